Context: an optimization exercise on an open-source flow, tuned for small area. The choices shown serve that exercise and are no tape-out recipe. At most, simulation tests tie the RTL to the original design; equivalence was not proved. The runs stand in the order in which they began. Some may have run side by side, so a run need not build on the results above it, and the first need not be the original design. Some runs may be left out. An edit can pass the tests and still lose a function that they never use. Function not checked in run 1: the RTL went through the layout flow alone. No activity file was given, so power comes from the tool's default toggle rates.

==> flow/design.v <==
module ahb_pwm(
    input              I_ahb_clk,
    input              I_rst,
    input   [1:0]      I_ahb_htrans,
    input              I_ahb_hwrite,
    input   [31:0]     I_ahb_haddr,        
    input   [2:0]      I_ahb_hsize,
    input   [2:0]      I_ahb_hburst,
    input   [3:0]      I_ahb_hprot,
    input              I_ahb_hmastlock,
    input   [31:0]     I_ahb_hwdata,       
    output  reg [31:0] O_ahb_hrdata,       
    output  wire[1:0]  O_ahb_hresp,
    output  reg        O_ahb_hready,
    output  [7:0]  	   pwmo
);
    reg        S_ahb_wr_trig;
    reg        S_ahb_wr_trig_1d;
    reg[7:0]   S_ahb_wr_addr;
    reg[31:0]  S_ahb_wr_data;
    reg        S_ahb_rd_trig;
    reg        S_ahb_rd_trig_1d;
    reg[7:0]   S_ahb_rd_addr;
reg [31:00] clkdiv;
reg [15:00] period0;
reg [15:00] period1;
reg [15:00] period2;
reg [15:00] period3;
reg [15:00] period4;
reg [15:00] period5;
reg [15:00] period6;
reg [15:00] period7;
reg [15:00] duty0;
reg [15:00] duty1;
reg [15:00] duty2;
reg [15:00] duty3;
reg [15:00] duty4;
reg [15:00] duty5;
reg [15:00] duty6;
reg [15:00] duty7;
reg [7:0]	en;
    always @(posedge I_ahb_clk or posedge I_rst) begin
        if(I_rst)
            O_ahb_hready <= 1'b1;
        else
            if(I_ahb_htrans == 2'b10)
                O_ahb_hready <= 1'b0;
            else if(S_ahb_wr_trig_1d || S_ahb_rd_trig_1d)
                O_ahb_hready <= 1'b1;
            else
                O_ahb_hready <= O_ahb_hready;
    end
    always @(posedge I_ahb_clk or posedge I_rst) begin
        if(I_rst)
            S_ahb_wr_trig <= 1'b0;
        else
            if(I_ahb_htrans == 2'b10 && I_ahb_hwrite)
                S_ahb_wr_trig <= 1'b1;
            else
                S_ahb_wr_trig <= 1'b0;
    end
    always @(posedge I_ahb_clk) begin
        S_ahb_wr_trig_1d <= S_ahb_wr_trig;
    end
    always @(posedge I_ahb_clk or posedge I_rst) begin
        if(I_rst)
            S_ahb_wr_addr <= 'd0;
        else
            if(S_ahb_wr_trig)
                S_ahb_wr_addr <= I_ahb_haddr[7:0];
            else
                S_ahb_wr_addr <= S_ahb_wr_addr;
    end
    always @(posedge I_ahb_clk or posedge I_rst) begin
        if(I_rst)
            S_ahb_wr_data <= 'd0;
        else
            if(S_ahb_wr_trig)
                S_ahb_wr_data <= I_ahb_hwdata;
            else
                S_ahb_wr_data <= S_ahb_wr_data;
    end
    always @(posedge I_ahb_clk or posedge I_rst) begin
        if(I_rst)
            begin
                en  		<= 'd0;
                clkdiv		<= 'd0;     	
                period0 	<= 'd0;   
                period1  	<= 'd0;   
                period2  	<= 'd0;   
                period3  	<= 'd0;   
                period4  	<= 'd0;
                period5  	<= 'd0;   
                period6  	<= 'd0;   
                period7  	<= 'd0;   
				duty0  		<= 'd0;      	
				duty1  		<= 'd0;      	
				duty2 		<= 'd0;     	
                duty3 		<= 'd0;     	
                duty4 		<= 'd0;     	
                duty5 		<= 'd0;     	
                duty6 		<= 'd0;     	
                duty7 		<= 'd0;     	
            end
        else
            begin
                if(S_ahb_wr_trig_1d)
                    begin
                        case(S_ahb_wr_addr[7:0])
                            8'h00:  en  	  <= S_ahb_wr_data;  
                            8'h04:  clkdiv    <= S_ahb_wr_data;  
                            8'h08:  period0   <= S_ahb_wr_data;  
                            8'h0C:  period1   <= S_ahb_wr_data;  
                            8'h10:  period2   <= S_ahb_wr_data;  
                            8'h14:  period3   <= S_ahb_wr_data;  
                            8'h18:  period4   <= S_ahb_wr_data;  
                            8'h1C:  period5   <= S_ahb_wr_data;  
                            8'h20:  period6   <= S_ahb_wr_data;  
                            8'h24:  period7   <= S_ahb_wr_data;  
                            8'h28:  duty0  	  <= S_ahb_wr_data;  
                            8'h2C:  duty1  	  <= S_ahb_wr_data;  
                            8'h30:  duty2 	  <= S_ahb_wr_data;  
                            8'h34:  duty3 	  <= S_ahb_wr_data;  
                            8'h38:  duty4 	  <= S_ahb_wr_data;  
                            8'h3c:  duty5 	  <= S_ahb_wr_data;
                            8'h40:  duty6 	  <= S_ahb_wr_data; 
                            8'h44:  duty7 	  <= S_ahb_wr_data;
                        endcase
                    end
                else
                    begin
                        en  	 <= en  	;
                        clkdiv   <= clkdiv  ;
                        period0  <= period0 ;
                        period1  <= period1 ;
                        period2  <= period2 ;
                        period3  <= period3 ;
                        period4  <= period4 ;
                        period5  <= period5 ;
                        period6  <= period6 ;
                        period7  <= period7 ;
                        duty0  	 <= duty0  	;
                        duty1  	 <= duty1  	;
                        duty2 	 <= duty2 	;
                        duty3 	 <= duty3 	;
                        duty4 	 <= duty4 	;
                        duty5 	 <= duty5 	;
                        duty6 	 <= duty6 	;
                        duty7 	 <= duty7 	;
                    end
            end
    end
    always @(posedge I_ahb_clk or posedge I_rst) begin
        if(I_rst)
            S_ahb_rd_trig <= 1'b0;
        else
            if(I_ahb_htrans == 2'b10 && (!I_ahb_hwrite))
                S_ahb_rd_trig <= 1'b1;
            else
                S_ahb_rd_trig <= 1'b0;
    end
    always @(posedge I_ahb_clk) begin
        S_ahb_rd_trig_1d <= S_ahb_rd_trig;
    end
    always @(posedge I_ahb_clk or posedge I_rst) begin
        if(I_rst)
            S_ahb_rd_addr <= 'd0;
        else
            if(S_ahb_rd_trig)
                S_ahb_rd_addr <= I_ahb_haddr[7:0];
            else
                S_ahb_rd_addr <= S_ahb_rd_addr;
    end
    always @(posedge I_ahb_clk or posedge I_rst) begin
        if(I_rst)
            O_ahb_hrdata <= 'd0;
        else
            begin
                if(S_ahb_rd_trig_1d)
                    begin
                        case(S_ahb_rd_addr[7:0])
                            8'h00: O_ahb_hrdata  <=en  	    ;
                            8'h04: O_ahb_hrdata  <=clkdiv   ;
                            8'h08: O_ahb_hrdata  <=period0  ;
                            8'h0C: O_ahb_hrdata  <=period1  ;
                            8'h10: O_ahb_hrdata  <=period2  ;
                            8'h14: O_ahb_hrdata  <=period3  ;
                            8'h18: O_ahb_hrdata  <=period4  ;
                            8'h1C: O_ahb_hrdata  <=period5  ;
                            8'h20: O_ahb_hrdata  <=period6  ;
                            8'h24: O_ahb_hrdata  <=period7  ;
                            8'h28: O_ahb_hrdata  <=duty0    ;  
                            8'h2C: O_ahb_hrdata  <=duty1    ;  
                            8'h30: O_ahb_hrdata  <=duty2    ;  
                            8'h34: O_ahb_hrdata  <=duty3    ;  
                            8'h38: O_ahb_hrdata  <=duty4    ;  
                            8'h3c: O_ahb_hrdata  <=duty5    ;
                            8'h40: O_ahb_hrdata  <=duty6    ;
                            8'h44: O_ahb_hrdata  <=duty7    ; 
                        endcase
                    end
                else
                    O_ahb_hrdata <= O_ahb_hrdata;
            end
    end
    assign O_ahb_hresp = 2'b00;
counter pwm0(.clk(I_ahb_clk), .rst(I_rst), .clkdiv(clkdiv[3:0]  ), .period(period0), .duty(duty0), .state(pwmo[0]), .en(en[0]));
counter pwm1(.clk(I_ahb_clk), .rst(I_rst), .clkdiv(clkdiv[7:4]  ), .period(period1), .duty(duty1), .state(pwmo[1]), .en(en[1]));
counter pwm2(.clk(I_ahb_clk), .rst(I_rst), .clkdiv(clkdiv[11:8] ), .period(period2), .duty(duty2), .state(pwmo[2]), .en(en[2]));
counter pwm3(.clk(I_ahb_clk), .rst(I_rst), .clkdiv(clkdiv[15:12]), .period(period3), .duty(duty3), .state(pwmo[3]), .en(en[3]));
counter pwm4(.clk(I_ahb_clk), .rst(I_rst), .clkdiv(clkdiv[19:16]), .period(period4), .duty(duty4), .state(pwmo[4]), .en(en[4]));
counter pwm5(.clk(I_ahb_clk), .rst(I_rst), .clkdiv(clkdiv[23:20]), .period(period5), .duty(duty5), .state(pwmo[5]), .en(en[5]));
counter pwm6(.clk(I_ahb_clk), .rst(I_rst), .clkdiv(clkdiv[27:24]), .period(period6), .duty(duty6), .state(pwmo[6]), .en(en[6]));
counter pwm7(.clk(I_ahb_clk), .rst(I_rst), .clkdiv(clkdiv[31:28]), .period(period7), .duty(duty7), .state(pwmo[7]), .en(en[7]));
endmodule
module counter(
    input clk,
    input rst,
    input [3:0] clkdiv,
    input en,
    input [15:0] period,
    input [15:0] duty,
    output reg   state
    ); 
reg [4:0] contclk;
reg [16:0] contper;
wire clk_div_tick = (contclk == clkdiv);
	always @(posedge clk or posedge rst) begin
		if(rst)
			contclk <= 0;
		else if(en == 1)begin
			if (clk_div_tick) begin   
                contclk <= 0;
            end else begin 
                contclk <= contclk+1;
                end
		end
	end
	always @(posedge clk or posedge rst) begin
		if(rst)
			contper <= 0;
		else if(en == 1 && clk_div_tick)begin
			if(contper >= period-1) begin
				contper <= 0;
			end else begin
				contper <= contper + 1;
			end
		end
	end
	always @(posedge clk or posedge rst) begin
		if(rst)
			state <= 0;
		else if(en == 1 && clk_div_tick)begin
			if(contper <= duty-1)begin
				state <= 1;
			end else begin
				state <= 0;
			end
		end
	end
endmodule
==> flow/constraint.sdc <==
create_clock -name core_clock -period 5.0 [get_ports {I_ahb_clk}]
set_input_delay 1.0000 -clock core_clock [delete_from_list [all_inputs] [get_ports {I_ahb_clk}]]
set_output_delay 1.0000 -clock core_clock [all_outputs]
set_load 0.01 [all_outputs]
==> flow/config.mk <==
export PLATFORM = sky130hd
export DESIGN_NAME = ahb_pwm
export DESIGN_NICKNAME = ahb_pwm
export VERILOG_FILES = /design/flow/design.v
export SDC_FILE = /design/flow/constraint.sdc
export NUM_CORES = 4
export LEC_CHECK = 0
export CAP_MARGIN = 20
export CORE_MARGIN = 2
export CORE_UTILIZATION = 40
export PLACE_DENSITY = 0.6
export SLEW_MARGIN = 20
==> flow/run.sh <==
#!/bin/bash
# synth_recipe.tcl (not shown) runs the flow's synth.tcl, then flattens the netlist and writes it again
# the make line also repeats each setting of config.mk as NAME=value (left out here)
make -C /OpenROAD-flow-scripts/flow DESIGN_CONFIG=/design/flow/config.mk WORK_HOME=/design/flow/orfs CLKGATE_MAP_FILE= SYNTH_SCRIPT=/design/flow/synth_recipe.tcl finish
==> flow_metrics.tcl, run 1 <==
set metrics [dict create \
    critical_path_required_ps 5480 \
    port_buffers 85 \
    critical_path.most_common_cell "sky130_fd_sc_hd__nand2_1" \
    post_synth_instance_area_um2 36100 \
    seqCellArea_um2 14100 \
    placement_rows 110 \
    critical_path.reg2reg.endpoint "pwm6.contper[2]" \
    crit_slowest_cell "sky130_fd_sc_hd__nor2_1" \
    power.switching_fraction 0.351 \
    p_seq_frac 0.378 \
    critical_path_cell_by_cell "nor4_1 -> nand2_1 -> nor3b_1 -> nand2_1 -> xor2_1 -> ha_1 -> and4_1 -> and2_1 -> o311a_1 -> o31ai_1 -> nor2_1 -> o22ai_1" \
    yosys_register_bits 565 \
    detail_route.wl_per_cell_um 23.7 \
    initial_utilization 0.402 \
    clock_power_share 0.340 \
    synth_largest_type_area_fraction 0.390 \
    cts.sink_count 565 \
    outcome "timing/DRC/antenna clean" \
    crit_family "simple AND/OR/NAND/NOR gates" \
    synth-simple-area-share 0.169 \
    tritoncts "done" \
    detail_route.first_pass.iterations 7 \
    postSynthAreaPerCell_um2 9.98 \
    comb_power_share 0.282 \
    dominantRegCellSynth "sky130_fd_sc_hd__dfrtp_1" \
    critPathLaunch "period6[4]" \
    share_of_final_layout_standard_cells_stronger_than_drive_strength_1 0.154 \
    worst_ir_drop_vdd_uv 261 \
    finish.net_count 4047 \
    maxCapViolCount 0 \
    rsz0062_at_grt "no" \
    synth-xor-area-share 0.0834 \
    fillCellCount 8582 \
    multi_input_area_um2 21000 \
    yosysTopAreaCell "sky130_fd_sc_hd__dfrtp_1" \
    cts-buffers-inserted 69 \
    grt_first_pass_wirelength_um 176000 \
    fp.dieArea_um2 92700 \
    timing.reg2reg.worst_path_depth 12 \
    worstSetupEndpoint "pwm6.contper[2]" \
    cts.clk_slew.worst_paths_ps 60 \
    transition_time_of_the_tightest_slew_check_pin_ps 1180 \
    vias 28600 \
    finalCoreUtilization 0.453 \
    routabilityCongestion 1.03 \
    finClkSkew_ps 38.9 \
    synth_fa_ha_area_frac 0.0998 \
    pin_count_of_the_biggest_net_entering_global_routing 124 \
    total_setup_violations_reported_at_the_end_of_the_flow 0 \
    insertion_delay_ps 660 \
    startpoint_type "flop" \
    synth-seq-area-share 0.391 \
    synth_edf_count 0 \
    finalHoldViolCount 0 \
    cp_slowest_stage_delay_ps 630 \
    synth_area_leaders "sky130_fd_sc_hd__dfrtp_1, sky130_fd_sc_hd__mux2_2, sky130_fd_sc_hd__ha_1, sky130_fd_sc_hd__xnor2_1, sky130_fd_sc_hd__xor2_1" \
    cts_resized 0 \
    post_cts_hold_buffer_count 0 \
    die_extent_in_x_um 304 \
    globalRoute.totalOverflow 0 \
    grt_pass1_vias 27700 \
    chipHeight_um 304 \
    vias_per_cell 5.83 \
    worst-path-buf-inv 0 \
    finalCriticalPeriod_ps 4050 \
    cell_internal_pwr_w 0.00972 \
    drc_errors 0 \
    yosys.cell_types.count 88 \
    fp.coreArea_um2 89700 \
    antenna_violations_before_repair 1 \
    proportion_of_synthesized_flip_flops_having_asynchronous_set_or_reset 0.996 \
    startpoint_of_the_most_critical_register_to_register_path "period6[4]" \
    h-tree-depth 3 \
    timing.final.crit_share 0.809 \
    synthesized_area_fraction_occupied_by_ao_oa_aoi_and_oai_cells 0.0961 \
    r2r_setup_slack_ps 950 \
    worstSetupEndpointType "flop" \
    detailedPlacementHpwl_um 86400 \
    timing.hold.worst.class "reg -> reg" \
    design_power_total_w 0.0150 \
    path_depth 12 \
    largest_family_of_logic_cells_by_synthesized_area "simple AND/OR/NAND/NOR gates" \
    worst_hold_slack_ps 484 \
    antenna_cells 0 \
    clk_root_buffer_cell "sky130_fd_sc_hd__clkbuf_16" \
    timing.fmax_ghz 0.247 \
    timing_worst_setup_path_type "reg -> reg" \
    cts.path.max_buffers 3 \
    post_synth_inst_count 3617 \
    layout_setup_ws_ps 954 \
    routed_wirelength_um 116000 \
    dr.first_iter.drc_count 2310 \
    worst_slew_margin_rel 0.213 \
    synthToLayoutAreaGrowth_pct 12.6 \
    muxShareOfSynthArea 0.132 \
    grt_use_total 0.249 \
    pin_count 123 \
    post_cts_setup_repair_bufs 0 \
    slew_viols_final 0 \
    p_sw_w 0.00526 \
    power.density_nw_per_um2 368 \
    post_drt_antenna_nets 0 \
    path_max_fanout 12 \
    timing.critical_path.arrival_ps 4520 \
    static_leakage_nw 19.8 \
    preCtsSetupSlack_ps 998 \
    synth_warnings 2 \
]
-- synthesized netlist by cell type (7+ instances only) --
| cell | n |
|---|---|
| sky130_fd_sc_hd__o22ai_1 | 32 |
| sky130_fd_sc_hd__a2111oi_0 | 7 |
| sky130_fd_sc_hd__nand4_1 | 76 |
| sky130_fd_sc_hd__a21o_1 | 35 |
| sky130_fd_sc_hd__a211o_1 | 7 |
| sky130_fd_sc_hd__nor3_1 | 113 |
| sky130_fd_sc_hd__nand3_1 | 106 |
| sky130_fd_sc_hd__a211oi_1 | 19 |
| sky130_fd_sc_hd__o211ai_1 | 15 |
| sky130_fd_sc_hd__clkbuf_1 | 106 |
| sky130_fd_sc_hd__xor2_1 | 134 |
| sky130_fd_sc_hd__o21bai_1 | 7 |
| sky130_fd_sc_hd__xnor2_1 | 210 |
| sky130_fd_sc_hd__dfrtp_1 | 562 |
| sky130_fd_sc_hd__or4_1 | 20 |
| sky130_fd_sc_hd__buf_2 | 20 |
| sky130_fd_sc_hd__nand2_1 | 291 |
| sky130_fd_sc_hd__and4_1 | 11 |
| sky130_fd_sc_hd__inv_1 | 91 |
| sky130_fd_sc_hd__buf_4 | 10 |
| sky130_fd_sc_hd__and2_1 | 22 |
| sky130_fd_sc_hd__mux2_2 | 362 |
| sky130_fd_sc_hd__or3_1 | 23 |
| sky130_fd_sc_hd__mux2i_1 | 61 |
| sky130_fd_sc_hd__ha_1 | 288 |
| sky130_fd_sc_hd__o31ai_1 | 13 |
| sky130_fd_sc_hd__a21oi_1 | 120 |
| sky130_fd_sc_hd__o32ai_1 | 7 |
| sky130_fd_sc_hd__a22oi_1 | 43 |
| sky130_fd_sc_hd__nor2b_1 | 38 |
| sky130_fd_sc_hd__a22o_1 | 14 |
| sky130_fd_sc_hd__nand2b_1 | 26 |
| sky130_fd_sc_hd__buf_1 | 17 |
| sky130_fd_sc_hd__nor3b_1 | 13 |
| sky130_fd_sc_hd__nor2_1 | 274 |
| sky130_fd_sc_hd__o21ai_0 | 142 |
| sky130_fd_sc_hd__and3_1 | 49 |
| sky130_fd_sc_hd__nand3b_1 | 25 |
| sky130_fd_sc_hd__nor4_1 | 73 |
| sky130_fd_sc_hd__a31oi_1 | 20 |
-- per-layer routing --
layer	share of wire	track usage	vias up
met5	0.000069	0	-
li1	-	-	13300
met1	0.45	0.349	14200
met2	0.45	0.387	848
met4	0.041	0.0989	2
met3	0.058	0.0342	203
-- through the flow --
| step | area (µm²) | TNS [ps] | cells |
|---|---|---|---|
| floorplan | 36100 | -2061170 | 3618 |
| global placement | 38300 | 0 | 4783 |
| detailed placement | 38300 | 0 | 4783 |
| CTS | 40600 | 0 | 4903 |
| global route | 40600 | 0 | 4904 |
| finish | 40600 | 0 | 4904 |
-- cells by family (layout without fill, tap and decap cells) --
family | after synthesis | in the layout
buffers and inverters | 246 | 356
muxes | 427 | 427
adders and majority gates | 288 | 288
DFF | 565 | 565
other | 1 | 2
AOI/OAI and AO/OA | 541 | 541
and+or+nand+nor | 1205 | 1205
xor gates and xnor gates | 344 | 344
-- registers in the layout (all words and copies together) (netlist names), 17 cells and up --
| register | flops |
|---|---|
| O_ahb_hrdata | 32 |
| S_ahb_wr_data | 32 |
| clkdiv | 32 |
| pwm0.contper | 17 |
| pwm1.contper | 17 |
| pwm2.contper | 17 |
| pwm3.contper | 17 |
| pwm4.contper | 17 |
| pwm5.contper | 17 |
| pwm6.contper | 17 |
| pwm7.contper | 17 |
-- worst reg2reg max path: cells and delay by family (launching register included) --
family,cells,cell delay [ps]
xor+xnor,1,170
flops,1,470
fa+ha+maj,1,300
simple gates,7,2440
compound gates,3,530
-- power by group through the flow --
stage | combinational, W | sequential (W) | clock, W
2_1_floorplan | 0.00321 | 0.00531 | 0
3_3_place_gp | 0.00412 | 0.00571 | 0
3_5_place_dp | 0.00420 | 0.00573 | 0
4_1_cts | 0.00422 | 0.00564 | 0.00520
5_1_grt | 0.00476 | 0.00571 | 0.00536
6_report | 0.00422 | 0.00566 | 0.00509
-- cells in the final DEF (no fill, tap or decap), drive strengths merged, types with 9 or more instances in the layout --
master and instances:
a211oi 19, a21o 35, a21oi 120, a22o 14
a22oi 43, a31oi 20, and2 25, and3 50
and4 11, buf 60, clkbuf 94, clkdlybuf4s50 85
clkinv 17, dfrtp 562, ha 288, inv 92
mux2 362, mux2i 61, nand2 291, nand2b 27
nand3 106, nand3b 26, nand4 76, nor2 274
nor2b 38, nor3 114, nor3b 13, nor4 74
nor4b 9, o211ai 15, o21ai 142, o22ai 32
o31ai 13, or3 24, or4 21, xnor2 210
xor2 134
-- worst min-delay path by stage --
stage,slack [ps],endpoint,start,cells past startpoint
2_1_floorplan,350,S_ahb_rd_trig_1d,S_ahb_rd_trig,0
3_3_place_gp,460,O_ahb_hrdata[30],O_ahb_hrdata[30],2
3_5_place_dp,470,O_ahb_hrdata[16],O_ahb_hrdata[16],2
4_1_cts,480,O_ahb_hrdata[16],O_ahb_hrdata[16],2
5_1_grt,510,O_ahb_hrdata[4],O_ahb_hrdata[4],1
6_report,480,O_ahb_hrdata[16],O_ahb_hrdata[16],2
-- final cells by class --
cell class / instances / area share
multi-input combinational: 2807 / 0.518
sequential: 565 / 0.348
clock buffer: 94 / 0.0490
tap: 1176 / 0.0362
timing repair buffer: 145 / 0.0330
inverter: 91 / 0.00850
clock inverter: 26 / 0.00779
==> run 2: changes to the inputs <==
==> flow/design.v (replaced) <==
module ahb_pwm(
    input              I_ahb_clk,
    input              I_rst,
    input   [1:0]      I_ahb_htrans,
    input              I_ahb_hwrite,
    input   [31:0]     I_ahb_haddr,
    input   [2:0]      I_ahb_hsize,
    input   [2:0]      I_ahb_hburst,
    input   [3:0]      I_ahb_hprot,
    input              I_ahb_hmastlock,
    input   [31:0]     I_ahb_hwdata,
    output  reg [31:0] O_ahb_hrdata,
    output  wire[1:0]  O_ahb_hresp,
    output  wire       O_ahb_hready,
    output  [7:0]      pwmo
);
reg s1, s2;
always @(posedge I_ahb_clk or posedge I_rst) begin
    if (I_rst) begin
        s1 <= 1'b0;
        s2 <= 1'b0;
    end else begin
        s1 <= (I_ahb_htrans == 2'b10);
        s2 <= s1;
    end
end
assign O_ahb_hready = ~(s1 | s2);
assign O_ahb_hresp  = 2'b00;
wire [7:0] a    = I_ahb_haddr[7:0];
wire       a_ok = (a[1:0] == 2'b00) && (a[7:2] < 6'd18);
wire       wen  = s1 & I_ahb_hwrite & a_ok;
wire [31:0] wdn = ~(I_ahb_hwdata & {32{~I_rst}});
reg  [7:0]   enn;
reg  [31:0]  divn;
reg  [127:0] pern;
reg  [127:0] dutn;
wire [7:0]   enn_d;
wire [31:0]  divn_d;
wire [127:0] pern_d;
wire [127:0] dutn_d;
wire [17:0] sel;
genvar g, b;
generate
for (g = 0; g < 18; g = g + 1) begin : wsel
    assign sel[g] = I_rst | (wen & (a[6:2] == g));
end
for (b = 0; b < 8; b = b + 1) begin : wen_b
    c_a22o m (.a1(sel[0]), .a2(wdn[b]), .b1(~sel[0]), .b2(enn[b]), .y(enn_d[b]));
end
for (b = 0; b < 32; b = b + 1) begin : wdiv_b
    c_a22o m (.a1(sel[1]), .a2(wdn[b]), .b1(~sel[1]), .b2(divn[b]), .y(divn_d[b]));
end
for (g = 0; g < 8; g = g + 1) begin : wch
    for (b = 0; b < 16; b = b + 1) begin : bt
        c_a22o mp (.a1(sel[g+2]),  .a2(wdn[b]), .b1(~sel[g+2]),  .b2(pern[16*g+b]), .y(pern_d[16*g+b]));
        c_a22o md (.a1(sel[g+10]), .a2(wdn[b]), .b1(~sel[g+10]), .b2(dutn[16*g+b]), .y(dutn_d[16*g+b]));
    end
end
endgenerate
always @(posedge I_ahb_clk) begin
    enn  <= enn_d;
    divn <= divn_d;
    pern <= pern_d;
    dutn <= dutn_d;
end
reg       rv;
reg [4:0] ra;
always @(posedge I_ahb_clk) begin
    rv <= s1 & ~I_ahb_hwrite & a_ok;
    ra <= a[6:2];
end
reg [31:0] rmux;
integer k;
always @(*) begin
    rmux = 32'd0;
    if (ra == 5'd0) rmux = rmux | {24'd0, ~enn};
    if (ra == 5'd1) rmux = rmux | ~divn;
    for (k = 0; k < 8; k = k + 1) begin
        if (ra == k + 2)  rmux = rmux | {16'd0, ~pern[16*k +: 16]};
        if (ra == k + 10) rmux = rmux | {16'd0, ~dutn[16*k +: 16]};
    end
end
always @(posedge I_ahb_clk or posedge I_rst) begin
    if (I_rst)
        O_ahb_hrdata <= 32'd0;
    else if (rv)
        O_ahb_hrdata <= rmux;
end
generate
for (g = 0; g < 8; g = g + 1) begin : ch
    pwm_ch u (
        .clk(I_ahb_clk), .rst(I_rst), .enn(enn[g]),
        .divn(divn[4*g +: 4]), .pern(pern[16*g +: 16]),
        .dutn(dutn[16*g +: 16]), .pwm(pwmo[g]));
end
endgenerate
endmodule
module pwm_ch(
    input         clk,
    input         rst,
    input         enn,
    input  [3:0]  divn,
    input  [15:0] pern,
    input  [15:0] dutn,
    output reg    pwm
);
reg [4:0]  cc;
reg [16:0] cp;
reg        st;
wire en   = ~enn;
wire tick = ((cc[3:0] ^ divn) == 4'hf) & ~cc[4];
wire t    = en & tick;
wire [4:0] ccs;
wire [4:0] ccc;
c_ha hcc0 (.a(cc[0]), .b(en), .s(ccs[0]), .co(ccc[0]));
genvar i;
generate
for (i = 1; i < 4; i = i + 1) begin : hcc
    c_ha h (.a(cc[i]), .b(ccc[i-1]), .s(ccs[i]), .co(ccc[i]));
end
endgenerate
assign ccs[4] = cc[4] ^ ccc[3];
assign ccc[4] = 1'b0;
wire [16:0] inc;
wire [16:0] cpc;
c_ha hcp0 (.a(cp[0]), .b(t), .s(inc[0]), .co(cpc[0]));
generate
for (i = 1; i < 16; i = i + 1) begin : hcp
    c_ha h (.a(cp[i]), .b(cpc[i-1]), .s(inc[i]), .co(cpc[i]));
end
endgenerate
assign inc[16] = cp[16] ^ cpc[15];
assign cpc[16] = 1'b0;
wire [15:0] bp;
wire [15:0] bd;
assign bp[0] = inc[0] | pern[0];
assign bd[0] = cp[0] | dutn[0];
generate
for (i = 1; i < 16; i = i + 1) begin : cmp
    c_maj mp (.a(inc[i]), .b(pern[i]), .c(bp[i-1]), .y(bp[i]));
    c_maj md (.a(cp[i]),  .b(dutn[i]), .c(bd[i-1]), .y(bd[i]));
end
endgenerate
wire pz   = &pern;
wire dz   = &dutn;
wire keep = pz | ~(inc[16] | bp[15]);
wire nst  = dz | ~(cp[16] | bd[15]);
wire zc = rst | t;
wire zp = rst | (t & ~keep);
always @(posedge clk) begin
    cc <= ccs & {5{~zc}};
    cp <= inc & {17{~zp}};
    st <= ~rst & (t ? nst : st);
end
always @(posedge clk or posedge rst) begin
    if (rst)
        pwm <= 1'b0;
    else
        pwm <= st;
end
endmodule
module c_ha(input a, input b, output s, output co);
    assign s  = a ^ b;
    assign co = a & b;
endmodule
module c_maj(input a, input b, input c, output y);
    assign y = (a & b) | (a & c) | (b & c);
endmodule
module c_a22o(input a1, input a2, input b1, input b2, output y);
    assign y = (a1 & a2) | (b1 & b2);
endmodule
--- a/flow/config.mk
+++ b/flow/config.mk
@@ -10,3 +10,4 @@
 export CORE_UTILIZATION = 40
 export PLACE_DENSITY = 0.6
 export SLEW_MARGIN = 20
+export SYNTH_HIERARCHICAL = 1
==> flow_metrics.tcl, run 2 <==
set metrics [dict create \
    outcome "finished with violations" \
    check_faults "negative setup slack" \
    most-common-layout-cells "sky130_fd_sc_hd__dfxtp_1, sky130_fd_sc_hd__a22o_1, sky130_fd_sc_hd__buf_4, sky130_fd_sc_hd__maj3_2, sky130_fd_sc_hd__ha_1" \
    yosys_register_bits 528 \
    finClkSkew_ps 18.2 \
    critPathLaunch "divn[1]" \
    r2r_setup_slack_ps -1740 \
    synth-xor-area-share 0.00864 \
    chipHeight_um 251 \
    postLayoutCellArea_um2 30400 \
    grt_use_total 0.260 \
    antenna_violations_before_repair 3 \
    tns_ps -212820 \
    synthesized_area_fraction_occupied_by_ao_oa_aoi_and_oai_cells 0.181 \
    grt_pass1_vias 19700 \
    timing_worst_setup_path_type "reg -> reg" \
    synth_edf_count 0 \
    worst_ir_drop_vdd_uv 244 \
    timing.final.crit_share 1.35 \
    grt_first_pass_wirelength_um 124000 \
    preCtsSetupSlack_ps -1710 \
    yosysTopAreaCell "sky130_fd_sc_hd__dfxtp_1" \
    maxCapViolCount 0 \
    startpoint_type "flop" \
    vias_per_cell 5.88 \
    final_cells 3334 \
    detail_route.wl_per_cell_um 24.9 \
    worstSetupEndpointType "flop" \
    finish.net_count 2742 \
    fp.coreArea_um2 60200 \
    fp.dieArea_um2 62800 \
    routed_wirelength_um 82900 \
    startpoint_of_the_most_critical_register_to_register_path "divn[1]" \
    dr.first_iter.drc_count 2049 \
    clk_root_buffer_cell "sky130_fd_sc_hd__clkbuf_16" \
    pin_count_of_the_biggest_net_entering_global_routing 49 \
    insertion_delay_ps 620 \
    placed_cell_area_um2 28300 \
    synth_area_leaders "sky130_fd_sc_hd__dfxtp_1, sky130_fd_sc_hd__maj3_2, sky130_fd_sc_hd__a22o_1, sky130_fd_sc_hd__ha_1, sky130_fd_sc_hd__dfrtp_1" \
    yosys-top-cells-count "sky130_fd_sc_hd__dfxtp_1, sky130_fd_sc_hd__a22o_1, sky130_fd_sc_hd__maj3_2" \
    max_flop_register "ch.u.cp" \
    largest_family_of_logic_cells_by_synthesized_area "adder cells" \
    port_buffers 85 \
    cts.sink_count 528 \
    proportion_of_synthesized_flip_flops_having_asynchronous_set_or_reset 0.0795 \
    transition_time_of_the_tightest_slew_check_pin_ps 1030 \
    finalHoldViolCount 0 \
    timing.fmax_ghz 0.148 \
    path_max_fanout 16 \
    yosys.cell_types.count 55 \
    initial_utilization 0.404 \
    static_leakage_nw 13.5 \
    synth-seq-area-share 0.443 \
    hold_path.startpoint "ch[1].u.st" \
    synth_fa_ha_area_frac 0.193 \
    post_synth_instance_area_um2 24300 \
    timing.reg2reg.worst_path_depth 24 \
    postSynthAreaPerCell_um2 11.4 \
    most_used_standard_cell_by_instance_count_after_synthesis "sky130_fd_sc_hd__dfxtp_1" \
    drc_errors 0 \
    dpl.cell_count 3216 \
    total_setup_violations_reported_at_the_end_of_the_flow 136 \
    reg_top3 "ch.u.cp (136), dutn (128), pern (128)" \
    globalRoute.totalOverflow 0 \
    share_of_final_layout_standard_cells_stronger_than_drive_strength_1 0.360 \
    detailedPlacementHpwl_um 60900 \
    layout.cells.most_common "sky130_fd_sc_hd__dfxtp_1" \
    dominantRegCellSynth "sky130_fd_sc_hd__dfxtp_1" \
    critical_path.reg2reg.endpoint "ch[0].u.cp[5]" \
    power.density_nw_per_um2 347 \
    cts-buffers-inserted 57 \
    slew_viols_final 0 \
    detail_route.first_pass.iterations 6 \
    muxShareOfSynthArea 0.0342 \
    synth_largest_type_area_fraction 0.400 \
    die_extent_in_x_um 251 \
    cts.path.max_buffers 3 \
    worstSetupEndpoint "ch[0].u.cp[5]" \
    vias 19600 \
    placement_rows 90 \
    finalCriticalPeriod_ps 6740 \
    cts.clk_slew.worst_paths_ps 60 \
    post_synth_inst_count 2125 \
    timing.hold.worst.class "reg -> reg" \
    layout_setup_ws_ps -1740 \
    post_drt_antenna_nets 0 \
    synth-simple-area-share 0.124 \
    timing.critical_path.arrival_ps 7310 \
    h-tree-depth 2 \
    tritoncts "done" \
    worst_slew_margin_rel 0.311 \
    largest_register_ff_count 136 \
    pin_count 123 \
    routabilityCongestion 1.01 \
    critical_path_required_ps 5570 \
    synth_warnings 8 \
    synthToLayoutAreaGrowth_pct 25.0 \
    rsz0062_at_grt "yes" \
]
-- run 2: changes by cell type in the layout (fill, tap and decap cells not counted), moves of 134 or more --
cell	delta
sky130_fd_sc_hd__dfrtp_1	-514
sky130_fd_sc_hd__dfxtp_1	+458
sky130_fd_sc_hd__mux2_2	-305
sky130_fd_sc_hd__a22o_1	+282
sky130_fd_sc_hd__maj3_2	+240
sky130_fd_sc_hd__nand2_1	-222
sky130_fd_sc_hd__buf_4	+203
sky130_fd_sc_hd__nor2_1	-197
sky130_fd_sc_hd__xnor2_1	-186
sky130_fd_sc_hd__ha_1	-136
sky130_fd_sc_hd__xor2_1	-134
-- run 2: cell families after synthesis --
family,Yosys count
simple gates,490
mux,76
buf+inv,80
other cells,1
fa+ha+maj,400
compound gates,526
flops,528
xor+xnor,24
-- run 2: layout make-up --
class | instances | area, µm²
clock buffer | 77 | 1670
sequential | 528 | 10800
clock inverter | 31 | 248
timing repair buffer | 366 | 3110
antenna | 1 | 2.50
multi-input combinational | 1518 | 13500
fill | 5369 | 29800
tap | 782 | 978
inverter | 31 | 116
-- run 2: metal layers --
layer  up-vias  track usage  part of all wire
met5         -            0           0.00016
met4         2        0.114             0.043
met3       176       0.0495             0.087
met2       907        0.413              0.45
met1      9573        0.344              0.42
li1       8943            -                 -
-- run 2: how the worst min path moves through the flow --
stage / end / slack, ps / cells past startpoint
floorplan: ch[0].u.pwm / 330 / 0
global placement: ch[7].u.pwm / 340 / 0
detailed placement: ch[7].u.pwm / 340 / 0
CTS: ch[7].u.pwm / 350 / 0
global route: ch[2].u.pwm / 360 / 0
finish: ch[1].u.pwm / 350 / 0
-- run 2: per-stage QoR --
stage               utilization  power [W]  hold WS (ps)
finish                    0.505     0.0106           348
global route              0.505     0.0109           361
CTS                       0.504     0.0106           352
detailed placement        0.469    0.00627           339
global placement          0.469    0.00624           339
floorplan                     -    0.00550           332
-- run 2: per-module statistics from Yosys, one instance, submodules excluded --
module | area, µm² | cells | flip-flops and latches
c_ha | 12.5 | 1 | 0
ahb_pwm | 9840 | 813 | 336
c_maj | 11.3 | 1 | 0
pwm_ch | 898 | 77 | 24
c_a22o | 8.76 | 1 | 0
-- run 2: worst max-delay path: stages, from the launching register on --
cell and delay, ps:
sky130_fd_sc_hd__dfxtp_2 320, sky130_fd_sc_hd__a211o_1 330, sky130_fd_sc_hd__a2111oi_4 230, sky130_fd_sc_hd__and2_4 230, sky130_fd_sc_hd__ha_4 200, sky130_fd_sc_hd__or2_4 220, sky130_fd_sc_hd__maj3_2 290, sky130_fd_sc_hd__maj3_2 300
sky130_fd_sc_hd__maj3_2 300, sky130_fd_sc_hd__maj3_2 290, sky130_fd_sc_hd__maj3_2 300, sky130_fd_sc_hd__maj3_2 300, sky130_fd_sc_hd__maj3_2 300, sky130_fd_sc_hd__maj3_2 300, sky130_fd_sc_hd__maj3_2 300, sky130_fd_sc_hd__maj3_2 290
sky130_fd_sc_hd__maj3_2 290, sky130_fd_sc_hd__maj3_2 290, sky130_fd_sc_hd__maj3_2 290, sky130_fd_sc_hd__maj3_2 300, sky130_fd_sc_hd__maj3_2 300, sky130_fd_sc_hd__nand2b_4 150, sky130_fd_sc_hd__a41oi_4 240, sky130_fd_sc_hd__buf_12 170
sky130_fd_sc_hd__and2_2 140
-- run 2: repair_timing --
| item | in CTS | in global routing |
|---|---|---|
| resized for setup | 46 | 19 |
| hold buffers | 0 | 0 |
| endpoints found under the setup margin | 136 | 136 |
| cloned | 3 | 1 |
| pin swaps | 28 | 25 |
| buffers inserted | 4 | 3 |
| endpoints found under the hold margin | 0 | 0 |
-- run 2: power breakdown --
part,internal [W],leakage (nW),switching (W)
registers,0.00451,4.60,0.000410
clock network,0.00249,0.966,0.00182
logic,0.000667,7.97,0.000664
==> run 3: changes to the inputs <==
==> flow/design.v (replaced) <==
module ahb_pwm(
    input              I_ahb_clk,
    input              I_rst,
    input   [1:0]      I_ahb_htrans,
    input              I_ahb_hwrite,
    input   [31:0]     I_ahb_haddr,
    input   [2:0]      I_ahb_hsize,
    input   [2:0]      I_ahb_hburst,
    input   [3:0]      I_ahb_hprot,
    input              I_ahb_hmastlock,
    input   [31:0]     I_ahb_hwdata,
    output  reg [31:0] O_ahb_hrdata,
    output  wire[1:0]  O_ahb_hresp,
    output  wire       O_ahb_hready,
    output  [7:0]      pwmo
);
localparam [31:0] POL = 32'hffff_5554;
reg s1, s2;
always @(posedge I_ahb_clk or posedge I_rst) begin
    if (I_rst) begin
        s1 <= 1'b0;
        s2 <= 1'b0;
    end else begin
        s1 <= (I_ahb_htrans == 2'b10);
        s2 <= s1;
    end
end
assign O_ahb_hready = ~(s1 | s2);
assign O_ahb_hresp  = 2'b00;
wire [7:0] a    = I_ahb_haddr[7:0];
wire       a_ok = (a[1:0] == 2'b00) && (a[7:2] < 6'd18);
wire       wen  = s1 & I_ahb_hwrite & a_ok;
wire        rstn = ~I_rst;
wire [31:0] ws;
genvar g, b;
generate
for (b = 0; b < 32; b = b + 1) begin : wd
    if (POL[b])
        c_and2  n (.a(I_ahb_hwdata[b]), .b(rstn), .y(ws[b]));
    else
        c_nand2 n (.a(I_ahb_hwdata[b]), .b(rstn), .y(ws[b]));
end
endgenerate
wire [3:0] wj;
wire [4:0] wm;
assign wj[0] = wen & (a[3:2] == 2'd0);
assign wj[1] = wen & (a[3:2] == 2'd1);
assign wj[2] = wen & (a[3:2] == 2'd2);
assign wj[3] = wen & (a[3:2] == 2'd3);
assign wm[0] = (a[6:4] == 3'd0);
assign wm[1] = (a[6:4] == 3'd1);
assign wm[2] = (a[6:4] == 3'd2);
assign wm[3] = (a[6:4] == 3'd3);
assign wm[4] = (a[6:4] == 3'd4);
wire [17:0] sel, seln;
generate
for (g = 0; g < 18; g = g + 1) begin : wsl
    c_a21o  s (.a1(wj[g % 4]), .a2(wm[g / 4]), .b1(I_rst), .y(sel[g]));
    c_a21oi n (.a1(wj[g % 4]), .a2(wm[g / 4]), .b1(I_rst), .y(seln[g]));
end
endgenerate
reg  [7:0]   ens;
reg  [31:0]  divs;
reg  [127:0] pers;
reg  [127:0] duts;
wire [7:0]   ens_d;
wire [31:0]  divs_d;
wire [127:0] pers_d;
wire [127:0] duts_d;
generate
for (b = 0; b < 8; b = b + 1) begin : wen_b
    c_a22o m (.a1(sel[0]), .a2(ws[b]), .b1(seln[0]), .b2(ens[b]), .y(ens_d[b]));
end
for (b = 0; b < 32; b = b + 1) begin : wdiv_b
    c_a22o m (.a1(sel[1]), .a2(ws[b]), .b1(seln[1]), .b2(divs[b]), .y(divs_d[b]));
end
for (g = 0; g < 8; g = g + 1) begin : wch
    for (b = 0; b < 16; b = b + 1) begin : bt
        c_a22o mp (.a1(sel[g+2]),  .a2(ws[b]), .b1(seln[g+2]),  .b2(pers[16*g+b]), .y(pers_d[16*g+b]));
        c_a22o md (.a1(sel[g+10]), .a2(ws[b]), .b1(seln[g+10]), .b2(duts[16*g+b]), .y(duts_d[16*g+b]));
    end
end
endgenerate
always @(posedge I_ahb_clk) begin
    ens  <= ens_d;
    divs <= divs_d;
    pers <= pers_d;
    duts <= duts_d;
end
reg       rv;
reg [4:0] ra;
always @(posedge I_ahb_clk) begin
    rv <= s1 & ~I_ahb_hwrite & a_ok;
    ra <= a[6:2];
end
wire [3:0] rj;
wire [4:0] rm;
assign rj[0] = rv & (ra[1:0] == 2'd0);
assign rj[1] = rv & (ra[1:0] == 2'd1);
assign rj[2] = rv & (ra[1:0] == 2'd2);
assign rj[3] = rv & (ra[1:0] == 2'd3);
assign rm[0] = (ra[4:2] == 3'd0);
assign rm[1] = (ra[4:2] == 3'd1);
assign rm[2] = (ra[4:2] == 3'd2);
assign rm[3] = (ra[4:2] == 3'd3);
assign rm[4] = (ra[4:2] == 3'd4);
wire rvn = ~rv;
wire [17:0] rsel, rseln;
generate
for (g = 0; g < 18; g = g + 1) begin : rsl
    c_nand2 n (.a(rj[g % 4]), .b(rm[g / 4]), .y(rseln[g]));
    c_and2  p (.a(rj[g % 4]), .b(rm[g / 4]), .y(rsel[g]));
end
endgenerate
wire [31:0] hr_d;
generate
for (b = 0; b < 16; b = b + 1) begin : rlo
    wire [17:0] src;
    assign src[0] = (b < 8) ? ens[b % 8] : ~POL[b];
    assign src[1] = divs[b];
    for (g = 0; g < 8; g = g + 1) begin : s
        assign src[g+2]  = pers[16*g+b];
        assign src[g+10] = duts[16*g+b];
    end
    wire [8:0] p;
    wire n1, n2, n3, h;
    c_nand2 r4 (.a(rvn), .b(O_ahb_hrdata[b]), .y(h));
    if (POL[b]) begin : t
        for (g = 0; g < 9; g = g + 1) begin : o
            if (b >= 8 && g == 0)
                c_nand2 q (.a(rsel[1]), .b(src[1]), .y(p[g]));
            else
                c_a22oi q (.a1(rsel[2*g]), .a2(src[2*g]), .b1(rsel[2*g+1]), .b2(src[2*g+1]), .y(p[g]));
        end
        c_nand3 r1 (.a(p[0]), .b(p[1]), .c(p[2]), .y(n1));
        c_nand3 r2 (.a(p[3]), .b(p[4]), .c(p[5]), .y(n2));
        c_nand3 r3 (.a(p[6]), .b(p[7]), .c(p[8]), .y(n3));
        wire m;
        c_nor3  r5 (.a(n1), .b(n2), .c(n3), .y(m));
        c_nand2 r6 (.a(m), .b(h), .y(hr_d[b]));
    end else begin : n
        for (g = 0; g < 9; g = g + 1) begin : o
            if (b >= 8 && g == 0)
                c_nor2 q (.a(rseln[1]), .b(src[1]), .y(p[g]));
            else
                c_o22ai q (.a1(rseln[2*g]), .a2(src[2*g]), .b1(rseln[2*g+1]), .b2(src[2*g+1]), .y(p[g]));
        end
        c_nor3  r1 (.a(p[0]), .b(p[1]), .c(p[2]), .y(n1));
        c_nor3  r2 (.a(p[3]), .b(p[4]), .c(p[5]), .y(n2));
        c_nor3  r3 (.a(p[6]), .b(p[7]), .c(p[8]), .y(n3));
        c_nand4 r5 (.a(n1), .b(n2), .c(n3), .d(h), .y(hr_d[b]));
    end
end
for (b = 16; b < 32; b = b + 1) begin : rhi
    c_a22o q (.a1(rsel[1]), .a2(divs[b]), .b1(rvn), .b2(O_ahb_hrdata[b]), .y(hr_d[b]));
end
endgenerate
always @(posedge I_ahb_clk or posedge I_rst) begin
    if (I_rst)
        O_ahb_hrdata <= 32'd0;
    else
        O_ahb_hrdata <= hr_d;
end
generate
for (g = 0; g < 8; g = g + 1) begin : ch
    wire en = POL[g] ? ens[g] : ~ens[g];
    pwm_ch #(.DPOL(POL[4*g +: 4])) u (
        .clk(I_ahb_clk), .rst(I_rst), .en(en),
        .divs(divs[4*g +: 4]), .pers(pers[16*g +: 16]),
        .duts(duts[16*g +: 16]), .pwm(pwmo[g]));
end
endgenerate
endmodule
module pwm_ch #(
    parameter [3:0] DPOL = 4'b0100    
) (
    input         clk,
    input         rst,
    input         en,
    input  [3:0]  divs,
    input  [15:0] pers,
    input  [15:0] duts,
    output reg    pwm
);
reg [4:0]  cc;
reg [16:0] cpp;      
reg        st;
genvar i;
wire [3:0] eq;
generate
for (i = 0; i < 4; i = i + 1) begin : e
    if (DPOL[i])
        c_xnor2 x (.a(cc[i]), .b(divs[i]), .y(eq[i]));
    else
        c_xor2  x (.a(cc[i]), .b(divs[i]), .y(eq[i]));
end
endgenerate
wire t = en & ~cc[4] & (&eq);
wire [4:0] ccs, ccd;
wire [3:0] ccc;
c_ha  hcc0 (.a(cc[0]), .b(en), .s(ccs[0]), .co(ccc[0]));
generate
for (i = 1; i < 4; i = i + 1) begin : hcc
    c_ha h (.a(cc[i]), .b(ccc[i-1]), .s(ccs[i]), .co(ccc[i]));
end
endgenerate
c_xor2 xcc4 (.a(cc[4]), .b(ccc[3]), .y(ccs[4]));
wire zcn = ~(rst | t);
generate
for (i = 0; i < 5; i = i + 1) begin : mcc
    c_and2 m (.a(ccs[i]), .b(zcn), .y(ccd[i]));
end
endgenerate
wire [16:0] inc, cpd;
wire [15:0] cpc;
c_ha hcp0 (.a(cpp[0]), .b(t), .s(inc[0]), .co(cpc[0]));
generate
for (i = 1; i < 16; i = i + 1) begin : hcp
    c_ha h (.a(cpp[i]), .b(cpc[i-1]), .s(inc[i]), .co(cpc[i]));
end
endgenerate
c_xor2 xcp16 (.a(cpp[16]), .b(cpc[15]), .y(inc[16]));
wire [16:1] kp, kd;
wire [15:0] an;
c_nor2  kp0 (.a(cpp[0]), .b(pers[0]), .y(kp[1]));
c_nand2 kd0 (.a(cpp[0]), .b(duts[0]), .y(kd[1]));
generate
for (i = 1; i < 16; i = i + 1) begin : cmp
    if (i % 2 == 1) begin : a
        c_cmpa sp (.a(cpp[i]), .bn(pers[i]), .c(kp[i]), .y(kp[i+1]));
        c_cmpa sd (.a(cpp[i]), .bn(duts[i]), .c(kd[i]), .y(kd[i+1]));
    end else begin : b
        c_inv  ia (.a(cpp[i]), .y(an[i]));
        c_cmpb sp (.an(an[i]), .b(pers[i]), .cn(kp[i]), .y(kp[i+1]));
        c_cmpb sd (.an(an[i]), .b(duts[i]), .cn(kd[i]), .y(kd[i+1]));
    end
end
endgenerate
wire ltp, led;
c_nor2 ultp (.a(cpp[16]), .b(kp[16]), .y(ltp));
c_nor2 uled (.a(cpp[16]), .b(kd[16]), .y(led));
localparam [15:0] P = 16'h5554;
wire pz = ((pers ^ ~P) == 16'd0);
wire dz = ((duts ^ ~P) == 16'd0);
wire nz = |cpp;
wire z   = rst | (t & ~(pz | ltp));
wire zn  = ~z;
c_or2 mcp0 (.a(inc[0]), .b(z), .y(cpd[0]));
generate
for (i = 1; i < 17; i = i + 1) begin : mcp
    c_and2 m (.a(inc[i]), .b(zn), .y(cpd[i]));
end
endgenerate
wire nst = dz | (nz & led);
wire std = ~rst & (t ? nst : st);
always @(posedge clk) begin
    cc  <= ccd;
    cpp <= cpd;
    st  <= std;
end
always @(posedge clk or posedge rst) begin
    if (rst)
        pwm <= 1'b0;
    else
        pwm <= st;
end
endmodule
module c_cmpa(input a, input bn, input c, output y);
    wire g, p;
    c_nor2  ug (.a(a), .b(bn), .y(g));
    c_nand2 up (.a(a), .b(bn), .y(p));
    c_a21oi uy (.a1(p), .a2(c), .b1(g), .y(y));
endmodule
module c_cmpb(input an, input b, input cn, output y);
    wire gn, pn;
    c_nand2 ug (.a(an), .b(b), .y(gn));
    c_nor2  up (.a(an), .b(b), .y(pn));
    c_a21oi uy (.a1(gn), .a2(cn), .b1(pn), .y(y));
endmodule
module c_inv(input a, output y);
    assign y = ~a;
endmodule
module c_and2(input a, input b, output y);
    assign y = a & b;
endmodule
module c_or2(input a, input b, output y);
    assign y = a | b;
endmodule
module c_nand2(input a, input b, output y);
    assign y = ~(a & b);
endmodule
module c_nor2(input a, input b, output y);
    assign y = ~(a | b);
endmodule
module c_nand3(input a, input b, input c, output y);
    assign y = ~(a & b & c);
endmodule
module c_nor3(input a, input b, input c, output y);
    assign y = ~(a | b | c);
endmodule
module c_nand4(input a, input b, input c, input d, output y);
    assign y = ~(a & b & c & d);
endmodule
module c_xor2(input a, input b, output y);
    assign y = a ^ b;
endmodule
module c_xnor2(input a, input b, output y);
    assign y = ~(a ^ b);
endmodule
module c_ha(input a, input b, output s, output co);
    assign s  = a ^ b;
    assign co = a & b;
endmodule
module c_a21o(input a1, input a2, input b1, output y);
    assign y = (a1 & a2) | b1;
endmodule
module c_a21oi(input a1, input a2, input b1, output y);
    assign y = ~((a1 & a2) | b1);
endmodule
module c_a22o(input a1, input a2, input b1, input b2, output y);
    assign y = (a1 & a2) | (b1 & b2);
endmodule
module c_a22oi(input a1, input a2, input b1, input b2, output y);
    assign y = ~((a1 & a2) | (b1 & b2));
endmodule
module c_o22ai(input a1, input a2, input b1, input b2, output y);
    assign y = ~((a1 | a2) & (b1 | b2));
endmodule
==> flow_metrics.tcl, run 3 <==
set metrics [dict create \
    yosys_register_bits 528 \
    tns_ps 0 \
    timing.final.crit_share 0.857 \
    yosysTopAreaCell "sky130_fd_sc_hd__dfxtp_1" \
    worst_slew_margin_rel 0.289 \
    critical_path.reg2reg.endpoint "ch[5].u.cpp[16]" \
    post_drt_antenna_nets 0 \
    holdPathEnd "ch[7].u.pwm" \
    power.density_nw_per_um2 354 \
    yosys.cell_types.count 38 \
    pin_count_of_the_biggest_net_entering_global_routing 66 \
    grt_pass1_vias 20400 \
    synthToLayoutAreaGrowth_pct 16.7 \
    grt_use_total 0.251 \
    post_synth_instance_area_um2 25500 \
    critical_path_required_ps 5520 \
    initial_utilization 0.404 \
    detailedPlacementHpwl_um 61700 \
    share_of_final_layout_standard_cells_stronger_than_drive_strength_1 0.177 \
    vias_per_cell 5.82 \
    insertion_delay_ps 640 \
    preCtsSetupSlack_ps 755 \
    fp.coreArea_um2 63100 \
    layout.cells.most_common "sky130_fd_sc_hd__dfxtp_1" \
    finClkSkew_ps 25.1 \
    slew_viols_final 0 \
    chipHeight_um 257 \
    fp.dieArea_um2 65800 \
    proportion_of_synthesized_flip_flops_having_asynchronous_set_or_reset 0.0795 \
    port_buffers 85 \
    yosys-top-cells-count "sky130_fd_sc_hd__dfxtp_1, sky130_fd_sc_hd__a22o_1, sky130_fd_sc_hd__nand2_1" \
    cts.clk_slew.worst_paths_ps 60 \
    timing_worst_setup_path_type "reg -> reg" \
    cts.sink_count 528 \
    routabilityCongestion 0.969 \
    cts.path.max_buffers 3 \
    fillCellCount 5982 \
    detail_route.first_pass.iterations 5 \
    drc_errors 0 \
    timing.fmax_ghz 0.233 \
    synth_area_leaders "sky130_fd_sc_hd__dfxtp_1, sky130_fd_sc_hd__a22o_1, sky130_fd_sc_hd__a21oi_2, sky130_fd_sc_hd__ha_1, sky130_fd_sc_hd__and2_1" \
    design_power_total_w 0.0105 \
    hold_path.startpoint "ch[7].u.st" \
    h-tree-depth 2 \
    grt_first_pass_wirelength_um 127000 \
    max_flop_register "ch.u.cpp" \
    synth_warnings 10 \
    startpoint_type "flop" \
    maxCapViolCount 0 \
    postLayoutCellArea_um2 29800 \
    timing.reg2reg.worst_path_depth 22 \
    layout_setup_ws_ps 717 \
    antenna_violations_before_repair 1 \
    transition_time_of_the_tightest_slew_check_pin_ps 1070 \
    most_used_standard_cell_by_instance_count_after_synthesis "sky130_fd_sc_hd__dfxtp_1" \
    detail_route.wl_per_cell_um 22.9 \
    dr.first_iter.drc_count 1892 \
    clk_root_buffer_cell "sky130_fd_sc_hd__clkbuf_16" \
    wl_met2_um 36700 \
    timing.critical_path.arrival_ps 4800 \
    timing.hold.worst.class "reg -> reg" \
    placed_cell_area_um2 27700 \
    routed_wirelength_um 84400 \
    static_leakage_nw 12.7 \
    finalHoldViolCount 0 \
    routed-wl-met3_um 6630 \
    finish.net_count 3033 \
    post_cts_setup_repair_bufs 0 \
    post_cts_hold_buffer_count 0 \
    globalRoute.totalOverflow 0 \
    antenna_cells 0 \
    synth-seq-area-share 0.423 \
    postSynthAreaPerCell_um2 9.76 \
    largest_register_ff_count 136 \
    cts-buffers-inserted 58 \
    reg_top3 "ch.u.cpp (136), duts (128), pers (128)" \
    top_layer_used "met5" \
    vias 21500 \
    path_max_fanout 5 \
    r2r_setup_slack_ps 720 \
    m1WireLength_um 37400 \
    outcome "timing/DRC/antenna clean" \
    min_path_cells 0 \
    cts_resized 0 \
    dominantRegCellSynth "sky130_fd_sc_hd__dfxtp_1" \
    synth_edf_count 0 \
    placement_rows 92 \
    total_setup_violations_reported_at_the_end_of_the_flow 0 \
    startpoint_of_the_most_critical_register_to_register_path "ens[5]" \
    tritoncts "done" \
    most-common-layout-cells "sky130_fd_sc_hd__dfxtp_1, sky130_fd_sc_hd__a22o_1, sky130_fd_sc_hd__nand2_1, sky130_fd_sc_hd__nor2_1, sky130_fd_sc_hd__a21oi_2" \
    pin_count 123 \
    synth_largest_type_area_fraction 0.381 \
    die_extent_in_x_um 257 \
    post_synth_inst_count 2614 \
    rsz0062_at_grt "no" \
    finalCriticalPeriod_ps 4280 \
    worst_ir_drop_vdd_uv 247 \
    worstSetupEndpointType "flop" \
]
run 3: cell types whose count changed after synthesis, sizes merged, moves of 30 or more:
cell / change
clkbuf: -30
mux2: -57
nand2: +243
maj3: -240
inv: +57
a22oi: +59
and2: +40
nor4bb: +48
nand4: -31
nor2: +216
a21oi: +199
run 3: cell families (layout without fill, tap and decap cells):
family | Yosys count | count (layout) | synth area share
AND/OR/NAND/NOR | 1028 | 1028 | 0.207
AO/OA/AOI/OAI | 759 | 759 | 0.261
flip-flops | 528 | 528 | 0.423
adder cells (fa/ha/maj) | 160 | 160 | 0.0785
buffers and inverters | 90 | 316 | 0.0135
XOR/XNOR | 48 | 48 | 0.0165
other | 1 | 2 | 0.000147
run 3: worst max-delay path by stage:
stage	to	from	cells past startpoint
2_1_floorplan	ch[0].u.cpp[16]	divs[0]	21
4_1_cts	ch[5].u.cpp[16]	ens[5]	22
3_5_place_dp	ch[5].u.cpp[16]	ens[5]	22
5_1_grt	ch[4].u.cpp[16]	divs[16]	21
6_report	ch[5].u.cpp[16]	ens[5]	22
3_3_place_gp	ch[5].u.cpp[16]	ens[5]	22
run 3: where the power goes:
part | internal [W] | switching, W | total (W)
sequential | 0.00449 | 0.000435 | 0.00492
clock | 0.00279 | 0.00183 | 0.00462
combinational | 0.000470 | 0.000524 | 0.000994
run 3: per-module statistics from Yosys, one instance, submodules excluded, excerpt:
module / copies in the design / flops+latches
c_xnor2: 23 / 0
c_a22o: 312 / 0
c_inv: 56 / 0
c_nor2: 268 / 0
c_ha: 160 / 0
c_xor2: 25 / 0
c_a21oi: 258 / 0
c_nand2: 302 / 0
c_o22ai: 77 / 0
run 3: layout make-up:
class	count	area [µm²]	share of cell area
repair buffers	120	1110	0.0373
clock inverters	26	385	0.0129
multi-input cells	1997	14400	0.485
flip-flops and latches	528	10800	0.362
well taps	846	1060	0.0356
inverters	88	330	0.0111
clock buffers	82	1670	0.0562
run 3: routing by layer:
layer	GRT usage	up-vias
met2	0.388	919
met3	0.0445	205
met1	0.344	10300
li1	-	9996
met5	0	-
met4	0.104	2
run 3: worst max-delay path, stage by stage (launching register included):
cell	delay, ps
sky130_fd_sc_hd__dfxtp_1	450
sky130_fd_sc_hd__inv_1	120
sky130_fd_sc_hd__nand4b_1	110
sky130_fd_sc_hd__nor2_1	50
sky130_fd_sc_hd__buf_4	180
sky130_fd_sc_hd__ha_1	200
sky130_fd_sc_hd__ha_1	180
sky130_fd_sc_hd__ha_1	180
sky130_fd_sc_hd__ha_1	180
sky130_fd_sc_hd__ha_1	180
sky130_fd_sc_hd__ha_1	180
sky130_fd_sc_hd__ha_1	200
sky130_fd_sc_hd__ha_1	190
sky130_fd_sc_hd__ha_1	190
sky130_fd_sc_hd__ha_1	180
sky130_fd_sc_hd__ha_1	180
sky130_fd_sc_hd__ha_1	180
sky130_fd_sc_hd__ha_1	180
sky130_fd_sc_hd__ha_1	180
sky130_fd_sc_hd__ha_1	180
sky130_fd_sc_hd__ha_1	190
sky130_fd_sc_hd__xor2_1	150
sky130_fd_sc_hd__and2_1	150
run 3: metrics by stage:
| step | hold slack, ps | cells | util |
|---|---|---|---|
| after global routing | 345 | 3687 | 0.472 |
| after detailed placement | 334 | 3579 | 0.439 |
| after global placement | 333 | 3579 | 0.439 |
| after CTS | 340 | 3687 | 0.471 |
| after floorplan | 329 | 2615 | - |
| final | 340 | 3687 | 0.472 |
==> run 4: changes to the inputs <==
--- a/flow/config.mk
+++ b/flow/config.mk
@@ -7,7 +7,8 @@
 export LEC_CHECK = 0
 export CAP_MARGIN = 20
 export CORE_MARGIN = 2
-export CORE_UTILIZATION = 40
-export PLACE_DENSITY = 0.6
+export CORE_UTILIZATION = 60
+export CTS_BUF_LIST = sky130_fd_sc_hd__clkbuf_4
+export PLACE_DENSITY = 0.7
 export SLEW_MARGIN = 20
 export SYNTH_HIERARCHICAL = 1
==> flow_metrics.tcl, run 4 <==
set metrics [dict create \
    post_cts_setup_repair_bufs 0 \
    pin_count 123 \
    largest_family_of_logic_cells_by_synthesized_area "compound AO/OA/AOI/OAI gates" \
    initial_utilization 0.608 \
    largest_register_ff_count 136 \
    clock_power_share 0.396 \
    finalHoldViolCount 0 \
    grt_pass1_vias 21000 \
    pin_count_of_the_biggest_net_entering_global_routing 38 \
    critPathLaunch "ens[5]" \
    synth_largest_type_area_fraction 0.381 \
    cts_resized 0 \
    design_power_total_w 0.00979 \
    finish.net_count 3112 \
    gr-usage-met1 0.488 \
    drc_errors 0 \
    use_met2 0.547 \
    worstSetupEndpointType "flop" \
    startpoint_type "flop" \
    share_of_final_layout_standard_cells_stronger_than_drive_strength_1 0.210 \
    finalCoreUtilization 0.693 \
    synth-simple-area-share 0.207 \
    finalCriticalPeriod_ps 4240 \
    fillCellCount 3362 \
    detailedPlacementHpwl_um 57900 \
    path_max_fanout 3 \
    postSynthAreaPerCell_um2 9.76 \
    chipHeight_um 210 \
    cell_internal_pwr_w 0.00706 \
    critical_path.reg2reg.endpoint "ch[5].u.cpp[16]" \
    yosys_register_bits 528 \
    routed_wirelength_um 80800 \
    critical_path_required_ps 5870 \
    routabilityCongestion 0.962 \
    grt_use_total 0.367 \
    static_leakage_nw 12.7 \
    p_sw_w 0.00273 \
    post_drt_antenna_nets 0 \
    rsz0062_at_grt "no" \
    vias_per_cell 6.34 \
    globalRoute.totalOverflow 0 \
    cts.sink_count 528 \
    slew_viols_final 0 \
    outcome "timing/DRC/antenna clean" \
    transition_time_of_the_tightest_slew_check_pin_ps 1200 \
    layout.cells.most_common "sky130_fd_sc_hd__dfxtp_1" \
    insertion_delay_ps 1010 \
    yosys-top-cells-count "sky130_fd_sc_hd__dfxtp_1, sky130_fd_sc_hd__a22o_1, sky130_fd_sc_hd__nand2_1" \
    power.density_nw_per_um2 336 \
    timing_worst_setup_path_type "reg -> reg" \
    synth-xor-area-share 0.0165 \
    yosysTopAreaCell "sky130_fd_sc_hd__dfxtp_1" \
    reg_top3 "ch.u.cpp (136), duts (128), pers (128)" \
    detail_route.first_pass.iterations 6 \
    tritoncts "done" \
    die_extent_in_x_um 210 \
    port_buffers 85 \
    timing.hold.worst.class "in -> async" \
    antenna_violations_before_repair 2 \
    yosys.cell_types.count 38 \
    timing.fmax_ghz 0.236 \
    synth_edf_count 0 \
    power.switching_fraction 0.279 \
    total_setup_violations_reported_at_the_end_of_the_flow 0 \
    placement_rows 75 \
    h-tree-depth 4 \
    detail_route.wl_per_cell_um 23.1 \
    proportion_of_synthesized_flip_flops_having_asynchronous_set_or_reset 0.0795 \
    vias 22200 \
    post_cts_hold_buffer_count 0 \
    timing.critical_path.arrival_ps 5110 \
    cts.path.max_buffers 3 \
    most_used_standard_cell_by_instance_count_after_synthesis "sky130_fd_sc_hd__dfxtp_1" \
    muxShareOfSynthArea 0 \
    timing.reg2reg.worst_path_depth 21 \
    synth_fa_ha_area_frac 0.0785 \
    cts-buffers-inserted 139 \
    clk_root_buffer_cell "sky130_fd_sc_hd__clkbuf_4" \
    synth_area_leaders "sky130_fd_sc_hd__dfxtp_1, sky130_fd_sc_hd__a22o_1, sky130_fd_sc_hd__a21oi_2, sky130_fd_sc_hd__ha_1, sky130_fd_sc_hd__and2_1" \
    fp.dieArea_um2 44200 \
    dominantRegCellSynth "sky130_fd_sc_hd__dfxtp_1" \
    post_synth_instance_area_um2 25500 \
    startpoint_of_the_most_critical_register_to_register_path "ens[5]" \
    worst_ir_drop_vdd_uv 222 \
    comb_power_share 0.101 \
    max_flop_register "ch.u.cpp" \
    grt_first_pass_wirelength_um 122000 \
    synth_warnings 10 \
    most-common-layout-cells "sky130_fd_sc_hd__dfxtp_1, sky130_fd_sc_hd__a22o_1, sky130_fd_sc_hd__nand2_1, sky130_fd_sc_hd__nor2_1, sky130_fd_sc_hd__a21oi_2" \
    gr-usage-met3 0.102 \
    worst_slew_margin_rel 0.196 \
    maxCapViolCount 0 \
    tns_ps 0 \
    dr.first_iter.drc_count 2324 \
    r2r_setup_slack_ps 760 \
    synthToLayoutAreaGrowth_pct 14.1 \
    grt.busiest_layer "met2" \
    post_synth_inst_count 2614 \
    timing.final.crit_share 0.848 \
    cts.clk_slew.worst_paths_ps 70 \
    finClkSkew_ps 50.0 \
    synth-seq-area-share 0.423 \
    synthesized_area_fraction_occupied_by_ao_oa_aoi_and_oai_cells 0.261 \
    p_seq_frac 0.503 \
    fp.coreArea_um2 41900 \
]
## run 4: cell counts after synthesis
Identical to the previous run, type by type.
## run 4: worst max-delay path by stage
stage	to	cells past startpoint
floorplan	ch[0].u.cpp[16]	21
global placement	ch[5].u.cpp[16]	21
detailed placement	ch[7].u.cpp[16]	21
CTS	ch[5].u.cpp[16]	21
global route	ch[5].u.cpp[16]	21
finish	ch[5].u.cpp[16]	21
## run 4: cell families after synthesis
group / after synthesis
and+or+nand+nor: 1028
AOI/OAI and AO/OA: 759
DFF: 528
adders and majority gates: 160
buffers and inverters: 90
xor gates and xnor gates: 48
other: 1
## run 4: per-module statistics from Yosys (local to each module, per instance), excerpt
module / cells / flops+latches
c_a22o: 1 / 0
c_xnor2: 1 / 0
c_a21o: 1 / 0
c_nand4: 1 / 0
c_or2: 1 / 0
c_inv: 1 / 0
c_nand2: 1 / 0
## run 4: cell type report
| type | instances | area [µm²] | area share |
|---|---|---|---|
| inverter | 88 | 330 | 0.0114 |
| tap | 539 | 674 | 0.0232 |
| clock buffer | 203 | 1520 | 0.0524 |
| clock inverter | 25 | 239 | 0.00822 |
| timing repair buffer | 118 | 1110 | 0.0381 |
| antenna | 5 | 12.5 | 0.000430 |
| multi-input combinational | 1997 | 14400 | 0.496 |
| sequential | 528 | 10800 | 0.371 |
## run 4: metal layers
layer | share of wire | wire [µm] | vias up
met5 | 0 | 0 | -
met3 | 0.11 | 9130 | 226
met4 | 0.044 | 3560 | 0
met1 | 0.41 | 33400 | 10500
met2 | 0.43 | 34700 | 1255
li1 | - | - | 10200
## run 4: critical path, cell delays in order, from the launching register on
cell and delay [ps]:
sky130_fd_sc_hd__dfxtp_1 510, sky130_fd_sc_hd__inv_1 110, sky130_fd_sc_hd__nand4b_1 120, sky130_fd_sc_hd__nor2_1 100
sky130_fd_sc_hd__ha_1 200, sky130_fd_sc_hd__ha_1 180, sky130_fd_sc_hd__ha_1 180, sky130_fd_sc_hd__ha_1 180
sky130_fd_sc_hd__ha_1 190, sky130_fd_sc_hd__ha_1 190, sky130_fd_sc_hd__ha_1 180, sky130_fd_sc_hd__ha_1 180
sky130_fd_sc_hd__ha_1 180, sky130_fd_sc_hd__ha_1 190, sky130_fd_sc_hd__ha_1 180, sky130_fd_sc_hd__ha_1 190
sky130_fd_sc_hd__ha_1 190, sky130_fd_sc_hd__ha_1 180, sky130_fd_sc_hd__ha_1 180, sky130_fd_sc_hd__ha_1 190
sky130_fd_sc_hd__xor2_1 150, sky130_fd_sc_hd__and2_1 160
## run 4: power by group through the flow
| stage | combinational (W) | sequential (W) | clock [W] |
|---|---|---|---|
| 2_1_floorplan | 0.000674 | 0.00482 | 0 |
| 3_3_place_gp | 0.000933 | 0.00498 | 0 |
| 3_5_place_dp | 0.000971 | 0.00499 | 0 |
| 4_1_cts | 0.000975 | 0.00490 | 0.00393 |
| 5_1_grt | 0.00108 | 0.00494 | 0.00416 |
| 6_report | 0.000992 | 0.00492 | 0.00387 |
## run 4: through the flow
| stage | cell area [µm²] | worst slack (ps) | hold slack, ps | std cells |
|---|---|---|---|---|
| floorplan | 25500 | 1220 | 329 | 2615 |
| global route | 29100 | 540 | 28.8 | 3503 |
| finish | 29100 | 761 | 108 | 3503 |
| detailed placement | 27300 | 858 | 335 | 3270 |
| CTS | 29000 | 787 | 11.1 | 3498 |
| global placement | 27300 | 921 | 332 | 3270 |
==> run 5: changes to the inputs <==
--- a/flow/design.v
+++ b/flow/design.v
@@ -56,7 +56,7 @@
 generate
 for (g = 0; g < 18; g = g + 1) begin : wsl
     c_a21o  s (.a1(wj[g % 4]), .a2(wm[g / 4]), .b1(I_rst), .y(sel[g]));
-    c_a21oi n (.a1(wj[g % 4]), .a2(wm[g / 4]), .b1(I_rst), .y(seln[g]));
+    c_inv   n (.a(sel[g]), .y(seln[g]));
 end
 endgenerate
 reg  [7:0]   ens;
@@ -123,33 +123,28 @@
         assign src[g+10] = duts[16*g+b];
     end
     wire [8:0] p;
-    wire n1, n2, n3, h;
-    c_nand2 r4 (.a(rvn), .b(O_ahb_hrdata[b]), .y(h));
-    if (POL[b]) begin : t
-        for (g = 0; g < 9; g = g + 1) begin : o
-            if (b >= 8 && g == 0)
-                c_nand2 q (.a(rsel[1]), .b(src[1]), .y(p[g]));
+    for (g = 0; g < 9; g = g + 1) begin : o
+        if (b >= 8 && g == 0) begin : d
+            if (POL[b])
+                c_and2 q (.a(rsel[1]), .b(src[1]), .y(p[g]));
             else
-                c_a22oi q (.a1(rsel[2*g]), .a2(src[2*g]), .b1(rsel[2*g+1]), .b2(src[2*g+1]), .y(p[g]));
-        end
-        c_nand3 r1 (.a(p[0]), .b(p[1]), .c(p[2]), .y(n1));
-        c_nand3 r2 (.a(p[3]), .b(p[4]), .c(p[5]), .y(n2));
-        c_nand3 r3 (.a(p[6]), .b(p[7]), .c(p[8]), .y(n3));
-        wire m;
-        c_nor3  r5 (.a(n1), .b(n2), .c(n3), .y(m));
-        c_nand2 r6 (.a(m), .b(h), .y(hr_d[b]));
-    end else begin : n
-        for (g = 0; g < 9; g = g + 1) begin : o
-            if (b >= 8 && g == 0)
                 c_nor2 q (.a(rseln[1]), .b(src[1]), .y(p[g]));
+        end else begin : d
+            if (POL[b])
+                c_a22o  q (.a1(rsel[2*g]), .a2(src[2*g]), .b1(rsel[2*g+1]), .b2(src[2*g+1]), .y(p[g]));
             else
                 c_o22ai q (.a1(rseln[2*g]), .a2(src[2*g]), .b1(rseln[2*g+1]), .b2(src[2*g+1]), .y(p[g]));
         end
-        c_nor3  r1 (.a(p[0]), .b(p[1]), .c(p[2]), .y(n1));
-        c_nor3  r2 (.a(p[3]), .b(p[4]), .c(p[5]), .y(n2));
-        c_nor3  r3 (.a(p[6]), .b(p[7]), .c(p[8]), .y(n3));
-        c_nand4 r5 (.a(n1), .b(n2), .c(n3), .d(h), .y(hr_d[b]));
     end
+    wire [3:0] q;
+    wire r, h;
+    c_nor2  r0 (.a(p[0]), .b(p[1]), .y(q[0]));
+    c_nor2  r1 (.a(p[2]), .b(p[3]), .y(q[1]));
+    c_nor2  r2 (.a(p[4]), .b(p[5]), .y(q[2]));
+    c_nor2  r3 (.a(p[6]), .b(p[7]), .y(q[3]));
+    c_nand4 r4 (.a(q[0]), .b(q[1]), .c(q[2]), .d(q[3]), .y(r));
+    c_and2  r5 (.a(rvn), .b(O_ahb_hrdata[b]), .y(h));
+    c_or3   r6 (.a(r), .b(p[8]), .c(h), .y(hr_d[b]));
 end
 for (b = 16; b < 32; b = b + 1) begin : rhi
     c_a22o q (.a1(rsel[1]), .a2(divs[b]), .b1(rvn), .b2(O_ahb_hrdata[b]), .y(hr_d[b]));
@@ -269,13 +264,13 @@
     wire g, p;
     c_nor2  ug (.a(a), .b(bn), .y(g));
     c_nand2 up (.a(a), .b(bn), .y(p));
-    c_a21oi uy (.a1(p), .a2(c), .b1(g), .y(y));
+    c_o21ai uy (.a1(g), .a2(c), .b1(p), .y(y));
 endmodule
 module c_cmpb(input an, input b, input cn, output y);
     wire gn, pn;
     c_nand2 ug (.a(an), .b(b), .y(gn));
     c_nor2  up (.a(an), .b(b), .y(pn));
-    c_a21oi uy (.a1(gn), .a2(cn), .b1(pn), .y(y));
+    c_o21ai uy (.a1(pn), .a2(cn), .b1(gn), .y(y));
 endmodule
 module c_inv(input a, output y);
     assign y = ~a;
@@ -292,12 +287,6 @@
 module c_nor2(input a, input b, output y);
     assign y = ~(a | b);
 endmodule
-module c_nand3(input a, input b, input c, output y);
-    assign y = ~(a & b & c);
-endmodule
-module c_nor3(input a, input b, input c, output y);
-    assign y = ~(a | b | c);
-endmodule
 module c_nand4(input a, input b, input c, input d, output y);
     assign y = ~(a & b & c & d);
 endmodule
@@ -314,14 +303,14 @@
 module c_a21o(input a1, input a2, input b1, output y);
     assign y = (a1 & a2) | b1;
 endmodule
-module c_a21oi(input a1, input a2, input b1, output y);
-    assign y = ~((a1 & a2) | b1);
+module c_o21ai(input a1, input a2, input b1, output y);
+    assign y = ~((a1 | a2) & b1);
 endmodule
 module c_a22o(input a1, input a2, input b1, input b2, output y);
     assign y = (a1 & a2) | (b1 & b2);
 endmodule
-module c_a22oi(input a1, input a2, input b1, input b2, output y);
-    assign y = ~((a1 & a2) | (b1 & b2));
+module c_or3(input a, input b, input c, output y);
+    assign y = a | b | c;
 endmodule
 module c_o22ai(input a1, input a2, input b1, input b2, output y);
     assign y = ~((a1 | a2) & (b1 | b2));
--- a/flow/config.mk
+++ b/flow/config.mk
@@ -8,7 +8,9 @@
 export CAP_MARGIN = 20
 export CORE_MARGIN = 2
 export CORE_UTILIZATION = 60
-export CTS_BUF_LIST = sky130_fd_sc_hd__clkbuf_4
+export CTS_BUF_LIST = sky130_fd_sc_hd__clkbuf_8
+export CTS_CLUSTER_DIAMETER = 60
+export CTS_CLUSTER_SIZE = 16
 export PLACE_DENSITY = 0.7
 export SLEW_MARGIN = 20
 export SYNTH_HIERARCHICAL = 1
==> flow_metrics.tcl, run 5 <==
set metrics [dict create \
    outcome "timing/DRC/antenna clean" \
    largest_family_of_logic_cells_by_synthesized_area "compound AO/OA/AOI/OAI gates" \
    synth-simple-area-share 0.216 \
    clk_root_buffer_cell "sky130_fd_sc_hd__clkbuf_8" \
    post_synth_inst_count 2639 \
    final_cells 3367 \
    yosys_register_bits 528 \
    finClkSkew_ps 29.1 \
    detail_route.first_pass.iterations 5 \
    globalRoute.totalOverflow 0 \
    max_flop_register "ch.u.cpp" \
    fillCellCount 3286 \
    timing.critical_path.arrival_ps 4740 \
    antenna_violations_before_repair 0 \
    yosysTopAreaCell "sky130_fd_sc_hd__dfxtp_1" \
    fp.coreArea_um2 39800 \
    drc_errors 0 \
    fp.dieArea_um2 42000 \
    yosys.cell_types.count 36 \
    grt_first_pass_wirelength_um 117000 \
    static_leakage_nw 12.3 \
    synth-seq-area-share 0.444 \
    chipHeight_um 205 \
    post_cts_setup_repair_bufs 0 \
    cts_resized 0 \
    pin_count_of_the_biggest_net_entering_global_routing 52 \
    port_buffers 85 \
    die_extent_in_x_um 205 \
    timing_worst_setup_path_type "reg -> reg" \
    dpl.cell_count 3292 \
    detail_route.wl_per_cell_um 23.0 \
    dominantRegCellSynth "sky130_fd_sc_hd__dfxtp_1" \
    worst_ir_drop_vdd_uv 335 \
    layout.cells.most_common "sky130_fd_sc_hd__dfxtp_1" \
    finalHoldViolCount 0 \
    cts-buffers-inserted 44 \
    share_of_final_layout_standard_cells_stronger_than_drive_strength_1 0.0444 \
    slew_viols_final 0 \
    yosys-top-cells-count "sky130_fd_sc_hd__dfxtp_1, sky130_fd_sc_hd__a22o_1, sky130_fd_sc_hd__nor2_1" \
    post_drt_antenna_nets 0 \
    most-common-layout-cells "sky130_fd_sc_hd__dfxtp_1, sky130_fd_sc_hd__a22o_1, sky130_fd_sc_hd__nor2_1, sky130_fd_sc_hd__nand2_1, sky130_fd_sc_hd__o21ai_1" \
    proportion_of_synthesized_flip_flops_having_asynchronous_set_or_reset 0.0795 \
    most_used_standard_cell_by_instance_count_after_synthesis "sky130_fd_sc_hd__dfxtp_1" \
    cts.clk_slew.worst_paths_ps 100 \
    tns_ps 0 \
    synth_edf_count 0 \
    timing.fmax_ghz 0.238 \
    reg_top3 "ch.u.cpp (136), duts (128), pers (128)" \
    cts.sink_count 528 \
    synth-xor-area-share 0.0173 \
    postSynthAreaPerCell_um2 9.19 \
    muxShareOfSynthArea 0 \
    pin_count 123 \
    synth_area_leaders "sky130_fd_sc_hd__dfxtp_1, sky130_fd_sc_hd__a22o_1, sky130_fd_sc_hd__ha_1, sky130_fd_sc_hd__and2_1, sky130_fd_sc_hd__nor2_1" \
    synthToLayoutAreaGrowth_pct 11.2 \
    post_cts_hold_buffer_count 0 \
    synth_largest_type_area_fraction 0.401 \
    largest_register_ff_count 136 \
    path_max_fanout 3 \
    timing.hold.worst.class "reg -> reg" \
    critical_path_required_ps 5540 \
    finish.net_count 3053 \
    grt_pass1_vias 19700 \
    tritoncts "done" \
    vias_per_cell 6.36 \
    synthesized_area_fraction_occupied_by_ao_oa_aoi_and_oai_cells 0.222 \
    timing.final.crit_share 0.839 \
    initial_utilization 0.609 \
    total_setup_violations_reported_at_the_end_of_the_flow 0 \
    placement_rows 73 \
    post_synth_instance_area_um2 24300 \
    insertion_delay_ps 660 \
    power.density_nw_per_um2 309 \
    grt_use_total 0.366 \
    startpoint_type "flop" \
    transition_time_of_the_tightest_slew_check_pin_ps 1050 \
    routed_wirelength_um 77400 \
    synth_fa_ha_area_frac 0.0825 \
    vias 21400 \
    routabilityCongestion 1.04 \
    rsz0062_at_grt "no" \
    worstSetupEndpointType "flop" \
    worst_slew_margin_rel 0.296 \
    finalCriticalPeriod_ps 4200 \
    h-tree-depth 2 \
    maxCapViolCount 0 \
    detailedPlacementHpwl_um 56000 \
    dr.first_iter.drc_count 2239 \
    cts.path.max_buffers 3 \
    synth_warnings 10 \
]
==> run 5: Yosys stat by module, one instance, submodules excluded, excerpt <==
module | flops+latches | area, µm² | times used
c_o21ai | 0 | 5.00 | 240
c_or3 | 0 | 6.26 | 16
c_nand2 | 0 | 3.75 | 275
c_ha | 0 | 12.5 | 160
c_and2 | 0 | 6.26 | 229
c_nor2 | 0 | 3.75 | 332
c_xor2 | 0 | 8.76 | 25
c_a21o | 0 | 7.51 | 18
c_nand4 | 0 | 6.26 | 16
c_a22o | 0 | 8.76 | 371
c_inv | 0 | 3.75 | 74
c_or2 | 0 | 6.26 | 8
ahb_pwm | 336 | 7150 | 1
c_o22ai | 0 | 6.26 | 77
c_xnor2 | 0 | 8.76 | 23
==> run 5: worst paths after layout <==
path | cells after the start | slack (ps) | start | to
hold / removal | 0 | 330 | ch[1].u.st | ch[1].u.pwm
hold reg to reg | 0 | 330 | ch[1].u.st | ch[1].u.pwm
setup reg to reg | 21 | 800 | divs[25] | ch[6].u.cpp[16]
max in group asynchronous | 3 | 3490 | I_rst | O_ahb_hrdata[4]
setup / recovery | 21 | 800 | divs[25] | ch[6].u.cpp[16]
min in group asynchronous | 2 | 400 | I_rst | ch[1].u.pwm
==> run 5: metal layers <==
layer  vias to the layer above  part of all wire  track usage
met5                         -            0.0012            0
met4                         2             0.044        0.151
met2                      1129              0.42        0.547
li1                       9954                 -            -
met1                     10100              0.43        0.517
met3                       196              0.11       0.0708
==> run 5: layout make-up <==
class                      instances  area [µm²]  area share
multi-input combinational       2004       13100       0.485
sequential                       528       10800       0.400
timing repair buffer             129        1180      0.0436
tap                              525         657      0.0243
clock buffer                      46         633      0.0235
inverter                         106         398      0.0147
clock inverter                    28         238     0.00881
antenna                            1        2.50   0.0000928
==> run 5: critical path: stages (launching register included) <==
cell and delay (ps):
sky130_fd_sc_hd__dfxtp_1 410, sky130_fd_sc_hd__xnor2_1 100, sky130_fd_sc_hd__nand4b_1 100, sky130_fd_sc_hd__nor2_1 140, sky130_fd_sc_hd__ha_1 220, sky130_fd_sc_hd__ha_1 180
sky130_fd_sc_hd__ha_1 190, sky130_fd_sc_hd__ha_1 200, sky130_fd_sc_hd__ha_1 190, sky130_fd_sc_hd__ha_1 180, sky130_fd_sc_hd__ha_1 180, sky130_fd_sc_hd__ha_1 180
sky130_fd_sc_hd__ha_1 180, sky130_fd_sc_hd__ha_1 180, sky130_fd_sc_hd__ha_1 180, sky130_fd_sc_hd__ha_1 190, sky130_fd_sc_hd__ha_1 190, sky130_fd_sc_hd__ha_1 190
sky130_fd_sc_hd__ha_1 180, sky130_fd_sc_hd__ha_1 190, sky130_fd_sc_hd__xor2_1 160, sky130_fd_sc_hd__and2_1 160
==> run 5: stage by stage <==
stage          utilization  power, W  area (µm²)  hold slack [ps]  worst slack [ps]
6_report             0.677   0.00835       27000              327               804
5_1_grt              0.677   0.00863       27000              338               605
4_1_cts              0.677   0.00834       27000              329               795
3_5_place_dp         0.655   0.00586       26100              332               858
3_3_place_gp         0.655   0.00582       26100              331               934
2_1_floorplan            -   0.00540       24300              329              1220
==> run 5: power breakdown <==
group          internal [W]  switching [W]  total, W
Clock               0.00104        0.00150   0.00254
Combinational      0.000459       0.000462  0.000922
Sequential          0.00448       0.000405   0.00489
==> run 5: cell families after synthesis <==
| kind of cell | count (synthesis) |
|---|---|
| and+or+nand+nor | 1053 |
| other | 1 |
| xor gates and xnor gates | 48 |
| buffers and inverters | 108 |
| DFF | 528 |
| adders and majority gates | 160 |
| AOI/OAI and AO/OA | 741 |
==> run 6: changes to the inputs <==
--- a/flow/config.mk
+++ b/flow/config.mk
@@ -8,9 +8,9 @@
 export CAP_MARGIN = 20
 export CORE_MARGIN = 2
 export CORE_UTILIZATION = 60
-export CTS_BUF_LIST = sky130_fd_sc_hd__clkbuf_8
-export CTS_CLUSTER_DIAMETER = 60
-export CTS_CLUSTER_SIZE = 16
+export CTS_BUF_LIST = sky130_fd_sc_hd__clkbuf_16
+export CTS_CLUSTER_DIAMETER = 80
+export CTS_CLUSTER_SIZE = 24
 export PLACE_DENSITY = 0.7
 export SLEW_MARGIN = 20
 export SYNTH_HIERARCHICAL = 1
==> flow_metrics.tcl, run 6 <==
set metrics [dict create \
    outcome "timing/DRC/antenna clean" \
    startpoint_of_the_most_critical_register_to_register_path "divs[25]" \
    wl_met2_um 32800 \
    tritoncts "done" \
    timing.final.crit_share 0.836 \
    dominantRegCellSynth "sky130_fd_sc_hd__dfxtp_1" \
    slew_viols_final 0 \
    post_cts_setup_repair_bufs 0 \
    largest_register_ff_count 136 \
    detailedPlacementHpwl_um 56000 \
    chipHeight_um 205 \
    timing.critical_path.arrival_ps 4690 \
    cts.sink_count 528 \
    transition_time_of_the_tightest_slew_check_pin_ps 1070 \
    yosys.cell_types.count 36 \
    synth_largest_type_area_fraction 0.401 \
    synth_warnings 10 \
    max_flop_register "ch.u.cpp" \
    postSynthAreaPerCell_um2 9.19 \
    finish.net_count 3038 \
    timing.reg2reg.worst_path_depth 21 \
    crit_family "adder cells" \
    r2r_setup_slack_ps 820 \
    cell_internal_pwr_w 0.00609 \
    crit_slowest_cell "sky130_fd_sc_hd__dfxtp_1" \
    post_synth_instance_area_um2 24300 \
    finalHoldViolCount 0 \
    grt_use_total 0.364 \
    rsz0062_at_grt "no" \
    most_used_standard_cell_by_instance_count_after_synthesis "sky130_fd_sc_hd__dfxtp_1" \
    dr.first_iter.drc_count 2232 \
    clk_root_buffer_cell "sky130_fd_sc_hd__clkbuf_16" \
    worstSetupEndpointType "flop" \
    die_extent_in_x_um 205 \
    holdPathEnd "ch[5].u.pwm" \
    routed_wirelength_um 77100 \
    layout.cells.most_common "sky130_fd_sc_hd__dfxtp_1" \
    post_drt_antenna_nets 0 \
    finalCoreUtilization 0.678 \
    share_of_final_layout_standard_cells_stronger_than_drive_strength_1 0.0373 \
    p_seq_frac 0.578 \
    timing.hold.worst.class "reg -> reg" \
    post_cts_hold_buffer_count 0 \
    initial_utilization 0.609 \
    static_leakage_nw 12.2 \
    worst_slew_margin_rel 0.282 \
    preCtsSetupSlack_ps 858 \
    comb_power_share 0.109 \
    top_layer_used "met4" \
    routabilityCongestion 1.04 \
    critical_path.most_common_cell "sky130_fd_sc_hd__ha_1" \
    startpoint_type "flop" \
    power.density_nw_per_um2 313 \
    cts.path.max_buffers 3 \
    timing_worst_setup_path_type "reg -> reg" \
    worst_hold_slack_ps 340 \
    pin_count_of_the_biggest_net_entering_global_routing 52 \
    power.switching_fraction 0.280 \
    p_sw_w 0.00236 \
    yosysTopAreaCell "sky130_fd_sc_hd__dfxtp_1" \
    critical_path_required_ps 5510 \
    h-tree-depth 1 \
    placement_rows 73 \
    synth_edf_count 0 \
    fp.dieArea_um2 42000 \
    vias_per_cell 6.37 \
    worst-path-buf-inv 0 \
    cts_resized 0 \
    m1WireLength_um 32800 \
    grt_first_pass_wirelength_um 117000 \
    globalRoute.totalOverflow 0 \
    layout_setup_ws_ps 818 \
    yosys-top-cells-count "sky130_fd_sc_hd__dfxtp_1, sky130_fd_sc_hd__a22o_1, sky130_fd_sc_hd__nor2_1" \
    most-common-layout-cells "sky130_fd_sc_hd__dfxtp_1, sky130_fd_sc_hd__a22o_1, sky130_fd_sc_hd__nor2_1, sky130_fd_sc_hd__nand2_1, sky130_fd_sc_hd__o21ai_1" \
    cts-buffers-inserted 29 \
    finClkSkew_ps 30.2 \
    antenna_violations_before_repair 0 \
    vias 21300 \
    yosys_register_bits 528 \
    critical_path_cell_by_cell "xnor2_1 -> nand4b_1 -> nor2_1 -> ha_1 -> ha_1 -> ha_1 -> ha_1 -> ha_1 -> ha_1 -> ha_1 -> ha_1 -> ha_1 -> ha_1 -> ha_1 -> ha_1 -> ha_1 -> ha_1 -> ha_1 -> ha_1 -> xor2_1 -> and2_1" \
    detail_route.first_pass.iterations 6 \
    reg_top3 "ch.u.cpp (136), duts (128), pers (128)" \
    critical_path.reg2reg.endpoint "ch[6].u.cpp[16]" \
    finalCriticalPeriod_ps 4180 \
    detail_route.wl_per_cell_um 23.0 \
    pin_count 123 \
    design_power_total_w 0.00845 \
    cts.clk_slew.worst_paths_ps 100 \
    path_max_fanout 3 \
    maxCapViolCount 0 \
    synth-seq-area-share 0.444 \
    grt_pass1_vias 19700 \
    tns_ps 0 \
    proportion_of_synthesized_flip_flops_having_asynchronous_set_or_reset 0.0795 \
    min_path_cells 0 \
    hold_path.startpoint "ch[5].u.st" \
    clock_power_share 0.313 \
    worst_ir_drop_vdd_uv 272 \
    insertion_delay_ps 630 \
    antenna_cells 0 \
    fp.coreArea_um2 39800 \
    synth_area_leaders "sky130_fd_sc_hd__dfxtp_1, sky130_fd_sc_hd__a22o_1, sky130_fd_sc_hd__ha_1, sky130_fd_sc_hd__and2_1, sky130_fd_sc_hd__nor2_1" \
    drc_errors 0 \
    port_buffers 85 \
    synthToLayoutAreaGrowth_pct 11.4 \
    cp_slowest_stage_delay_ps 400 \
    total_setup_violations_reported_at_the_end_of_the_flow 0 \
    timing.fmax_ghz 0.239 \
    post_synth_inst_count 2639 \
    routed-wl-met3_um 8300 \
]
==> run 6: area by class of cell <==
cell class	instances	area (µm²)
flip-flops and latches	528	10800
well taps	525	657
clock inverters	22	188
inverters	106	398
clock buffers	29	726
fillers	3281	12800
multi-input cells	2004	13100
repair buffers	129	1180
==> run 6: kinds of logic (layout without fill, tap and decap cells) <==
| logic type | count (synthesis) | in the layout | synth area share |
|---|---|---|---|
| DFF | 528 | 528 | 0.444 |
| buffers and inverters | 108 | 286 | 0.0170 |
| other | 1 | 2 | 0.000155 |
| and+or+nand+nor | 1053 | 1053 | 0.216 |
| AOI/OAI and AO/OA | 741 | 741 | 0.222 |
| adders and majority gates | 160 | 160 | 0.0825 |
| xor gates and xnor gates | 48 | 48 | 0.0173 |
==> run 6: metrics by stage <==
stage	instances	cell area, µm²
final	3343	27000
after global routing	3343	27000
after CTS	3343	27000
after detailed placement	3292	26100
after global placement	3292	26100
after floorplan	2640	24300
==> run 6: worst max-delay path by stage <==
stage / startpoint / to / cells after the start
3_3_place_gp: divs[28] / ch[7].u.cpp[16] / 21
2_1_floorplan: divs[0] / ch[0].u.cpp[16] / 21
5_1_grt: divs[5] / ch[1].u.cpp[16] / 21
6_report: divs[25] / ch[6].u.cpp[16] / 21
4_1_cts: divs[25] / ch[6].u.cpp[16] / 21
3_5_place_dp: divs[5] / ch[1].u.cpp[16] / 21
==> run 6: metal layers <==
layer	up-vias	global-route usage
met3	175	0.0611
met2	1110	0.554
li1	9928	-
met4	0	0.136
met1	10100	0.517
met5	-	0
==> run 6: modules after synthesis, one instance, submodules excluded, a selection <==
module | times used | cells inside | flip-flops and latches | cell area, µm²
c_and2 | 229 | 1 | 0 | 6.26
c_o22ai | 77 | 1 | 0 | 6.26
c_nand2 | 275 | 1 | 0 | 3.75
c_xnor2 | 23 | 1 | 0 | 8.76
c_or3 | 16 | 1 | 0 | 6.26
c_or2 | 8 | 1 | 0 | 6.26
c_a21o | 18 | 1 | 0 | 7.51
c_inv | 74 | 1 | 0 | 3.75
c_xor2 | 25 | 1 | 0 | 8.76
c_nor2 | 332 | 1 | 0 | 3.75
==> run 6: worst register-to-register path, cell delays in order, from the launching register on <==
cell                       delay [ps]
sky130_fd_sc_hd__dfxtp_1          400
sky130_fd_sc_hd__xnor2_1          100
sky130_fd_sc_hd__nand4b_1         100
sky130_fd_sc_hd__nor2_1           140
sky130_fd_sc_hd__ha_1             220
sky130_fd_sc_hd__ha_1             190
sky130_fd_sc_hd__ha_1             190
sky130_fd_sc_hd__ha_1             190
sky130_fd_sc_hd__ha_1             190
sky130_fd_sc_hd__ha_1             180
sky130_fd_sc_hd__ha_1             180
sky130_fd_sc_hd__ha_1             180
sky130_fd_sc_hd__ha_1             180
sky130_fd_sc_hd__ha_1             190
sky130_fd_sc_hd__ha_1             190
sky130_fd_sc_hd__ha_1             190
sky130_fd_sc_hd__ha_1             200
sky130_fd_sc_hd__ha_1             190
sky130_fd_sc_hd__ha_1             180
sky130_fd_sc_hd__ha_1             190
sky130_fd_sc_hd__xor2_1           170
sky130_fd_sc_hd__and2_1           160
==> run 6: power by group through the flow <==
stage          combinational [W]  sequential, W  clock (W)
4_1_cts                 0.000909        0.00487    0.00267
6_report                0.000922        0.00489    0.00265
3_5_place_dp            0.000902        0.00496          0
2_1_floorplan           0.000600        0.00480          0
3_3_place_gp            0.000873        0.00494          0
5_1_grt                  0.00101        0.00492    0.00281
==> run 7: changes to the inputs <==
==> flow/flow/run.sh (new file) <==
#!/bin/bash
# Layout flow: the standard ORFS flow (standard.sh, unchanged synthesis),
# with three changes to how the layout is made:
#  - ports are buffered with sky130_fd_sc_hd__buf_1 instead of the default
#    port buffer cell;
#  - clock tree synthesis uses clkbuf_8 leaf clusters and no dummy loads;
#  - after global routing, cells on paths with positive slack are downsized
#    (ORFS RECOVER_POWER).
# All tool output goes to flow.log in this folder; ORFS keeps each step's
# log under orfs/logs/.
set -euo pipefail
bash standard.sh \
  "BUFFER_PORTS_ARGS=-buffer_cell sky130_fd_sc_hd__buf_1" \
  "CTS_ARGS=-sink_clustering_enable -repair_clock_nets -dont_use_dummy_load -buf_list sky130_fd_sc_hd__clkbuf_8 -sink_clustering_size 16 -sink_clustering_max_diameter 60" \
  "RECOVER_POWER=100" \
  finish > flow.log 2>&1
==> flow/standard.sh (new file) <==
#!/bin/bash
# synth_recipe.tcl (not shown) runs the flow's synth.tcl, then flattens the netlist and writes it again
# the make line also repeats each setting of config.mk as NAME=value (left out here)
make -C /OpenROAD-flow-scripts/flow DESIGN_CONFIG=/design/flow/config.mk WORK_HOME=/design/flow/orfs CLKGATE_MAP_FILE= SYNTH_SCRIPT=/design/flow/synth_recipe.tcl "${@:-finish}"
--- a/flow/config.mk
+++ b/flow/config.mk
@@ -8,9 +8,9 @@
 export CAP_MARGIN = 20
 export CORE_MARGIN = 2
 export CORE_UTILIZATION = 60
-export CTS_BUF_LIST = sky130_fd_sc_hd__clkbuf_16
-export CTS_CLUSTER_DIAMETER = 80
-export CTS_CLUSTER_SIZE = 24
+export CTS_BUF_LIST = sky130_fd_sc_hd__clkbuf_8
+export CTS_CLUSTER_DIAMETER = 60
+export CTS_CLUSTER_SIZE = 16
 export PLACE_DENSITY = 0.7
 export SLEW_MARGIN = 20
 export SYNTH_HIERARCHICAL = 1
removed: flow/run.sh
==> flow_metrics.tcl, run 7 <==
set metrics [dict create \
    finalCriticalPeriod_ps 4800 \
    cts_resized 0 \
    share_of_final_layout_standard_cells_stronger_than_drive_strength_1 0.0257 \
    maxCapViolCount 19 \
    power.switching_fraction 0.282 \
    yosys-top-cells-count "sky130_fd_sc_hd__dfxtp_1, sky130_fd_sc_hd__a22o_1, sky130_fd_sc_hd__nor2_1" \
    post_drt_antenna_nets 0 \
    chipHeight_um 205 \
    routabilityCongestion 1.03 \
    p_seq_frac 0.622 \
    synthToLayoutAreaGrowth_pct 7.28 \
    post_cts_setup_repair_bufs 0 \
    detail_route.wl_per_cell_um 23.1 \
    fillCellCount 3388 \
    placement_rows 73 \
    die_extent_in_x_um 205 \
    finalHoldViolCount 0 \
    timing.hold.worst.class "reg -> reg" \
    pin_count 123 \
    yosysTopAreaCell "sky130_fd_sc_hd__dfxtp_1" \
    insertion_delay_ps 650 \
    yosys_register_bits 528 \
    routed_wirelength_um 76900 \
    most-common-layout-cells "sky130_fd_sc_hd__dfxtp_1, sky130_fd_sc_hd__a22o_1, sky130_fd_sc_hd__nor2_1, sky130_fd_sc_hd__nand2_1, sky130_fd_sc_hd__o21ai_1" \
    postSynthAreaPerCell_um2 9.19 \
    synth_area_leaders "sky130_fd_sc_hd__dfxtp_1, sky130_fd_sc_hd__a22o_1, sky130_fd_sc_hd__ha_1, sky130_fd_sc_hd__and2_1, sky130_fd_sc_hd__nor2_1" \
    timing.critical_path.arrival_ps 5330 \
    synth_largest_type_area_fraction 0.401 \
    min_path_cells 0 \
    timing_worst_setup_path_type "in -> reg" \
    p_sw_w 0.00222 \
    worstSetupEndpointType "flop" \
    dominantRegCellSynth "sky130_fd_sc_hd__dfxtp_1" \
    multi_input_area_um2 13100 \
    dr.first_iter.drc_count 2123 \
    critical_path_required_ps 5530 \
    largest_register_ff_count 136 \
    vias_per_cell 6.38 \
    timing.reg2reg.worst_path_depth 5 \
    detailedPlacementHpwl_um 55500 \
    timing.final.crit_share 0.959 \
    synth_edf_count 0 \
    post_synth_inst_count 2639 \
    critical_path.reg2reg.endpoint "divs[24]" \
    check_faults "max-capacitance violations, max-slew violations" \
    rsz0062_at_grt "no" \
    yosys.cell_types.count 36 \
    power.density_nw_per_um2 302 \
    grt_first_pass_wirelength_um 116000 \
    total_setup_violations_reported_at_the_end_of_the_flow 0 \
    detail_route.first_pass.iterations 6 \
    postLayoutCellArea_um2 26000 \
    layout.cells.most_common "sky130_fd_sc_hd__dfxtp_1" \
    finish.net_count 3044 \
    cell_internal_pwr_w 0.00564 \
    slew_viols_final 354 \
    tritoncts "done" \
    h-tree-depth 2 \
    cts-buffers-inserted 42 \
    holdPathEnd "ch[6].u.pwm" \
    comb_power_share 0.109 \
    reg_top3 "ch.u.cpp (136), duts (128), pers (128)" \
    post_cts_hold_buffer_count 0 \
    outcome "finished with violations" \
    tns_ps 0 \
    proportion_of_synthesized_flip_flops_having_asynchronous_set_or_reset 0.0795 \
    vias 21200 \
    timing.fmax_ghz 0.209 \
    drc_errors 0 \
    synth_warnings 10 \
    globalRoute.totalOverflow 0 \
    worst_slew_margin_rel -0.644 \
    grt_use_total 0.365 \
    hold_path.startpoint "ch[6].u.st" \
    pin_count_of_the_biggest_net_entering_global_routing 41 \
    clk_root_buffer_cell "sky130_fd_sc_hd__clkbuf_8" \
    synth-seq-area-share 0.444 \
    cts.path.max_buffers 3 \
    placed_cell_area_um2 25500 \
    max_flop_register "ch.u.cpp" \
    startpoint_type "input port" \
    fp.coreArea_um2 39800 \
    static_leakage_nw 11.6 \
    r2r_setup_slack_ps 330 \
    clock_power_share 0.268 \
    port_buffers 85 \
    fp.dieArea_um2 42000 \
    path_max_fanout 32 \
    startpoint_of_the_most_critical_register_to_register_path "s1" \
    post_synth_instance_area_um2 24300 \
    most_used_standard_cell_by_instance_count_after_synthesis "sky130_fd_sc_hd__dfxtp_1" \
    transition_time_of_the_tightest_slew_check_pin_ps 2400 \
    finClkSkew_ps 39.7 \
    initial_utilization 0.609 \
    antenna_violations_before_repair 3 \
    seqCellArea_um2 10800 \
    worst_ir_drop_vdd_uv 217 \
    grt_pass1_vias 19300 \
    cts.clk_slew.worst_paths_ps 90 \
    cts.sink_count 528 \
]
[run 7: cell counts after synthesis]
Identical to the previous run, type by type.
[run 7: area by class of cell]
class,count,area share
multi-input combinational,2004,0.502
sequential,528,0.414
tap,525,0.0252
clock buffer,42,0.0222
timing repair buffer,122,0.0208
inverter,106,0.0153
antenna,2,0.000192
[run 7: worst max-delay path: stages]
cell,delay (ps)
sky130_fd_sc_hd__buf_1,60
sky130_fd_sc_hd__or4b_1,690
sky130_fd_sc_hd__a2111oi_0,1880
sky130_fd_sc_hd__a21o_1,340
sky130_fd_sc_hd__clkinv_1,830
sky130_fd_sc_hd__a22o_1,510
[run 7: how the worst max path moves through the flow]
| stage | startpoint | endpoint | slack [ps] | depth (start not counted) |
|---|---|---|---|---|
| detailed placement | divs[9] | ch[2].u.cpp[16] | 870 | 21 |
| global placement | ens[7] | ch[7].u.cpp[16] | 930 | 21 |
| finish | I_ahb_haddr[1] | divs[24] | 200 | 6 |
| CTS | ens[7] | ch[7].u.cpp[16] | 820 | 21 |
| floorplan | divs[0] | ch[0].u.cpp[16] | 1220 | 21 |
| global route | I_ahb_haddr[1] | divs[5] | 340 | 6 |
[run 7: logic make-up after synthesis]
kind of cell / count (synthesis) / share of synthesized area
compound gates: 741 / 0.222
fa+ha+maj: 160 / 0.0825
other cells: 1 / 0.000155
buf+inv: 108 / 0.0170
xor+xnor: 48 / 0.0173
simple gates: 1053 / 0.216
flops: 528 / 0.444
[run 7: power groups by stage]
stage	sequential (W)	clock [W]	combinational, W
2_1_floorplan	0.00480	0	0.000600
3_3_place_gp	0.00495	0	0.000822
3_5_place_dp	0.00497	0	0.000851
4_1_cts	0.00487	0.00214	0.000853
5_1_grt	0.00492	0.00228	0.000945
6_report	0.00489	0.00211	0.000860
[run 7: Yosys stat by module (local to each module, per instance), a selection]
module   flops+latches  cells  copies in the design  cell area (µm²)
c_o21ai              0      1                   240             5.00
c_ha                 0      1                   160             12.5
c_a21o               0      1                    18             7.51
ahb_pwm            336    375                     1             7150
c_or2                0      1                     8             6.26
c_or3                0      1                    16             6.26
c_xor2               0      1                    25             8.76
c_inv                0      1                    74             3.75
c_nand4              0      1                    16             6.26
c_nand2              0      1                   275             3.75
c_xnor2              0      1                    23             8.76
c_o22ai              0      1                    77             6.26
[run 7: through the flow]
| stage | hold WS [ps] | util | std cells | worst slack (ps) | total power [W] |
|---|---|---|---|---|---|
| after detailed placement | 335 | 0.641 | 3284 | 866 | 0.00582 |
| after CTS | 348 | 0.655 | 3326 | 824 | 0.00786 |
| after global routing | 354 | 0.653 | 3329 | 339 | 0.00814 |
| final | 346 | 0.653 | 3329 | 205 | 0.00786 |
| after global placement | 331 | 0.641 | 3284 | 932 | 0.00577 |
| after floorplan | 329 | - | 2640 | 1220 | 0.00540 |
[run 7: metal layers]
| layer | vias up | wire length (µm) | GRT usage |
|---|---|---|---|
| met5 | - | 4 | 0 |
| met4 | 2 | 3370 | 0.159 |
| met3 | 199 | 8540 | 0.0682 |
| met2 | 1082 | 31900 | 0.535 |
| met1 | 10000 | 33100 | 0.524 |
| li1 | 9902 | - | - |
==> run 8: changes to the inputs <==
==> flow/flow/run.sh (replaced) <==
#!/bin/bash
# Layout flow: the standard ORFS flow (standard.sh, unchanged synthesis),
# with two changes to how the layout is made:
#  - ports are buffered with sky130_fd_sc_hd__buf_1 instead of the default
#    port buffer cell;
#  - clock tree synthesis uses clkbuf_8 leaf clusters and no dummy loads.
# All tool output goes to flow.log in this folder; ORFS keeps each step's
# log under orfs/logs/.
set -euo pipefail
bash standard.sh \
  "BUFFER_PORTS_ARGS=-buffer_cell sky130_fd_sc_hd__buf_1" \
  "CTS_ARGS=-sink_clustering_enable -repair_clock_nets -dont_use_dummy_load -buf_list sky130_fd_sc_hd__clkbuf_8 -sink_clustering_size 16 -sink_clustering_max_diameter 60" \
  finish > flow.log 2>&1
==> flow_metrics.tcl, run 8 <==
set metrics [dict create \
    post_drt_antenna_nets 0 \
    worstSetupEndpointType "flop" \
    yosysTopAreaCell "sky130_fd_sc_hd__dfxtp_1" \
    finish.net_count 3044 \
    timing.fmax_ghz 0.240 \
    cts_resized 0 \
    post_synth_instance_area_um2 24300 \
    finClkSkew_ps 47.2 \
    critPathLaunch "ens[7]" \
    startpoint_type "flop" \
    dominantRegCellSynth "sky130_fd_sc_hd__dfxtp_1" \
    insertion_delay_ps 650 \
    timing.critical_path.arrival_ps 4700 \
    clk_root_buffer_cell "sky130_fd_sc_hd__clkbuf_8" \
    detailedPlacementHpwl_um 55500 \
    placement_rows 73 \
    max_flop_register "ch.u.cpp" \
    timing.hold.worst.class "reg -> reg" \
    rsz0062_at_grt "no" \
    cts.sink_count 528 \
    synth_area_leaders "sky130_fd_sc_hd__dfxtp_1, sky130_fd_sc_hd__a22o_1, sky130_fd_sc_hd__ha_1, sky130_fd_sc_hd__and2_1, sky130_fd_sc_hd__nor2_1" \
    yosys.cell_types.count 36 \
    critical_path_required_ps 5530 \
    startpoint_of_the_most_critical_register_to_register_path "ens[7]" \
    synth_edf_count 0 \
    detail_route.first_pass.iterations 6 \
    layout_setup_ws_ps 830 \
    transition_time_of_the_tightest_slew_check_pin_ps 1080 \
    postSynthAreaPerCell_um2 9.19 \
    fp.coreArea_um2 39800 \
    h-tree-depth 2 \
    cts-buffers-inserted 42 \
    post_cts_setup_repair_bufs 0 \
    synth_fa_ha_area_frac 0.0825 \
    finalCoreUtilization 0.656 \
    r2r_setup_slack_ps 830 \
    grt_pass1_vias 19300 \
    total_setup_violations_reported_at_the_end_of_the_flow 0 \
    share_of_final_layout_standard_cells_stronger_than_drive_strength_1 0.0353 \
    synthToLayoutAreaGrowth_pct 7.70 \
    drc_errors 0 \
    antenna_violations_before_repair 3 \
    cts.clk_slew.worst_paths_ps 100 \
    post_cts_hold_buffer_count 0 \
    timing_worst_setup_path_type "reg -> reg" \
    post_synth_inst_count 2639 \
    fillCellCount 3355 \
    synth-xor-area-share 0.0173 \
    worst_slew_margin_rel 0.277 \
    static_leakage_nw 11.8 \
    multi_input_area_um2 13100 \
    grt_use_total 0.365 \
    most_used_standard_cell_by_instance_count_after_synthesis "sky130_fd_sc_hd__dfxtp_1" \
    detail_route.wl_per_cell_um 23.1 \
    fp.dieArea_um2 42000 \
    worst_ir_drop_vdd_uv 219 \
    path_max_fanout 3 \
    largest_register_ff_count 136 \
    chipHeight_um 205 \
    hold_path.startpoint "ch[6].u.st" \
    cts.path.max_buffers 3 \
    synth_warnings 10 \
    routabilityCongestion 1.03 \
    vias_per_cell 6.38 \
    timing.final.crit_share 0.834 \
    maxCapViolCount 0 \
    vias 21200 \
    finalHoldViolCount 0 \
    proportion_of_synthesized_flip_flops_having_asynchronous_set_or_reset 0.0795 \
    seqCellArea_um2 10800 \
    most-common-layout-cells "sky130_fd_sc_hd__dfxtp_1, sky130_fd_sc_hd__a22o_1, sky130_fd_sc_hd__nor2_1, sky130_fd_sc_hd__nand2_1, sky130_fd_sc_hd__o21ai_1" \
    die_extent_in_x_um 205 \
    synth_largest_type_area_fraction 0.401 \
    reg_top3 "ch.u.cpp (136), duts (128), pers (128)" \
    yosys-top-cells-count "sky130_fd_sc_hd__dfxtp_1, sky130_fd_sc_hd__a22o_1, sky130_fd_sc_hd__nor2_1" \
    grt_first_pass_wirelength_um 116000 \
    finalCriticalPeriod_ps 4170 \
    synth-simple-area-share 0.216 \
    port_buffers 85 \
    preCtsSetupSlack_ps 866 \
    globalRoute.totalOverflow 0 \
    design_power_total_w 0.00787 \
    slew_viols_final 0 \
    initial_utilization 0.609 \
    routed_wirelength_um 76900 \
    tritoncts "done" \
    outcome "timing/DRC/antenna clean" \
    yosys_register_bits 528 \
    tns_ps 0 \
    dr.first_iter.drc_count 2296 \
    pin_count 123 \
    largest_family_of_logic_cells_by_synthesized_area "compound AO/OA/AOI/OAI gates" \
    final_cells 3329 \
    layout.cells.most_common "sky130_fd_sc_hd__dfxtp_1" \
    muxShareOfSynthArea 0 \
    synthesized_area_fraction_occupied_by_ao_oa_aoi_and_oai_cells 0.222 \
    power.density_nw_per_um2 301 \
    synth-seq-area-share 0.444 \
    pin_count_of_the_biggest_net_entering_global_routing 41 \
    dpl.cell_count 3284 \
]
## run 8: cell counts after synthesis
No cell type changed its count.
## run 8: report_power, final
part           internal [W]  total, W  switching (W)
clock              0.000754   0.00211        0.00136
sequential          0.00448   0.00489       0.000408
combinational      0.000409  0.000869       0.000460
## run 8: final timing paths
kind	endpoint	depth (start not counted)
worst max-delay path	ch[7].u.cpp[16]	21
worst min-delay path	ch[6].u.pwm	0
worst max register to register	ch[7].u.cpp[16]	21
worst min register to register	ch[6].u.pwm	0
max in group asynchronous	O_ahb_hrdata[20]	3
min in group asynchronous	ch[3].u.pwm	2
## run 8: modules after synthesis (local to each module, per instance), a selection
module,cells inside,copies in the design
c_nor2,1,332
c_o22ai,1,77
c_or3,1,16
c_inv,1,74
c_ha,1,160
c_a22o,1,371
c_o21ai,1,240
c_a21o,1,18
## run 8: per-layer routing
layer / part of all wire / global-route usage / wire length (µm)
met1: 0.43 / 0.524 / 33300
met2: 0.41 / 0.535 / 31800
met3: 0.11 / 0.0682 / 8430
met4: 0.043 / 0.159 / 3340
met5: 0.000052 / 0 / 4
## run 8: cell type report
cell class              instances  area share
multi-input cells            2004       0.501
clock buffers                  42      0.0221
inverters                     106      0.0152
repair buffers                122      0.0233
diodes                          2    0.000192
flip-flops and latches        528       0.413
well taps                     525      0.0251
## run 8: worst max-delay path, stage by stage, from the launching register on
cell and delay [ps]:
sky130_fd_sc_hd__dfxtp_1 430, sky130_fd_sc_hd__inv_1 90, sky130_fd_sc_hd__nand4b_1 110, sky130_fd_sc_hd__nor2_1 130
sky130_fd_sc_hd__ha_1 220, sky130_fd_sc_hd__ha_1 190, sky130_fd_sc_hd__ha_1 180, sky130_fd_sc_hd__ha_1 180
sky130_fd_sc_hd__ha_1 180, sky130_fd_sc_hd__ha_1 190, sky130_fd_sc_hd__ha_1 190, sky130_fd_sc_hd__ha_1 180
sky130_fd_sc_hd__ha_1 180, sky130_fd_sc_hd__ha_1 180, sky130_fd_sc_hd__ha_1 180, sky130_fd_sc_hd__ha_1 190
sky130_fd_sc_hd__ha_1 190, sky130_fd_sc_hd__ha_1 180, sky130_fd_sc_hd__ha_1 180, sky130_fd_sc_hd__ha_1 190
sky130_fd_sc_hd__xor2_1 150, sky130_fd_sc_hd__and2_1 160
## run 8: metrics by stage
stage          cell area (µm²)  hold WS, ps
3_3_place_gp             25500          331
3_5_place_dp             25500          335
2_1_floorplan            24300          329
6_report                 26100          348
5_1_grt                  26100          354
4_1_cts                  26100          348
## run 8: cell families (layout without fill, tap and decap cells)
logic type | Yosys count | after routing
AOI/OAI and AO/OA | 741 | 741
DFF | 528 | 528
buffers and inverters | 108 | 270
adders and majority gates | 160 | 160
xor gates and xnor gates | 48 | 48
and+or+nand+nor | 1053 | 1053
other | 1 | 4
==> run 9: changes to the inputs <==
--- a/flow/config.mk
+++ b/flow/config.mk
@@ -7,10 +7,11 @@
 export LEC_CHECK = 0
 export CAP_MARGIN = 20
 export CORE_MARGIN = 2
-export CORE_UTILIZATION = 60
+export CORE_UTILIZATION = 70
 export CTS_BUF_LIST = sky130_fd_sc_hd__clkbuf_8
 export CTS_CLUSTER_DIAMETER = 60
 export CTS_CLUSTER_SIZE = 16
-export PLACE_DENSITY = 0.7
+export GPL_TIMING_DRIVEN = 0
+export PLACE_DENSITY = 0.8
 export SLEW_MARGIN = 20
 export SYNTH_HIERARCHICAL = 1
==> flow_metrics.tcl, run 9 <==
set metrics [dict create \
    outcome "timing/DRC/antenna clean" \
    timing_worst_setup_path_type "reg -> reg" \
    grt_pass1_vias 19700 \
    yosysTopAreaCell "sky130_fd_sc_hd__dfxtp_1" \
    reg_top3 "ch.u.cpp (136), duts (128), pers (128)" \
    rsz0062_at_grt "no" \
    worst_ir_drop_vdd_uv 255 \
    dominantRegCellSynth "sky130_fd_sc_hd__dfxtp_1" \
    most_used_standard_cell_by_instance_count_after_synthesis "sky130_fd_sc_hd__dfxtp_1" \
    cts_resized 0 \
    synth_warnings 10 \
    yosys-top-cells-count "sky130_fd_sc_hd__dfxtp_1, sky130_fd_sc_hd__a22o_1, sky130_fd_sc_hd__nor2_1" \
    vias_per_cell 6.69 \
    synth_edf_count 0 \
    vias 21600 \
    die_extent_in_x_um 190 \
    grt_first_pass_wirelength_um 112000 \
    worstSetupEndpointType "flop" \
    placement_rows 68 \
    min_path_cells 0 \
    detail_route.wl_per_cell_um 23.0 \
    proportion_of_synthesized_flip_flops_having_asynchronous_set_or_reset 0.0795 \
    clk_root_buffer_cell "sky130_fd_sc_hd__clkbuf_8" \
    r2r_setup_slack_ps 700 \
    synthToLayoutAreaGrowth_pct 6.48 \
    max_flop_register "ch.u.cpp" \
    pin_count_of_the_biggest_net_entering_global_routing 67 \
    static_leakage_nw 11.7 \
    layout.cells.most_common "sky130_fd_sc_hd__dfxtp_1" \
    drc_errors 0 \
    finish.net_count 3011 \
    critical_path_required_ps 5490 \
    port_buffers 85 \
    power.density_nw_per_um2 301 \
    startpoint_type "flop" \
    routed_wirelength_um 74300 \
    tns_ps 0 \
    share_of_final_layout_standard_cells_stronger_than_drive_strength_1 0.0293 \
    dr.first_iter.drc_count 2183 \
    grt_use_total 0.404 \
    slew_viols_final 0 \
    timing.reg2reg.worst_path_depth 21 \
    postSynthAreaPerCell_um2 9.19 \
    transition_time_of_the_tightest_slew_check_pin_ps 1220 \
    synth_area_leaders "sky130_fd_sc_hd__dfxtp_1, sky130_fd_sc_hd__a22o_1, sky130_fd_sc_hd__ha_1, sky130_fd_sc_hd__and2_1, sky130_fd_sc_hd__nor2_1" \
    fillCellCount 2528 \
    synth_largest_type_area_fraction 0.401 \
    antenna_cells 0 \
    tritoncts "done" \
    detail_route.first_pass.iterations 7 \
    globalRoute.totalOverflow 0 \
    critical_path.reg2reg.endpoint "ch[7].u.cpp[16]" \
    post_drt_antenna_nets 0 \
    maxCapViolCount 0 \
    cts.path.max_buffers 3 \
    chipHeight_um 190 \
    hold_path.startpoint "ch[5].u.st" \
    total_setup_violations_reported_at_the_end_of_the_flow 0 \
    synth-seq-area-share 0.444 \
    post_synth_inst_count 2639 \
    detailedPlacementHpwl_um 53800 \
    most-common-layout-cells "sky130_fd_sc_hd__dfxtp_1, sky130_fd_sc_hd__a22o_1, sky130_fd_sc_hd__nor2_1, sky130_fd_sc_hd__nand2_1, sky130_fd_sc_hd__o21ai_1" \
    post_synth_instance_area_um2 24300 \
    largest_register_ff_count 136 \
    pin_count 123 \
    yosys_register_bits 528 \
    cts-buffers-inserted 40 \
    initial_utilization 0.706 \
    finClkSkew_ps 38.8 \
    post_cts_hold_buffer_count 0 \
    holdPathEnd "ch[5].u.pwm" \
    cts.clk_slew.worst_paths_ps 90 \
    timing.hold.worst.class "reg -> reg" \
    worst_slew_margin_rel 0.182 \
    antenna_violations_before_repair 0 \
    worst_hold_slack_ps 345 \
    yosys.cell_types.count 36 \
    routabilityCongestion 1.03 \
    timing.critical_path.arrival_ps 4780 \
    fp.dieArea_um2 36200 \
    timing.final.crit_share 0.859 \
    path_max_fanout 5 \
    post_cts_setup_repair_bufs 0 \
    startpoint_of_the_most_critical_register_to_register_path "ens[7]" \
    timing.fmax_ghz 0.233 \
    fp.coreArea_um2 34400 \
    cts.sink_count 528 \
    insertion_delay_ps 600 \
    finalCriticalPeriod_ps 4300 \
    h-tree-depth 2 \
    finalHoldViolCount 0 \
]
run 9: cell counts after synthesis:
Identical to the previous run, type by type.
run 9: final cells by class:
type	instances	area [µm²]	share of cell area
tap	455	569	0.0220
timing repair buffer	89	387	0.0150
inverter	106	400	0.0155
sequential	528	10800	0.417
clock buffer	40	551	0.0213
buffer	2	15.0	0.000581
multi-input combinational	2004	13100	0.508
run 9: critical path: stages (launching register included):
cell                       delay (ps)
sky130_fd_sc_hd__dfxtp_1          420
sky130_fd_sc_hd__inv_1            110
sky130_fd_sc_hd__nand4b_1         130
sky130_fd_sc_hd__nor2_1           190
sky130_fd_sc_hd__ha_1             260
sky130_fd_sc_hd__ha_1             180
sky130_fd_sc_hd__ha_1             180
sky130_fd_sc_hd__ha_1             180
sky130_fd_sc_hd__ha_1             180
sky130_fd_sc_hd__ha_1             180
sky130_fd_sc_hd__ha_1             180
sky130_fd_sc_hd__ha_1             180
sky130_fd_sc_hd__ha_1             180
sky130_fd_sc_hd__ha_1             180
sky130_fd_sc_hd__ha_1             180
sky130_fd_sc_hd__ha_1             180
sky130_fd_sc_hd__ha_1             190
sky130_fd_sc_hd__ha_1             180
sky130_fd_sc_hd__ha_1             200
sky130_fd_sc_hd__ha_1             200
sky130_fd_sc_hd__xor2_1           160
sky130_fd_sc_hd__and2_1           150
run 9: cell families after synthesis:
logic type               Yosys count  synth area share
AND/OR/NAND/NOR                 1053             0.216
AO/OA/AOI/OAI                    741             0.222
flip-flops                       528             0.444
adder cells (fa/ha/maj)          160            0.0825
buffers and inverters            108            0.0170
XOR/XNOR                          48            0.0173
other                              1          0.000155
run 9: through the flow:
| step | util | power (W) | cell area, µm² | instances | setup WS (ps) |
|---|---|---|---|---|---|
| after floorplan | - | 0.00540 | 24300 | 2640 | 1220 |
| after global placement | 0.732 | 0.00572 | 25100 | 3180 | -2380 |
| after detailed placement | 0.735 | 0.00579 | 25200 | 3184 | 46.8 |
| after CTS | 0.751 | 0.00772 | 25800 | 3224 | 657 |
| after global routing | 0.751 | 0.00802 | 25800 | 3224 | 504 |
| final | 0.751 | 0.00776 | 25800 | 3224 | 704 |
run 9: metal layers:
metal,GRT usage,wire length [µm],up-vias
li1,-,-,9846
met1,0.555,29900,10200
met2,0.600,30800,1294
met3,0.0948,9630,245
met4,0.194,3930,0
met5,0,0,-
run 9: modules after synthesis, one instance, submodules excluded, excerpt:
module / cells inside / times used / flip-flops and latches / cell area (µm²)
c_ha: 1 / 160 / 0 / 12.5
c_o22ai: 1 / 77 / 0 / 6.26
c_a22o: 1 / 371 / 0 / 8.76
c_nand2: 1 / 275 / 0 / 3.75
ahb_pwm: 375 / 1 / 336 / 7150
c_xnor2: 1 / 23 / 0 / 8.76
c_a21o: 1 / 18 / 0 / 7.51
c_or3: 1 / 16 / 0 / 6.26
c_o21ai: 1 / 240 / 0 / 5.00
run 9: how the worst max path moves through the flow:
| stage | startpoint | cells past startpoint | endpoint |
|---|---|---|---|
| floorplan | divs[0] | 21 | ch[0].u.cpp[16] |
| global placement | I_rst | 4 | pers[63] |
| detailed placement | I_ahb_haddr[5] | 6 | divs[27] |
| CTS | I_ahb_haddr[5] | 6 | divs[22] |
| global route | divs[29] | 21 | ch[7].u.cpp[16] |
| finish | ens[7] | 21 | ch[7].u.cpp[16] |
run 9: power breakdown:
| group | total [W] | internal (W) | switching, W |
|---|---|---|---|
| Sequential | 0.00489 | 0.00448 | 0.000408 |
| Clock | 0.00202 | 0.000721 | 0.00130 |
| Combinational | 0.000852 | 0.000395 | 0.000458 |
==> run 10: changes to the inputs <==
==> flow/flow/run.sh (replaced) <==
#!/bin/bash
# Layout flow: the standard ORFS flow (standard.sh, unchanged synthesis),
# with two changes to how the layout is made:
#  - ports are buffered with sky130_fd_sc_hd__buf_1 instead of the default
#    port buffer cell;
#  - clock tree synthesis uses clkbuf_4 leaf clusters and no dummy loads.
# All tool output goes to flow.log in this folder; ORFS keeps each step's
# log under orfs/logs/.
set -euo pipefail
bash standard.sh \
  "BUFFER_PORTS_ARGS=-buffer_cell sky130_fd_sc_hd__buf_1" \
  "CTS_ARGS=-sink_clustering_enable -repair_clock_nets -dont_use_dummy_load -buf_list sky130_fd_sc_hd__clkbuf_4 -sink_clustering_size 10 -sink_clustering_max_diameter 40" \
  finish > flow.log 2>&1
==> flow_metrics.tcl, run 10 <==
set metrics [dict create \
    outcome "timing/DRC/antenna clean" \
    cp_slowest_stage_delay_ps 400 \
    postLayoutCellArea_um2 25800 \
    h-tree-depth 3 \
    post_synth_inst_count 2639 \
    pin_count 123 \
    total_setup_violations_reported_at_the_end_of_the_flow 0 \
    gr-usage-met1 0.561 \
    finish.net_count 3042 \
    share_of_final_layout_standard_cells_stronger_than_drive_strength_1 0.0400 \
    postSynthAreaPerCell_um2 9.19 \
    yosys-top-cells-count "sky130_fd_sc_hd__dfxtp_1, sky130_fd_sc_hd__a22o_1, sky130_fd_sc_hd__nor2_1" \
    fp.coreArea_um2 34400 \
    layout.cells.most_common "sky130_fd_sc_hd__dfxtp_1" \
    max_flop_register "ch.u.cpp" \
    dr.first_iter.drc_count 2149 \
    finalHoldViolCount 0 \
    post_drt_antenna_nets 0 \
    vias_per_cell 6.67 \
    critical_path_required_ps 5680 \
    use_met2 0.586 \
    routed_wirelength_um 74700 \
    insertion_delay_ps 800 \
    post_cts_hold_buffer_count 0 \
    synthToLayoutAreaGrowth_pct 6.42 \
    most_used_standard_cell_by_instance_count_after_synthesis "sky130_fd_sc_hd__dfxtp_1" \
    antenna_violations_before_repair 1 \
    timing.critical_path.arrival_ps 4990 \
    r2r_setup_slack_ps 690 \
    synth_largest_type_area_fraction 0.401 \
    dominantRegCellSynth "sky130_fd_sc_hd__dfxtp_1" \
    design_power_total_w 0.00776 \
    cts_resized 0 \
    proportion_of_synthesized_flip_flops_having_asynchronous_set_or_reset 0.0795 \
    crit_family "adder cells" \
    globalRoute.totalOverflow 0 \
    rsz0062_at_grt "no" \
    yosys.cell_types.count 36 \
    post_synth_instance_area_um2 24300 \
    layout_setup_ws_ps 694 \
    detail_route.wl_per_cell_um 22.9 \
    reg_top3 "ch.u.cpp (136), duts (128), pers (128)" \
    grt.busiest_layer "met2" \
    power.density_nw_per_um2 301 \
    drc_errors 0 \
    post_cts_setup_repair_bufs 0 \
    slew_viols_final 0 \
    most-common-layout-cells "sky130_fd_sc_hd__dfxtp_1, sky130_fd_sc_hd__a22o_1, sky130_fd_sc_hd__nor2_1, sky130_fd_sc_hd__nand2_1, sky130_fd_sc_hd__o21ai_1" \
    detailedPlacementHpwl_um 53800 \
    crit_slowest_cell "sky130_fd_sc_hd__dfxtp_1" \
    gr-usage-met3 0.105 \
    timing_worst_setup_path_type "reg -> reg" \
    cts.clk_slew.worst_paths_ps 110 \
    largest_register_ff_count 136 \
    routabilityCongestion 1.03 \
    timing.final.crit_share 0.861 \
    preCtsSetupSlack_ps 46.8 \
    clk_root_buffer_cell "sky130_fd_sc_hd__clkbuf_4" \
    timing.fmax_ghz 0.232 \
    critical_path_cell_by_cell "xnor2_1 -> nand4b_1 -> nor2_1 -> ha_1 -> ha_1 -> ha_1 -> ha_1 -> ha_1 -> ha_1 -> ha_1 -> ha_1 -> ha_1 -> ha_1 -> ha_1 -> ha_1 -> ha_1 -> ha_1 -> ha_1 -> ha_1 -> xor2_1 -> and2_1" \
    synth_warnings 10 \
    startpoint_type "flop" \
    transition_time_of_the_tightest_slew_check_pin_ps 1250 \
    timing.hold.worst.class "reg -> reg" \
    port_buffers 85 \
    placed_cell_area_um2 25200 \
    synth-seq-area-share 0.444 \
    critical_path.most_common_cell "sky130_fd_sc_hd__ha_1" \
    cts.sink_count 528 \
    detail_route.first_pass.iterations 6 \
    grt_first_pass_wirelength_um 113000 \
    yosys_register_bits 528 \
    worst_hold_slack_ps 337 \
    cts-buffers-inserted 71 \
    tritoncts "done" \
    vias 21700 \
    worst_slew_margin_rel 0.167 \
    worstSetupEndpointType "flop" \
    pin_count_of_the_biggest_net_entering_global_routing 67 \
    chipHeight_um 190 \
    path_depth 21 \
    tns_ps 0 \
    worst_ir_drop_vdd_uv 218 \
    min_path_cells 0 \
    worst-path-buf-inv 0 \
    finClkSkew_ps 87.3 \
    placement_rows 68 \
    cts.path.max_buffers 3 \
    path_max_fanout 5 \
    initial_utilization 0.706 \
    static_leakage_nw 11.7 \
    synth_area_leaders "sky130_fd_sc_hd__dfxtp_1, sky130_fd_sc_hd__a22o_1, sky130_fd_sc_hd__ha_1, sky130_fd_sc_hd__and2_1, sky130_fd_sc_hd__nor2_1" \
    maxCapViolCount 0 \
    grt_use_total 0.407 \
    die_extent_in_x_um 190 \
    synth_edf_count 0 \
    finalCriticalPeriod_ps 4310 \
    fp.dieArea_um2 36200 \
    timing.reg2reg.worst_path_depth 21 \
    yosysTopAreaCell "sky130_fd_sc_hd__dfxtp_1" \
    grt_pass1_vias 19800 \
]
[run 10: power breakdown]
| part | switching, W | internal, W | leakage [nW] | total, W |
|---|---|---|---|---|
| Sequential | 0.000410 | 0.00448 | 4.59 | 0.00489 |
| Clock | 0.00136 | 0.000654 | 0.327 | 0.00202 |
| Combinational | 0.000457 | 0.000395 | 6.81 | 0.000851 |
[run 10: final cells by class]
type                    instances  area [µm²]
diodes                          1        2.50
plain buffers                   2        15.0
clock buffers                  71         533
fillers                      2530        8560
inverters                     106         400
multi-input cells            2004       13100
flip-flops and latches        528       10800
well taps                     455         569
repair buffers                 89         387
[run 10: worst paths after layout]
check	startpoint	endpoint
min in group asynchronous	I_rst	ch[0].u.pwm
worst max-delay path	divs[25]	ch[6].u.cpp[16]
worst min-delay path	ch[3].u.st	ch[3].u.pwm
worst min register to register	ch[3].u.st	ch[3].u.pwm
max in group asynchronous	I_rst	O_ahb_hrdata[7]
worst max register to register	divs[25]	ch[6].u.cpp[16]
[run 10: Yosys stat by module, one instance, submodules excluded, excerpt]
module   area, µm²  flip-flops and latches  copies in the design
c_o21ai       5.00                       0                   240
c_nand4       6.26                       0                    16
c_a21o        7.51                       0                    18
c_nor2        3.75                       0                   332
c_a22o        8.76                       0                   371
c_inv         3.75                       0                    74
c_o22ai       6.26                       0                    77
c_xnor2       8.76                       0                    23
c_and2        6.26                       0                   229
ahb_pwm       7150                     336                     1
c_ha          12.5                       0                   160
c_nand2       3.75                       0                   275
[run 10: metrics by stage]
step                      utilization  cells
final                           0.751   3256
after global placement          0.732   3180
after floorplan                     -   2640
after global routing            0.751   3256
after detailed placement        0.735   3184
after CTS                       0.750   3255
[run 10: metal layers]
metal | routed length, µm | part of all wire
met2 | 30200 | 0.40
met3 | 9760 | 0.13
met4 | 4590 | 0.061
met5 | 0 | 0
met1 | 30100 | 0.40
[run 10: cells by family after synthesis]
group | Yosys count | synth area share
AOI/OAI and AO/OA | 741 | 0.222
xor gates and xnor gates | 48 | 0.0173
adders and majority gates | 160 | 0.0825
buffers and inverters | 108 | 0.0170
DFF | 528 | 0.444
other | 1 | 0.000155
and+or+nand+nor | 1053 | 0.216
==> run 11: changes to the inputs <==
--- a/flow/design.v
+++ b/flow/design.v
@@ -122,29 +122,44 @@
         assign src[g+2]  = pers[16*g+b];
         assign src[g+10] = duts[16*g+b];
     end
-    wire [8:0] p;
-    for (g = 0; g < 9; g = g + 1) begin : o
-        if (b >= 8 && g == 0) begin : d
-            if (POL[b])
-                c_and2 q (.a(rsel[1]), .b(src[1]), .y(p[g]));
-            else
-                c_nor2 q (.a(rseln[1]), .b(src[1]), .y(p[g]));
-        end else begin : d
-            if (POL[b])
-                c_a22o  q (.a1(rsel[2*g]), .a2(src[2*g]), .b1(rsel[2*g+1]), .b2(src[2*g+1]), .y(p[g]));
+    if (POL[b] && b < 8) begin : t
+        wire [5:0] y;
+        for (g = 0; g < 6; g = g + 1) begin : o
+            c_a222oi q (.a1(rsel[3*g]), .a2(src[3*g]), .b1(rsel[3*g+1]), .b2(src[3*g+1]),
+                        .c1(rsel[3*g+2]), .c2(src[3*g+2]), .y(y[g]));
+        end
+        wire u1, u2, hn;
+        c_nand2 r0 (.a(rvn), .b(O_ahb_hrdata[b]), .y(hn));
+        c_nand4 r1 (.a(y[0]), .b(y[1]), .c(y[2]), .d(y[3]), .y(u1));
+        c_nand3 r2 (.a(y[4]), .b(y[5]), .c(hn), .y(u2));
+        c_or2   r3 (.a(u1), .b(u2), .y(hr_d[b]));
+    end else if (POL[b]) begin : th
+        wire [6:0] y;
+        for (g = 0; g < 5; g = g + 1) begin : o
+            c_a222oi q (.a1(rsel[3*g+1]), .a2(src[3*g+1]), .b1(rsel[3*g+2]), .b2(src[3*g+2]),
+                        .c1(rsel[3*g+3]), .c2(src[3*g+3]), .y(y[g]));
+        end
+        c_nand2 q5 (.a(rsel[16]), .b(src[16]), .y(y[5]));
+        c_nand2 q6 (.a(rsel[17]), .b(src[17]), .y(y[6]));
+        wire u1, u2, hn;
+        c_nand2 r0 (.a(rvn), .b(O_ahb_hrdata[b]), .y(hn));
+        c_nand4 r1 (.a(y[0]), .b(y[1]), .c(y[2]), .d(y[3]), .y(u1));
+        c_nand4 r2 (.a(y[4]), .b(y[5]), .c(y[6]), .d(hn), .y(u2));
+        c_or2   r3 (.a(u1), .b(u2), .y(hr_d[b]));
+    end else begin : n
+        wire [8:0] p;
+        for (g = 0; g < 9; g = g + 1) begin : o
+            if (b >= 8 && g == 0)
+                c_nor2  q (.a(rseln[1]), .b(src[1]), .y(p[g]));
             else
                 c_o22ai q (.a1(rseln[2*g]), .a2(src[2*g]), .b1(rseln[2*g+1]), .b2(src[2*g+1]), .y(p[g]));
         end
+        wire o1, o2, h;
+        c_or4  r0 (.a(p[0]), .b(p[1]), .c(p[2]), .d(p[3]), .y(o1));
+        c_or4  r1 (.a(p[4]), .b(p[5]), .c(p[6]), .d(p[7]), .y(o2));
+        c_and2 r2 (.a(rvn), .b(O_ahb_hrdata[b]), .y(h));
+        c_or4  r3 (.a(o1), .b(o2), .c(p[8]), .d(h), .y(hr_d[b]));
     end
-    wire [3:0] q;
-    wire r, h;
-    c_nor2  r0 (.a(p[0]), .b(p[1]), .y(q[0]));
-    c_nor2  r1 (.a(p[2]), .b(p[3]), .y(q[1]));
-    c_nor2  r2 (.a(p[4]), .b(p[5]), .y(q[2]));
-    c_nor2  r3 (.a(p[6]), .b(p[7]), .y(q[3]));
-    c_nand4 r4 (.a(q[0]), .b(q[1]), .c(q[2]), .d(q[3]), .y(r));
-    c_and2  r5 (.a(rvn), .b(O_ahb_hrdata[b]), .y(h));
-    c_or3   r6 (.a(r), .b(p[8]), .c(h), .y(hr_d[b]));
 end
 for (b = 16; b < 32; b = b + 1) begin : rhi
     c_a22o q (.a1(rsel[1]), .a2(divs[b]), .b1(rvn), .b2(O_ahb_hrdata[b]), .y(hr_d[b]));
@@ -309,8 +324,14 @@
 module c_a22o(input a1, input a2, input b1, input b2, output y);
     assign y = (a1 & a2) | (b1 & b2);
 endmodule
-module c_or3(input a, input b, input c, output y);
-    assign y = a | b | c;
+module c_nand3(input a, input b, input c, output y);
+    assign y = ~(a & b & c);
+endmodule
+module c_or4(input a, input b, input c, input d, output y);
+    assign y = a | b | c | d;
+endmodule
+module c_a222oi(input a1, input a2, input b1, input b2, input c1, input c2, output y);
+    assign y = ~((a1 & a2) | (b1 & b2) | (c1 & c2));
 endmodule
 module c_o22ai(input a1, input a2, input b1, input b2, output y);
     assign y = ~((a1 | a2) & (b1 | b2));
==> flow/flow/run.sh (replaced) <==
#!/bin/bash
# Layout flow: the standard ORFS flow (standard.sh, unchanged synthesis),
# with two changes to how the layout is made:
#  - ports are buffered with sky130_fd_sc_hd__buf_1 instead of the default
#    port buffer cell;
#  - clock tree synthesis uses clkbuf_8 leaf clusters and no dummy loads.
# All tool output goes to flow.log in this folder; ORFS keeps each step's
# log under orfs/logs/.
set -euo pipefail
bash standard.sh \
  "BUFFER_PORTS_ARGS=-buffer_cell sky130_fd_sc_hd__buf_1" \
  "CTS_ARGS=-sink_clustering_enable -repair_clock_nets -dont_use_dummy_load -buf_list sky130_fd_sc_hd__clkbuf_8 -sink_clustering_size 16 -sink_clustering_max_diameter 60" \
  finish > flow.log 2>&1
==> flow_metrics.tcl, run 11 <==
set metrics [dict create \
    outcome "timing/DRC/antenna clean" \
    rsz0062_at_grt "no" \
    largest_register_ff_count 136 \
    drc_errors 0 \
    tritoncts "done" \
    worst-path-buf-inv 2 \
    crit_family "compound AO/OA/AOI/OAI gates" \
    startpoint_type "input port" \
    insertion_delay_ps 630 \
    cts-buffers-inserted 40 \
    detail_route.wl_per_cell_um 25.3 \
    multi_input_area_um2 12900 \
    dominantRegCellSynth "sky130_fd_sc_hd__dfxtp_1" \
    h-tree-depth 2 \
    die_extent_in_x_um 189 \
    finalCriticalPeriod_ps 4350 \
    design_power_total_w 0.00784 \
    placement_rows 67 \
    share_of_final_layout_standard_cells_stronger_than_drive_strength_1 0.0289 \
    post_synth_instance_area_um2 24000 \
    routed_wirelength_um 79800 \
    post_drt_antenna_nets 0 \
    post_cts_hold_buffer_count 0 \
    reg_top3 "ch.u.cpp (136), duts (128), pers (128)" \
    yosys-top-cells-count "sky130_fd_sc_hd__dfxtp_1, sky130_fd_sc_hd__a22o_1, sky130_fd_sc_hd__nand2_1" \
    crit_slowest_cell "sky130_fd_sc_hd__clkinv_1" \
    initial_utilization 0.714 \
    power.density_nw_per_um2 307 \
    grt_pass1_vias 20500 \
    critical_path.reg2reg.endpoint "ch[3].u.cpp[16]" \
    layout.cells.most_common "sky130_fd_sc_hd__dfxtp_1" \
    timing_worst_setup_path_type "in -> reg" \
    most_used_standard_cell_by_instance_count_after_synthesis "sky130_fd_sc_hd__dfxtp_1" \
    synthToLayoutAreaGrowth_pct 6.42 \
    antenna_violations_before_repair 0 \
    timing.fmax_ghz 0.230 \
    dpl.cell_count 3111 \
    proportion_of_synthesized_flip_flops_having_asynchronous_set_or_reset 0.0795 \
    synth_warnings 10 \
    path_max_fanout 33 \
    synth_edf_count 0 \
    max_flop_register "ch.u.cpp" \
    slew_viols_final 0 \
    synth-seq-area-share 0.449 \
    critical_path_required_ps 5460 \
    startpoint_of_the_most_critical_register_to_register_path "divs[12]" \
    worst_slew_margin_rel 0.120 \
    synth_area_leaders "sky130_fd_sc_hd__dfxtp_1, sky130_fd_sc_hd__a22o_1, sky130_fd_sc_hd__ha_1, sky130_fd_sc_hd__and2_1, sky130_fd_sc_hd__o21ai_1" \
    yosys.cell_types.count 38 \
    worstSetupEndpointType "flop" \
    final_cells 3151 \
    fp.dieArea_um2 35800 \
    min_path_cells 0 \
    maxCapViolCount 0 \
    transition_time_of_the_tightest_slew_check_pin_ps 1320 \
    clk_root_buffer_cell "sky130_fd_sc_hd__clkbuf_8" \
    hold_path.startpoint "ch[4].u.st" \
    grt_first_pass_wirelength_um 119000 \
    finClkSkew_ps 54.8 \
    detailedPlacementHpwl_um 58100 \
    grt_use_total 0.438 \
    cp_slowest_stage_delay_ps 1110 \
    r2r_setup_slack_ps 660 \
    routabilityCongestion 1.08 \
    chipHeight_um 189 \
    most-common-layout-cells "sky130_fd_sc_hd__dfxtp_1, sky130_fd_sc_hd__a22o_1, sky130_fd_sc_hd__nor2_1, sky130_fd_sc_hd__nand2_1, sky130_fd_sc_hd__o21ai_1" \
    globalRoute.totalOverflow 0 \
    timing.hold.worst.class "reg -> reg" \
    dr.first_iter.drc_count 3165 \
    cts_resized 0 \
    cts.sink_count 528 \
    fillCellCount 2382 \
    postSynthAreaPerCell_um2 9.32 \
    cts.path.max_buffers 3 \
    worst_ir_drop_vdd_uv 271 \
    antenna_cells 0 \
    total_setup_violations_reported_at_the_end_of_the_flow 0 \
    pin_count_of_the_biggest_net_entering_global_routing 67 \
    detail_route.first_pass.iterations 11 \
    vias 21900 \
    synth_largest_type_area_fraction 0.405 \
    timing.critical_path.arrival_ps 4810 \
    post_synth_inst_count 2574 \
    holdPathEnd "ch[4].u.pwm" \
    critical_path_cell_by_cell "buf_1 -> or2_2 -> a2111oi_4 -> a21o_2 -> clkinv_1 -> a22o_1" \
    fp.coreArea_um2 33600 \
    finalHoldViolCount 0 \
    yosys_register_bits 528 \
    post_cts_setup_repair_bufs 0 \
    timing.final.crit_share 0.869 \
    pin_count 123 \
    yosysTopAreaCell "sky130_fd_sc_hd__dfxtp_1" \
    timing.reg2reg.worst_path_depth 21 \
    finish.net_count 2945 \
    seqCellArea_um2 10800 \
    finalCoreUtilization 0.760 \
    static_leakage_nw 11.6 \
    port_buffers 85 \
    cts.clk_slew.worst_paths_ps 90 \
    vias_per_cell 6.96 \
]
-- run 11: cell types whose count changed after synthesis --
cell | before | now
sky130_fd_sc_hd__or2_1 | 8 | 15
sky130_fd_sc_hd__or3_1 | 16 | 0
sky130_fd_sc_hd__a22o_1 | 371 | 312
sky130_fd_sc_hd__nand4_1 | 40 | 35
sky130_fd_sc_hd__nand3_1 | 0 | 3
sky130_fd_sc_hd__nor2_1 | 360 | 296
sky130_fd_sc_hd__nand2_1 | 285 | 300
sky130_fd_sc_hd__a222oi_1 | 0 | 38
sky130_fd_sc_hd__and2_1 | 229 | 218
sky130_fd_sc_hd__or4_1 | 0 | 27
-- run 11: through the flow --
| stage | setup WS, ps | hold WS (ps) | instance area [µm²] | TNS [ps] |
|---|---|---|---|---|
| 6_report | 655 | 345 | 25500 | 0 |
| 5_1_grt | 359 | 352 | 25500 | 0 |
| 4_1_cts | 659 | 346 | 25500 | 0 |
| 3_5_place_dp | 688 | 333 | 25000 | 0 |
| 3_3_place_gp | -2650 | 331 | 24900 | -679890 |
| 2_1_floorplan | 1220 | 329 | 24000 | 0 |
-- run 11: kinds of logic after synthesis --
group	synth area share
DFF	0.449
adders and majority gates	0.0834
buffers and inverters	0.0172
and+or+nand+nor	0.213
xor gates and xnor gates	0.0175
other	0.000156
AOI/OAI and AO/OA	0.219
-- run 11: worst max path at each step --
| stage | startpoint | to | cells past startpoint |
|---|---|---|---|
| finish | I_ahb_haddr[5] | divs[12] | 6 |
| global placement | I_rst | pers[31] | 4 |
| floorplan | divs[0] | ch[0].u.cpp[16] | 21 |
| CTS | divs[12] | ch[3].u.cpp[16] | 21 |
| detailed placement | divs[12] | ch[3].u.cpp[16] | 21 |
| global route | divs[12] | ch[3].u.cpp[15] | 20 |
-- run 11: final cells by class --
cell class	instances	share of cell area
clock buffers	40	0.0216
inverters	106	0.0157
well taps	448	0.0220
flip-flops and latches	528	0.422
multi-input cells	1939	0.504
plain buffers	2	0.000588
repair buffers	88	0.0142
-- run 11: power by group --
part / switching (W) / internal (W) / total, W / leakage [nW]
registers: 0.000466 / 0.00448 / 0.00495 / 4.59
logic: 0.000464 / 0.000396 / 0.000860 / 6.68
clock network: 0.00132 / 0.000721 / 0.00204 / 0.288
-- run 11: Yosys stat by module, one instance, submodules excluded, a selection --
module / cells / cell area, µm²
ahb_pwm: 375 / 7150
c_xnor2: 1 / 8.76
c_a22o: 1 / 8.76
c_or4: 1 / 7.51
c_a21o: 1 / 7.51
c_nand3: 1 / 5.00
c_nor2: 1 / 3.75
-- run 11: worst reg2reg max path, delay by kind of cell (launching register included) --
family        cells  cell delay [ps]
xor+xnor          2              290
fa+ha+maj        16             3100
flops             1              440
simple gates      3              480
-- run 11: per-layer routing --
| layer | GRT usage | share of wire |
|---|---|---|
| met5 | 0 | 0 |
| met4 | 0.248 | 0.069 |
| met3 | 0.0992 | 0.14 |
| met2 | 0.652 | 0.42 |
| met1 | 0.589 | 0.38 |
==> run 12: changes to the inputs <==
==> flow/config.mk (replaced) <==
export PLATFORM = sky130hd
export DESIGN_NAME = ahb_pwm
export DESIGN_NICKNAME = ahb_pwm
export VERILOG_FILES = /design/flow/design.v
export SDC_FILE = /design/flow/constraint.sdc
export NUM_CORES = 4
export LEC_CHECK = 0
export CAP_MARGIN = 20
export CORE_MARGIN = 2
export CORE_UTILIZATION = 75
export GPL_TIMING_DRIVEN = 0
export PLACE_DENSITY = 0.85
export SLEW_MARGIN = 20
export SYNTH_HIERARCHICAL = 1
==> flow_metrics.tcl, run 12 <==
set metrics [dict create \
    outcome "timing/DRC/antenna clean" \
    r2r_setup_slack_ps 420 \
    timing.hold.worst.class "reg -> reg" \
    cts.sink_count 528 \
    worstSetupEndpointType "flop" \
    placement_rows 65 \
    synth_warnings 10 \
    cts-buffers-inserted 41 \
    reg_top3 "ch.u.cpp (136), duts (128), pers (128)" \
    drc_errors 0 \
    finish.net_count 2947 \
    synth_largest_type_area_fraction 0.405 \
    routed_wirelength_um 85200 \
    fillCellCount 1794 \
    post_cts_hold_buffer_count 0 \
    postSynthAreaPerCell_um2 9.32 \
    tritoncts "done" \
    dr.first_iter.drc_count 3941 \
    grt_first_pass_wirelength_um 126000 \
    preCtsSetupSlack_ps 164 \
    finalHoldViolCount 0 \
    detail_route.first_pass.iterations 17 \
    cell_internal_pwr_w 0.00562 \
    critical_path_required_ps 5460 \
    fp.dieArea_um2 33400 \
    initial_utilization 0.760 \
    power.switching_fraction 0.292 \
    chipHeight_um 183 \
    synth-seq-area-share 0.449 \
    cts_resized 0 \
    cts.clk_slew.worst_paths_ps 100 \
    finalCoreUtilization 0.808 \
    postLayoutCellArea_um2 25500 \
    p_seq_frac 0.625 \
    timing_worst_setup_path_type "reg -> reg" \
    h-tree-depth 2 \
    seqCellArea_um2 10800 \
    yosysTopAreaCell "sky130_fd_sc_hd__dfxtp_1" \
    finClkSkew_ps 63.9 \
    critical_path_cell_by_cell "xor2_1 -> nand2_1 -> nor2_1 -> ha_1 -> ha_1 -> ha_1 -> ha_1 -> ha_1 -> ha_1 -> ha_1 -> ha_1 -> ha_1 -> ha_1 -> ha_1 -> ha_1 -> ha_1 -> ha_1 -> ha_1 -> ha_1 -> xor2_1 -> and2_1" \
    critical_path.most_common_cell "sky130_fd_sc_hd__ha_1" \
    yosys.cell_types.count 38 \
    timing.fmax_ghz 0.218 \
    pin_count_of_the_biggest_net_entering_global_routing 67 \
    dominantRegCellSynth "sky130_fd_sc_hd__dfxtp_1" \
    slew_viols_final 0 \
    port_buffers 85 \
    detail_route.wl_per_cell_um 27.4 \
    rsz0062_at_grt "no" \
    die_extent_in_x_um 183 \
    post_synth_instance_area_um2 24000 \
    pin_count 123 \
    post_cts_setup_repair_bufs 0 \
    yosys_register_bits 528 \
    yosys-top-cells-count "sky130_fd_sc_hd__dfxtp_1, sky130_fd_sc_hd__a22o_1, sky130_fd_sc_hd__nand2_1" \
    static_leakage_nw 11.6 \
    cp_slowest_stage_delay_ps 800 \
    startpoint_type "flop" \
    timing.final.crit_share 0.916 \
    synth_edf_count 0 \
    path_max_fanout 5 \
    antenna_violations_before_repair 2 \
    comb_power_share 0.112 \
    proportion_of_synthesized_flip_flops_having_asynchronous_set_or_reset 0.0795 \
    clk_root_buffer_cell "sky130_fd_sc_hd__clkbuf_8" \
    largest_register_ff_count 136 \
    routabilityCongestion 1.07 \
    clock_power_share 0.263 \
    layout.cells.most_common "sky130_fd_sc_hd__dfxtp_1" \
    insertion_delay_ps 600 \
    most-common-layout-cells "sky130_fd_sc_hd__dfxtp_1, sky130_fd_sc_hd__a22o_1, sky130_fd_sc_hd__nand2_1, sky130_fd_sc_hd__nor2_1, sky130_fd_sc_hd__o21ai_1" \
    crit_slowest_cell "sky130_fd_sc_hd__nor2_1" \
    most_used_standard_cell_by_instance_count_after_synthesis "sky130_fd_sc_hd__dfxtp_1" \
    post_drt_antenna_nets 0 \
    vias_per_cell 7.36 \
    max_flop_register "ch.u.cpp" \
    placed_cell_area_um2 24900 \
    tns_ps 0 \
    synth_area_leaders "sky130_fd_sc_hd__dfxtp_1, sky130_fd_sc_hd__a22o_1, sky130_fd_sc_hd__ha_1, sky130_fd_sc_hd__and2_1, sky130_fd_sc_hd__o21ai_1" \
    detailedPlacementHpwl_um 59400 \
    cts.path.max_buffers 3 \
    share_of_final_layout_standard_cells_stronger_than_drive_strength_1 0.0292 \
    multi_input_area_um2 12900 \
    power.density_nw_per_um2 311 \
    transition_time_of_the_tightest_slew_check_pin_ps 1340 \
    layout_setup_ws_ps 418 \
    grt_use_total 0.499 \
    fp.coreArea_um2 31600 \
    timing.critical_path.arrival_ps 5050 \
    total_setup_violations_reported_at_the_end_of_the_flow 0 \
    vias 22900 \
    grt_pass1_vias 21600 \
    p_sw_w 0.00232 \
    worst_ir_drop_vdd_uv 261 \
    maxCapViolCount 0 \
    synthToLayoutAreaGrowth_pct 6.31 \
    globalRoute.totalOverflow 0 \
    worst_slew_margin_rel 0.108 \
    post_synth_inst_count 2574 \
    finalCriticalPeriod_ps 4580 \
]
[run 12: changes by cell type in the layout (fill, tap and decap cells not counted), sizes merged]
cell,previous run,this run
clkinv,1,0
clkbuf,40,41
buf,90,91
inv,105,106
diode,0,2
[run 12: worst paths after layout]
kind / end / start / depth (start not counted)
max in group asynchronous: O_ahb_hrdata[9] / I_rst / 3
max: ch[1].u.cpp[16] / divs[7] / 21
max reg2reg: ch[1].u.cpp[16] / divs[7] / 21
min reg2reg: ch[3].u.pwm / ch[3].u.st / 0
min: ch[3].u.pwm / ch[3].u.st / 0
min in group asynchronous: ch[6].u.pwm / I_rst / 2
[run 12: per-layer routing]
layer  routed length [µm]  GRT usage
met1                30500      0.629
met2                35900      0.749
met3                12300      0.153
met4                 6540      0.315
met5                    0          0
[run 12: logic make-up after synthesis]
| logic type | count (synthesis) | share of synthesized area |
|---|---|---|
| flops | 528 | 0.449 |
| xor+xnor | 48 | 0.0175 |
| simple gates | 1009 | 0.213 |
| other cells | 1 | 0.000156 |
| compound gates | 720 | 0.219 |
| fa+ha+maj | 160 | 0.0834 |
| buf+inv | 108 | 0.0172 |
[run 12: Yosys stat by module, one instance, submodules excluded, a selection]
module   times used  cell area [µm²]  flip-flops and latches
c_nand4          11             6.26                       0
c_a21o           18             7.51                       0
c_or4            27             7.51                       0
c_nand2         290             3.75                       0
c_nand3           3             5.00                       0
c_and2          218             6.26                       0
[run 12: power by group through the flow]
stage | sequential [W] | clock, W | combinational [W]
2_1_floorplan | 0.00480 | 0 | 0.000601
3_3_place_gp | 0.00498 | 0 | 0.000773
3_5_place_dp | 0.00500 | 0 | 0.000834
4_1_cts | 0.00491 | 0.00203 | 0.000852
5_1_grt | 0.00497 | 0.00219 | 0.000948
6_report | 0.00496 | 0.00209 | 0.000892
[run 12: critical path: cells and delay by family, from the launching register on]
| kind | cells | cell delay, ps |
|---|---|---|
| AND/OR/NAND/NOR | 3 | 1030 |
| adder cells (fa/ha/maj) | 16 | 2720 |
| XOR/XNOR | 2 | 250 |
| flip-flops | 1 | 440 |
[run 12: area by class of cell]
class,count,area share
multi-input combinational,1939,0.505
sequential,528,0.423
clock buffer,41,0.0221
tap,402,0.0197
inverter,106,0.0157
timing repair buffer,89,0.0145
buffer,2,0.000589
antenna,2,0.000196
[run 12: through the flow]
step	hold WS, ps	cells	power [W]
2_1_floorplan	329	2575	0.00540
3_3_place_gp	331	3062	0.00575
3_5_place_dp	332	3065	0.00584
4_1_cts	352	3106	0.00779
5_1_grt	358	3107	0.00810
6_report	353	3109	0.00794
==> run 13: changes to the inputs <==
--- a/flow/config.mk
+++ b/flow/config.mk
@@ -7,8 +7,8 @@
 export LEC_CHECK = 0
 export CAP_MARGIN = 20
 export CORE_MARGIN = 2
-export CORE_UTILIZATION = 75
+export CORE_UTILIZATION = 65
 export GPL_TIMING_DRIVEN = 0
-export PLACE_DENSITY = 0.85
+export PLACE_DENSITY = 0.75
 export SLEW_MARGIN = 20
 export SYNTH_HIERARCHICAL = 1
==> flow_metrics.tcl, run 13 <==
set metrics [dict create \
    outcome "timing/DRC/antenna clean" \
    postSynthAreaPerCell_um2 9.32 \
    max_flop_register "ch.u.cpp" \
    die_extent_in_x_um 196 \
    pin_count 123 \
    grt_pass1_vias 19400 \
    vias_per_cell 6.73 \
    largest_register_ff_count 136 \
    wl_met2_um 32400 \
    rsz0062_at_grt "no" \
    timing_worst_setup_path_type "reg -> reg" \
    post_synth_inst_count 2574 \
    synth-seq-area-share 0.449 \
    synth_edf_count 0 \
    path_max_fanout 5 \
    total_setup_violations_reported_at_the_end_of_the_flow 0 \
    post_cts_setup_repair_bufs 0 \
    cts.clk_slew.worst_paths_ps 100 \
    initial_utilization 0.657 \
    proportion_of_synthesized_flip_flops_having_asynchronous_set_or_reset 0.0795 \
    detail_route.wl_per_cell_um 24.7 \
    vias 21400 \
    worst_slew_margin_rel 0.102 \
    routed-wl-met3_um 9700 \
    power.density_nw_per_um2 308 \
    clk_root_buffer_cell "sky130_fd_sc_hd__clkbuf_8" \
    finalHoldViolCount 0 \
    dpl.cell_count 3132 \
    fp.coreArea_um2 36500 \
    chipHeight_um 196 \
    synth_largest_type_area_fraction 0.405 \
    dr.first_iter.drc_count 3007 \
    timing.critical_path.arrival_ps 4830 \
    finish.net_count 2949 \
    globalRoute.totalOverflow 0 \
    yosys-top-cells-count "sky130_fd_sc_hd__dfxtp_1, sky130_fd_sc_hd__a22o_1, sky130_fd_sc_hd__nand2_1" \
    yosys.cell_types.count 38 \
    clock_power_share 0.269 \
    port_buffers 85 \
    reg_top3 "ch.u.cpp (136), duts (128), pers (128)" \
    slew_viols_final 0 \
    startpoint_of_the_most_critical_register_to_register_path "ens[7]" \
    timing.final.crit_share 0.862 \
    cts-buffers-inserted 43 \
    routed_wirelength_um 78500 \
    critical_path_required_ps 5520 \
    tritoncts "done" \
    synthToLayoutAreaGrowth_pct 6.93 \
    most_used_standard_cell_by_instance_count_after_synthesis "sky130_fd_sc_hd__dfxtp_1" \
    grt_use_total 0.403 \
    timing.hold.worst.class "reg -> reg" \
    final_cells 3176 \
    most-common-layout-cells "sky130_fd_sc_hd__dfxtp_1, sky130_fd_sc_hd__a22o_1, sky130_fd_sc_hd__nor2_1, sky130_fd_sc_hd__nand2_1, sky130_fd_sc_hd__o21ai_1" \
    routabilityCongestion 1.06 \
    comb_power_share 0.107 \
    post_drt_antenna_nets 0 \
    synth_warnings 10 \
    antenna_violations_before_repair 2 \
    grt_first_pass_wirelength_um 117000 \
    post_synth_instance_area_um2 24000 \
    tns_ps 0 \
    worstSetupEndpointType "flop" \
    hold_path.startpoint "ch[4].u.st" \
    drc_errors 0 \
    finClkSkew_ps 68.8 \
    top_layer_used "met5" \
    pin_count_of_the_biggest_net_entering_global_routing 67 \
    post_cts_hold_buffer_count 0 \
    detailedPlacementHpwl_um 57700 \
    fp.dieArea_um2 38500 \
    cts_resized 0 \
    p_sw_w 0.00226 \
    r2r_setup_slack_ps 690 \
    h-tree-depth 2 \
    p_seq_frac 0.624 \
    cts.path.max_buffers 3 \
    detail_route.first_pass.iterations 10 \
    timing.fmax_ghz 0.232 \
    cts.sink_count 528 \
    power.switching_fraction 0.286 \
    finalCriticalPeriod_ps 4310 \
    startpoint_type "flop" \
    maxCapViolCount 0 \
    dominantRegCellSynth "sky130_fd_sc_hd__dfxtp_1" \
    insertion_delay_ps 660 \
    m1WireLength_um 31800 \
    critPathLaunch "ens[7]" \
    layout.cells.most_common "sky130_fd_sc_hd__dfxtp_1" \
    worst_ir_drop_vdd_uv 241 \
    yosysTopAreaCell "sky130_fd_sc_hd__dfxtp_1" \
    yosys_register_bits 528 \
    placement_rows 70 \
    synth_area_leaders "sky130_fd_sc_hd__dfxtp_1, sky130_fd_sc_hd__a22o_1, sky130_fd_sc_hd__ha_1, sky130_fd_sc_hd__and2_1, sky130_fd_sc_hd__o21ai_1" \
    share_of_final_layout_standard_cells_stronger_than_drive_strength_1 0.0325 \
    cell_internal_pwr_w 0.00565 \
    static_leakage_nw 11.6 \
    transition_time_of_the_tightest_slew_check_pin_ps 1340 \
]
## run 13: cell counts after synthesis
Identical to the previous run, type by type.
## run 13: metrics by stage
step | util | power, W | instance area [µm²] | setup WS, ps | hold slack (ps)
after floorplan | - | 0.00540 | 24000 | 1220 | 329
after global placement | 0.682 | 0.00577 | 24900 | -2640 | 330
after detailed placement | 0.685 | 0.00583 | 25000 | 540 | 337
after CTS | 0.702 | 0.00786 | 25600 | 715 | 338
after global routing | 0.702 | 0.00816 | 25700 | 417 | 347
final | 0.703 | 0.00791 | 25700 | 688 | 350
## run 13: modules after synthesis (local to each module, per instance), excerpt
module / cells inside / times used / flip-flops and latches / cell area, µm²
c_o22ai: 1 / 77 / 0 / 6.26
c_or4: 1 / 27 / 0 / 7.51
c_a222oi: 1 / 38 / 0 / 10.0
c_xnor2: 1 / 23 / 0 / 8.76
c_a22o: 1 / 312 / 0 / 8.76
c_nand3: 1 / 3 / 0 / 5.00
c_xor2: 1 / 25 / 0 / 8.76
## run 13: routing by layer
metal	global-route usage	up-vias
met5	0	-
met4	0.201	2
met3	0.0988	236
met2	0.587	1313
met1	0.559	10100
li1	-	9738
## run 13: power by group through the flow
stage / clock [W] / combinational, W / sequential (W)
floorplan: 0 / 0.000601 / 0.00480
global placement: 0 / 0.000783 / 0.00499
detailed placement: 0 / 0.000825 / 0.00500
CTS: 0.00213 / 0.000829 / 0.00491
global route: 0.00227 / 0.000930 / 0.00496
finish: 0.00213 / 0.000846 / 0.00494
## run 13: cell families (layout without fill, tap and decap cells)
kind of cell / Yosys count / after routing / synth area share
simple gates: 1009 / 1009 / 0.213
compound gates: 720 / 720 / 0.219
flops: 528 / 528 / 0.449
fa+ha+maj: 160 / 160 / 0.0834
buf+inv: 108 / 240 / 0.0172
xor+xnor: 48 / 48 / 0.0175
other cells: 1 / 3 / 0.000156
## run 13: cell type report
| type | instances | area [µm²] |
|---|---|---|
| fill | 2875 | 10900 |
| clock buffer | 43 | 592 |
| antenna | 1 | 2.50 |
| inverter | 106 | 400 |
| buffer | 2 | 15.0 |
| sequential | 528 | 10800 |
| timing repair buffer | 89 | 394 |
| tap | 468 | 586 |
| multi-input combinational | 1939 | 12900 |
## run 13: worst max-delay path, cell delays in order (launching register included)
cell	delay, ps
sky130_fd_sc_hd__dfxtp_1	440
sky130_fd_sc_hd__inv_1	90
sky130_fd_sc_hd__nand4b_1	100
sky130_fd_sc_hd__nor2_1	180
sky130_fd_sc_hd__ha_1	250
sky130_fd_sc_hd__ha_1	180
sky130_fd_sc_hd__ha_1	180
sky130_fd_sc_hd__ha_1	180
sky130_fd_sc_hd__ha_1	190
sky130_fd_sc_hd__ha_1	190
sky130_fd_sc_hd__ha_1	180
sky130_fd_sc_hd__ha_1	180
sky130_fd_sc_hd__ha_1	190
sky130_fd_sc_hd__ha_1	190
sky130_fd_sc_hd__ha_1	190
sky130_fd_sc_hd__ha_1	190
sky130_fd_sc_hd__ha_1	190
sky130_fd_sc_hd__ha_1	180
sky130_fd_sc_hd__ha_1	190
sky130_fd_sc_hd__ha_1	200
sky130_fd_sc_hd__xor2_1	160
sky130_fd_sc_hd__and2_1	160
## run 13: path summary, 6_finish.rpt
check                      depth (start not counted)                to
setup / recovery                                  21   ch[7].u.cpp[16]
hold / removal                                     0       ch[4].u.pwm
setup reg to reg                                  21   ch[7].u.cpp[16]
hold reg to reg                                    0       ch[4].u.pwm
max in group asynchronous                          3  O_ahb_hrdata[11]
min in group asynchronous                          2       ch[3].u.pwm
==> run 14: changes to the inputs <==
--- a/flow/flow/run.sh
+++ b/flow/flow/run.sh
@@ -9,5 +9,5 @@
 set -euo pipefail
 bash standard.sh \
   "BUFFER_PORTS_ARGS=-buffer_cell sky130_fd_sc_hd__buf_1" \
-  "CTS_ARGS=-sink_clustering_enable -repair_clock_nets -dont_use_dummy_load -buf_list sky130_fd_sc_hd__clkbuf_8 -sink_clustering_size 16 -sink_clustering_max_diameter 60" \
+  "CTS_ARGS=-sink_clustering_enable -repair_clock_nets -dont_use_dummy_load -buf_list {sky130_fd_sc_hd__clkbuf_4 sky130_fd_sc_hd__clkbuf_8} -sink_clustering_size 12 -sink_clustering_max_diameter 45" \
   finish > flow.log 2>&1
--- a/flow/config.mk
+++ b/flow/config.mk
@@ -7,8 +7,11 @@
 export LEC_CHECK = 0
 export CAP_MARGIN = 20
 export CORE_MARGIN = 2
-export CORE_UTILIZATION = 65
+export CORE_UTILIZATION = 70
+export CTS_BUF_LIST = sky130_fd_sc_hd__clkbuf_8
+export CTS_CLUSTER_DIAMETER = 60
+export CTS_CLUSTER_SIZE = 16
 export GPL_TIMING_DRIVEN = 0
-export PLACE_DENSITY = 0.75
+export PLACE_DENSITY = 0.8
 export SLEW_MARGIN = 20
 export SYNTH_HIERARCHICAL = 1
==> flow_metrics.tcl, run 14 <==
set metrics [dict create \
    finalCriticalPeriod_ps 4370 \
    cts.path.max_buffers 3 \
    worst_ir_drop_vdd_uv 284 \
    timing.hold.worst.class "reg -> reg" \
    most_used_standard_cell_by_instance_count_after_synthesis "sky130_fd_sc_hd__dfxtp_1" \
    vias_per_cell 6.97 \
    finClkSkew_ps 68.4 \
    finish.net_count 2960 \
    routed_wirelength_um 80500 \
    postSynthAreaPerCell_um2 9.32 \
    timing.final.crit_share 0.874 \
    clk_root_buffer_cell "sky130_fd_sc_hd__clkbuf_8" \
    yosys_register_bits 528 \
    post_cts_setup_repair_bufs 0 \
    reg_top3 "ch.u.cpp (136), duts (128), pers (128)" \
    layout.cells.most_common "sky130_fd_sc_hd__dfxtp_1" \
    transition_time_of_the_tightest_slew_check_pin_ps 1340 \
    path_max_fanout 5 \
    largest_register_ff_count 136 \
    yosys-top-cells-count "sky130_fd_sc_hd__dfxtp_1, sky130_fd_sc_hd__a22o_1, sky130_fd_sc_hd__nand2_1" \
    detail_route.wl_per_cell_um 25.4 \
    most-common-layout-cells "sky130_fd_sc_hd__dfxtp_1, sky130_fd_sc_hd__a22o_1, sky130_fd_sc_hd__nor2_1, sky130_fd_sc_hd__nand2_1, sky130_fd_sc_hd__o21ai_1" \
    power.switching_fraction 0.285 \
    finalHoldViolCount 0 \
    grt_first_pass_wirelength_um 120000 \
    dr.first_iter.drc_count 3153 \
    post_synth_instance_area_um2 24000 \
    outcome "timing/DRC/antenna clean" \
    grt_pass1_vias 20700 \
    power.density_nw_per_um2 318 \
    cts.sink_count 528 \
    yosysTopAreaCell "sky130_fd_sc_hd__dfxtp_1" \
    cts-buffers-inserted 55 \
    worst_slew_margin_rel 0.105 \
    rsz0062_at_grt "no" \
    comb_power_share 0.105 \
    detailedPlacementHpwl_um 58100 \
    static_leakage_nw 11.7 \
    worst_hold_slack_ps 343 \
    cell_internal_pwr_w 0.00585 \
    clock_power_share 0.290 \
    placement_rows 67 \
    share_of_final_layout_standard_cells_stronger_than_drive_strength_1 0.0346 \
    fp.dieArea_um2 35800 \
    antenna_violations_before_repair 0 \
    cts_resized 0 \
    globalRoute.totalOverflow 0 \
    yosys.cell_types.count 38 \
    timing_worst_setup_path_type "reg -> reg" \
    chipHeight_um 189 \
    slew_viols_final 0 \
    post_synth_inst_count 2574 \
    synthToLayoutAreaGrowth_pct 7.33 \
    routabilityCongestion 1.08 \
    layout_setup_ws_ps 630 \
    fp.coreArea_um2 33600 \
    timing.reg2reg.worst_path_depth 20 \
    p_sw_w 0.00233 \
    max_flop_register "ch.u.cpp" \
    preCtsSetupSlack_ps 688 \
    dominantRegCellSynth "sky130_fd_sc_hd__dfxtp_1" \
    synth_edf_count 0 \
    tritoncts "done" \
    design_power_total_w 0.00818 \
    total_setup_violations_reported_at_the_end_of_the_flow 0 \
    timing.fmax_ghz 0.229 \
    postLayoutCellArea_um2 25800 \
    pin_count 123 \
    multi_input_area_um2 12900 \
    initial_utilization 0.714 \
    post_cts_hold_buffer_count 0 \
    grt_use_total 0.443 \
    die_extent_in_x_um 189 \
    placed_cell_area_um2 25000 \
    synth_largest_type_area_fraction 0.405 \
    pin_count_of_the_biggest_net_entering_global_routing 67 \
    p_seq_frac 0.605 \
    cts.clk_slew.worst_paths_ps 80 \
    synth_area_leaders "sky130_fd_sc_hd__dfxtp_1, sky130_fd_sc_hd__a22o_1, sky130_fd_sc_hd__ha_1, sky130_fd_sc_hd__and2_1, sky130_fd_sc_hd__o21ai_1" \
    detail_route.first_pass.iterations 11 \
    worstSetupEndpointType "flop" \
    seqCellArea_um2 10800 \
    h-tree-depth 2 \
    post_drt_antenna_nets 0 \
    drc_errors 0 \
    synth-seq-area-share 0.449 \
    port_buffers 85 \
    timing.critical_path.arrival_ps 4940 \
    min_path_cells 0 \
    maxCapViolCount 0 \
    synth_warnings 10 \
    critical_path_required_ps 5570 \
    vias 22100 \
    fillCellCount 2356 \
    proportion_of_synthesized_flip_flops_having_asynchronous_set_or_reset 0.0795 \
    insertion_delay_ps 680 \
    startpoint_type "flop" \
]
==> run 14: logic make-up after synthesis <==
logic type | synth area share
compound gates | 0.219
xor+xnor | 0.0175
fa+ha+maj | 0.0834
buf+inv | 0.0172
flops | 0.449
other cells | 0.000156
simple gates | 0.213
==> run 14: per-stage QoR <==
| step | util | TNS, ps | cells |
|---|---|---|---|
| floorplan | - | 0 | 2575 |
| detailed placement | 0.743 | 0 | 3111 |
| global placement | 0.740 | -679890 | 3108 |
| CTS | 0.765 | 0 | 3166 |
| global route | 0.766 | 0 | 3166 |
| finish | 0.766 | 0 | 3168 |
==> run 14: area by class of cell <==
| cell class | instances | share of cell area |
|---|---|---|
| Clock buffer | 55 | 0.0294 |
| Tap cell | 448 | 0.0218 |
| Antenna cell | 2 | 0.000194 |
| Buffer | 2 | 0.000583 |
| Inverter | 106 | 0.0155 |
| Timing Repair Buffer | 88 | 0.0141 |
| Sequential cell | 528 | 0.419 |
| Multi-Input combinational cell | 1939 | 0.500 |
==> run 14: per-layer routing <==
| layer | vias up | track usage | wire, µm |
|---|---|---|---|
| met5 | - | 0 | 0 |
| li1 | 9759 | - | - |
| met2 | 1601 | 0.651 | 33200 |
| met3 | 367 | 0.108 | 10800 |
| met1 | 10400 | 0.589 | 30600 |
| met4 | 0 | 0.270 | 5850 |
==> run 14: power by group through the flow <==
stage / logic [W] / registers [W] / clock network, W
2_1_floorplan: 0.000601 / 0.00480 / 0
3_3_place_gp: 0.000779 / 0.00498 / 0
3_5_place_dp: 0.000828 / 0.00500 / 0
4_1_cts: 0.000836 / 0.00491 / 0.00236
5_1_grt: 0.000927 / 0.00496 / 0.00251
6_report: 0.000861 / 0.00495 / 0.00237
==> run 14: final timing paths <==
path / from / slack, ps / end
min in group asynchronous: I_rst / 490 / ch[6].u.pwm
max: divs[13] / 630 / ch[3].u.cpp[15]
max in group asynchronous: I_rst / 3420 / O_ahb_hrdata[11]
min reg2reg: ch[0].u.st / 340 / ch[0].u.pwm
min: ch[0].u.st / 340 / ch[0].u.pwm
max reg2reg: divs[13] / 630 / ch[3].u.cpp[15]
==> run 14: critical path, stage by stage (launching register included) <==
cell	delay, ps
sky130_fd_sc_hd__dfxtp_1	410
sky130_fd_sc_hd__xor2_1	160
sky130_fd_sc_hd__nand4b_1	110
sky130_fd_sc_hd__nor2_1	740
sky130_fd_sc_hd__ha_1	320
sky130_fd_sc_hd__ha_1	160
sky130_fd_sc_hd__ha_1	170
sky130_fd_sc_hd__ha_1	160
sky130_fd_sc_hd__ha_1	140
sky130_fd_sc_hd__ha_1	140
sky130_fd_sc_hd__ha_1	140
sky130_fd_sc_hd__ha_1	160
sky130_fd_sc_hd__ha_1	150
sky130_fd_sc_hd__ha_1	160
sky130_fd_sc_hd__ha_1	150
sky130_fd_sc_hd__ha_1	150
sky130_fd_sc_hd__ha_1	170
sky130_fd_sc_hd__ha_1	150
sky130_fd_sc_hd__ha_1	140
sky130_fd_sc_hd__ha_1	220
sky130_fd_sc_hd__and2_1	160
==> run 14: per-module statistics from Yosys (local to each module, per instance), a selection <==
module	flops+latches	cells
c_xnor2	0	1
c_or4	0	1
ahb_pwm	336	375
c_nand3	0	1
c_o22ai	0	1
c_a222oi	0	1
==> run 15: changes to the inputs <==
--- a/flow/flow/run.sh
+++ b/flow/flow/run.sh
@@ -9,5 +9,5 @@
 set -euo pipefail
 bash standard.sh \
   "BUFFER_PORTS_ARGS=-buffer_cell sky130_fd_sc_hd__buf_1" \
-  "CTS_ARGS=-sink_clustering_enable -repair_clock_nets -dont_use_dummy_load -buf_list {sky130_fd_sc_hd__clkbuf_4 sky130_fd_sc_hd__clkbuf_8} -sink_clustering_size 12 -sink_clustering_max_diameter 45" \
+  "CTS_ARGS=-sink_clustering_enable -repair_clock_nets -dont_use_dummy_load -buf_list sky130_fd_sc_hd__clkbuf_8 -sink_clustering_size 18 -sink_clustering_max_diameter 60" \
   finish > flow.log 2>&1
==> flow_metrics.tcl, run 15 <==
set metrics [dict create \
    chipHeight_um 189 \
    reg_top3 "ch.u.cpp (136), duts (128), pers (128)" \
    path_max_fanout 5 \
    cts_resized 0 \
    hold_path.startpoint "ch[3].u.st" \
    yosysTopAreaCell "sky130_fd_sc_hd__dfxtp_1" \
    routed_wirelength_um 79700 \
    largest_register_ff_count 136 \
    startpoint_type "flop" \
    timing.fmax_ghz 0.228 \
    initial_utilization 0.714 \
    timing.hold.worst.class "reg -> reg" \
    maxCapViolCount 0 \
    timing.reg2reg.worst_path_depth 20 \
    synth_area_leaders "sky130_fd_sc_hd__dfxtp_1, sky130_fd_sc_hd__a22o_1, sky130_fd_sc_hd__ha_1, sky130_fd_sc_hd__and2_1, sky130_fd_sc_hd__o21ai_1" \
    globalRoute.totalOverflow 0 \
    vias 22000 \
    grt_use_total 0.437 \
    outcome "timing/DRC/antenna clean" \
    finalHoldViolCount 0 \
    slew_viols_final 0 \
    pin_count_of_the_biggest_net_entering_global_routing 67 \
    detailedPlacementHpwl_um 58100 \
    power.density_nw_per_um2 305 \
    fp.coreArea_um2 33600 \
    max_flop_register "ch.u.cpp" \
    worst-path-buf-inv 0 \
    critical_path.most_common_cell "sky130_fd_sc_hd__ha_1" \
    worst_ir_drop_vdd_uv 259 \
    vias_per_cell 7.00 \
    detail_route.first_pass.iterations 12 \
    worst_slew_margin_rel 0.140 \
    detail_route.wl_per_cell_um 25.3 \
    startpoint_of_the_most_critical_register_to_register_path "divs[13]" \
    critical_path.reg2reg.endpoint "ch[3].u.cpp[15]" \
    routabilityCongestion 1.08 \
    cts.sink_count 528 \
    cts.path.max_buffers 3 \
    grt_first_pass_wirelength_um 119000 \
    finalCriticalPeriod_ps 4380 \
    post_synth_instance_area_um2 24000 \
    share_of_final_layout_standard_cells_stronger_than_drive_strength_1 0.0278 \
    r2r_setup_slack_ps 620 \
    post_synth_inst_count 2574 \
    yosys-top-cells-count "sky130_fd_sc_hd__dfxtp_1, sky130_fd_sc_hd__a22o_1, sky130_fd_sc_hd__nand2_1" \
    total_setup_violations_reported_at_the_end_of_the_flow 0 \
    critical_path_required_ps 5490 \
    critical_path_cell_by_cell "xor2_1 -> nand4b_1 -> nor2_1 -> ha_1 -> ha_1 -> ha_1 -> ha_1 -> ha_1 -> ha_1 -> ha_1 -> ha_1 -> ha_1 -> ha_1 -> ha_1 -> ha_1 -> ha_1 -> ha_1 -> ha_1 -> ha_1 -> and2_1" \
    finalCoreUtilization 0.759 \
    h-tree-depth 2 \
    post_drt_antenna_nets 0 \
    worstSetupEndpointType "flop" \
    critPathLaunch "divs[13]" \
    layout.cells.most_common "sky130_fd_sc_hd__dfxtp_1" \
    dominantRegCellSynth "sky130_fd_sc_hd__dfxtp_1" \
    most_used_standard_cell_by_instance_count_after_synthesis "sky130_fd_sc_hd__dfxtp_1" \
    synth-seq-area-share 0.449 \
    port_buffers 85 \
    cts.clk_slew.worst_paths_ps 110 \
    finish.net_count 2942 \
    grt_pass1_vias 20400 \
    clk_root_buffer_cell "sky130_fd_sc_hd__clkbuf_8" \
    finClkSkew_ps 60.6 \
    cp_slowest_stage_delay_ps 740 \
    drc_errors 0 \
    post_cts_hold_buffer_count 0 \
    synth_edf_count 0 \
    fp.dieArea_um2 35800 \
    die_extent_in_x_um 189 \
    holdPathEnd "ch[3].u.pwm" \
    cts-buffers-inserted 37 \
    rsz0062_at_grt "no" \
    timing_worst_setup_path_type "reg -> reg" \
    tritoncts "done" \
    timing.critical_path.arrival_ps 4880 \
    dr.first_iter.drc_count 3422 \
    synthToLayoutAreaGrowth_pct 6.27 \
    transition_time_of_the_tightest_slew_check_pin_ps 1290 \
    static_leakage_nw 11.5 \
    crit_slowest_cell "sky130_fd_sc_hd__nor2_1" \
    antenna_violations_before_repair 0 \
    post_cts_setup_repair_bufs 0 \
    min_path_cells 0 \
    yosys_register_bits 528 \
    placement_rows 67 \
    pin_count 123 \
    proportion_of_synthesized_flip_flops_having_asynchronous_set_or_reset 0.0795 \
    most-common-layout-cells "sky130_fd_sc_hd__dfxtp_1, sky130_fd_sc_hd__a22o_1, sky130_fd_sc_hd__nor2_1, sky130_fd_sc_hd__nand2_1, sky130_fd_sc_hd__o21ai_1" \
    postSynthAreaPerCell_um2 9.32 \
    insertion_delay_ps 630 \
    yosys.cell_types.count 38 \
    synth_warnings 10 \
    path_depth 20 \
    synth_largest_type_area_fraction 0.405 \
    worst_hold_slack_ps 346 \
    crit_family "adder cells" \
    timing.final.crit_share 0.876 \
]
## run 15: cell types whose count changed in the layout (fill, tap and decap cells not counted), sizes merged
cell and delta:
clkbuf -18
## run 15: worst reg2reg max path, cell delays in order, from the launching register on
cell and delay (ps):
sky130_fd_sc_hd__dfxtp_1 440, sky130_fd_sc_hd__xor2_1 170, sky130_fd_sc_hd__nand4b_1 110, sky130_fd_sc_hd__nor2_1 740, sky130_fd_sc_hd__ha_1 330, sky130_fd_sc_hd__ha_1 160
sky130_fd_sc_hd__ha_1 170, sky130_fd_sc_hd__ha_1 160, sky130_fd_sc_hd__ha_1 140, sky130_fd_sc_hd__ha_1 140, sky130_fd_sc_hd__ha_1 150, sky130_fd_sc_hd__ha_1 160
sky130_fd_sc_hd__ha_1 150, sky130_fd_sc_hd__ha_1 150, sky130_fd_sc_hd__ha_1 150, sky130_fd_sc_hd__ha_1 150, sky130_fd_sc_hd__ha_1 140, sky130_fd_sc_hd__ha_1 140
sky130_fd_sc_hd__ha_1 140, sky130_fd_sc_hd__ha_1 220, sky130_fd_sc_hd__and2_1 160
## run 15: worst max-delay path by stage
stage / end
global route: ch[7].u.cpp[16]
detailed placement: ch[3].u.cpp[16]
global placement: pers[31]
CTS: ch[3].u.cpp[16]
floorplan: ch[0].u.cpp[16]
finish: ch[3].u.cpp[15]
## run 15: cell type report
cell class / count / area [µm²]
timing repair buffer: 88 / 363
clock buffer: 37 / 509
inverter: 106 / 400
tap: 448 / 561
multi-input combinational: 1939 / 12900
sequential: 528 / 10800
buffer: 2 / 15.0
fill: 2383 / 8120
antenna: 2 / 5.00
## run 15: logic make-up after synthesis
group | count (synthesis) | synth area share
flops | 528 | 0.449
compound gates | 720 | 0.219
other cells | 1 | 0.000156
buf+inv | 108 | 0.0172
simple gates | 1009 | 0.213
fa+ha+maj | 160 | 0.0834
xor+xnor | 48 | 0.0175
## run 15: modules after synthesis (local to each module, per instance), a selection
module	times used	cells	flip-flops and latches
ahb_pwm	1	375	336
c_a222oi	38	1	0
c_a22o	312	1	0
c_xor2	25	1	0
c_xnor2	23	1	0
c_or4	27	1	0
c_a21o	18	1	0
c_o22ai	77	1	0
c_or2	15	1	0
c_and2	218	1	0
c_nand4	11	1	0
c_nand3	3	1	0
c_nor2	268	1	0
c_nand2	290	1	0
## run 15: power breakdown
group          internal (W)  total, W  switching (W)
clock network      0.000670   0.00197        0.00130
registers           0.00448   0.00495       0.000464
logic              0.000395  0.000858       0.000463
total               0.00555   0.00778        0.00223
## run 15: stage by stage
stage / worst slack, ps / total power [W] / setup TNS (ps) / instance area, µm² / instances
6_report: 618 / 0.00778 / 0 / 25500 / 3150
5_1_grt: 422 / 0.00799 / 0 / 25500 / 3148
4_1_cts: 696 / 0.00771 / 0 / 25500 / 3148
3_5_place_dp: 688 / 0.00583 / 0 / 25000 / 3111
3_3_place_gp: -2650 / 0.00576 / -679890 / 24900 / 3108
2_1_floorplan: 1220 / 0.00540 / 0 / 24000 / 2575
## run 15: metal layers
metal | GRT usage | vias to the layer above | part of all wire | routed length (µm)
met2 | 0.650 | 1696 | 0.42 | 33400
li1 | - | 9715 | - | -
met5 | 0 | - | 0 | 0
met3 | 0.101 | 332 | 0.14 | 11100
met4 | 0.232 | 0 | 0.064 | 5120
met1 | 0.592 | 10300 | 0.38 | 30100
==> run 16: changes to the inputs <==
--- a/flow/design.v
+++ b/flow/design.v
@@ -14,7 +14,7 @@
     output  wire       O_ahb_hready,
     output  [7:0]      pwmo
 );
-localparam [31:0] POL = 32'hffff_5554;
+localparam [31:0] POL = 32'hffff_5540;
 reg s1, s2;
 always @(posedge I_ahb_clk or posedge I_rst) begin
     if (I_rst) begin
@@ -182,7 +182,7 @@
 endgenerate
 endmodule
 module pwm_ch #(
-    parameter [3:0] DPOL = 4'b0100    
+    parameter [3:0] DPOL = 4'b0000    
 ) (
     input         clk,
     input         rst,
@@ -232,11 +232,14 @@
 c_xor2 xcp16 (.a(cpp[16]), .b(cpc[15]), .y(inc[16]));
 wire [16:1] kp, kd;
 wire [15:0] an;
-c_nor2  kp0 (.a(cpp[0]), .b(pers[0]), .y(kp[1]));
-c_nand2 kd0 (.a(cpp[0]), .b(duts[0]), .y(kd[1]));
+c_or2  kp0 (.a(cpp[0]), .b(pers[0]), .y(kp[1]));
+c_and2 kd0 (.a(cpp[0]), .b(duts[0]), .y(kd[1]));
 generate
 for (i = 1; i < 16; i = i + 1) begin : cmp
-    if (i % 2 == 1) begin : a
+    if (i < 6) begin : m
+        c_maj  sp (.a(cpp[i]), .b(pers[i]), .c(kp[i]), .y(kp[i+1]));
+        c_maj  sd (.a(cpp[i]), .b(duts[i]), .c(kd[i]), .y(kd[i+1]));
+    end else if (i % 2 == 1) begin : a
         c_cmpa sp (.a(cpp[i]), .bn(pers[i]), .c(kp[i]), .y(kp[i+1]));
         c_cmpa sd (.a(cpp[i]), .bn(duts[i]), .c(kd[i]), .y(kd[i+1]));
     end else begin : b
@@ -249,7 +252,7 @@
 wire ltp, led;
 c_nor2 ultp (.a(cpp[16]), .b(kp[16]), .y(ltp));
 c_nor2 uled (.a(cpp[16]), .b(kd[16]), .y(led));
-localparam [15:0] P = 16'h5554;
+localparam [15:0] P = 16'h5540;
 wire pz = ((pers ^ ~P) == 16'd0);
 wire dz = ((duts ^ ~P) == 16'd0);
 wire nz = |cpp;
@@ -311,6 +314,9 @@
 module c_xnor2(input a, input b, output y);
     assign y = ~(a ^ b);
 endmodule
+module c_maj(input a, input b, input c, output y);
+    assign y = (a & b) | (a & c) | (b & c);
+endmodule
 module c_ha(input a, input b, output s, output co);
     assign s  = a ^ b;
     assign co = a & b;
==> flow_metrics.tcl, run 16 <==
set metrics [dict create \
    layout.cells.most_common "sky130_fd_sc_hd__dfxtp_1" \
    worst_slew_margin_rel 0.0327 \
    final_cells 2990 \
    most-common-layout-cells "sky130_fd_sc_hd__dfxtp_1, sky130_fd_sc_hd__a22o_1, sky130_fd_sc_hd__nor2_1, sky130_fd_sc_hd__and2_1, sky130_fd_sc_hd__nand2_1" \
    outcome "timing/DRC/antenna clean" \
    finish.net_count 2784 \
    critical_path_required_ps 5490 \
    worstSetupEndpointType "flop" \
    cts.clk_slew.worst_paths_ps 110 \
    timing_worst_setup_path_type "reg -> reg" \
    routed_wirelength_um 79200 \
    worst_ir_drop_vdd_uv 242 \
    placement_rows 67 \
    reg_top3 "ch.u.cpp (136), duts (128), pers (128)" \
    port_buffers 85 \
    cts_resized 0 \
    rsz0062_at_grt "no" \
    critical_path.reg2reg.endpoint "ch[7].u.cpp[16]" \
    min_path_cells 0 \
    critical_path.most_common_cell "sky130_fd_sc_hd__ha_1" \
    die_extent_in_x_um 189 \
    total_setup_violations_reported_at_the_end_of_the_flow 0 \
    proportion_of_synthesized_flip_flops_having_asynchronous_set_or_reset 0.0795 \
    chipHeight_um 189 \
    vias 21100 \
    grt_first_pass_wirelength_um 118000 \
    layout_setup_ws_ps 388 \
    p_seq_frac 0.635 \
    tritoncts "done" \
    maxCapViolCount 0 \
    crit_slowest_cell "sky130_fd_sc_hd__dfxtp_1" \
    detailedPlacementHpwl_um 58300 \
    critical_path_cell_by_cell "inv_1 -> nand4b_1 -> nor2_1 -> ha_1 -> ha_1 -> ha_1 -> ha_1 -> ha_1 -> ha_1 -> ha_1 -> ha_1 -> ha_1 -> ha_1 -> ha_1 -> ha_1 -> ha_1 -> ha_1 -> ha_1 -> ha_1 -> xor2_1 -> and2_1" \
    transition_time_of_the_tightest_slew_check_pin_ps 1450 \
    detail_route.wl_per_cell_um 26.5 \
    post_synth_instance_area_um2 23900 \
    synth_edf_count 0 \
    timing.hold.worst.class "reg -> reg" \
    globalRoute.totalOverflow 0 \
    dpl.cell_count 2952 \
    finClkSkew_ps 52.2 \
    most_used_standard_cell_by_instance_count_after_synthesis "sky130_fd_sc_hd__dfxtp_1" \
    cts.sink_count 528 \
    grt_use_total 0.437 \
    routabilityCongestion 1.06 \
    synth_warnings 11 \
    largest_register_ff_count 136 \
    clock_power_share 0.254 \
    hold_path.startpoint "ch[0].u.st" \
    pin_count_of_the_biggest_net_entering_global_routing 47 \
    cell_internal_pwr_w 0.00560 \
    yosys-top-cells-count "sky130_fd_sc_hd__dfxtp_1, sky130_fd_sc_hd__a22o_1, sky130_fd_sc_hd__and2_1" \
    grt_pass1_vias 19800 \
    antenna_violations_before_repair 1 \
    drc_errors 0 \
    finalHoldViolCount 0 \
    cp_slowest_stage_delay_ps 450 \
    comb_power_share 0.111 \
    finalCriticalPeriod_ps 4610 \
    power.switching_fraction 0.284 \
    post_cts_hold_buffer_count 0 \
    dominantRegCellSynth "sky130_fd_sc_hd__dfxtp_1" \
    vias_per_cell 7.07 \
    insertion_delay_ps 610 \
    startpoint_of_the_most_critical_register_to_register_path "ens[7]" \
    clk_root_buffer_cell "sky130_fd_sc_hd__clkbuf_8" \
    slew_viols_final 0 \
    startpoint_type "flop" \
    preCtsSetupSlack_ps 519 \
    p_sw_w 0.00222 \
    yosys_register_bits 528 \
    synth_area_leaders "sky130_fd_sc_hd__dfxtp_1, sky130_fd_sc_hd__a22o_1, sky130_fd_sc_hd__ha_1, sky130_fd_sc_hd__and2_1, sky130_fd_sc_hd__dfrtp_1" \
    timing.reg2reg.worst_path_depth 21 \
    static_leakage_nw 11.3 \
    post_cts_setup_repair_bufs 0 \
    post_drt_antenna_nets 0 \
    synth-seq-area-share 0.452 \
    initial_utilization 0.712 \
    timing.final.crit_share 0.922 \
    h-tree-depth 2 \
    antenna_cells 0 \
    max_flop_register "ch.u.cpp" \
    path_max_fanout 4 \
    cts.path.max_buffers 3 \
    fp.coreArea_um2 33500 \
    postSynthAreaPerCell_um2 9.89 \
    share_of_final_layout_standard_cells_stronger_than_drive_strength_1 0.0598 \
    synth_largest_type_area_fraction 0.408 \
    synthToLayoutAreaGrowth_pct 6.38 \
    post_synth_inst_count 2414 \
    dr.first_iter.drc_count 3445 \
    power.density_nw_per_um2 308 \
    pin_count 123 \
    yosys.cell_types.count 38 \
    timing.fmax_ghz 0.217 \
    timing.critical_path.arrival_ps 5100 \
    fp.dieArea_um2 35600 \
    cts-buffers-inserted 38 \
    yosysTopAreaCell "sky130_fd_sc_hd__dfxtp_1" \
    detail_route.first_pass.iterations 8 \
    holdPathEnd "ch[0].u.pwm" \
    r2r_setup_slack_ps 390 \
]
==> run 16: cell types whose count changed in the layout (fill, tap and decap cells not counted), moves of 18 or more <==
cell                       delta
sky130_fd_sc_hd__nand2_1     -85
sky130_fd_sc_hd__maj3_2      +80
sky130_fd_sc_hd__nor2_1      -72
sky130_fd_sc_hd__o21ai_1     -72
sky130_fd_sc_hd__nor4bb_1    -32
sky130_fd_sc_hd__inv_1       -30
sky130_fd_sc_hd__o22ai_1     +18
==> run 16: routing by layer <==
| layer | wire, µm | up-vias | GRT usage | part of all wire |
|---|---|---|---|---|
| li1 | - | 9243 | - | - |
| met1 | 31600 | 10000 | 0.611 | 0.40 |
| met2 | 32600 | 1571 | 0.637 | 0.41 |
| met3 | 9630 | 311 | 0.0775 | 0.12 |
| met4 | 5460 | 0 | 0.256 | 0.069 |
| met5 | 0 | - | 0 | 0 |
==> run 16: stage by stage <==
step	util	hold slack [ps]	area [µm²]	setup TNS [ps]	total power (W)
finish	0.757	337	25400	0	0.00782
global route	0.757	351	25400	0	0.00802
CTS	0.757	341	25400	0	0.00774
detailed placement	0.741	337	24900	0	0.00586
global placement	0.738	335	24700	-622130	0.00578
floorplan	-	332	23900	0	0.00543
==> run 16: logic make-up (layout without fill, tap and decap cells) <==
kind of cell    count (synthesis)  count (layout)  synth area share
simple gates                  881             881             0.195
compound gates                638             638             0.201
flops                         528             528             0.452
fa+ha+maj                     240             240             0.122
buf+inv                        78             205            0.0126
xor+xnor                       48              48            0.0176
other cells                     1               2          0.000157
==> run 16: worst max path at each step <==
stage / cells past startpoint / slack [ps] / start / to
global placement: 4 / -2390 / I_rst / duts[103]
global route: 20 / 180 / pers[112] / ch[7].u.cpp[5]
detailed placement: 21 / 520 / ens[7] / ch[7].u.cpp[16]
CTS: 21 / 490 / ens[7] / ch[7].u.cpp[16]
finish: 21 / 390 / ens[7] / ch[7].u.cpp[16]
floorplan: 21 / 1200 / divs[0] / ch[0].u.cpp[16]
==> run 16: power by group through the flow <==
stage	Clock [W]	Sequential [W]	Combinational (W)
after floorplan	0	0.00482	0.000615
after global placement	0	0.00500	0.000787
after detailed placement	0	0.00502	0.000840
after CTS	0.00197	0.00492	0.000847
after global routing	0.00212	0.00497	0.000934
final	0.00199	0.00496	0.000869
==> run 16: critical path: cells and delay by family, from the launching register on <==
kind	cells	cell delay, ps
buffers and inverters	1	160
DFF	1	450
and+or+nand+nor	3	680
xor gates and xnor gates	1	170
adders and majority gates	16	3040
==> run 16: Yosys stat by module (local to each module, per instance), excerpt <==
module / cell area (µm²) / times used / flip-flops and latches / cells inside
c_maj: 11.3 / 80 / 0 / 1
c_a22o: 8.76 / 312 / 0 / 1
c_xor2: 8.76 / 27 / 0 / 1
c_a21o: 7.51 / 18 / 0 / 1
c_or4: 7.51 / 33 / 0 / 1
c_nand4: 6.26 / 9 / 0 / 1
c_nand3: 5.00 / 1 / 0 / 1
c_nand2: 3.75 / 202 / 0 / 1
==> run 16: layout make-up <==
| type | instances | area (µm²) |
|---|---|---|
| fill | 2244 | 8150 |
| multi-input combinational | 1809 | 12800 |
| inverter | 76 | 288 |
| sequential | 528 | 10800 |
| clock buffer | 38 | 523 |
| tap | 448 | 561 |
| buffer | 2 | 15.0 |
| timing repair buffer | 89 | 400 |

re-timing with driven ports:
The flow's constraints put no driver on any port. The routed layouts listed below were extracted and timed again, unchanged, in two steps.
Step 1: set_driving_cell puts a clkbuf_16 on I_ahb_clk and a buf_2 on each other input, an assumption about the parent block.
Step 2, shift: input delay + t, output delay - t, t = (earliest + latest rising clock arrival at the registers) / 2. This alone moves slack from input paths to output paths.
a / b / c = ideal / step 1 / step 2; a / b = the first two.
run	t, ns	setup WS [ns]	cell pins on the clock port's net
run 1	0.707	0.954 / 0.954 / 0.954	1
run 2	0.674	-1.742 / -1.742 / -1.742	1
run 3	0.689	0.717 / 0.717 / 0.717	1
run 4	1.035	0.761 / 0.761 / 0.761	1
run 5	0.702	0.804 / 0.804 / 0.804	1
run 6	0.671	0.818 / 0.818 / 0.817	1
run 7	0.686	0.205 / 0.237 / -0.450	1
run 8	0.683	0.830 / 0.830 / 0.795	1
run 9	0.635	0.704 / 0.704 / 0.401	1
run 10	0.807	0.694 / 0.694 / 0.375	1
run 11	0.652	0.655 / 0.656 / 0.021	1
run 12	0.627	0.418 / 0.418 / 0.418	1
run 13	0.679	0.688 / 0.688 / 0.688	1
run 14	0.700	0.630 / 0.630 / 0.054	1
run 15	0.651	0.618 / 0.618 / 0.057	1
run 16	0.635	0.388 / 0.388 / 0.388	1
For run 7, which loses most, drivers alone change the setup slack by +0.032 ns; drivers and shift together by -0.655 ns.
